From an optimization exercise on the open Yosys and OpenROAD flow, aimed at small area and a short achievable clock period; shortcuts taken in it are not production practice. RTL that was checked went through simulation tests only; none was proved equivalent to the original. Order is by start time. A run may have started before the one above it ended, and the first run may already hold edits. Some runs may be left out. An edit can pass the tests and still lose a function that they never use. Function not checked in runs 3, 7 and 10 to 14: the RTL went through the layout flow alone. Power figures rest on the tool's default switching activity, not on a simulated workload.

### design/flow/design.v
`timescale 1 ps / 1 ps
module Camera_To_AXIS_Converter # (
    parameter C_WIDTH = 8,  
    parameter TUSER_WIDTH = 1, 
    parameter FIFO_DEPTH = 4096,
    parameter PIXEL_PER_CLK = 1,
    parameter DEBUBBLE = 0,
    parameter LINES_TO_SKIP = 1
) (
    input   i_video_reset, 
    input   i_video_clk,
    input   i_frame_start,
    input   i_data_valid,
    input   [PIXEL_PER_CLK * C_WIDTH - 1 : 0] i_Data,
    input   [11:0]   i_vres,
    input   [11:0]   i_hres,
    output  reg [15:0]   o_frames_skipped,  
    output  reg o_pushback_detected,  
    input   i_axis_reset, 
    input   i_axis_clk,
    input   i_tready,
    output  o_tlast,
    output  o_tvalid,
    output  [TUSER_WIDTH-1:0] o_tuser,
    output  [PIXEL_PER_CLK * C_WIDTH - 1 : 0] o_tdata
);
    wire EOF, EOL, SOF, s, r;
    wire fifo_o_valid;
    reg SOF_delay;
    reg q;
    reg frame_start_delay;
    reg data_valid_fe, data_valid_re, frame_start_re;
    reg data_valid_delay [1:0];
    reg  [PIXEL_PER_CLK * C_WIDTH - 1 : 0] data_i_delay[1:0];
    reg [11:0] v_count;
    reg [12:0] flush_v_count, flush_h_count;
    reg skip_frame;
    reg i_frame_start_reg;
    assign o_tvalid = fifo_o_valid & !skip_frame;
    assign EOL = data_valid_fe;
    assign SOF = data_valid_re & q;
    assign s = frame_start_re;
    assign r = data_valid_re && (v_count == 1);
    wire axis_tvalid;
    always @ (posedge i_video_clk or posedge i_video_reset) begin
        if (i_video_reset)
            q <= 1;
        else begin
            if (s == 1)
                q <= 1;
            else if (r == 1)
                q <= 0;
            else
                q <= q;
        end
    end
    always @ (posedge i_video_clk or posedge i_video_reset) begin
        if (i_video_reset) begin 
            v_count <= 0;
        end
        else begin
            if (i_frame_start_reg == 0 && i_frame_start == 1)
                v_count <= 0;
            else if (data_valid_fe) begin 
                v_count <= v_count + 1;
            end
        end
    end
    integer i;
    always @ (posedge i_video_clk or posedge i_video_reset) begin
        if (i_video_reset) begin
            frame_start_delay <= 0;
            data_valid_delay[0] <= 0;
            data_valid_delay[1] <= 0;
            data_valid_fe <= 0;
            data_valid_re <= 0;
            frame_start_re <= 0;
            data_i_delay[0] <= 0;
            data_i_delay[1] <= 0;
            SOF_delay <= 0;
            i_frame_start_reg <= 0;
        end
        else begin
            SOF_delay <= SOF;
            i_frame_start_reg <= i_frame_start;
            for(i=0; i < PIXEL_PER_CLK; i = i + 1)
                data_i_delay[0][C_WIDTH * i +: C_WIDTH ] <= i_Data[C_WIDTH * i +: C_WIDTH];
            data_i_delay[1] <= data_i_delay[0]; 
            data_valid_delay[0] <= i_data_valid;
            data_valid_delay[1] <= data_valid_delay[0];
            frame_start_delay <= i_frame_start;
            data_valid_fe <= (data_valid_delay[0] & !i_data_valid) ? 1 : 0;
            data_valid_re <= (!data_valid_delay[0] & i_data_valid) ? 1 : 0;
            frame_start_re <= (!frame_start_delay & i_frame_start) ? 1 : 0;
        end
    end
    always @ (posedge i_axis_clk) begin
        if (i_axis_reset) begin
            skip_frame <= 0; 
            o_frames_skipped <= 0;
            o_pushback_detected <= 0;
        end
        else if (fifo_o_valid && (o_tuser[0] == 1) && !i_tready && !skip_frame) begin 
            skip_frame <= 1;
            o_frames_skipped <= o_frames_skipped + 1;
            o_pushback_detected <= 1;
        end
        else if(flush_v_count == i_vres-1 && flush_h_count == i_hres-1)begin
            skip_frame <= 0;
        end
    end
    always @ (posedge i_axis_clk) begin
        if (i_axis_reset) begin
            flush_v_count <= 0;
            flush_h_count <= 0;
        end
        else if (!skip_frame) begin 
            flush_v_count <= 0;
            flush_h_count <= 0;
        end
        else if(fifo_o_valid)begin
            if (flush_h_count < i_hres-1)
                flush_h_count <= flush_h_count+PIXEL_PER_CLK;
            else begin
                flush_h_count <= 0;
                if (flush_v_count < i_vres-1)
                    flush_v_count <= flush_v_count+1;
                else
                    flush_v_count <= 0;
            end
        end
    end
    assign axis_tvalid = (LINES_TO_SKIP > 0) ? (data_valid_delay[1] && (v_count > LINES_TO_SKIP - 1)) : data_valid_delay[1];
    axis_async_fifo #(
        .DEPTH          (FIFO_DEPTH),
        .DATA_WIDTH     (PIXEL_PER_CLK * C_WIDTH),
        .KEEP_ENABLE    (0),
        .LAST_ENABLE    (1),
        .USER_ENABLE    (1),
        .USER_WIDTH     (1),
        .FRAME_FIFO     (DEBUBBLE)
    ) FIFO_A(
        .s_clk          (i_video_clk),
        .s_rst          (i_video_reset),
        .s_axis_tdata   (data_i_delay[1]),
        .s_axis_tvalid  (axis_tvalid),
        .s_axis_tlast   (EOL),
        .s_axis_tuser   (SOF_delay),
        .m_clk          (i_axis_clk),
        .m_rst          (i_axis_reset),
        .m_axis_tlast   (o_tlast),
        .m_axis_tuser   (o_tuser),
        .m_axis_tdata   (o_tdata),
        .m_axis_tvalid  (fifo_o_valid),
        .m_axis_tready  (i_tready | skip_frame)
    );
endmodule
module axis_async_fifo #
(
    parameter DEPTH = 4096,
    parameter DATA_WIDTH = 8,
    parameter KEEP_ENABLE = (DATA_WIDTH>8),
    parameter KEEP_WIDTH = ((DATA_WIDTH+7)/8),
    parameter LAST_ENABLE = 1,
    parameter ID_ENABLE = 0,
    parameter ID_WIDTH = 8,
    parameter DEST_ENABLE = 0,
    parameter DEST_WIDTH = 8,
    parameter USER_ENABLE = 1,
    parameter USER_WIDTH = 1,
    parameter RAM_PIPELINE = 1,
    parameter OUTPUT_FIFO_ENABLE = 0,
    parameter FRAME_FIFO = 0,
    parameter USER_BAD_FRAME_VALUE = 1'b1,
    parameter USER_BAD_FRAME_MASK = 1'b1,
    parameter DROP_OVERSIZE_FRAME = FRAME_FIFO,
    parameter DROP_BAD_FRAME = 0,
    parameter DROP_WHEN_FULL = 0
)
(
    input  wire                   s_clk,
    input  wire                   s_rst,
    input  wire [DATA_WIDTH-1:0]  s_axis_tdata,
    input  wire [KEEP_WIDTH-1:0]  s_axis_tkeep,
    input  wire                   s_axis_tvalid,
    output wire                   s_axis_tready,
    input  wire                   s_axis_tlast,
    input  wire [ID_WIDTH-1:0]    s_axis_tid,
    input  wire [DEST_WIDTH-1:0]  s_axis_tdest,
    input  wire [USER_WIDTH-1:0]  s_axis_tuser,
    input  wire                   m_clk,
    input  wire                   m_rst,
    output wire [DATA_WIDTH-1:0]  m_axis_tdata,
    output wire [KEEP_WIDTH-1:0]  m_axis_tkeep,
    output wire                   m_axis_tvalid,
    input  wire                   m_axis_tready,
    output wire                   m_axis_tlast,
    output wire [ID_WIDTH-1:0]    m_axis_tid,
    output wire [DEST_WIDTH-1:0]  m_axis_tdest,
    output wire [USER_WIDTH-1:0]  m_axis_tuser,
    output wire                   s_status_overflow,
    output wire                   s_status_bad_frame,
    output wire                   s_status_good_frame,
    output wire                   m_status_overflow,
    output wire                   m_status_bad_frame,
    output wire                   m_status_good_frame
);
parameter ADDR_WIDTH = (KEEP_ENABLE && KEEP_WIDTH > 1) ? $clog2(DEPTH/KEEP_WIDTH) : $clog2(DEPTH);
parameter OUTPUT_FIFO_ADDR_WIDTH = RAM_PIPELINE < 2 ? 3 : $clog2(RAM_PIPELINE*2+7);
localparam KEEP_OFFSET = DATA_WIDTH;
localparam LAST_OFFSET = KEEP_OFFSET + (KEEP_ENABLE ? KEEP_WIDTH : 0);
localparam ID_OFFSET   = LAST_OFFSET + (LAST_ENABLE ? 1          : 0);
localparam DEST_OFFSET = ID_OFFSET   + (ID_ENABLE   ? ID_WIDTH   : 0);
localparam USER_OFFSET = DEST_OFFSET + (DEST_ENABLE ? DEST_WIDTH : 0);
localparam WIDTH       = USER_OFFSET + (USER_ENABLE ? USER_WIDTH : 0);
reg [ADDR_WIDTH:0] wr_ptr_reg;
reg [ADDR_WIDTH:0] wr_ptr_cur_reg;
reg [ADDR_WIDTH:0] wr_ptr_gray_reg;
reg [ADDR_WIDTH:0] wr_ptr_sync_gray_reg;
reg [ADDR_WIDTH:0] wr_ptr_cur_gray_reg;
reg [ADDR_WIDTH:0] rd_ptr_reg;
reg [ADDR_WIDTH:0] rd_ptr_gray_reg;
reg [ADDR_WIDTH:0] wr_ptr_temp;
reg [ADDR_WIDTH:0] rd_ptr_temp;
(* SHREG_EXTRACT = "NO" *)
reg [ADDR_WIDTH:0] wr_ptr_gray_sync1_reg;
(* SHREG_EXTRACT = "NO" *)
reg [ADDR_WIDTH:0] wr_ptr_gray_sync2_reg;
(* SHREG_EXTRACT = "NO" *)
reg [ADDR_WIDTH:0] rd_ptr_gray_sync1_reg;
(* SHREG_EXTRACT = "NO" *)
reg [ADDR_WIDTH:0] rd_ptr_gray_sync2_reg;
reg wr_ptr_update_valid_reg;
reg wr_ptr_update_reg;
(* SHREG_EXTRACT = "NO" *)
reg wr_ptr_update_sync1_reg;
(* SHREG_EXTRACT = "NO" *)
reg wr_ptr_update_sync2_reg;
(* SHREG_EXTRACT = "NO" *)
reg wr_ptr_update_sync3_reg;
(* SHREG_EXTRACT = "NO" *)
reg wr_ptr_update_ack_sync1_reg;
(* SHREG_EXTRACT = "NO" *)
reg wr_ptr_update_ack_sync2_reg;
(* SHREG_EXTRACT = "NO" *)
reg s_rst_sync1_reg;
(* SHREG_EXTRACT = "NO" *)
reg s_rst_sync2_reg;
(* SHREG_EXTRACT = "NO" *)
reg s_rst_sync3_reg;
(* SHREG_EXTRACT = "NO" *)
reg m_rst_sync1_reg;
(* SHREG_EXTRACT = "NO" *)
reg m_rst_sync2_reg;
(* SHREG_EXTRACT = "NO" *)
reg m_rst_sync3_reg;
(* ramstyle = "no_rw_check" *)
reg [WIDTH-1:0] mem[(2**ADDR_WIDTH)-1:0];
reg [WIDTH-1:0] mem_read_data_reg;
reg mem_read_data_valid_reg;
(* shreg_extract = "no" *)
reg [WIDTH-1:0] m_axis_pipe_reg[RAM_PIPELINE+1-1:0];
reg [RAM_PIPELINE+1-1:0] m_axis_tvalid_pipe_reg;
wire full = wr_ptr_gray_reg == (rd_ptr_gray_sync2_reg ^ {2'b11, {ADDR_WIDTH-1{1'b0}}});
wire full_cur = wr_ptr_cur_gray_reg == (rd_ptr_gray_sync2_reg ^ {2'b11, {ADDR_WIDTH-1{1'b0}}});
wire empty = rd_ptr_gray_reg == (FRAME_FIFO ? wr_ptr_gray_sync1_reg : wr_ptr_gray_sync2_reg);
wire full_wr = wr_ptr_reg == (wr_ptr_cur_reg ^ {1'b1, {ADDR_WIDTH{1'b0}}});
reg write;
reg read;
reg store_output;
reg s_frame_reg;
reg m_frame_reg;
reg drop_frame_reg;
reg send_frame_reg;
reg overflow_reg;
reg bad_frame_reg;
reg good_frame_reg;
reg m_drop_frame_reg;
reg m_terminate_frame_reg;
reg overflow_sync1_reg;
reg overflow_sync2_reg;
reg overflow_sync3_reg;
reg overflow_sync4_reg;
reg bad_frame_sync1_reg;
reg bad_frame_sync2_reg;
reg bad_frame_sync3_reg;
reg bad_frame_sync4_reg;
reg good_frame_sync1_reg;
reg good_frame_sync2_reg;
reg good_frame_sync3_reg;
reg good_frame_sync4_reg;
assign s_axis_tready = (FRAME_FIFO ? (!full_cur || (full_wr && DROP_OVERSIZE_FRAME) || DROP_WHEN_FULL) : !full) && !s_rst_sync3_reg;
wire [WIDTH-1:0] s_axis;
generate
    assign s_axis[DATA_WIDTH-1:0] = s_axis_tdata;
    if (KEEP_ENABLE) assign s_axis[KEEP_OFFSET +: KEEP_WIDTH] = s_axis_tkeep;
    if (LAST_ENABLE) assign s_axis[LAST_OFFSET]               = s_axis_tlast;
    if (ID_ENABLE)   assign s_axis[ID_OFFSET   +: ID_WIDTH]   = s_axis_tid;
    if (DEST_ENABLE) assign s_axis[DEST_OFFSET +: DEST_WIDTH] = s_axis_tdest;
    if (USER_ENABLE) assign s_axis[USER_OFFSET +: USER_WIDTH] = s_axis_tuser;
endgenerate
wire [WIDTH-1:0] m_axis = RAM_PIPELINE ? m_axis_pipe_reg[RAM_PIPELINE+1-1] : mem_read_data_reg;
wire                   m_axis_tvalid_pipe = m_axis_tvalid_pipe_reg[RAM_PIPELINE+1-1];
wire [DATA_WIDTH-1:0]  m_axis_tdata_pipe  = m_axis[DATA_WIDTH-1:0];
wire [KEEP_WIDTH-1:0]  m_axis_tkeep_pipe  = KEEP_ENABLE ? m_axis[KEEP_OFFSET +: KEEP_WIDTH] : {KEEP_WIDTH{1'b1}};
wire                   m_axis_tlast_pipe  = LAST_ENABLE ? m_axis[LAST_OFFSET] | m_terminate_frame_reg : 1'b1;
wire [ID_WIDTH-1:0]    m_axis_tid_pipe    = ID_ENABLE   ? m_axis[ID_OFFSET +: ID_WIDTH] : {ID_WIDTH{1'b0}};
wire [DEST_WIDTH-1:0]  m_axis_tdest_pipe  = DEST_ENABLE ? m_axis[DEST_OFFSET +: DEST_WIDTH] : {DEST_WIDTH{1'b0}};
wire [USER_WIDTH-1:0]  m_axis_tuser_pipe  = USER_ENABLE ? (m_terminate_frame_reg ? USER_BAD_FRAME_VALUE : m_axis[USER_OFFSET +: USER_WIDTH]) : {USER_WIDTH{1'b0}};
wire pipe_ready;
assign s_status_overflow = overflow_reg;
assign s_status_bad_frame = bad_frame_reg;
assign s_status_good_frame = good_frame_reg;
assign m_status_overflow = overflow_sync3_reg ^ overflow_sync4_reg;
assign m_status_bad_frame = bad_frame_sync3_reg ^ bad_frame_sync4_reg;
assign m_status_good_frame = good_frame_sync3_reg ^ good_frame_sync4_reg;
always @(posedge m_clk or posedge m_rst) begin
    if (m_rst) begin
        s_rst_sync1_reg <= 1'b1;
    end else begin
        s_rst_sync1_reg <= 1'b0;
    end
end
always @(posedge s_clk) begin
    s_rst_sync2_reg <= s_rst_sync1_reg;
    s_rst_sync3_reg <= s_rst_sync2_reg;
end
always @(posedge s_clk or posedge s_rst) begin
    if (s_rst) begin
        m_rst_sync1_reg <= 1'b1;
    end else begin
        m_rst_sync1_reg <= 1'b0;
    end
end
always @(posedge m_clk) begin
    m_rst_sync2_reg <= m_rst_sync1_reg;
    m_rst_sync3_reg <= m_rst_sync2_reg;
end
always @(posedge s_clk) begin
    overflow_reg <= 1'b0;
    bad_frame_reg <= 1'b0;
    good_frame_reg <= 1'b0;
    if (FRAME_FIFO && wr_ptr_update_valid_reg) begin
        if (wr_ptr_update_reg == wr_ptr_update_ack_sync2_reg) begin
            wr_ptr_update_valid_reg <= 1'b0;
            wr_ptr_sync_gray_reg <= wr_ptr_gray_reg;
            wr_ptr_update_reg <= !wr_ptr_update_ack_sync2_reg;
        end
    end
    if (s_axis_tready && s_axis_tvalid && LAST_ENABLE) begin
        s_frame_reg <= !s_axis_tlast;
    end
    if (s_rst_sync3_reg && LAST_ENABLE) begin
        if (s_frame_reg && !(s_axis_tready && s_axis_tvalid && s_axis_tlast)) begin
            drop_frame_reg <= 1'b1;
        end
        if (s_axis_tready && s_axis_tvalid && !s_axis_tlast) begin
            drop_frame_reg <= 1'b1;
        end
    end
    if (s_axis_tready && s_axis_tvalid) begin
        if (!FRAME_FIFO) begin
            mem[wr_ptr_reg[ADDR_WIDTH-1:0]] <= s_axis;
            if (drop_frame_reg && LAST_ENABLE) begin
                if (s_axis_tlast) begin
                    drop_frame_reg <= 1'b0;
                end
            end else begin
                wr_ptr_temp = wr_ptr_reg + 1;
                wr_ptr_reg <= wr_ptr_temp;
                wr_ptr_gray_reg <= wr_ptr_temp ^ (wr_ptr_temp >> 1);
            end
        end else if ((full_cur && DROP_WHEN_FULL) || (full_wr && DROP_OVERSIZE_FRAME) || drop_frame_reg) begin
            drop_frame_reg <= 1'b1;
            if (s_axis_tlast) begin
                wr_ptr_temp = wr_ptr_reg;
                wr_ptr_cur_reg <= wr_ptr_temp;
                wr_ptr_cur_gray_reg <= wr_ptr_temp ^ (wr_ptr_temp >> 1);
                drop_frame_reg <= 1'b0;
                overflow_reg <= 1'b1;
            end
        end else begin
            mem[wr_ptr_cur_reg[ADDR_WIDTH-1:0]] <= s_axis;
            wr_ptr_temp = wr_ptr_cur_reg + 1;
            wr_ptr_cur_reg <= wr_ptr_temp;
            wr_ptr_cur_gray_reg <= wr_ptr_temp ^ (wr_ptr_temp >> 1);
            if (s_axis_tlast || (!DROP_OVERSIZE_FRAME && (full_wr || send_frame_reg))) begin
                send_frame_reg <= !s_axis_tlast;
                if (s_axis_tlast && DROP_BAD_FRAME && USER_BAD_FRAME_MASK & ~(s_axis_tuser ^ USER_BAD_FRAME_VALUE)) begin
                    wr_ptr_temp = wr_ptr_reg;
                    wr_ptr_cur_reg <= wr_ptr_temp;
                    wr_ptr_cur_gray_reg <= wr_ptr_temp ^ (wr_ptr_temp >> 1);
                    bad_frame_reg <= 1'b1;
                end else begin
                    wr_ptr_temp = wr_ptr_cur_reg + 1;
                    wr_ptr_reg <= wr_ptr_temp;
                    wr_ptr_gray_reg <= wr_ptr_temp ^ (wr_ptr_temp >> 1);
                    if (wr_ptr_update_reg == wr_ptr_update_ack_sync2_reg) begin
                        wr_ptr_update_valid_reg <= 1'b0;
                        wr_ptr_sync_gray_reg <= wr_ptr_temp ^ (wr_ptr_temp >> 1);
                        wr_ptr_update_reg <= !wr_ptr_update_ack_sync2_reg;
                    end else begin
                        wr_ptr_update_valid_reg <= 1'b1;
                    end
                    good_frame_reg <= s_axis_tlast;
                end
            end
        end
    end else if (s_axis_tvalid && full_wr && FRAME_FIFO && !DROP_OVERSIZE_FRAME) begin
        send_frame_reg <= 1'b1;
        wr_ptr_temp = wr_ptr_cur_reg;
        wr_ptr_reg <= wr_ptr_temp;
        wr_ptr_gray_reg <= wr_ptr_temp ^ (wr_ptr_temp >> 1);
        if (wr_ptr_update_reg == wr_ptr_update_ack_sync2_reg) begin
            wr_ptr_update_valid_reg <= 1'b0;
            wr_ptr_sync_gray_reg <= wr_ptr_temp ^ (wr_ptr_temp >> 1);
            wr_ptr_update_reg <= !wr_ptr_update_ack_sync2_reg;
        end else begin
            wr_ptr_update_valid_reg <= 1'b1;
        end
    end
    if (s_rst_sync3_reg) begin
        wr_ptr_reg <= {ADDR_WIDTH+1{1'b0}};
        wr_ptr_cur_reg <= {ADDR_WIDTH+1{1'b0}};
        wr_ptr_gray_reg <= {ADDR_WIDTH+1{1'b0}};
        wr_ptr_sync_gray_reg <= {ADDR_WIDTH+1{1'b0}};
        wr_ptr_cur_gray_reg <= {ADDR_WIDTH+1{1'b0}};
        wr_ptr_update_valid_reg <= 1'b0;
        wr_ptr_update_reg <= 1'b0;
    end
    if (s_rst) begin
        wr_ptr_reg <= {ADDR_WIDTH+1{1'b0}};
        wr_ptr_cur_reg <= {ADDR_WIDTH+1{1'b0}};
        wr_ptr_gray_reg <= {ADDR_WIDTH+1{1'b0}};
        wr_ptr_sync_gray_reg <= {ADDR_WIDTH+1{1'b0}};
        wr_ptr_cur_gray_reg <= {ADDR_WIDTH+1{1'b0}};
        wr_ptr_update_valid_reg <= 1'b0;
        wr_ptr_update_reg <= 1'b0;
        s_frame_reg <= 1'b0;
        drop_frame_reg <= 1'b0;
        send_frame_reg <= 1'b0;
        overflow_reg <= 1'b0;
        bad_frame_reg <= 1'b0;
        good_frame_reg <= 1'b0;
    end
end
always @(posedge s_clk) begin
    rd_ptr_gray_sync1_reg <= rd_ptr_gray_reg;
    rd_ptr_gray_sync2_reg <= rd_ptr_gray_sync1_reg;
    wr_ptr_update_ack_sync1_reg <= wr_ptr_update_sync3_reg;
    wr_ptr_update_ack_sync2_reg <= wr_ptr_update_ack_sync1_reg;
    if (s_rst) begin
        rd_ptr_gray_sync1_reg <= {ADDR_WIDTH+1{1'b0}};
        rd_ptr_gray_sync2_reg <= {ADDR_WIDTH+1{1'b0}};
        wr_ptr_update_ack_sync1_reg <= 1'b0;
        wr_ptr_update_ack_sync2_reg <= 1'b0;
    end
end
always @(posedge m_clk) begin
    if (!FRAME_FIFO) begin
        wr_ptr_gray_sync1_reg <= wr_ptr_gray_reg;
    end else if (wr_ptr_update_sync2_reg ^ wr_ptr_update_sync3_reg) begin
        wr_ptr_gray_sync1_reg <= wr_ptr_sync_gray_reg;
    end
    wr_ptr_gray_sync2_reg <= wr_ptr_gray_sync1_reg;
    wr_ptr_update_sync1_reg <= wr_ptr_update_reg;
    wr_ptr_update_sync2_reg <= wr_ptr_update_sync1_reg;
    wr_ptr_update_sync3_reg <= wr_ptr_update_sync2_reg;
    if (FRAME_FIFO && m_rst_sync3_reg) begin
        wr_ptr_gray_sync1_reg <= {ADDR_WIDTH+1{1'b0}};
    end
    if (m_rst) begin
        wr_ptr_gray_sync1_reg <= {ADDR_WIDTH+1{1'b0}};
        wr_ptr_gray_sync2_reg <= {ADDR_WIDTH+1{1'b0}};
        wr_ptr_update_sync1_reg <= 1'b0;
        wr_ptr_update_sync2_reg <= 1'b0;
        wr_ptr_update_sync3_reg <= 1'b0;
    end
end
always @(posedge s_clk) begin
    overflow_sync1_reg <= overflow_sync1_reg ^ overflow_reg;
    bad_frame_sync1_reg <= bad_frame_sync1_reg ^ bad_frame_reg;
    good_frame_sync1_reg <= good_frame_sync1_reg ^ good_frame_reg;
    if (s_rst) begin
        overflow_sync1_reg <= 1'b0;
        bad_frame_sync1_reg <= 1'b0;
        good_frame_sync1_reg <= 1'b0;
    end
end
always @(posedge m_clk) begin
    overflow_sync2_reg <= overflow_sync1_reg;
    overflow_sync3_reg <= overflow_sync2_reg;
    overflow_sync4_reg <= overflow_sync3_reg;
    bad_frame_sync2_reg <= bad_frame_sync1_reg;
    bad_frame_sync3_reg <= bad_frame_sync2_reg;
    bad_frame_sync4_reg <= bad_frame_sync3_reg;
    good_frame_sync2_reg <= good_frame_sync1_reg;
    good_frame_sync3_reg <= good_frame_sync2_reg;
    good_frame_sync4_reg <= good_frame_sync3_reg;
    if (m_rst) begin
        overflow_sync2_reg <= 1'b0;
        overflow_sync3_reg <= 1'b0;
        overflow_sync4_reg <= 1'b0;
        bad_frame_sync2_reg <= 1'b0;
        bad_frame_sync3_reg <= 1'b0;
        bad_frame_sync4_reg <= 1'b0;
        good_frame_sync2_reg <= 1'b0;
        good_frame_sync3_reg <= 1'b0;
        good_frame_sync4_reg <= 1'b0;
    end
end
integer j;
always @(posedge m_clk) begin
    if (OUTPUT_FIFO_ENABLE || m_axis_tready) begin
        m_axis_tvalid_pipe_reg[RAM_PIPELINE+1-1] <= 1'b0;
        m_terminate_frame_reg <= 1'b0;
    end
    for (j = RAM_PIPELINE+1-1; j > 0; j = j - 1) begin
        if (OUTPUT_FIFO_ENABLE || m_axis_tready || ((~m_axis_tvalid_pipe_reg) >> j)) begin
            m_axis_tvalid_pipe_reg[j] <= m_axis_tvalid_pipe_reg[j-1];
            m_axis_pipe_reg[j] <= j == 1 ? mem_read_data_reg : m_axis_pipe_reg[j-1];
            m_axis_tvalid_pipe_reg[j-1] <= 1'b0;
        end
    end
    if (OUTPUT_FIFO_ENABLE || m_axis_tready || ~m_axis_tvalid_pipe_reg) begin
        m_axis_tvalid_pipe_reg[0] <= 1'b0;
        mem_read_data_reg <= mem[rd_ptr_reg[ADDR_WIDTH-1:0]];
        if (!empty && !m_rst_sync3_reg && !m_drop_frame_reg && pipe_ready) begin
            m_axis_tvalid_pipe_reg[0] <= 1'b1;
            rd_ptr_temp = rd_ptr_reg + 1;
            rd_ptr_reg <= rd_ptr_temp;
            rd_ptr_gray_reg <= rd_ptr_temp ^ (rd_ptr_temp >> 1);
        end
    end
    if (m_axis_tvalid_pipe && LAST_ENABLE) begin
        if (m_axis_tlast_pipe && (OUTPUT_FIFO_ENABLE || m_axis_tready)) begin
            m_frame_reg <= 1'b0;
        end else begin
            m_frame_reg <= 1'b1;
        end
    end
    if (m_drop_frame_reg && (OUTPUT_FIFO_ENABLE ? pipe_ready : m_axis_tready || !m_axis_tvalid_pipe) && LAST_ENABLE) begin
        m_axis_tvalid_pipe_reg[RAM_PIPELINE+1-1] <= 1'b1;
        m_terminate_frame_reg <= 1'b1;
        m_drop_frame_reg <= 1'b0;
    end
    if (m_rst_sync3_reg && LAST_ENABLE) begin
        if (RAM_PIPELINE > 0) begin
            m_axis_tvalid_pipe_reg[RAM_PIPELINE+1-2:0] <= 0;
        end
        if (m_frame_reg && (!m_axis_tvalid_pipe || (m_axis_tvalid_pipe && !m_axis_tlast_pipe)) &&
                !(m_drop_frame_reg || m_terminate_frame_reg)) begin
            m_drop_frame_reg <= 1'b1;
        end
    end
    if (m_rst_sync3_reg) begin
        rd_ptr_reg <= {ADDR_WIDTH+1{1'b0}};
        rd_ptr_gray_reg <= {ADDR_WIDTH+1{1'b0}};
    end
    if (m_rst) begin
        rd_ptr_reg <= {ADDR_WIDTH+1{1'b0}};
        rd_ptr_gray_reg <= {ADDR_WIDTH+1{1'b0}};
        m_axis_tvalid_pipe_reg <= 0;
        m_frame_reg <= 1'b0;
        m_drop_frame_reg <= 1'b0;
        m_terminate_frame_reg <= 1'b0;
    end
end
generate
if (!OUTPUT_FIFO_ENABLE) begin
    assign pipe_ready = 1'b1;
    assign m_axis_tvalid = m_axis_tvalid_pipe;
    assign m_axis_tdata = m_axis_tdata_pipe;
    assign m_axis_tkeep = m_axis_tkeep_pipe;
    assign m_axis_tlast = m_axis_tlast_pipe;
    assign m_axis_tid   = m_axis_tid_pipe;
    assign m_axis_tdest = m_axis_tdest_pipe;
    assign m_axis_tuser = m_axis_tuser_pipe;
end else begin
    reg [DATA_WIDTH-1:0] m_axis_tdata_reg;
    reg [KEEP_WIDTH-1:0] m_axis_tkeep_reg;
    reg                  m_axis_tvalid_reg;
    reg                  m_axis_tlast_reg;
    reg [ID_WIDTH-1:0]   m_axis_tid_reg;
    reg [DEST_WIDTH-1:0] m_axis_tdest_reg;
    reg [USER_WIDTH-1:0] m_axis_tuser_reg;
    reg [OUTPUT_FIFO_ADDR_WIDTH+1-1:0] out_fifo_wr_ptr_reg;
    reg [OUTPUT_FIFO_ADDR_WIDTH+1-1:0] out_fifo_rd_ptr_reg;
    reg out_fifo_half_full_reg;
    wire out_fifo_full = out_fifo_wr_ptr_reg == (out_fifo_rd_ptr_reg ^ {1'b1, {OUTPUT_FIFO_ADDR_WIDTH{1'b0}}});
    wire out_fifo_empty = out_fifo_wr_ptr_reg == out_fifo_rd_ptr_reg;
    (* ram_style = "distributed", ramstyle = "no_rw_check, mlab" *)
    reg [DATA_WIDTH-1:0] out_fifo_tdata[2**OUTPUT_FIFO_ADDR_WIDTH-1:0];
    (* ram_style = "distributed", ramstyle = "no_rw_check, mlab" *)
    reg [KEEP_WIDTH-1:0] out_fifo_tkeep[2**OUTPUT_FIFO_ADDR_WIDTH-1:0];
    (* ram_style = "distributed", ramstyle = "no_rw_check, mlab" *)
    reg                  out_fifo_tlast[2**OUTPUT_FIFO_ADDR_WIDTH-1:0];
    (* ram_style = "distributed", ramstyle = "no_rw_check, mlab" *)
    reg [ID_WIDTH-1:0]   out_fifo_tid[2**OUTPUT_FIFO_ADDR_WIDTH-1:0];
    (* ram_style = "distributed", ramstyle = "no_rw_check, mlab" *)
    reg [DEST_WIDTH-1:0] out_fifo_tdest[2**OUTPUT_FIFO_ADDR_WIDTH-1:0];
    (* ram_style = "distributed", ramstyle = "no_rw_check, mlab" *)
    reg [USER_WIDTH-1:0] out_fifo_tuser[2**OUTPUT_FIFO_ADDR_WIDTH-1:0];
    assign pipe_ready = !out_fifo_half_full_reg;
    assign m_axis_tdata  = m_axis_tdata_reg;
    assign m_axis_tkeep  = KEEP_ENABLE ? m_axis_tkeep_reg : {KEEP_WIDTH{1'b1}};
    assign m_axis_tvalid = m_axis_tvalid_reg;
    assign m_axis_tlast  = LAST_ENABLE ? m_axis_tlast_reg : 1'b1;
    assign m_axis_tid    = ID_ENABLE   ? m_axis_tid_reg   : {ID_WIDTH{1'b0}};
    assign m_axis_tdest  = DEST_ENABLE ? m_axis_tdest_reg : {DEST_WIDTH{1'b0}};
    assign m_axis_tuser  = USER_ENABLE ? m_axis_tuser_reg : {USER_WIDTH{1'b0}};
    always @(posedge m_clk) begin
        m_axis_tvalid_reg <= m_axis_tvalid_reg && !m_axis_tready;
        out_fifo_half_full_reg <= $unsigned(out_fifo_wr_ptr_reg - out_fifo_rd_ptr_reg) >= 2**(OUTPUT_FIFO_ADDR_WIDTH-1);
        if (!out_fifo_full && m_axis_tvalid_pipe) begin
            out_fifo_tdata[out_fifo_wr_ptr_reg[OUTPUT_FIFO_ADDR_WIDTH-1:0]] <= m_axis_tdata_pipe;
            out_fifo_tkeep[out_fifo_wr_ptr_reg[OUTPUT_FIFO_ADDR_WIDTH-1:0]] <= m_axis_tkeep_pipe;
            out_fifo_tlast[out_fifo_wr_ptr_reg[OUTPUT_FIFO_ADDR_WIDTH-1:0]] <= m_axis_tlast_pipe;
            out_fifo_tid[out_fifo_wr_ptr_reg[OUTPUT_FIFO_ADDR_WIDTH-1:0]] <= m_axis_tid_pipe;
            out_fifo_tdest[out_fifo_wr_ptr_reg[OUTPUT_FIFO_ADDR_WIDTH-1:0]] <= m_axis_tdest_pipe;
            out_fifo_tuser[out_fifo_wr_ptr_reg[OUTPUT_FIFO_ADDR_WIDTH-1:0]] <= m_axis_tuser_pipe;
            out_fifo_wr_ptr_reg <= out_fifo_wr_ptr_reg + 1;
        end
        if (!out_fifo_empty && (!m_axis_tvalid_reg || m_axis_tready)) begin
            m_axis_tdata_reg <= out_fifo_tdata[out_fifo_rd_ptr_reg[OUTPUT_FIFO_ADDR_WIDTH-1:0]];
            m_axis_tkeep_reg <= out_fifo_tkeep[out_fifo_rd_ptr_reg[OUTPUT_FIFO_ADDR_WIDTH-1:0]];
            m_axis_tvalid_reg <= 1'b1;
            m_axis_tlast_reg <= out_fifo_tlast[out_fifo_rd_ptr_reg[OUTPUT_FIFO_ADDR_WIDTH-1:0]];
            m_axis_tid_reg <= out_fifo_tid[out_fifo_rd_ptr_reg[OUTPUT_FIFO_ADDR_WIDTH-1:0]];
            m_axis_tdest_reg <= out_fifo_tdest[out_fifo_rd_ptr_reg[OUTPUT_FIFO_ADDR_WIDTH-1:0]];
            m_axis_tuser_reg <= out_fifo_tuser[out_fifo_rd_ptr_reg[OUTPUT_FIFO_ADDR_WIDTH-1:0]];
            out_fifo_rd_ptr_reg <= out_fifo_rd_ptr_reg + 1;
        end
        if (m_rst) begin
            out_fifo_wr_ptr_reg <= 0;
            out_fifo_rd_ptr_reg <= 0;
            m_axis_tvalid_reg <= 1'b0;
        end
    end
end
endgenerate
endmodule
`resetall
module camera_to_axis (
    input          clk,
    input          rst,
    input          i_frame_start,
    input          i_data_valid,
    input  [23:0]  i_data,
    input  [11:0]  i_vres,
    input  [11:0]  i_hres,
    input          i_tready,
    output         o_tvalid,
    output         o_tlast,
    output         o_tuser,
    output [23:0]  o_tdata,
    output [15:0]  o_frames_skipped,
    output         o_pushback_detected
);
    Camera_To_AXIS_Converter #(
        .C_WIDTH       (24),
        .TUSER_WIDTH   (1),
        .FIFO_DEPTH    (64),
        .PIXEL_PER_CLK (1),
        .DEBUBBLE      (0),
        .LINES_TO_SKIP (1)
    ) u_conv (
        .i_video_reset       (rst),
        .i_video_clk         (clk),
        .i_frame_start       (i_frame_start),
        .i_data_valid        (i_data_valid),
        .i_Data              (i_data),
        .i_vres              (i_vres),
        .i_hres              (i_hres),
        .o_frames_skipped    (o_frames_skipped),
        .o_pushback_detected (o_pushback_detected),
        .i_axis_reset        (rst),
        .i_axis_clk          (clk),
        .i_tready            (i_tready),
        .o_tlast             (o_tlast),
        .o_tvalid            (o_tvalid),
        .o_tuser             (o_tuser),
        .o_tdata             (o_tdata)
    );
endmodule
### design/flow/run.sh
#!/bin/bash
# synth_recipe.tcl (not shown) runs the flow's synth.tcl, then flattens the netlist and writes it again
# the make line also repeats each setting of config.mk as NAME=value (left out here)
make -C /OpenROAD-flow-scripts/flow DESIGN_CONFIG=/design/flow/config.mk WORK_HOME=/design/flow/orfs CLKGATE_MAP_FILE= SYNTH_SCRIPT=/design/flow/synth_recipe.tcl finish
### design/flow/config.mk
export PLATFORM = sky130hd
export DESIGN_NAME = camera_to_axis
export DESIGN_NICKNAME = camera_to_axis
export VERILOG_FILES = /design/flow/design.v
export SDC_FILE = /design/flow/constraint.sdc
export NUM_CORES = 4
export LEC_CHECK = 0
export CAP_MARGIN = 20
export CORE_MARGIN = 2
export CORE_UTILIZATION = 45
export PLACE_DENSITY = 0.6
export SLEW_MARGIN = 20
### design/flow/constraint.sdc
create_clock -name core_clock -period 5.0 [get_ports {clk}]
set_input_delay 1.0000 -clock core_clock [delete_from_list [all_inputs] [get_ports {clk}]]
set_output_delay 1.0000 -clock core_clock [all_outputs]
set_load 0.01 [all_outputs]
==> results.toml, run 1 <==
[final_layout]
layoutNonFillerInstCount = 5864
finish.utilization_pct = 51.9
synthToLayoutAreaGrowth_pct = 14.7
largest_register_ffs = 1664
leading_cell_types_in_the_layout_fill_and_taps_excluded = "sky130_fd_sc_hd__edfxtp_1, sky130_fd_sc_hd__mux4_2, sky130_fd_sc_hd__clkbuf_16, sky130_fd_sc_hd__buf_4, sky130_fd_sc_hd__dfxtp_1"
fillerInstances = 12400
share_of_final_layout_standard_cells_stronger_than_drive_strength_1_pct = 28.1
stdcell_area_sq_um = 83100
final_common_cell = "sky130_fd_sc_hd__edfxtp_1"
design.final.nets = 3633

[yosys]
synthesized_nets = 3389
synth_warnings = 7
number_of_distinct_library_cells_after_synthesis = 58
seq_area_frac_synth_pct = 76.5
syn_avg_cell_area_sq_um = 21.9
synth-adder-area-share_pct = 0.587
postSynthCellCount = 3302
share_of_synthesized_area_spent_on_multiplexers_pct = 16.3
synth_top_family_by_area = "multiplexers"
async_reset_ff_share_pct = 3.65
synth_top_flop_cell = "sky130_fd_sc_hd__edfxtp_1"
count_of_flip_flops_with_a_built_in_enable_after_synthesis = 1716
synthXorXnorAreaFrac_pct = 1.22
complex_gate_fraction_of_the_synthesized_area_pct = 1.30
mappedNetlistArea_sq_um = 72500
synth_simple_gate_area_share_pct = 2.68
yosys_register_bits = 1892

[clock_tree]
cts_inserted_buffers = 184
clock_sinks = 1892
cts_hold_repair.buffers = 0
clock_latency_ns = 0.82
tritoncts = "yes"
cts_root_buf = "sky130_fd_sc_hd__clkbuf_16"
post_cts_resize_count = 0
postCtsSetupBuffers = 0
ctsHtreeMaxLevel = 4
deepest_clock_path_buffer_count = 3
cts.reportedPaths.clkPinSlew_ns = 0.07

[route]
drt_first_iter_violations = 3711
remaining_drc_errors = 0
routed_via_density = 5.75
detailroute.via_count = 33700
route.detailed.wl_per_inst_um = 28.9
detail_route.first_pass.iterations = 7
detail_route.wirelength_mm = 169
ant_nets = 0

[placement]
dp.final_hpwl_mm = 94.4
pre_cts_ws_ns = 0.382
place_congestion = 0.804
place_inst = 5515
dpl-instance-area_sq_um = 77100
number_of_i_o_port_buffers = 96

[setup_path]
cpMaxStageDelayCell = "sky130_fd_sc_hd__nor2_4"
reg2reg_depth = 8
path_cells = "inv_1 > ha_1 > and4_1 > a211oi_2 > nand4b_1 > buf_4 > nor2_4 > buf_4"
cp_max_fo = 20
critical-path-top-cell-by-count = "sky130_fd_sc_hd__buf_4"
crit-reg2reg-capture = "u_conv.FIFO_A.mem[38][0]"
worst-r2r-setup-slack_ns = 1.13
critPathKind = "reg2reg"
launching_point_of_the_worst_reg2reg_path = "u_conv.v_count[0]"
crit_path_max_incr_delay_ns = 0.75
crit_path_end = "u_conv.FIFO_A.mem[38][0]"
critical_path_arrival_ns = 4.38
startpoint_type = "flip-flop"
critical_path_origin = "u_conv.v_count[0]"
endpoint_kind = "flip-flop"
worstPathRequired_ns = 5.51

[global_routing]
gr-total-overflow = 0
grt_pass1_wl_mm = 245
first_global_vias = 34100
gr-usage-all-layers_pct = 20.8
antenna_found_initial = 4
grt_max_degree = 71

[sta]
worst_clock_skew_ns = 0.0296
fmax_mhz = 259
setup_ws_ns = 1.13
period_share_pct = 77.4
max-slew-margin-rel_pct = 28.3
final.setup.tns_ns = 0
tightest_slew_ns = 1.07
hold_viol = 0
rsz_0062_raised_after_global_routing = "false"
report.final.setup_viol = 0
slew_violations = 0
holdWs_ns = 0.165
post-route-min-period_ns = 3.87

[worst_hold_path]
worstHoldPathType = "in2async"

[power_and_ir_drop]
power_switching_share_pct = 20.2
share_seq_of_total_power_pct = 54.5
intPower_mw = 25.5
leakagePower_nw = 25.4
power_frac_clock_pct = 42.4
report.power.total_mw = 31.9
p_per_area_nw_per_um2 = 384
combPwrFrac_pct = 3.0
ir_drop_uv = 277
netSwitchingPower_mw = 6.46

[die]
die-area_sq_um = 164000
floorplan.initialDensity_pct = 45.2
coreArea_sq_um = 160000
die-width_um = 405
fp-row-count = 147
die_h_um = 405
io-pin-count = 97

[job]
maxCapViolations = 0

[outcome]
run_status = "finished clean"
## worst min-delay path by stage
stage                             startpoint                             to  slack [ns]  depth (start not counted)
3_3_place_gp   u_conv.FIFO_A.m_rst_sync2_reg  u_conv.FIFO_A.m_rst_sync3_reg        0.31                          0
5_1_grt                                  rst      u_conv.data_i_delay[0][1]        0.15                          2
2_1_floorplan  u_conv.FIFO_A.m_rst_sync2_reg  u_conv.FIFO_A.m_rst_sync3_reg        0.31                          0
6_report                                 rst              u_conv.v_count[2]        0.16                          2
3_5_place_dp   u_conv.FIFO_A.m_rst_sync2_reg  u_conv.FIFO_A.m_rst_sync3_reg        0.33                          0
4_1_cts                                  rst      u_conv.data_i_delay[0][1]        0.11                          2
## synth_stat cells, types with 30 or more instances
library cell               count  area share, %
sky130_fd_sc_hd__xnor2_1      42           0.51
sky130_fd_sc_hd__dfrtp_1      67            2.3
sky130_fd_sc_hd__buf_2        30           0.21
sky130_fd_sc_hd__dfxtp_1     107            3.0
sky130_fd_sc_hd__nand2_1      67           0.35
sky130_fd_sc_hd__buf_4        44           0.46
sky130_fd_sc_hd__nor2b_1      40           0.35
sky130_fd_sc_hd__clkbuf_1     85           0.44
sky130_fd_sc_hd__mux4_2      520             16
sky130_fd_sc_hd__a22oi_1      53           0.55
sky130_fd_sc_hd__nand3_1      35           0.24
sky130_fd_sc_hd__nor2_1      156           0.81
sky130_fd_sc_hd__xor2_1       59           0.71
sky130_fd_sc_hd__edfxtp_1   1716             71
sky130_fd_sc_hd__ha_1         34           0.59
## metal layers
| metal | GRT usage (%) | vias to the layer above | part of all wire [%] |
|---|---|---|---|
| li1 | - | 14200 | - |
| met1 | 30.9 | 18200 | 43 |
| met2 | 32.5 | 1201 | 48 |
| met3 | 3.44 | 182 | 6.7 |
| met4 | 5.24 | 0 | 1.8 |
| met5 | 0 | - | 0 |
## cells by family after synthesis
| group | count (synthesis) |
|---|---|
| AOI/OAI and AO/OA | 131 |
| xor gates and xnor gates | 101 |
| adders and majority gates | 34 |
| buffers and inverters | 210 |
| DFF | 1892 |
| muxes | 531 |
| other | 1 |
| and+or+nand+nor | 402 |
## cell type report
type | instances | area, sq um | area share [%]
flip-flops and latches | 1892 | 55500 | 66.7
multi-input cells | 1200 | 16500 | 19.9
clock buffers | 247 | 5060 | 6.09
well taps | 2160 | 2700 | 3.25
repair buffers | 245 | 2490 | 3.00
clock inverters | 96 | 827 | 0.995
inverters | 23 | 88.8 | 0.107
diodes | 1 | 2.50 | 0.00301
## worst max-delay path: cells and delay by family (launching register included)
kind,cells,cell delay [ns]
buf+inv,3,0.76
flops,1,0.42
compound gates,1,0.54
fa+ha+maj,1,0.19
simple gates,3,1.65
## power groups by stage
| stage | clock, mW | sequential, mW | combinational, mW |
|---|---|---|---|
| 2_1_floorplan | 0 | 17.8 | 0.475 |
| 3_3_place_gp | 0 | 17.7 | 0.963 |
| 3_5_place_dp | 0 | 17.8 | 0.980 |
| 4_1_cts | 13.8 | 17.4 | 0.981 |
| 5_1_grt | 14.4 | 17.4 | 1.04 |
| 6_report | 13.6 | 17.4 | 0.966 |
==> run 2, diff against run 1 <==
==> design/flow/design.v (replaced) <==
module Camera_To_AXIS_Converter (
    input             clk,
    input             rst,
    input             i_frame_start,
    input             i_data_valid,
    input      [23:0] i_data,
    input      [11:0] i_vres,
    input      [11:0] i_hres,
    input             i_tready,
    output            o_tvalid,
    output            o_tlast,
    output            o_tuser,
    output     [23:0] o_tdata,
    output reg [15:0] o_frames_skipped,
    output reg        o_pushback_detected
);
    reg        fs_d;         
    reg        dv_d0, dv_d1;
    reg        dv_fe, dv_re, fs_re;
    reg        q;            
    reg        sof_d;
    reg [11:0] v_count;
    reg [23:0] data_d0, data_d1;
    wire fs_rise = ~fs_d & i_frame_start;
    always @(posedge clk or posedge rst) begin
        if (rst) begin
            fs_d    <= 1'b0;
            dv_d0   <= 1'b0;
            dv_d1   <= 1'b0;
            dv_fe   <= 1'b0;
            dv_re   <= 1'b0;
            fs_re   <= 1'b0;
            sof_d   <= 1'b0;
            q       <= 1'b1;
            v_count <= 12'd0;
        end else begin
            fs_d  <= i_frame_start;
            dv_d0 <= i_data_valid;
            dv_d1 <= dv_d0;
            dv_fe <= dv_d0 & ~i_data_valid;
            dv_re <= ~dv_d0 & i_data_valid;
            fs_re <= fs_rise;
            sof_d <= dv_re & q;
            if (fs_re)
                q <= 1'b1;
            else if (dv_re && v_count == 12'd1)
                q <= 1'b0;
            if (fs_rise)
                v_count <= 12'd0;
            else if (dv_fe)
                v_count <= v_count + 12'd1;
        end
    end
    always @(posedge clk) begin
        data_d0 <= i_data;
        data_d1 <= data_d0;
    end
    reg r1, r2, r3;
    always @(posedge clk or posedge rst) begin
        if (rst) r1 <= 1'b1;
        else     r1 <= 1'b0;
    end
    always @(posedge clk) begin
        r2 <= r1;
        r3 <= r2;
    end
    reg [6:0] wr_ptr;
    reg [6:0] rd_ptr_d1;     
    reg       wr_en;         
    reg [25:0] mem [0:63];
    wire [6:0] wr_ptr_next = r3 ? 7'd0 : wr_ptr + {6'd0, wr_en};
    wire [6:0] wr_fill_next = wr_ptr_next - rd_ptr_d1;
    wire       full_next = wr_fill_next == 7'd64;
    wire       v_nz_next = ~fs_rise & (dv_fe ? (v_count != 12'hfff) : (v_count != 12'd0));
    always @(posedge clk or posedge rst) begin
        if (rst) wr_en <= 1'b0;
        else     wr_en <= ~full_next & ~r2 & dv_d0 & v_nz_next;
    end
    always @(posedge clk) begin
        if (rst) wr_ptr <= 7'd0;
        else     wr_ptr <= wr_ptr_next;
    end
    always @(posedge clk) begin
        if (wr_en)
            mem[wr_ptr[5:0]] <= {sof_d, dv_fe, data_d1};
    end
    reg [6:0]  rd_ptr;
    reg [6:0]  wr_ptr_d1, wr_ptr_d2;
    reg        tv0, tv1;
    reg [25:0] st0, st1;
    reg        skip_frame;
    reg        tvalid_q;
    wire empty = rd_ptr == wr_ptr_d2;
    wire ready = i_tready | skip_frame;
    wire ld1   = ready | ~tv1;
    wire ld0   = ld1 | ~tv0;
    wire rd_en = ld0 & ~empty & ~r3;
    wire tv1_next = rst ? 1'b0 : (ld1 ? tv0 : tv1);
    always @(posedge clk) begin
        if (rst) begin
            rd_ptr    <= 7'd0;
            rd_ptr_d1 <= 7'd0;
            wr_ptr_d1 <= 7'd0;
            wr_ptr_d2 <= 7'd0;
            tv0       <= 1'b0;
        end else begin
            rd_ptr    <= r3 ? 7'd0 : rd_ptr + {6'd0, rd_en};
            rd_ptr_d1 <= rd_ptr;
            wr_ptr_d1 <= wr_ptr;
            wr_ptr_d2 <= wr_ptr_d1;
            tv0       <= ~r3 & (~ld0 | ~empty);
        end
        tv1 <= tv1_next;
        if (ld1) st1 <= st0;
        if (ld0) st0 <= mem[rd_ptr[5:0]];
    end
    reg [13:0] h_cnt1, v_cnt1;
    wire skip_set = tv1 & st1[25] & ~i_tready & ~skip_frame;
    wire skip_end = (h_cnt1 == {2'b00, i_hres}) & (v_cnt1 == {2'b00, i_vres});
    wire h_lt = (i_hres == 12'd0) | (h_cnt1 < {2'b00, i_hres});
    wire v_lt = (i_vres == 12'd0) | (v_cnt1 < {2'b00, i_vres});
    wire [13:0] h_inc = h_cnt1[13] ? 14'd1 : h_cnt1 + 14'd1;
    wire [13:0] v_inc = v_cnt1[13] ? 14'd1 : v_cnt1 + 14'd1;
    wire skip_next = rst ? 1'b0 : skip_set ? 1'b1 : skip_end ? 1'b0 : skip_frame;
    always @(posedge clk) begin
        skip_frame <= skip_next;
        tvalid_q   <= tv1_next & ~skip_next;
        if (rst) begin
            o_frames_skipped    <= 16'd0;
            o_pushback_detected <= 1'b0;
        end else if (skip_set) begin
            o_frames_skipped    <= o_frames_skipped + 16'd1;
            o_pushback_detected <= 1'b1;
        end
        if (rst || !skip_frame) begin
            h_cnt1 <= 14'd1;
            v_cnt1 <= 14'd1;
        end else if (tv1) begin
            if (h_lt) begin
                h_cnt1 <= h_inc;
            end else begin
                h_cnt1 <= 14'd1;
                v_cnt1 <= v_lt ? v_inc : 14'd1;
            end
        end
    end
    assign o_tvalid = tvalid_q;
    assign o_tdata  = st1[23:0];
    assign o_tlast  = st1[24];
    assign o_tuser  = st1[25];
endmodule
module camera_to_axis (
    input          clk,
    input          rst,
    input          i_frame_start,
    input          i_data_valid,
    input  [23:0]  i_data,
    input  [11:0]  i_vres,
    input  [11:0]  i_hres,
    input          i_tready,
    output         o_tvalid,
    output         o_tlast,
    output         o_tuser,
    output [23:0]  o_tdata,
    output [15:0]  o_frames_skipped,
    output         o_pushback_detected
);
    Camera_To_AXIS_Converter u_conv (
        .clk                 (clk),
        .rst                 (rst),
        .i_frame_start       (i_frame_start),
        .i_data_valid        (i_data_valid),
        .i_data              (i_data),
        .i_vres              (i_vres),
        .i_hres              (i_hres),
        .i_tready            (i_tready),
        .o_tvalid            (o_tvalid),
        .o_tlast             (o_tlast),
        .o_tuser             (o_tuser),
        .o_tdata             (o_tdata),
        .o_frames_skipped    (o_frames_skipped),
        .o_pushback_detected (o_pushback_detected)
    );
endmodule
==> run 2 against run 1 <==
Maximum frequency increased by 13%; clock skew decreased by 0.0039 ns; routed wire length fell by 1.2%; largest cell class unchanged; via count grew 2.0%; setup slack gained 0.43 ns; flip-flop and latch count shrank 21; sequential share of layout area rose by 0.98 points; register-to-register slack better by 0.43 ns; synthesized area decreased by 2.4%; critical path type unchanged.
==> results.toml, run 2 <==
[outcome]
run_status = "finished clean"

[setup_path]
startpoint_type = "flip-flop"
crit_buf_inv = 1
critPathKind = "reg2reg"
path_cells = "buf_12 > mux4_2 > a22o_1 > a221oi_1 > o221ai_1"
crit-reg2reg-capture = "u_conv.st0[7]"
cp_max_fo = 61
critical_path_arrival_ns = 3.95
launching_point_of_the_worst_reg2reg_path = "u_conv.rd_ptr[0]"
reg2reg_depth = 5
crit_path_max_incr_delay_ns = 0.74
worst-r2r-setup-slack_ns = 1.56
worstPathRequired_ns = 5.51
critPathTopFamily = "compound AO/OA/AOI/OAI gates"
cpMaxStageDelayCell = "sky130_fd_sc_hd__dfxtp_4"
endpoint_kind = "flip-flop"
critical_path_origin = "u_conv.rd_ptr[0]"

[sta]
tightest_slew_ns = 1.10
report.final.setup_viol = 0
max-slew-margin-rel_pct = 26.6
hold_viol = 0
post-route-min-period_ns = 3.44
fmax_mhz = 291
period_share_pct = 68.8
rsz_0062_raised_after_global_routing = "false"
worst_clock_skew_ns = 0.0257
final.setup.tns_ns = 0
slew_violations = 0
setup_ws_ns = 1.56

[route]
detailroute.via_count = 34400
routed_via_density = 5.90
drt_first_iter_violations = 3708
detail_route.wirelength_mm = 167
detail_route.first_pass.iterations = 5
remaining_drc_errors = 0
route.detailed.wl_per_inst_um = 28.7
ant_nets = 0

[yosys]
number_of_distinct_library_cells_after_synthesis = 66
synthesized_nets = 3459
commonest_cells_post_synth = "sky130_fd_sc_hd__edfxtp_1, sky130_fd_sc_hd__mux4_2, sky130_fd_sc_hd__dfxtp_1"
mappedNetlistArea_sq_um = 70700
netlist_top_cells_area = "sky130_fd_sc_hd__edfxtp_1, sky130_fd_sc_hd__mux4_2, sky130_fd_sc_hd__dfxtp_1, sky130_fd_sc_hd__a22oi_1, sky130_fd_sc_hd__a22o_1"
synth_top_flop_cell = "sky130_fd_sc_hd__edfxtp_1"
postSynthCellCount = 3365
cell_taking_the_most_area_after_synthesis = "sky130_fd_sc_hd__edfxtp_1"
async_reset_ff_share_pct = 1.12
count_of_flip_flops_with_a_built_in_enable_after_synthesis = 1716
yosysTopAreaCellShare_pct = 72.9
yosys_register_bits = 1871
seq_area_frac_synth_pct = 77.4
synth_warnings = 1
post-synth-top-count-cell = "sky130_fd_sc_hd__edfxtp_1"
syn_avg_cell_area_sq_um = 21.0

[placement]
place_inst = 5481
dp.final_hpwl_mm = 93.6
place_congestion = 0.860
number_of_i_o_port_buffers = 96
pre_cts_ws_ns = 1.28

[global_routing]
grt_max_degree = 105
first_global_vias = 34400
grt_pass1_wl_mm = 242
antenna_found_initial = 1
gr-total-overflow = 0
gr-usage-all-layers_pct = 20.9

[die]
die-area_sq_um = 160000
coreArea_sq_um = 156000
fp-row-count = 145
die_h_um = 400
io-pin-count = 97
floorplan.initialDensity_pct = 45.3
die-width_um = 400

[final_layout]
finish.utilization_pct = 51.8
share_of_final_layout_standard_cells_stronger_than_drive_strength_1_pct = 24.5
design.final.nets = 3704
final_common_cell = "sky130_fd_sc_hd__edfxtp_1"
ff_latch_area_sq_um = 54800
synthToLayoutAreaGrowth_pct = 14.5
multiInputGateArea_sq_um = 15400
layoutNonFillerInstCount = 5830
leading_cell_types_in_the_layout_fill_and_taps_excluded = "sky130_fd_sc_hd__edfxtp_1, sky130_fd_sc_hd__mux4_2, sky130_fd_sc_hd__clkbuf_16, sky130_fd_sc_hd__a22oi_1, sky130_fd_sc_hd__buf_4"
largest_register_ffs = 1664
fillerInstances = 12100

[power_and_ir_drop]
ir_drop_uv = 353
p_per_area_nw_per_um2 = 381
leakagePower_nw = 25.3
report.power.total_mw = 30.9

[clock_tree]
cts_hold_repair.buffers = 0
post_cts_resize_count = 0
clock_latency_ns = 0.81
cts_root_buf = "sky130_fd_sc_hd__clkbuf_16"
clock_sinks = 1871
deepest_clock_path_buffer_count = 3
ctsHtreeMaxLevel = 4
postCtsSetupBuffers = 0
cts.reportedPaths.clkPinSlew_ns = 0.06
tritoncts = "yes"
cts_inserted_buffers = 182

[worst_hold_path]
worstHoldPathType = "in2async"

[job]
maxCapViolations = 0
==> run 2: kinds of logic (layout without fill, tap and decap cells) <==
| group | after synthesis | in the layout | share of synthesized area, % |
|---|---|---|---|
| AOI/OAI and AO/OA | 349 | 349 | 3.82 |
| xor gates and xnor gates | 43 | 43 | 0.533 |
| adders and majority gates | 41 | 41 | 0.726 |
| buffers and inverters | 219 | 623 | 1.28 |
| DFF | 1871 | 1871 | 77.4 |
| muxes | 419 | 419 | 13.3 |
| other | 1 | 4 | 0.00530 |
| and+or+nand+nor | 422 | 422 | 2.92 |
==> run 2: worst max path at each step <==
stage                         to  slack [ns]  depth (start not counted)
2_1_floorplan  u_conv.mem[33][0]        1.94                          4
3_3_place_gp    u_conv.h_cnt1[0]        1.34                          8
3_5_place_dp    u_conv.v_cnt1[0]        1.28                          9
4_1_cts            u_conv.st0[6]        1.51                          6
5_1_grt            u_conv.st0[6]        1.32                          6
6_report           u_conv.st0[7]        1.56                          5
==> run 2: worst min-delay path, stage by stage <==
cell and delay (ns):
sky130_fd_sc_hd__buf_2 0.10, sky130_fd_sc_hd__inv_1 0.04, sky130_fd_sc_hd__buf_4 0.31
==> run 2: area by class of cell <==
type,count,area share (%)
Sequential cell,1871,67.7
Multi-Input combinational cell,1275,19.0
Clock buffer,240,6.07
Tap cell,2058,3.18
Timing Repair Buffer,238,2.85
Clock inverter,103,1.00
Inverter,42,0.195
Antenna cell,3,0.00927
==> run 2: metal layers <==
| metal | wire [um] | track usage (%) |
|---|---|---|
| met5 | 0 | 0 |
| met2 | 76100 | 31.1 |
| met4 | 3350 | 5.15 |
| met3 | 13100 | 4.25 |
| met1 | 74500 | 31.7 |
==> run 2: through the flow <==
step,hold WS [ns],instance area (sq um)
final,0.279,80900
after global routing,0.291,80900
after CTS,0.232,80900
after detailed placement,0.312,75100
after global placement,0.310,75000
after floorplan,0.310,70700
==> run 2: where the power goes <==
group          total [mW]  internal, mW  switching [mW]
combinational       0.538         0.137           0.401
clock                13.1          7.32            5.82
sequential           17.2          17.1          0.0509
==> run 3, diff against run 2 <==
--- a/design/flow/design.v
+++ b/design/flow/design.v
@@ -97,2 +97,16 @@
     wire rd_en = ld0 & ~empty & ~r3;
+    reg  [7:0] rd_lo, rd_hi;
+    reg  [25:0] rd_grp [0:7];
+    reg  [25:0] rd_data;
+    integer g, k;
+    always @(*) begin
+        for (g = 0; g < 8; g = g + 1) begin
+            rd_grp[g] = 26'd0;
+            for (k = 0; k < 8; k = k + 1)
+                rd_grp[g] = rd_grp[g] | (mem[8*g+k] & {26{rd_lo[k]}});
+        end
+        rd_data = 26'd0;
+        for (g = 0; g < 8; g = g + 1)
+            rd_data = rd_data | (rd_grp[g] & {26{rd_hi[g]}});
+    end
     wire tv1_next = rst ? 1'b0 : (ld1 ? tv0 : tv1);
@@ -101,2 +115,4 @@
             rd_ptr    <= 7'd0;
+            rd_lo     <= 8'd1;
+            rd_hi     <= 8'd1;
             rd_ptr_d1 <= 7'd0;
@@ -107,2 +123,9 @@
             rd_ptr    <= r3 ? 7'd0 : rd_ptr + {6'd0, rd_en};
+            if (r3) begin
+                rd_lo <= 8'd1;
+                rd_hi <= 8'd1;
+            end else if (rd_en) begin
+                rd_lo <= {rd_lo[6:0], rd_lo[7]};
+                if (rd_lo[7]) rd_hi <= {rd_hi[6:0], rd_hi[7]};
+            end
             rd_ptr_d1 <= rd_ptr;
@@ -114,3 +137,3 @@
         if (ld1) st1 <= st0;
-        if (ld0) st0 <= mem[rd_ptr[5:0]];
+        if (ld0) st0 <= rd_data;
     end
--- a/design/flow/config.mk
+++ b/design/flow/config.mk
@@ -11,2 +11,3 @@
 export PLACE_DENSITY = 0.6
+export SETUP_SLACK_MARGIN = 2.5
 export SLEW_MARGIN = 20
==> run 3 against run 2 <==
Combinational power grew 5.6%; critical path depth grew 6; synthesized cell count grew 16%; count of clock-buffer cells in the layout grew 22; core utilization grew 2.4 points; non-clock buffer count grew 130; highest routed layer is now met5; global-route usage grew 6.1 points; total power grew 1.6%; design area grew 0.47%; clock skew grew 0.013 ns; first-iteration DRC count grew 78%.
==> results.toml, run 3 <==
[outcome]
run_status = "finished clean"

[clock_tree]
clock_latency_ns = 0.83
cts_hold_repair.buffers = 0
clock_sinks = 1887
tritoncts = "yes"
ctsHtreeMaxLevel = 4
cts_inserted_buffers = 185
cts_root_buf = "sky130_fd_sc_hd__clkbuf_16"
cts.reportedPaths.clkPinSlew_ns = 0.06
deepest_clock_path_buffer_count = 3

[global_routing]
gr-usage-all-layers_pct = 27.0
grt_max_degree = 72
first_global_vias = 38100
grt_pass1_wl_mm = 293
antenna_found_initial = 14
gr-total-overflow = 0

[sta]
report.final.setup_viol = 0
fmax_mhz = 365
max-slew-margin-rel_pct = 16.4
holdWs_ns = 0.267
post-route-min-period_ns = 2.74
period_share_pct = 54.7
worst_clock_skew_ns = 0.0386
hold_viol = 0
tightest_slew_ns = 1.25
rsz_0062_raised_after_global_routing = "true"
final.setup.tns_ns = 0
slew_violations = 0

[die]
io-pin-count = 97
fp-row-count = 142
floorplan.initialDensity_pct = 45.4
die-area_sq_um = 155000
die-width_um = 393
die_h_um = 393
coreArea_sq_um = 150000

[power_and_ir_drop]
ir_drop_uv = 388
p_per_area_nw_per_um2 = 386
share_seq_of_total_power_pct = 55.2
intPower_mw = 25.0
netSwitchingPower_mw = 6.32
power_switching_share_pct = 20.2
combPwrFrac_pct = 1.8
report.power.total_mw = 31.4
power_frac_clock_pct = 43.0
leakagePower_nw = 25.5

[worst_hold_path]
worstHoldPathType = "in2async"

[setup_path]
critPathKind = "reg2reg"
endpoint_kind = "flip-flop"
worstPathRequired_ns = 5.69
cp_max_fo = 3
critical-path-top-cell-by-count = "sky130_fd_sc_hd__ha_4"
crit_path_max_incr_delay_ns = 0.46
cpMaxStageDelayCell = "sky130_fd_sc_hd__or4b_4"
startpoint_type = "flip-flop"
path_cells = "ha_4 > ha_4 > xnor2_2 > nor2_1 > ha_1 > o21ai_2 > a21oi_2 > o21ai_1 > or4b_4 > mux2_4 > o31a_1"
critical_path_arrival_ns = 3.43

[route]
drt_first_iter_violations = 6589
route.detailed.wl_per_inst_um = 33.4
routed_via_density = 6.42
detail_route.wirelength_mm = 215
detail_route.first_pass.iterations = 6
remaining_drc_errors = 0
detailroute.via_count = 41200
ant_nets = 0

[yosys]
seq_area_frac_synth_pct = 80.8
post-synth-top-count-cell = "sky130_fd_sc_hd__edfxtp_1"
async_reset_ff_share_pct = 1.11
count_of_flip_flops_with_a_built_in_enable_after_synthesis = 1716
syn_avg_cell_area_sq_um = 17.4
synthesized_nets = 4003
netlist_top_cells_area = "sky130_fd_sc_hd__edfxtp_1, sky130_fd_sc_hd__a22oi_1, sky130_fd_sc_hd__dfxtp_1, sky130_fd_sc_hd__nand4_1, sky130_fd_sc_hd__clkbuf_1"
commonest_cells_post_synth = "sky130_fd_sc_hd__edfxtp_1, sky130_fd_sc_hd__a22oi_1, sky130_fd_sc_hd__nand4_1"
synth_warnings = 2
postSynthCellCount = 3910
synth_top_flop_cell = "sky130_fd_sc_hd__edfxtp_1"
yosysTopAreaCellShare_pct = 75.6
cell_taking_the_most_area_after_synthesis = "sky130_fd_sc_hd__edfxtp_1"
yosys_register_bits = 1887
number_of_distinct_library_cells_after_synthesis = 60
mappedNetlistArea_sq_um = 68100

[final_layout]
largest_register_ffs = 1664
final_common_cell = "sky130_fd_sc_hd__edfxtp_1"
layoutNonFillerInstCount = 6417
design.final.nets = 4345
ff_latch_area_sq_um = 55200
multiInputGateArea_sq_um = 13500
leading_cell_types_in_the_layout_fill_and_taps_excluded = "sky130_fd_sc_hd__edfxtp_1, sky130_fd_sc_hd__a22oi_1, sky130_fd_sc_hd__nand4_1, sky130_fd_sc_hd__clkbuf_16, sky130_fd_sc_hd__buf_4"
fillerInstances = 11700
share_of_final_layout_standard_cells_stronger_than_drive_strength_1_pct = 18.9
synthToLayoutAreaGrowth_pct = 19.3

[placement]
number_of_i_o_port_buffers = 96
place_congestion = 0.878
place_inst = 5905
dp.final_hpwl_mm = 110

[job]
maxCapViolations = 0
run 3: area by class of cell:
class | instances | area share [%]
timing repair buffer | 368 | 5.11
tap | 2016 | 3.10
inverter | 39 | 0.206
clock buffer | 262 | 6.41
clock inverter | 72 | 0.722
multi-input combinational | 1771 | 16.6
sequential | 1887 | 67.8
antenna | 2 | 0.00615
run 3: final timing paths:
path	to	from	slack [ns]	depth (start not counted)
max	u_conv.wr_en	u_conv.wr_en	2.26	11
min	u_conv.v_count[0]	rst	0.27	2
max reg2reg	u_conv.wr_en	u_conv.wr_en	2.26	11
min reg2reg	u_conv.data_d1[23]	u_conv.data_d0[23]	0.33	0
max in group asynchronous	u_conv.sof_d	rst	4.38	2
min in group core_clock	u_conv.data_d1[23]	u_conv.data_d0[23]	0.33	0
run 3: per-layer routing:
metal | vias up | track usage [%] | share of wire [%]
met4 | 4 | 9.65 | 3.6
met2 | 2666 | 40.6 | 45
met5 | - | 0 | 0.011
met1 | 21300 | 38.9 | 40
li1 | 16900 | - | -
met3 | 362 | 5.92 | 12
run 3: critical path, delay by kind of cell (launching register included):
kind                       cells  cell delay (ns)
muxes                          1             0.27
DFF                            1             0.43
AOI/OAI and AO/OA              4             0.58
xor gates and xnor gates       1             0.16
adders and majority gates      3             0.65
and+or+nand+nor                2             0.52
run 3: cells by family after synthesis:
family / Yosys count / share of synthesized area (%)
AO/OA/AOI/OAI: 1030 / 11.2
XOR/XNOR: 44 / 0.565
adder cells (fa/ha/maj): 40 / 0.734
buffers and inverters: 280 / 1.56
flip-flops: 1887 / 80.8
multiplexers: 18 / 0.266
other: 1 / 0.00550
AND/OR/NAND/NOR: 610 / 4.83
run 3: metrics by stage:
stage	setup slack [ns]	utilization, %	instance area [sq um]
finish	2.26	54.2	81300
global route	2.17	54.2	81300
CTS	2.11	53.3	80100
detailed placement	1.22	48.3	72500
global placement	1.17	48.2	72400
floorplan	1.82	-	68400
run 3: what timing repair did:
action / 4_1_cts / 5_1_grt
gates resized for setup: 210 / 106
pin swaps: 68 / 73
cloned: 25 / 12
setup endpoints to repair: 1637 / 688
buffers inserted: 86 / 51
run 3: power groups by stage:
stage	clock, mW	sequential (mW)	combinational (mW)
finish	13.5	17.3	0.568
global route	14.2	17.3	0.593
CTS	13.6	17.3	0.535
detailed placement	0	17.7	0.525
global placement	0	17.7	0.513
floorplan	0	17.7	0.105
==> run 4, diff against run 3 <==
--- a/design/flow/design.v
+++ b/design/flow/design.v
@@ -17,8 +17,7 @@
     reg        fs_d;         
-    reg        dv_d0, dv_d1;
+    reg        dv_d0;
     reg        dv_fe, dv_re, fs_re;
     reg        q;            
-    reg        sof_d;
     reg [11:0] v_count;
-    reg [23:0] data_d0, data_d1;
+    reg [23:0] data_d0;
     wire fs_rise = ~fs_d & i_frame_start;
@@ -28,3 +27,2 @@
             dv_d0   <= 1'b0;
-            dv_d1   <= 1'b0;
             dv_fe   <= 1'b0;
@@ -32,3 +30,2 @@
             fs_re   <= 1'b0;
-            sof_d   <= 1'b0;
             q       <= 1'b1;
@@ -38,3 +35,2 @@
             dv_d0 <= i_data_valid;
-            dv_d1 <= dv_d0;
             dv_fe <= dv_d0 & ~i_data_valid;
@@ -42,3 +38,2 @@
             fs_re <= fs_rise;
-            sof_d <= dv_re & q;
             if (fs_re)
@@ -53,6 +48,4 @@
     end
-    always @(posedge clk) begin
+    always @(posedge clk)
         data_d0 <= i_data;
-        data_d1 <= data_d0;
-    end
     reg r1, r2, r3;
@@ -66,21 +59,18 @@
     end
+    reg [6:0] wr_ptr_ahead;
     reg [6:0] wr_ptr;
     reg [6:0] rd_ptr_d1;     
-    reg       wr_en;         
     reg [25:0] mem [0:63];
-    wire [6:0] wr_ptr_next = r3 ? 7'd0 : wr_ptr + {6'd0, wr_en};
-    wire [6:0] wr_fill_next = wr_ptr_next - rd_ptr_d1;
-    wire       full_next = wr_fill_next == 7'd64;
-    wire       v_nz_next = ~fs_rise & (dv_fe ? (v_count != 12'hfff) : (v_count != 12'd0));
+    wire full_next = (wr_ptr_ahead[6] != rd_ptr_d1[6]) & (wr_ptr_ahead[5:0] == rd_ptr_d1[5:0]);
+    wire v_nz_next = ~fs_rise & (dv_fe ? (v_count != 12'hfff) : (v_count != 12'd0));
+    wire wr_now    = ~full_next & ~r2 & dv_d0 & v_nz_next;
     always @(posedge clk or posedge rst) begin
-        if (rst) wr_en <= 1'b0;
-        else     wr_en <= ~full_next & ~r2 & dv_d0 & v_nz_next;
+        if (rst)     wr_ptr_ahead <= 7'd0;
+        else if (r2) wr_ptr_ahead <= 7'd0;
+        else         wr_ptr_ahead <= wr_ptr_ahead + {6'd0, wr_now};
     end
     always @(posedge clk) begin
-        if (rst) wr_ptr <= 7'd0;
-        else     wr_ptr <= wr_ptr_next;
-    end
-    always @(posedge clk) begin
-        if (wr_en)
-            mem[wr_ptr[5:0]] <= {sof_d, dv_fe, data_d1};
+        wr_ptr <= wr_ptr_ahead;
+        if (wr_now)
+            mem[wr_ptr_ahead[5:0]] <= {dv_re & q, dv_d0 & ~i_data_valid, data_d0};
     end
--- a/design/flow/config.mk
+++ b/design/flow/config.mk
@@ -9,4 +9,6 @@
 export CORE_MARGIN = 2
-export CORE_UTILIZATION = 45
-export PLACE_DENSITY = 0.6
+export CORE_UTILIZATION = 70
+export CTS_CLUSTER_DIAMETER = 60
+export CTS_CLUSTER_SIZE = 30
+export PLACE_DENSITY = 0.8
 export SETUP_SLACK_MARGIN = 2.5
==> run 4 against run 3 <==
Critical path type unchanged; count of clock-buffer cells in the layout shrank 152; hold slack gained 0.11 ns; routed wire length shrank 1.9%; still clean; register-to-register slack lost 0.20 ns.
==> results.toml, run 4 <==
[final_layout]
fillerInstances = 4175
final_common_cell = "sky130_fd_sc_hd__edfxtp_1"
finish.utilization_pct = 82.2
synthToLayoutAreaGrowth_pct = 17.0
leading_cell_types_in_the_layout_fill_and_taps_excluded = "sky130_fd_sc_hd__edfxtp_1, sky130_fd_sc_hd__a22oi_1, sky130_fd_sc_hd__nand4_1, sky130_fd_sc_hd__clkbuf_16, sky130_fd_sc_hd__buf_4"
ff_latch_area_sq_um = 54800
largest_register_ffs = 1664
multiInputGateArea_sq_um = 13200
share_of_final_layout_standard_cells_stronger_than_drive_strength_1_pct = 17.9
design.final.nets = 4217

[yosys]
netlist_top_cells_area = "sky130_fd_sc_hd__edfxtp_1, sky130_fd_sc_hd__a22oi_1, sky130_fd_sc_hd__dfxtp_1, sky130_fd_sc_hd__nand4_1, sky130_fd_sc_hd__clkbuf_1"
cell_taking_the_most_area_after_synthesis = "sky130_fd_sc_hd__edfxtp_1"
number_of_distinct_library_cells_after_synthesis = 54
synth_warnings = 2
async_reset_ff_share_pct = 1.39
post-synth-top-count-cell = "sky130_fd_sc_hd__edfxtp_1"
syn_avg_cell_area_sq_um = 17.6
yosys_register_bits = 1868
synthesized_nets = 3937
synth_top_flop_cell = "sky130_fd_sc_hd__edfxtp_1"
mappedNetlistArea_sq_um = 67700
postSynthCellCount = 3850
commonest_cells_post_synth = "sky130_fd_sc_hd__edfxtp_1, sky130_fd_sc_hd__a22oi_1, sky130_fd_sc_hd__nand4_1"
seq_area_frac_synth_pct = 80.8
yosysTopAreaCellShare_pct = 76.1
count_of_flip_flops_with_a_built_in_enable_after_synthesis = 1716

[global_routing]
grt_pass1_wl_mm = 269
gr-usage-all-layers_pct = 38.3
grt_max_degree = 107
first_global_vias = 38500
gr-total-overflow = 0
antenna_found_initial = 23

[setup_path]
path_cells = "buf_12 > a22oi_1 > nand4_1 > a22oi_1 > nand4_1"
startpoint_type = "flip-flop"
critical_path_arrival_ns = 3.36
endpoint_kind = "flip-flop"
crit_path_max_incr_delay_ns = 0.70
cpMaxStageDelayCell = "sky130_fd_sc_hd__nand4_1"
worstPathRequired_ns = 5.43
critPathTopFamily = "simple AND/OR/NAND/NOR gates"
cp_max_fo = 77
crit_buf_inv = 1
critPathKind = "reg2reg"

[power_and_ir_drop]
share_seq_of_total_power_pct = 60.5
intPower_mw = 21.9
combPwrFrac_pct = 2.5
netSwitchingPower_mw = 6.50
power_switching_share_pct = 22.9
ir_drop_uv = 441
p_per_area_nw_per_um2 = 359
power_frac_clock_pct = 37.0
leakagePower_nw = 25.0

[sta]
rsz_0062_raised_after_global_routing = "true"
report.final.setup_viol = 0
post-route-min-period_ns = 2.93
hold_viol = 0
fmax_mhz = 341
final.setup.tns_ns = 0
period_share_pct = 58.6
worst_clock_skew_ns = 0.0347
slew_violations = 0
tightest_slew_ns = 1.13
max-slew-margin-rel_pct = 24.7

[clock_tree]
deepest_clock_path_buffer_count = 3
clock_latency_ns = 0.75
clock_sinks = 1868
ctsHtreeMaxLevel = 3
cts.reportedPaths.clkPinSlew_ns = 0.10
cts_hold_repair.buffers = 0
cts_root_buf = "sky130_fd_sc_hd__clkbuf_16"
cts_inserted_buffers = 108
tritoncts = "yes"

[placement]
place_congestion = 0.935
dp.final_hpwl_mm = 101
number_of_i_o_port_buffers = 96

[die]
io-pin-count = 97
die-area_sq_um = 99200
fp-row-count = 114
die-width_um = 315
coreArea_sq_um = 96300
die_h_um = 315
floorplan.initialDensity_pct = 70.3

[route]
remaining_drc_errors = 0
detailroute.via_count = 43000
detail_route.wirelength_mm = 211
routed_via_density = 7.81
route.detailed.wl_per_inst_um = 38.3
detail_route.first_pass.iterations = 10
drt_first_iter_violations = 9401
ant_nets = 0

[worst_hold_path]
worstHoldPathType = "in2reg"

[job]
maxCapViolations = 0

[outcome]
run_status = "finished clean"
run 4: power by group through the flow:
stage | logic (mW) | registers, mW | clock network (mW)
2_1_floorplan | 0.174 | 17.6 | 0
3_3_place_gp | 0.547 | 17.5 | 0
3_5_place_dp | 0.562 | 17.5 | 0
4_1_cts | 0.598 | 17.2 | 10.3
5_1_grt | 0.713 | 17.2 | 11.0
6_report | 0.699 | 17.2 | 10.5
run 4: cell families after synthesis:
family / synth area share (%)
mux: 0.251
fa+ha+maj: 0.629
xor+xnor: 0.582
buf+inv: 1.60
other cells: 0.00554
flops: 80.8
simple gates: 4.83
compound gates: 11.3
run 4: routing by layer:
metal,routed length (um),track usage [%],vias to the layer above
li1,-,-,16500
met1,64600,51.8,21000
met2,94700,57.7,4505
met3,34400,10.9,943
met4,16400,20.4,30
met5,493,0.774,-
run 4: area by class of cell:
type	count	share of cell area (%)
inverter	36	0.171
sequential	1868	69.2
tap	1276	2.02
timing repair buffer	412	6.85
antenna	7	0.0221
clock buffer	110	3.42
clock inverter	92	1.63
multi-input combinational	1704	16.7
run 4: what timing repair did:
| item | CTS | global route |
|---|---|---|
| gates cloned | 14 | 40 |
| buffers inserted | 64 | 60 |
| endpoints found under the setup margin | 1760 | 1688 |
| resized for setup | 294 | 180 |
| pin swaps | 52 | 51 |
run 4: worst register-to-register path, stage by stage (launching register included):
cell and delay (ns):
sky130_fd_sc_hd__dfxtp_4 0.52, sky130_fd_sc_hd__buf_12 0.29, sky130_fd_sc_hd__a22oi_1 0.42, sky130_fd_sc_hd__nand4_1 0.70, sky130_fd_sc_hd__a22oi_1 0.47, sky130_fd_sc_hd__nand4_1 0.21
run 4: metrics by stage:
| step | hold slack, ns | setup WS (ns) | power (mW) | cell area, sq um | instances |
|---|---|---|---|---|---|
| after global placement | 0.387 | 0.709 | 18.1 | 71200 | 5118 |
| final | 0.381 | 2.07 | 28.4 | 79200 | 5505 |
| after detailed placement | 0.387 | 0.678 | 18.1 | 71200 | 5118 |
| after floorplan | 0.342 | 1.61 | 17.8 | 68200 | 3850 |
| after CTS | 0.380 | 2.32 | 28.1 | 76900 | 5398 |
| after global routing | 0.364 | 2.18 | 28.9 | 79200 | 5500 |
run 4: worst paths after layout:
check                           startpoint           endpoint  cells after the start  slack, ns
max                        u_conv.rd_lo[3]     u_conv.st0[25]                      5       2.07
min                          i_frame_start        u_conv.fs_d                      1       0.38
max reg2reg                u_conv.rd_lo[3]     u_conv.st0[25]                      5       2.07
min reg2reg                      u_conv.r1          u_conv.r2                      0       0.39
max in group asynchronous              rst          u_conv.r1                      4       3.62
min in group asynchronous              rst  u_conv.v_count[8]                      4       1.05
==> run 5, diff against run 4 <==
--- a/design/flow/config.mk
+++ b/design/flow/config.mk
@@ -9,6 +9,4 @@
 export CORE_MARGIN = 2
-export CORE_UTILIZATION = 70
-export CTS_CLUSTER_DIAMETER = 60
-export CTS_CLUSTER_SIZE = 30
-export PLACE_DENSITY = 0.8
+export CORE_UTILIZATION = 45
+export PLACE_DENSITY = 0.6
 export SETUP_SLACK_MARGIN = 2.5
==> run 5 against run 4 <==
Total power grew 11%; non-clock buffer count is 132 higher; synthesized area stayed put; synthesized cell count unchanged; via count down 3.0%; final cell count grew 18%; global-route usage shrank 11 points; critical endpoint is now u_conv.mem[56][8].
==> results.toml, run 5 <==
[die]
die-area_sq_um = 153000
coreArea_sq_um = 150000
die_h_um = 392
fp-row-count = 142
floorplan.initialDensity_pct = 45.2
io-pin-count = 97
die-width_um = 392

[final_layout]
final_common_cell = "sky130_fd_sc_hd__edfxtp_1"
design.final.nets = 4423
stdcell_area_sq_um = 85300
synthToLayoutAreaGrowth_pct = 26.0
largest_register_ffs = 1664
share_of_final_layout_standard_cells_stronger_than_drive_strength_1_pct = 20.9
fillerInstances = 11200
leading_cell_types_in_the_layout_fill_and_taps_excluded = "sky130_fd_sc_hd__edfxtp_1, sky130_fd_sc_hd__a22oi_1, sky130_fd_sc_hd__nand4_1, sky130_fd_sc_hd__clkbuf_16, sky130_fd_sc_hd__buf_12"
layoutNonFillerInstCount = 6512

[yosys]
mappedNetlistArea_sq_um = 67700
netlist_top_cells_area = "sky130_fd_sc_hd__edfxtp_1, sky130_fd_sc_hd__a22oi_1, sky130_fd_sc_hd__dfxtp_1, sky130_fd_sc_hd__nand4_1, sky130_fd_sc_hd__clkbuf_1"
cell_taking_the_most_area_after_synthesis = "sky130_fd_sc_hd__edfxtp_1"
synthesized_nets = 3937
synth_top_flop_cell = "sky130_fd_sc_hd__edfxtp_1"
number_of_distinct_library_cells_after_synthesis = 54
commonest_cells_post_synth = "sky130_fd_sc_hd__edfxtp_1, sky130_fd_sc_hd__a22oi_1, sky130_fd_sc_hd__nand4_1"
yosysTopAreaCellShare_pct = 76.1
yosys_register_bits = 1868
postSynthCellCount = 3850
count_of_flip_flops_with_a_built_in_enable_after_synthesis = 1716
async_reset_ff_share_pct = 1.39
synth_warnings = 2
post-synth-top-count-cell = "sky130_fd_sc_hd__edfxtp_1"
seq_area_frac_synth_pct = 80.8
syn_avg_cell_area_sq_um = 17.6

[sta]
hold_viol = 0
report.final.setup_viol = 0
slew_violations = 0
max-slew-margin-rel_pct = 25.2
post-route-min-period_ns = 2.76
fmax_mhz = 363
worst_clock_skew_ns = 0.0321
period_share_pct = 55.2
tightest_slew_ns = 1.12
final.setup.tns_ns = 0
rsz_0062_raised_after_global_routing = "true"
holdWs_ns = 0.391

[clock_tree]
tritoncts = "yes"
cts_hold_repair.buffers = 0
cts.reportedPaths.clkPinSlew_ns = 0.06
clock_sinks = 1868
ctsHtreeMaxLevel = 4
deepest_clock_path_buffer_count = 3
clock_latency_ns = 0.84
cts_inserted_buffers = 186
cts_root_buf = "sky130_fd_sc_hd__clkbuf_16"

[route]
detail_route.wirelength_mm = 222
detailroute.via_count = 41700
routed_via_density = 6.41
drt_first_iter_violations = 6642
route.detailed.wl_per_inst_um = 34.1
ant_nets = 0
remaining_drc_errors = 0
detail_route.first_pass.iterations = 6

[global_routing]
gr-total-overflow = 0
grt_pass1_wl_mm = 291
first_global_vias = 38300
antenna_found_initial = 14
grt_max_degree = 103
gr-usage-all-layers_pct = 26.8

[setup_path]
startpoint_type = "flip-flop"
critical-path-top-cell-by-count = "sky130_fd_sc_hd__buf_6"
crit_path_max_incr_delay_ns = 0.42
cpMaxStageDelayCell = "sky130_fd_sc_hd__or3_4"
worstPathRequired_ns = 5.53
critPathKind = "reg2reg"
critical_path_arrival_ns = 3.29
cp_max_fo = 6
path_cells = "and3_4 > nand4_1 > o32ai_4 > or3_4 > buf_6 > buf_6 > buf_16 > buf_12 > nor4_4 > buf_6 > clkbuf_16"
endpoint_kind = "flip-flop"

[power_and_ir_drop]
ir_drop_uv = 332
leakagePower_nw = 27.3
power_switching_share_pct = 20.8
p_per_area_nw_per_um2 = 370
power_frac_clock_pct = 43.2
intPower_mw = 25.0
netSwitchingPower_mw = 6.58
combPwrFrac_pct = 2.1
share_seq_of_total_power_pct = 54.7

[placement]
place_congestion = 0.849
dpl-instance-area_sq_um = 72200
place_inst = 5849
number_of_i_o_port_buffers = 96
dp.final_hpwl_mm = 105

[job]
maxCapViolations = 0

[outcome]
run_status = "finished clean"

[worst_hold_path]
worstHoldPathType = "in2reg"
-- run 5: cell counts after synthesis --
No cell type changed its count.
-- run 5: routing by layer --
layer	GRT usage (%)	up-vias	wire length [um]
li1	-	17100	-
met1	37.9	21400	84600
met2	41.5	2862	102000
met3	5.82	416	25900
met4	8.97	8	8990
met5	0	-	57
-- run 5: cell families (layout without fill, tap and decap cells) --
group / Yosys count / count (layout) / synth area share [%]
adders and majority gates: 34 / 34 / 0.629
DFF: 1868 / 1868 / 80.8
xor gates and xnor gates: 45 / 45 / 0.582
AOI/OAI and AO/OA: 1021 / 1021 / 11.3
muxes: 17 / 17 / 0.251
and+or+nand+nor: 581 / 582 / 4.83
other: 1 / 3 / 0.00554
buffers and inverters: 283 / 926 / 1.60
-- run 5: worst max-delay path: cells and delay by family (launching register included) --
kind / cells / cell delay (ns)
buf+inv: 6 / 0.97
flops: 1 / 0.39
simple gates: 4 / 0.94
compound gates: 1 / 0.15
-- run 5: what timing repair did --
action	4_1_cts	5_1_grt
pin swaps	54	52
setup endpoints to repair	1771	1711
gates cloned	59	85
setup buffers	120	51
gates resized for setup	472	166
endpoints found under the hold margin	0	0
-- run 5: layout make-up --
type / instances / area, sq um / share of cell area (%)
inverter: 36 / 135 / 0.158
clock buffer: 238 / 4920 / 5.77
tap: 2016 / 2520 / 2.96
multi-input combinational: 1700 / 13100 / 15.4
sequential: 1868 / 54800 / 64.3
timing repair buffer: 544 / 8810 / 10.3
antenna: 2 / 5.00 / 0.00587
clock inverter: 108 / 972 / 1.14
-- run 5: power by group through the flow --
stage	registers (mW)	clock network, mW	logic, mW
after floorplan	17.6	0	0.174
after global placement	17.6	0	0.498
after detailed placement	17.6	0	0.506
after CTS	17.3	13.7	0.618
after global routing	17.3	14.3	0.687
final	17.3	13.6	0.663
-- run 5: path summary, 6_finish.rpt --
path | start | endpoint | slack, ns | cells past startpoint
max | u_conv.v_count[7] | u_conv.mem[56][8] | 2.24 | 11
min | i_frame_start | u_conv.fs_d | 0.39 | 1
max reg2reg | u_conv.v_count[7] | u_conv.mem[56][8] | 2.24 | 11
min reg2reg | u_conv.r1 | u_conv.r2 | 0.40 | 0
max in group asynchronous | rst | u_conv.q | 4.00 | 3
min in group asynchronous | rst | u_conv.v_count[10] | 0.66 | 3
-- run 5: stage by stage --
step	power, mW	worst slack (ns)	util, %
3_5_place_dp	18.1	0.825	48.3
2_1_floorplan	17.8	1.61	-
5_1_grt	32.3	2.21	57.0
3_3_place_gp	18.1	0.866	48.3
6_report	31.6	2.24	57.0
4_1_cts	31.6	2.28	55.0
==> run 6, diff against run 5 <==
--- a/design/flow/config.mk
+++ b/design/flow/config.mk
@@ -10,2 +10,4 @@
 export CORE_UTILIZATION = 45
+export CTS_CLUSTER_DIAMETER = 60
+export CTS_CLUSTER_SIZE = 30
 export PLACE_DENSITY = 0.6
==> run 6 against run 5 <==
Still clean; die area stayed put; count of clock-buffer cells in the layout is 111 lower; global-route usage is 0.73 points lower; sequential share of layout area is 2.0 points higher; largest power group unchanged; highest routed layer unchanged.
==> results.toml, run 6 <==
[outcome]
run_status = "finished clean"

[setup_path]
worstPathRequired_ns = 5.51
cpMaxStageDelayCell = "sky130_fd_sc_hd__or3_4"
path_cells = "and3_4 > nand4_1 > o32ai_4 > or3_4 > or3b_4 > buf_12 > buf_12 > nor2_4 > buf_12 > clkbuf_16"
crit_path_max_incr_delay_ns = 0.43
endpoint_kind = "flip-flop"
critical_path_arrival_ns = 3.30
critPathKind = "reg2reg"
critical-path-top-cell-by-count = "sky130_fd_sc_hd__buf_12"
cp_max_fo = 8
startpoint_type = "flip-flop"
reg2reg_depth = 10

[yosys]
yosys_register_bits = 1868
synth_warnings = 2
count_of_flip_flops_with_a_built_in_enable_after_synthesis = 1716
post-synth-top-count-cell = "sky130_fd_sc_hd__edfxtp_1"
number_of_distinct_library_cells_after_synthesis = 54
syn_avg_cell_area_sq_um = 17.6
cell_taking_the_most_area_after_synthesis = "sky130_fd_sc_hd__edfxtp_1"
seq_area_frac_synth_pct = 80.8
postSynthCellCount = 3850
mappedNetlistArea_sq_um = 67700
yosysTopAreaCellShare_pct = 76.1
synth_top_flop_cell = "sky130_fd_sc_hd__edfxtp_1"
commonest_cells_post_synth = "sky130_fd_sc_hd__edfxtp_1, sky130_fd_sc_hd__a22oi_1, sky130_fd_sc_hd__nand4_1"
async_reset_ff_share_pct = 1.39
synthesized_nets = 3937
netlist_top_cells_area = "sky130_fd_sc_hd__edfxtp_1, sky130_fd_sc_hd__a22oi_1, sky130_fd_sc_hd__dfxtp_1, sky130_fd_sc_hd__nand4_1, sky130_fd_sc_hd__clkbuf_1"

[final_layout]
leading_cell_types_in_the_layout_fill_and_taps_excluded = "sky130_fd_sc_hd__edfxtp_1, sky130_fd_sc_hd__a22oi_1, sky130_fd_sc_hd__nand4_1, sky130_fd_sc_hd__clkbuf_16, sky130_fd_sc_hd__buf_12"
largest_register_ffs = 1664
final_common_cell = "sky130_fd_sc_hd__edfxtp_1"
design.final.nets = 4317
share_of_final_layout_standard_cells_stronger_than_drive_strength_1_pct = 19.6
synthToLayoutAreaGrowth_pct = 22.2

[placement]
place_congestion = 0.849
dp.final_hpwl_mm = 105
number_of_i_o_port_buffers = 96

[clock_tree]
clock_latency_ns = 0.80
cts_hold_repair.buffers = 0
cts_inserted_buffers = 121
tritoncts = "yes"
ctsHtreeMaxLevel = 3
cts.reportedPaths.clkPinSlew_ns = 0.09
deepest_clock_path_buffer_count = 3
cts_root_buf = "sky130_fd_sc_hd__clkbuf_16"
clock_sinks = 1868

[sta]
max-slew-margin-rel_pct = 27.4
slew_violations = 0
rsz_0062_raised_after_global_routing = "true"
post-route-min-period_ns = 2.79
worst_clock_skew_ns = 0.0565
period_share_pct = 55.9
report.final.setup_viol = 0
hold_viol = 0
fmax_mhz = 358
final.setup.tns_ns = 0
tightest_slew_ns = 1.09

[power_and_ir_drop]
combPwrFrac_pct = 2.2
netSwitchingPower_mw = 6.73
report.power.total_mw = 29.4
p_per_area_nw_per_um2 = 356
intPower_mw = 22.7
leakagePower_nw = 26.3
share_seq_of_total_power_pct = 58.6
power_frac_clock_pct = 39.2
ir_drop_uv = 305
power_switching_share_pct = 22.9

[global_routing]
gr-usage-all-layers_pct = 26.1
antenna_found_initial = 8
gr-total-overflow = 0
grt_pass1_wl_mm = 285
grt_max_degree = 103
first_global_vias = 37400

[die]
die-area_sq_um = 153000
coreArea_sq_um = 150000
floorplan.initialDensity_pct = 45.2
fp-row-count = 142
die-width_um = 392
io-pin-count = 97
die_h_um = 392

[job]
maxCapViolations = 0

[route]
detailroute.via_count = 40600
remaining_drc_errors = 0
detail_route.wirelength_mm = 214
drt_first_iter_violations = 6099
detail_route.first_pass.iterations = 9
ant_nets = 0
route.detailed.wl_per_inst_um = 33.7
routed_via_density = 6.39

[worst_hold_path]
min_delay_path_depth = 1
worstHoldPathType = "in2reg"
run 6: cells by family after synthesis:
kind of cell	synth area share [%]
buffers and inverters	1.60
multiplexers	0.251
AND/OR/NAND/NOR	4.83
AO/OA/AOI/OAI	11.3
XOR/XNOR	0.582
adder cells (fa/ha/maj)	0.629
flip-flops	80.8
other	0.00554
run 6: cell type report:
| cell class | instances | area, sq um |
|---|---|---|
| clock buffer | 127 | 3090 |
| inverter | 36 | 135 |
| fill | 11500 | 66900 |
| antenna | 1 | 2.50 |
| tap | 2016 | 2520 |
| multi-input combinational | 1700 | 13000 |
| sequential | 1868 | 54800 |
| timing repair buffer | 503 | 7600 |
| clock inverter | 105 | 1510 |
run 6: final timing paths:
| kind | from | end | slack [ns] |
|---|---|---|---|
| max | u_conv.v_count[7] | u_conv.mem[9][14] | 2.21 |
| min reg2reg | u_conv.r1 | u_conv.r2 | 0.40 |
| min in group asynchronous | rst | u_conv.dv_d0 | 0.72 |
| max in group asynchronous | rst | u_conv.r1 | 3.94 |
| max reg2reg | u_conv.v_count[7] | u_conv.mem[9][14] | 2.21 |
| min | i_frame_start | u_conv.fs_d | 0.36 |
run 6: metrics by stage:
| stage | hold slack (ns) | util (%) | cell area (sq um) | instances | setup slack, ns |
|---|---|---|---|---|---|
| after floorplan | 0.342 | - | 68200 | 3850 | 1.61 |
| after global placement | 0.387 | 48.3 | 72200 | 5849 | 0.866 |
| after detailed placement | 0.396 | 48.3 | 72200 | 5849 | 0.825 |
| after CTS | 0.398 | 53.7 | 80300 | 6242 | 2.27 |
| after global routing | 0.321 | 55.3 | 82700 | 6355 | 2.17 |
| final | 0.361 | 55.3 | 82700 | 6356 | 2.21 |
run 6: metal layers:
layer | vias up | GRT usage, % | share of wire (%)
met5 | - | 0 | 0.0065
met4 | 2 | 7.48 | 3.6
met3 | 326 | 5.51 | 11
met2 | 2467 | 40.5 | 46
met1 | 21100 | 37.4 | 39
li1 | 16800 | - | -
run 6: power groups by stage:
stage	Sequential, mW	Combinational [mW]	Clock [mW]
after floorplan	17.6	0.174	0
after global placement	17.6	0.498	0
after detailed placement	17.6	0.506	0
after CTS	17.3	0.628	11.7
after global routing	17.3	0.680	12.2
final	17.3	0.653	11.5
run 6: repair_timing:
action | in CTS | in global routing
gates cloned | 46 | 49
setup buffers | 115 | 64
setup endpoints to repair | 1771 | 1678
resized for setup | 404 | 132
pin swaps | 50 | 44
run 6: worst max-delay path: cells and delay by family (launching register included):
family	cells	cell delay [ns]
AOI/OAI and AO/OA	1	0.17
buffers and inverters	4	0.61
DFF	1	0.41
and+or+nand+nor	5	1.33
==> run 7, diff against run 6 <==
--- a/design/flow/design.v
+++ b/design/flow/design.v
@@ -64,4 +64,5 @@
     wire full_next = (wr_ptr_ahead[6] != rd_ptr_d1[6]) & (wr_ptr_ahead[5:0] == rd_ptr_d1[5:0]);
-    wire v_nz_next = ~fs_rise & (dv_fe ? (v_count != 12'hfff) : (v_count != 12'd0));
-    wire wr_now    = ~full_next & ~r2 & dv_d0 & v_nz_next;
+    wire v_nz_inc  = dv_fe ? (v_count != 12'hfff) : (v_count != 12'd0);
+    wire wr_try    = ~full_next & ~r2 & dv_d0 & v_nz_inc;
+    wire wr_now    = wr_try & ~fs_rise;
     always @(posedge clk or posedge rst) begin
@@ -73,3 +74,3 @@
         wr_ptr <= wr_ptr_ahead;
-        if (wr_now)
+        if (wr_try)
             mem[wr_ptr_ahead[5:0]] <= {dv_re & q, dv_d0 & ~i_data_valid, data_d0};
==> run 7 against run 6 <==
Still clean; synthesized cell count is 0.47% lower; flip-flop and latch count unchanged; clock power about the same; largest cell class unchanged.
==> results.toml, run 7 <==
[route]
detail_route.wirelength_mm = 216
detail_route.first_pass.iterations = 7
detailroute.via_count = 41200
route.detailed.wl_per_inst_um = 33.3
remaining_drc_errors = 0
wl_met2_mm = 102
drt_first_iter_violations = 6121
top_signal_layer_used = "met5"
routed_via_density = 6.37
met3WireLength_mm = 22.8
detail_route.wirelength.met1_mm = 81.7
ant_nets = 0

[final_layout]
largest_register_ffs = 1664
share_of_final_layout_standard_cells_stronger_than_drive_strength_1_pct = 22.2
synthToLayoutAreaGrowth_pct = 24.0
multiInputGateArea_sq_um = 13500
ff_latch_area_sq_um = 54800
fillerInstances = 11100
final_common_cell = "sky130_fd_sc_hd__edfxtp_1"
design.final.nets = 4443
leading_cell_types_in_the_layout_fill_and_taps_excluded = "sky130_fd_sc_hd__edfxtp_1, sky130_fd_sc_hd__a22oi_1, sky130_fd_sc_hd__nand4_1, sky130_fd_sc_hd__buf_12, sky130_fd_sc_hd__clkbuf_16"

[worst_hold_path]
worstHoldPathType = "reg2reg"

[sta]
post-route-min-period_ns = 2.88
hold_viol = 0
rsz_0062_raised_after_global_routing = "true"
period_share_pct = 57.6
final.setup.tns_ns = 0
max-slew-margin-rel_pct = 20.1
tightest_slew_ns = 1.20
setup_ws_ns = 2.12
fmax_mhz = 347
worst_clock_skew_ns = 0.0770
slew_violations = 0
report.final.setup_viol = 0

[yosys]
synth_top_flop_cell = "sky130_fd_sc_hd__edfxtp_1"
post-synth-top-count-cell = "sky130_fd_sc_hd__edfxtp_1"
netlist_top_cells_area = "sky130_fd_sc_hd__edfxtp_1, sky130_fd_sc_hd__a22oi_1, sky130_fd_sc_hd__dfxtp_1, sky130_fd_sc_hd__nand4_1, sky130_fd_sc_hd__clkbuf_1"
yosysTopAreaCellShare_pct = 76.3
synth_warnings = 2
syn_avg_cell_area_sq_um = 17.6
cell_taking_the_most_area_after_synthesis = "sky130_fd_sc_hd__edfxtp_1"
yosys_register_bits = 1868
async_reset_ff_share_pct = 1.39
number_of_distinct_library_cells_after_synthesis = 54
mappedNetlistArea_sq_um = 67600
seq_area_frac_synth_pct = 81.0
commonest_cells_post_synth = "sky130_fd_sc_hd__edfxtp_1, sky130_fd_sc_hd__a22oi_1, sky130_fd_sc_hd__nand4_1"
postSynthCellCount = 3832
count_of_flip_flops_with_a_built_in_enable_after_synthesis = 1716
synthesized_nets = 3919

[global_routing]
grt_pass1_wl_mm = 293
grt_max_degree = 87
first_global_vias = 38800
antenna_found_initial = 7
gr-total-overflow = 0
gr-usage-all-layers_pct = 27.0

[setup_path]
cp_max_fo = 13
startpoint_type = "flip-flop"
critPathKind = "reg2reg"
endpoint_kind = "flip-flop"
critical_path_arrival_ns = 3.37
worstPathRequired_ns = 5.49

[clock_tree]
cts_root_buf = "sky130_fd_sc_hd__clkbuf_16"
cts_hold_repair.buffers = 0
deepest_clock_path_buffer_count = 3
tritoncts = "yes"
ctsHtreeMaxLevel = 3
cts.reportedPaths.clkPinSlew_ns = 0.07
cts_inserted_buffers = 120
clock_sinks = 1868
clock_latency_ns = 0.83

[placement]
dp.final_hpwl_mm = 101
pre_cts_ws_ns = 1.37
number_of_i_o_port_buffers = 96
place_congestion = 0.835

[die]
die-area_sq_um = 153000
die_h_um = 391
floorplan.initialDensity_pct = 45.2
coreArea_sq_um = 149000
io-pin-count = 97
die-width_um = 391
fp-row-count = 142

[power_and_ir_drop]
p_per_area_nw_per_um2 = 350
leakagePower_nw = 26.3
ir_drop_uv = 313

[job]
maxCapViolations = 0

[outcome]
run_status = "finished clean"
-- run 7: cell families (layout without fill, tap and decap cells) --
family | count (synthesis) | in the layout | synth area share [%]
flip-flops | 1868 | 1868 | 81.0
AO/OA/AOI/OAI | 1020 | 1020 | 11.3
AND/OR/NAND/NOR | 569 | 620 | 4.64
buffers and inverters | 275 | 851 | 1.55
XOR/XNOR | 48 | 48 | 0.622
adder cells (fa/ha/maj) | 34 | 34 | 0.630
multiplexers | 17 | 17 | 0.252
other | 1 | 4 | 0.00555
-- run 7: worst paths after layout --
path | startpoint | to | slack (ns) | depth (start not counted)
max | u_conv.v_count[1] | u_conv.mem[39][8] | 2.12 | 13
min in group asynchronous | rst | u_conv.wr_ptr_ahead[2] | 0.72 | 3
min reg2reg | u_conv.r1 | u_conv.r2 | 0.40 | 0
min | u_conv.r1 | u_conv.r2 | 0.40 | 0
max in group asynchronous | rst | u_conv.r1 | 3.96 | 3
max reg2reg | u_conv.v_count[1] | u_conv.mem[39][8] | 2.12 | 13
-- run 7: through the flow --
stage               instances  total power [mW]  hold WS, ns  util (%)  instance area (sq um)
global placement         5799              18.1        0.386      48.1                  71800
floorplan                3832              17.8        0.342         -                  68300
CTS                      6402              29.3        0.398      54.7                  81800
global route             6475              30.0        0.404      56.0                  83700
detailed placement       5802              18.1        0.388      48.1                  71900
finish                   6478              29.3        0.398      56.1                  83800
-- run 7: final cells by class --
| class | instances | share of cell area [%] |
|---|---|---|
| repair buffers | 591 | 9.95 |
| diodes | 3 | 0.00896 |
| multi-input cells | 1740 | 16.1 |
| clock buffers | 127 | 3.67 |
| well taps | 2016 | 3.01 |
| clock inverters | 98 | 1.61 |
| flip-flops and latches | 1868 | 65.4 |
| inverters | 35 | 0.184 |
-- run 7: where the power goes --
part | internal [mW] | leakage [nW] | switching [mW]
registers | 17.1 | 16.9 | 0.0662
clock network | 5.60 | 2.14 | 5.79
logic | 0.254 | 7.25 | 0.488
-- run 7: metal layers --
layer	global-route usage [%]	vias up
li1	-	17000
met1	37.1	21200
met2	42.9	2567
met3	4.93	440
met4	10.2	2
met5	0	-
-- run 7: worst max-delay path, cell delays in order, from the launching register on --
cell	delay, ns
sky130_fd_sc_hd__dfrtp_2	0.45
sky130_fd_sc_hd__ha_4	0.18
sky130_fd_sc_hd__nand4_1	0.13
sky130_fd_sc_hd__nor2_4	0.06
sky130_fd_sc_hd__a311oi_4	0.32
sky130_fd_sc_hd__buf_6	0.15
sky130_fd_sc_hd__buf_6	0.09
sky130_fd_sc_hd__buf_6	0.08
sky130_fd_sc_hd__nand4_1	0.27
sky130_fd_sc_hd__buf_6	0.24
sky130_fd_sc_hd__buf_16	0.15
sky130_fd_sc_hd__buf_4	0.15
sky130_fd_sc_hd__nor2_4	0.13
sky130_fd_sc_hd__buf_12	0.18
-- run 7: timing repair --
| action | 4_1_cts | 5_1_grt |
|---|---|---|
| resized for setup | 299 | 227 |
| setup buffers | 303 | 54 |
| setup endpoints to repair | 1763 | 1720 |
| cloned | 72 | 17 |
| pin swaps | 127 | 55 |
==> run 8, diff against run 7 <==
--- a/design/flow/design.v
+++ b/design/flow/design.v
@@ -88,15 +88,28 @@
     wire rd_en = ld0 & ~empty & ~r3;
-    reg  [7:0] rd_lo, rd_hi;
-    reg  [25:0] rd_grp [0:7];
-    reg  [25:0] rd_data;
+    reg  [7:0]  ev_lo, od_lo;
+    reg  [3:0]  ev_hi, od_hi;
+    reg  [25:0] pf_even, pf_odd;
+    reg  [25:0] ev_grp [0:3];
+    reg  [25:0] od_grp [0:3];
+    reg  [25:0] ev_data, od_data;
     integer g, k;
     always @(*) begin
-        for (g = 0; g < 8; g = g + 1) begin
-            rd_grp[g] = 26'd0;
-            for (k = 0; k < 8; k = k + 1)
-                rd_grp[g] = rd_grp[g] | (mem[8*g+k] & {26{rd_lo[k]}});
-        end
-        rd_data = 26'd0;
-        for (g = 0; g < 8; g = g + 1)
-            rd_data = rd_data | (rd_grp[g] & {26{rd_hi[g]}});
+        for (g = 0; g < 4; g = g + 1) begin
+            ev_grp[g] = 26'd0;
+            od_grp[g] = 26'd0;
+            for (k = 0; k < 8; k = k + 1) begin
+                ev_grp[g] = ev_grp[g] | (mem[16*g+2*k]   & {26{ev_lo[k]}});
+                od_grp[g] = od_grp[g] | (mem[16*g+2*k+1] & {26{od_lo[k]}});
+            end
+        end
+        ev_data = 26'd0;
+        od_data = 26'd0;
+        for (g = 0; g < 4; g = g + 1) begin
+            ev_data = ev_data | (ev_grp[g] & {26{ev_hi[g]}});
+            od_data = od_data | (od_grp[g] & {26{od_hi[g]}});
+        end
+    end
+    always @(posedge clk) begin
+        pf_even <= ev_data;
+        pf_odd  <= od_data;
     end
@@ -106,4 +119,6 @@
             rd_ptr    <= 7'd0;
-            rd_lo     <= 8'd1;
-            rd_hi     <= 8'd1;
+            ev_lo     <= 8'd1;
+            ev_hi     <= 4'd1;
+            od_lo     <= 8'd1;
+            od_hi     <= 4'd1;
             rd_ptr_d1 <= 7'd0;
@@ -115,7 +130,14 @@
             if (r3) begin
-                rd_lo <= 8'd1;
-                rd_hi <= 8'd1;
+                ev_lo <= 8'd1;
+                ev_hi <= 4'd1;
+                od_lo <= 8'd1;
+                od_hi <= 4'd1;
             end else if (rd_en) begin
-                rd_lo <= {rd_lo[6:0], rd_lo[7]};
-                if (rd_lo[7]) rd_hi <= {rd_hi[6:0], rd_hi[7]};
+                if (!rd_ptr[0]) begin
+                    ev_lo <= {ev_lo[6:0], ev_lo[7]};
+                    if (ev_lo[7]) ev_hi <= {ev_hi[2:0], ev_hi[3]};
+                end else begin
+                    od_lo <= {od_lo[6:0], od_lo[7]};
+                    if (od_lo[7]) od_hi <= {od_hi[2:0], od_hi[3]};
+                end
             end
@@ -128,3 +150,3 @@
         if (ld1) st1 <= st0;
-        if (ld0) st0 <= rd_data;
+        if (ld0) st0 <= rd_ptr[0] ? pf_odd : pf_even;
     end
==> run 8 against run 7 <==
Die area up 2.6%; synthesized cell count up 4.1%; routed wire length down 8.6%; largest power group unchanged; highest routed layer unchanged; clock power about the same; flip-flop and latch count up 60; hold slack worse by 0.034 ns.
==> results.toml, run 8 <==
[outcome]
run_status = "finished clean"

[die]
io-pin-count = 97
die_h_um = 396
fp-row-count = 144
die-width_um = 396
die-area_sq_um = 157000
coreArea_sq_um = 154000
floorplan.initialDensity_pct = 45.2

[sta]
holdWs_ns = 0.364
rsz_0062_raised_after_global_routing = "true"
max-slew-margin-rel_pct = 34.4
hold_viol = 0
final.setup.tns_ns = 0
post-route-min-period_ns = 2.59
fmax_mhz = 386
slew_violations = 0
period_share_pct = 51.8
report.final.setup_viol = 0
worst_clock_skew_ns = 0.0450
setup_ws_ns = 2.41
tightest_slew_ns = 0.984

[setup_path]
critPathKind = "reg2reg"
critical_path_arrival_ns = 3.06
startpoint_type = "flip-flop"
endpoint_kind = "flip-flop"
worstPathRequired_ns = 5.47
cp_max_fo = 12
reg2reg_depth = 10

[yosys]
syn_avg_cell_area_sq_um = 17.4
post-synth-top-count-cell = "sky130_fd_sc_hd__edfxtp_1"
commonest_cells_post_synth = "sky130_fd_sc_hd__edfxtp_1, sky130_fd_sc_hd__a22oi_1, sky130_fd_sc_hd__nand4_1"
async_reset_ff_share_pct = 1.35
seq_area_frac_synth_pct = 80.7
postSynthCellCount = 3990
yosys_register_bits = 1928
count_of_flip_flops_with_a_built_in_enable_after_synthesis = 1716
number_of_distinct_library_cells_after_synthesis = 59
cell_taking_the_most_area_after_synthesis = "sky130_fd_sc_hd__edfxtp_1"
synthesized_nets = 4078
yosysTopAreaCellShare_pct = 74.3
synth_warnings = 3
mappedNetlistArea_sq_um = 69300
netlist_top_cells_area = "sky130_fd_sc_hd__edfxtp_1, sky130_fd_sc_hd__a22oi_1, sky130_fd_sc_hd__dfxtp_1, sky130_fd_sc_hd__nand4_1, sky130_fd_sc_hd__clkbuf_1"
synth_top_flop_cell = "sky130_fd_sc_hd__edfxtp_1"

[placement]
pre_cts_ws_ns = 1.21
place_congestion = 0.801
dp.final_hpwl_mm = 102
number_of_i_o_port_buffers = 96
place_inst = 6004
dpl-instance-area_sq_um = 73900

[global_routing]
first_global_vias = 37500
grt_max_degree = 88
gr-usage-all-layers_pct = 24.3
grt_pass1_wl_mm = 277
gr-total-overflow = 0
antenna_found_initial = 8

[route]
detail_route.first_pass.iterations = 5
detailroute.via_count = 39800
ant_nets = 0
drt_first_iter_violations = 5252
route.detailed.wl_per_inst_um = 30.9
remaining_drc_errors = 0
detail_route.wirelength_mm = 197
routed_via_density = 6.22

[final_layout]
design.final.nets = 4325
leading_cell_types_in_the_layout_fill_and_taps_excluded = "sky130_fd_sc_hd__edfxtp_1, sky130_fd_sc_hd__a22oi_1, sky130_fd_sc_hd__nand4_1, sky130_fd_sc_hd__clkbuf_16, sky130_fd_sc_hd__dfxtp_1"
ff_latch_area_sq_um = 56000
finish.utilization_pct = 53.0
largest_register_ffs = 1664
synthToLayoutAreaGrowth_pct = 17.4
final_common_cell = "sky130_fd_sc_hd__edfxtp_1"
stdcell_area_sq_um = 81400
fillerInstances = 12100
multiInputGateArea_sq_um = 13600
share_of_final_layout_standard_cells_stronger_than_drive_strength_1_pct = 18.1
layoutNonFillerInstCount = 6390

[clock_tree]
clock_latency_ns = 0.78
tritoncts = "yes"
cts_root_buf = "sky130_fd_sc_hd__clkbuf_16"
deepest_clock_path_buffer_count = 3
cts.reportedPaths.clkPinSlew_ns = 0.09
cts_inserted_buffers = 121
clock_sinks = 1928
ctsHtreeMaxLevel = 3

[power_and_ir_drop]
report.power.total_mw = 29.5
leakagePower_nw = 25.2
ir_drop_uv = 308
p_per_area_nw_per_um2 = 363

[worst_hold_path]
worstHoldPathType = "in2async"

[job]
maxCapViolations = 0
[run 8: cell types whose count changed after synthesis, sizes merged, moves of 9 or more]
cell / before / now
nand2: 34 / 99
dfxtp: 126 / 186
buf: 8 / 46
mux2: 0 / 26
nand4: 249 / 223
clkbuf: 232 / 209
nand3: 30 / 40
mux2i: 17 / 26
nor4: 13 / 22
[run 8: power by group]
part	internal (mW)	switching, mW	total (mW)	leakage [nW]
clock network	5.21	5.96	11.2	2.10
registers	17.6	0.0912	17.7	17.5
logic	0.185	0.472	0.657	5.67
[run 8: cell type report]
type | count | share of cell area (%)
tap | 2044 | 3.14
timing repair buffer | 366 | 5.68
sequential | 1928 | 68.9
antenna | 3 | 0.00923
inverter | 37 | 0.215
multi-input combinational | 1783 | 16.7
clock buffer | 133 | 3.91
clock inverter | 96 | 1.49
[run 8: final timing paths]
check	start	end	slack, ns
setup reg to reg	u_conv.v_count[7]	u_conv.mem[41][2]	2.41
max in group asynchronous	rst	u_conv.wr_ptr_ahead[1]	4.16
hold / removal	rst	u_conv.v_count[6]	0.36
setup / recovery	u_conv.v_count[7]	u_conv.mem[41][2]	2.41
min in group core_clock	u_conv.r1	u_conv.r2	0.40
hold reg to reg	u_conv.r1	u_conv.r2	0.40
[run 8: kinds of logic after synthesis]
logic type	after synthesis	synth area share, %
AOI/OAI and AO/OA	1005	10.9
xor gates and xnor gates	51	0.644
adders and majority gates	35	0.632
buffers and inverters	292	1.59
DFF	1928	80.7
muxes	52	0.798
other	1	0.00541
and+or+nand+nor	626	4.80
[run 8: per-layer routing]
layer	part of all wire, %	vias to the layer above	global-route usage (%)
li1	-	16800	-
met1	43	20700	37.4
met2	45	2041	35.8
met3	10	200	4.75
met4	2.0	8	5.49
met5	0.030	-	0
[run 8: repair_timing]
action,in CTS,in global routing
buffers inserted,104,16
gates resized for setup,240,170
setup endpoints to repair,1782,1651
hold buffers,0,0
pin swaps,38,29
gates cloned,15,19
[run 8: worst max-delay path, stage by stage (launching register included)]
cell	delay [ns]
sky130_fd_sc_hd__dfrtp_1	0.41
sky130_fd_sc_hd__and3_4	0.18
sky130_fd_sc_hd__and3_4	0.17
sky130_fd_sc_hd__and3_4	0.19
sky130_fd_sc_hd__nor4b_4	0.28
sky130_fd_sc_hd__buf_4	0.18
sky130_fd_sc_hd__buf_6	0.09
sky130_fd_sc_hd__nand3b_1	0.12
sky130_fd_sc_hd__buf_12	0.19
sky130_fd_sc_hd__nor2_4	0.24
sky130_fd_sc_hd__buf_12	0.21
==> run 9, diff against run 8 <==
==> design/flow/flow/run.sh (new file) <==
#!/bin/bash
export BUFFER_PORTS_ARGS="-buffer_cell sky130_fd_sc_hd__buf_4"
export CTS_ARGS="-sink_clustering_enable -repair_clock_nets -sink_clustering_size 30 -sink_clustering_max_diameter 60 -dont_use_dummy_load"
bash standard.sh > standard.log 2>&1
==> design/flow/standard.sh (new file) <==
#!/bin/bash
# synth_recipe.tcl (not shown) runs the flow's synth.tcl, then flattens the netlist and writes it again
# the make line also repeats each setting of config.mk as NAME=value (left out here)
make -C /OpenROAD-flow-scripts/flow DESIGN_CONFIG=/design/flow/config.mk WORK_HOME=/design/flow/orfs CLKGATE_MAP_FILE= SYNTH_SCRIPT=/design/flow/synth_recipe.tcl "${@:-finish}"
removed: design/flow/run.sh
==> run 9 against run 8 <==
Non-clock buffer count increased by 74; synthesized cell count is the same; largest power group unchanged; routed wire length up 2.2%; hold slack worse by 0.034 ns; setup slack got worse by 0.046 ns; combinational power grew 2%; critical path depth did not move; final cell count down 0.53%; flip-flop and latch count unchanged; highest routed layer unchanged; sequential share of layout area is essentially flat; still clean; critical path type unchanged; sequential power barely moved.
==> results.toml, run 9 <==
[global_routing]
gr-total-overflow = 0
grt_max_degree = 73
grt_pass1_wl_mm = 278
antenna_found_initial = 17
gr-usage-all-layers_pct = 24.4
first_global_vias = 37600

[outcome]
run_status = "finished clean"

[sta]
rsz_0062_raised_after_global_routing = "true"
fmax_mhz = 379
hold_viol = 0
tightest_slew_ns = 1.06
report.final.setup_viol = 0
setup_ws_ns = 2.36
period_share_pct = 52.7
worst_clock_skew_ns = 0.0828
max-slew-margin-rel_pct = 29.2
final.setup.tns_ns = 0
post-route-min-period_ns = 2.64
slew_violations = 0

[final_layout]
final_common_cell = "sky130_fd_sc_hd__edfxtp_1"
layoutNonFillerInstCount = 6356
synthToLayoutAreaGrowth_pct = 17.3
share_of_final_layout_standard_cells_stronger_than_drive_strength_1_pct = 19.3
stdcell_area_sq_um = 81300
finish.utilization_pct = 53.0
leading_cell_types_in_the_layout_fill_and_taps_excluded = "sky130_fd_sc_hd__edfxtp_1, sky130_fd_sc_hd__a22oi_1, sky130_fd_sc_hd__nand4_1, sky130_fd_sc_hd__buf_4, sky130_fd_sc_hd__dfxtp_1"
design.final.nets = 4400
largest_register_ffs = 1664

[setup_path]
crit_path_end = "u_conv.mem[62][14]"
critPathKind = "reg2reg"
launching_point_of_the_worst_reg2reg_path = "u_conv.wr_ptr_ahead[3]"
critical_path_origin = "u_conv.wr_ptr_ahead[3]"
reg2reg_depth = 10
worstPathRequired_ns = 5.42
critical_path_arrival_ns = 3.06
startpoint_type = "flip-flop"
endpoint_kind = "flip-flop"
crit-reg2reg-capture = "u_conv.mem[62][14]"
worst-r2r-setup-slack_ns = 2.36
cp_max_fo = 9

[power_and_ir_drop]
power_frac_clock_pct = 33.3
combPwrFrac_pct = 2.4
intPower_mw = 22.1
power_switching_share_pct = 20.0
leakagePower_nw = 25.2
p_per_area_nw_per_um2 = 339
share_seq_of_total_power_pct = 64.2
ir_drop_uv = 299
netSwitchingPower_mw = 5.51

[yosys]
postSynthCellCount = 3990
synth_warnings = 3
number_of_distinct_library_cells_after_synthesis = 59
async_reset_ff_share_pct = 1.35
yosysTopAreaCellShare_pct = 74.3
cell_taking_the_most_area_after_synthesis = "sky130_fd_sc_hd__edfxtp_1"
mappedNetlistArea_sq_um = 69300
post-synth-top-count-cell = "sky130_fd_sc_hd__edfxtp_1"
count_of_flip_flops_with_a_built_in_enable_after_synthesis = 1716
synthesized_nets = 4078
seq_area_frac_synth_pct = 80.7
yosys_register_bits = 1928
synth_top_flop_cell = "sky130_fd_sc_hd__edfxtp_1"
netlist_top_cells_area = "sky130_fd_sc_hd__edfxtp_1, sky130_fd_sc_hd__a22oi_1, sky130_fd_sc_hd__dfxtp_1, sky130_fd_sc_hd__nand4_1, sky130_fd_sc_hd__clkbuf_1"
commonest_cells_post_synth = "sky130_fd_sc_hd__edfxtp_1, sky130_fd_sc_hd__a22oi_1, sky130_fd_sc_hd__nand4_1"
syn_avg_cell_area_sq_um = 17.4

[placement]
dpl-instance-area_sq_um = 73600
pre_cts_ws_ns = 1.56
place_congestion = 0.811
place_inst = 6002
dp.final_hpwl_mm = 102
number_of_i_o_port_buffers = 96

[clock_tree]
ctsHtreeMaxLevel = 3
cts_inserted_buffers = 121
deepest_clock_path_buffer_count = 3
cts.reportedPaths.clkPinSlew_ns = 0.08
cts_root_buf = "sky130_fd_sc_hd__clkbuf_16"
cts_hold_repair.buffers = 0
tritoncts = "yes"
clock_latency_ns = 0.79
clock_sinks = 1928

[die]
floorplan.initialDensity_pct = 45.2
die-width_um = 396
die_h_um = 396
fp-row-count = 144
coreArea_sq_um = 154000
io-pin-count = 97
die-area_sq_um = 157000

[route]
detail_route.wirelength_mm = 201
detail_route.first_pass.iterations = 5
routed_via_density = 6.33
detailroute.via_count = 40200
ant_nets = 0
route.detailed.wl_per_inst_um = 31.7
drt_first_iter_violations = 6067
remaining_drc_errors = 0

[job]
maxCapViolations = 0

[worst_hold_path]
worstHoldPathType = "in2reg"
-- run 9: cell counts after synthesis --
Identical to the previous run, type by type.
-- run 9: worst min-delay path by stage --
stage / slack, ns / endpoint / from / depth (start not counted)
3_5_place_dp: 0.39 / u_conv.r2 / u_conv.r1 / 0
2_1_floorplan: 0.33 / u_conv.r3 / u_conv.r2 / 0
4_1_cts: 0.28 / u_conv.data_d0[2] / i_data[2] / 1
3_3_place_gp: 0.39 / u_conv.r2 / u_conv.r1 / 0
6_report: 0.33 / u_conv.data_d0[17] / i_data[17] / 1
5_1_grt: 0.30 / u_conv.data_d0[17] / i_data[17] / 1
-- run 9: final cells by class --
type | instances | area, sq um
antenna | 2 | 5.00
clock buffer | 121 | 3030
fill | 12000 | 72200
inverter | 37 | 175
multi-input combinational | 1783 | 13600
sequential | 1928 | 56000
tap | 2044 | 2560
timing repair buffer | 440 | 5900
timing repair inverter | 1 | 5.00
-- run 9: per-layer routing --
metal	share of wire [%]	vias up	track usage [%]
li1	-	16900	-
met1	42	20800	37.6
met2	45	2327	35.7
met3	11	232	4.63
met4	2.4	4	6.15
met5	0.011	-	0
-- run 9: power by group through the flow --
| stage | Clock [mW] | Sequential, mW | Combinational [mW] |
|---|---|---|---|
| floorplan | 0 | 18.1 | 0.178 |
| global placement | 0 | 18.1 | 0.588 |
| detailed placement | 0 | 18.1 | 0.598 |
| CTS | 9.29 | 17.7 | 0.630 |
| global route | 9.83 | 17.7 | 0.706 |
| finish | 9.18 | 17.7 | 0.673 |
-- run 9: stage by stage --
step                      hold WS [ns]  power (mW)
after floorplan                  0.329        18.3
after global placement           0.386        18.7
after detailed placement         0.391        18.7
after CTS                        0.280        27.6
after global routing             0.301        28.2
final                            0.330        27.6
-- run 9: logic make-up after synthesis --
logic type / share of synthesized area (%)
xor+xnor: 0.644
fa+ha+maj: 0.632
compound gates: 10.9
flops: 80.7
mux: 0.798
simple gates: 4.80
other cells: 0.00541
buf+inv: 1.59
-- run 9: critical path, cell delays in order, from the launching register on --
cell and delay, ns:
sky130_fd_sc_hd__dfrtp_2 0.47, sky130_fd_sc_hd__xnor2_2 0.16, sky130_fd_sc_hd__nand4_1 0.16, sky130_fd_sc_hd__o32ai_4 0.12
sky130_fd_sc_hd__nor4b_4 0.30, sky130_fd_sc_hd__buf_6 0.16, sky130_fd_sc_hd__nand4b_1 0.19, sky130_fd_sc_hd__buf_4 0.22
sky130_fd_sc_hd__buf_16 0.16, sky130_fd_sc_hd__nor2_4 0.17, sky130_fd_sc_hd__buf_12 0.17
-- run 9: timing repair --
item                                    in CTS  in global routing
pin swaps                                   40                 33
cloned                                      38                 32
buffers inserted                           121                 40
gates resized for setup                    263                 94
endpoints found under the setup margin    1691               1612
==> run 10, diff against run 9 <==
--- a/design/flow/design.v
+++ b/design/flow/design.v
@@ -21,2 +21,3 @@
     reg [11:0] v_count;
+    reg        v_zero, v_one, v_max;    
     reg [23:0] data_d0;
@@ -32,2 +33,5 @@
             v_count <= 12'd0;
+            v_zero  <= 1'b1;
+            v_one   <= 1'b0;
+            v_max   <= 1'b0;
         end else begin
@@ -40,8 +44,15 @@
                 q <= 1'b1;
-            else if (dv_re && v_count == 12'd1)
+            else if (dv_re && v_one)
                 q <= 1'b0;
-            if (fs_rise)
+            if (fs_rise) begin
                 v_count <= 12'd0;
-            else if (dv_fe)
+                v_zero  <= 1'b1;
+                v_one   <= 1'b0;
+                v_max   <= 1'b0;
+            end else if (dv_fe) begin
                 v_count <= v_count + 12'd1;
+                v_zero  <= v_max;
+                v_one   <= v_zero;
+                v_max   <= v_count == 12'hffe;
+            end
         end
@@ -64,3 +75,3 @@
     wire full_next = (wr_ptr_ahead[6] != rd_ptr_d1[6]) & (wr_ptr_ahead[5:0] == rd_ptr_d1[5:0]);
-    wire v_nz_inc  = dv_fe ? (v_count != 12'hfff) : (v_count != 12'd0);
+    wire v_nz_inc  = dv_fe ? ~v_max : ~v_zero;
     wire wr_try    = ~full_next & ~r2 & dv_d0 & v_nz_inc;
==> design/flow/run.sh (new file) <==
#!/bin/bash
# synth_recipe.tcl (not shown) runs the flow's synth.tcl, then flattens the netlist and writes it again
# the make line also repeats each setting of config.mk as NAME=value (left out here)
make -C /OpenROAD-flow-scripts/flow DESIGN_CONFIG=/design/flow/config.mk WORK_HOME=/design/flow/orfs CLKGATE_MAP_FILE= SYNTH_SCRIPT=/design/flow/synth_recipe.tcl finish
--- a/design/flow/config.mk
+++ b/design/flow/config.mk
@@ -7,3 +7,3 @@
 export LEC_CHECK = 0
-export CAP_MARGIN = 20
+export CAP_MARGIN = 0
 export CORE_MARGIN = 2
@@ -14,2 +14,2 @@
 export SETUP_SLACK_MARGIN = 2.5
-export SLEW_MARGIN = 20
+export SLEW_MARGIN = 0
removed: design/flow/flow/run.sh
removed: design/flow/standard.sh
==> run 10 against run 9 <==
First-iteration DRC count shrank 7.3%; synthesized cell count down 0.18%; via count hardly changed; final cell count rose by 1.5%; total power increased by 6.5%; critical path depth is 5 lower; routed wire length shrank 2.6%; clock skew is 0.024 ns lower; largest cell class unchanged; highest routed layer unchanged.
==> results.toml, run 10 <==
[outcome]
run_status = "finished clean"

[yosys]
synthesized_nets = 4070
netlist_top_cells_area = "sky130_fd_sc_hd__edfxtp_1, sky130_fd_sc_hd__a22oi_1, sky130_fd_sc_hd__dfxtp_1, sky130_fd_sc_hd__nand4_1, sky130_fd_sc_hd__clkbuf_1"
post-synth-top-count-cell = "sky130_fd_sc_hd__edfxtp_1"
yosysTopAreaCellShare_pct = 74.4
synth_warnings = 3
mappedNetlistArea_sq_um = 69300
postSynthCellCount = 3983
seq_area_frac_synth_pct = 80.8
async_reset_ff_share_pct = 1.50
yosys_register_bits = 1931
commonest_cells_post_synth = "sky130_fd_sc_hd__edfxtp_1, sky130_fd_sc_hd__a22oi_1, sky130_fd_sc_hd__nand4_1"
syn_avg_cell_area_sq_um = 17.4
number_of_distinct_library_cells_after_synthesis = 56
synth_top_flop_cell = "sky130_fd_sc_hd__edfxtp_1"
count_of_flip_flops_with_a_built_in_enable_after_synthesis = 1716
cell_taking_the_most_area_after_synthesis = "sky130_fd_sc_hd__edfxtp_1"

[sta]
fmax_mhz = 376
hold_viol = 0
post-route-min-period_ns = 2.66
period_share_pct = 53.2
slew_violations = 0
rsz_0062_raised_after_global_routing = "true"
worst_clock_skew_ns = 0.0591
max-slew-margin-rel_pct = 27.7
report.final.setup_viol = 0
holdWs_ns = 0.401
tightest_slew_ns = 1.08
final.setup.tns_ns = 0

[setup_path]
critPathKind = "reg2reg"
startpoint_type = "flip-flop"
cp_max_fo = 21
worst-r2r-setup-slack_ns = 2.34
endpoint_kind = "flip-flop"
reg2reg_depth = 5
critical_path_arrival_ns = 3.10
worstPathRequired_ns = 5.44

[route]
ant_nets = 0
detail_route.first_pass.iterations = 6
detailroute.via_count = 40200
detail_route.wirelength_mm = 196
routed_via_density = 6.23
drt_first_iter_violations = 5622
route.detailed.wl_per_inst_um = 30.4
remaining_drc_errors = 0

[global_routing]
gr-total-overflow = 0
first_global_vias = 37800
antenna_found_initial = 8
gr-usage-all-layers_pct = 24.2
grt_pass1_wl_mm = 276
grt_max_degree = 96

[power_and_ir_drop]
netSwitchingPower_mw = 6.36
power_frac_clock_pct = 38.1
ir_drop_uv = 312
p_per_area_nw_per_um2 = 362
leakagePower_nw = 25.4
report.power.total_mw = 29.4
combPwrFrac_pct = 1.8
share_seq_of_total_power_pct = 60.1
power_switching_share_pct = 21.7
intPower_mw = 23.0

[die]
die_h_um = 396
die-width_um = 396
floorplan.initialDensity_pct = 45.4
fp-row-count = 143
io-pin-count = 97
coreArea_sq_um = 152000
die-area_sq_um = 157000

[clock_tree]
cts.reportedPaths.clkPinSlew_ns = 0.09
clock_sinks = 1931
deepest_clock_path_buffer_count = 3
cts_inserted_buffers = 118
cts_root_buf = "sky130_fd_sc_hd__clkbuf_16"
tritoncts = "yes"
clock_latency_ns = 0.80
ctsHtreeMaxLevel = 3

[final_layout]
synthToLayoutAreaGrowth_pct = 17.2
leading_cell_types_in_the_layout_fill_and_taps_excluded = "sky130_fd_sc_hd__edfxtp_1, sky130_fd_sc_hd__a22oi_1, sky130_fd_sc_hd__nand4_1, sky130_fd_sc_hd__buf_4, sky130_fd_sc_hd__dfxtp_1"
final_common_cell = "sky130_fd_sc_hd__edfxtp_1"
share_of_final_layout_standard_cells_stronger_than_drive_strength_1_pct = 18.6
largest_register_ffs = 1664
design.final.nets = 4402

[worst_hold_path]
worstHoldPathType = "reg2reg"
min_delay_path_depth = 0

[placement]
number_of_i_o_port_buffers = 96
place_congestion = 0.820
dp.final_hpwl_mm = 99.6

[job]
maxCapViolations = 0
## run 10: cell count changes in the layout (fill, tap and decap cells not counted), sizes merged, moves of 11 or more
cell	change
clkinv	+35
nor2	+46
clkbuf	-16
clkdlybuf4s50	+41
bufinv	+11
clkdlybuf4s15	+13
buf	-107
inv	+46
dlygate4sd2	+22
## run 10: through the flow
step,cell area [sq um],worst slack (ns),util [%],instances
after floorplan,69500,1.97,-,3983
after global placement,73300,1.41,48.1,5947
after detailed placement,73300,1.41,48.1,5947
after CTS,79900,1.87,52.4,6376
after global routing,81100,2.31,53.2,6450
final,81100,2.34,53.2,6454
## run 10: what timing repair did
item	CTS	global route
pin swaps	80	47
endpoints found under the setup margin	1755	1615
hold buffers	0	0
buffers inserted	161	62
gates cloned	43	12
gates resized for setup	143	92
## run 10: path summary, 6_finish.rpt
path / from / endpoint
worst max-delay path: u_conv.wr_ptr_ahead[2] / u_conv.mem[45][8]
worst min-delay path: u_conv.r1 / u_conv.r2
worst max register to register: u_conv.wr_ptr_ahead[2] / u_conv.mem[45][8]
worst min register to register: u_conv.r1 / u_conv.r2
max in group asynchronous: rst / u_conv.dv_fe
min in group asynchronous: rst / u_conv.wr_ptr_ahead[0]
## run 10: cell type report
| cell class | count | area, sq um |
|---|---|---|
| Antenna cell | 4 | 10.0 |
| Tap cell | 2030 | 2540 |
| Fill cell | 12000 | 71300 |
| Multi-Input combinational cell | 1828 | 13700 |
| Sequential cell | 1931 | 56100 |
| Timing Repair Buffer | 401 | 4250 |
| Inverter | 34 | 146 |
| Clock buffer | 121 | 2990 |
| Clock inverter | 104 | 1380 |
| Timing Repair inverter | 1 | 5.00 |
## run 10: cell families after synthesis
| family | share of synthesized area [%] |
|---|---|
| mux | 0.827 |
| fa+ha+maj | 0.614 |
| flops | 80.8 |
| other cells | 0.00541 |
| buf+inv | 1.52 |
| simple gates | 4.68 |
| xor+xnor | 0.632 |
| compound gates | 10.9 |
## run 10: power by group through the flow
stage / combinational (mW) / clock (mW) / sequential (mW)
after floorplan: 0.111 / 0 / 18.1
after global placement: 0.487 / 0 / 18.0
final: 0.524 / 11.2 / 17.6
after global routing: 0.554 / 11.9 / 17.6
after detailed placement: 0.498 / 0 / 18.0
after CTS: 0.508 / 11.3 / 17.6
## run 10: per-layer routing
layer  up-vias  GRT usage [%]  wire length, um
li1      17000              -                -
met1     20700           36.7            83600
met2      2174           36.6            88400
met3       267           4.43            19700
met4         4           5.28             4540
met5         -              0               27
## run 10: worst max-delay path: stages, from the launching register on
cell	delay [ns]
sky130_fd_sc_hd__dfrtp_2	0.40
sky130_fd_sc_hd__buf_4	0.19
sky130_fd_sc_hd__nor2b_1	0.52
sky130_fd_sc_hd__nand2_4	0.46
sky130_fd_sc_hd__nor2_4	0.37
sky130_fd_sc_hd__buf_6	0.33
==> run 11, diff against run 10 <==
--- a/design/flow/config.mk
+++ b/design/flow/config.mk
@@ -7,3 +7,3 @@
 export LEC_CHECK = 0
-export CAP_MARGIN = 0
+export CAP_MARGIN = 20
 export CORE_MARGIN = 2
@@ -14,2 +14,2 @@
 export SETUP_SLACK_MARGIN = 2.5
-export SLEW_MARGIN = 0
+export SLEW_MARGIN = 20
==> run 11 against run 10 <==
Still clean on timing, DRC and antenna; register-to-register slack better by 0.03 ns; setup slack improved by 0.034 ns; global-route usage did not move; non-clock buffer count rose by 8; via count is 0.22% higher; hold slack hardly changed; clock power is essentially flat; synthesized cell count is the same; sequential power barely moved.
==> results.toml, run 11 <==
[die]
die-area_sq_um = 157000
floorplan.initialDensity_pct = 45.4
io-pin-count = 97
die-width_um = 396
fp-row-count = 143
die_h_um = 396
coreArea_sq_um = 152000

[global_routing]
grt_util_met2_pct = 36.6
grt_pass1_wl_mm = 276
global_route.peak_usage_layer = "met1"
grt.met3_usage_pct = 4.43
first_global_vias = 37800
antenna_found_initial = 7
gr-usage-all-layers_pct = 24.2
gr-total-overflow = 0
grt_max_degree = 96
grtUsageMet1_pct = 36.7

[route]
routed_via_density = 6.23
drt_first_iter_violations = 5700
detailroute.via_count = 40300
detail_route.first_pass.iterations = 8
ant_nets = 0
route.detailed.wl_per_inst_um = 30.5
remaining_drc_errors = 0
detail_route.wirelength_mm = 197

[yosys]
yosysTopAreaCellShare_pct = 74.4
netlist_top_cells_area = "sky130_fd_sc_hd__edfxtp_1, sky130_fd_sc_hd__a22oi_1, sky130_fd_sc_hd__dfxtp_1, sky130_fd_sc_hd__nand4_1, sky130_fd_sc_hd__clkbuf_1"
yosys_register_bits = 1931
syn_avg_cell_area_sq_um = 17.4
async_reset_ff_share_pct = 1.50
commonest_cells_post_synth = "sky130_fd_sc_hd__edfxtp_1, sky130_fd_sc_hd__a22oi_1, sky130_fd_sc_hd__nand4_1"
synth_warnings = 3
seq_area_frac_synth_pct = 80.8
number_of_distinct_library_cells_after_synthesis = 56
postSynthCellCount = 3983
post-synth-top-count-cell = "sky130_fd_sc_hd__edfxtp_1"
synthesized_nets = 4070
synth_top_flop_cell = "sky130_fd_sc_hd__edfxtp_1"
cell_taking_the_most_area_after_synthesis = "sky130_fd_sc_hd__edfxtp_1"
count_of_flip_flops_with_a_built_in_enable_after_synthesis = 1716
mappedNetlistArea_sq_um = 69300

[clock_tree]
cts_inserted_buffers = 118
clock_latency_ns = 0.80
clock_sinks = 1931
deepest_clock_path_buffer_count = 3
cts_root_buf = "sky130_fd_sc_hd__clkbuf_16"
ctsHtreeMaxLevel = 3
tritoncts = "yes"
cts.reportedPaths.clkPinSlew_ns = 0.09

[setup_path]
cpMaxStageDelayCell = "sky130_fd_sc_hd__nor2_1"
critical-path-top-cell-by-count = "sky130_fd_sc_hd__buf_4"
path_depth = 6
worst-r2r-setup-slack_ns = 2.37
critPathTopFamily = "simple AND/OR/NAND/NOR gates"
critPathKind = "reg2reg"
worstPathRequired_ns = 5.46
crit_buf_inv = 3
crit-reg2reg-capture = "u_conv.mem[24][12]"
path_cells = "buf_4 > buf_4 > nor2_1 > nand2_8 > nor2_4 > buf_8"
reg2reg_depth = 6
cp_max_fo = 17
crit_path_max_incr_delay_ns = 0.61
critical_path_arrival_ns = 3.09
startpoint_type = "flip-flop"
launching_point_of_the_worst_reg2reg_path = "u_conv.wr_ptr_ahead[1]"
endpoint_kind = "flip-flop"

[job]
maxCapViolations = 0

[final_layout]
leading_cell_types_in_the_layout_fill_and_taps_excluded = "sky130_fd_sc_hd__edfxtp_1, sky130_fd_sc_hd__a22oi_1, sky130_fd_sc_hd__nand4_1, sky130_fd_sc_hd__buf_4, sky130_fd_sc_hd__dfxtp_1"
fillerInstances = 12000
share_of_final_layout_standard_cells_stronger_than_drive_strength_1_pct = 18.8
layoutNonFillerInstCount = 6462
final_common_cell = "sky130_fd_sc_hd__edfxtp_1"
design.final.nets = 4410
largest_register_ffs = 1664
synthToLayoutAreaGrowth_pct = 17.3

[placement]
pre_cts_ws_ns = 1.41
number_of_i_o_port_buffers = 96
place_inst = 5947
dp.final_hpwl_mm = 99.6
place_congestion = 0.820

[power_and_ir_drop]
leakagePower_nw = 25.5
power_frac_clock_pct = 38.2
p_per_area_nw_per_um2 = 362
netSwitchingPower_mw = 6.38
ir_drop_uv = 314
intPower_mw = 23.0
power_switching_share_pct = 21.7
combPwrFrac_pct = 1.8
share_seq_of_total_power_pct = 60.1

[sta]
slew_violations = 0
worst_clock_skew_ns = 0.0627
final.setup.tns_ns = 0
period_share_pct = 52.5
fmax_mhz = 381
rsz_0062_raised_after_global_routing = "true"
post-route-min-period_ns = 2.63
max-slew-margin-rel_pct = 28.5
hold_viol = 0
holdWs_ns = 0.401
setup_ws_ns = 2.37
tightest_slew_ns = 1.07
report.final.setup_viol = 0

[outcome]
run_status = "finished clean"

[worst_hold_path]
min_delay_path_depth = 0
hold_path_startpoint = "u_conv.r1"
hold_end = "u_conv.r2"
worstHoldPathType = "reg2reg"
## run 11: logic make-up (layout without fill, tap and decap cells)
| logic type | count (synthesis) | after routing | share of synthesized area [%] |
|---|---|---|---|
| compound gates | 1011 | 1011 | 10.9 |
| xor+xnor | 50 | 50 | 0.632 |
| fa+ha+maj | 34 | 34 | 0.614 |
| mux | 54 | 54 | 0.827 |
| other cells | 1 | 5 | 0.00541 |
| simple gates | 624 | 678 | 4.68 |
| buf+inv | 278 | 669 | 1.52 |
| flops | 1931 | 1931 | 80.8 |
## run 11: routing by layer
| metal | vias to the layer above | part of all wire [%] | wire (um) |
|---|---|---|---|
| met1 | 20800 | 42 | 83200 |
| met5 | - | 0.014 | 27 |
| met2 | 2221 | 45 | 88700 |
| met3 | 252 | 10 | 20600 |
| met4 | 4 | 2.2 | 4340 |
| li1 | 17000 | - | - |
## run 11: power groups by stage
| stage | sequential (mW) | clock (mW) | combinational, mW |
|---|---|---|---|
| global route | 17.6 | 11.9 | 0.552 |
| global placement | 18.0 | 0 | 0.487 |
| floorplan | 18.1 | 0 | 0.111 |
| CTS | 17.6 | 11.3 | 0.508 |
| finish | 17.6 | 11.2 | 0.524 |
| detailed placement | 18.0 | 0 | 0.498 |
## run 11: how the worst max path moves through the flow
stage,start,endpoint,slack [ns]
after floorplan,u_conv.dv_fe,u_conv.mem[63][0],1.97
after global placement,i_vres[4],u_conv.v_cnt1[12],1.41
after detailed placement,i_vres[4],u_conv.v_cnt1[12],1.41
after CTS,u_conv.wr_ptr_ahead[1],u_conv.mem[27][24],1.87
after global routing,u_conv.wr_ptr_ahead[2],u_conv.mem[37][22],2.31
final,u_conv.wr_ptr_ahead[1],u_conv.mem[24][12],2.37
## run 11: final cells by class
type	count	area [sq um]	share of cell area (%)
timing repair inverter	1	5.00	0.00616
antenna	4	10.0	0.0123
clock buffer	121	2990	3.67
inverter	34	146	0.180
tap	2030	2540	3.13
timing repair buffer	409	4340	5.34
clock inverter	104	1380	1.70
sequential	1931	56100	69.1
multi-input combinational	1828	13700	16.9
## run 11: repair_timing
action / CTS / global route
setup endpoints to repair: 1755 / 1622
gates resized for setup: 143 / 90
gates cloned: 43 / 12
setup buffers: 161 / 69
pin swaps: 80 / 48
hold buffers: 0 / 0
## run 11: per-stage QoR
stage / total power, mW / area, sq um / util, %
global placement: 18.5 / 73300 / 48.1
detailed placement: 18.5 / 73300 / 48.1
global route: 30.1 / 81200 / 53.3
finish: 29.4 / 81200 / 53.3
floorplan: 18.2 / 69500 / -
CTS: 29.5 / 79900 / 52.4
==> run 12, diff against run 11 <==
--- a/design/flow/config.mk
+++ b/design/flow/config.mk
@@ -9,6 +9,6 @@
 export CORE_MARGIN = 2
-export CORE_UTILIZATION = 45
+export CORE_UTILIZATION = 55
 export CTS_CLUSTER_DIAMETER = 60
 export CTS_CLUSTER_SIZE = 30
-export PLACE_DENSITY = 0.6
+export PLACE_DENSITY = 0.7
 export SETUP_SLACK_MARGIN = 2.5
==> run 12 against run 11 <==
Flip-flop and latch count unchanged; hold slack better by 0.0019 ns; setup slack worse by 0.22 ns; count of clock-buffer cells in the layout down 1; synthesized area unchanged; global-route usage up 3.2 points; critical endpoint is now u_conv.mem[8][2].
==> results.toml, run 12 <==
[sta]
final.setup.tns_ns = 0
period_share_pct = 57.0
worst_clock_skew_ns = 0.0478
tightest_slew_ns = 1.11
post-route-min-period_ns = 2.85
hold_viol = 0
max-slew-margin-rel_pct = 25.9
rsz_0062_raised_after_global_routing = "true"
report.final.setup_viol = 0
fmax_mhz = 351
slew_violations = 0

[power_and_ir_drop]
ir_drop_uv = 291
share_seq_of_total_power_pct = 60.6
combPwrFrac_pct = 1.7
power_switching_share_pct = 21.0
leakagePower_nw = 24.8
power_frac_clock_pct = 37.7
p_per_area_nw_per_um2 = 368
intPower_mw = 23.0
report.power.total_mw = 29.1
netSwitchingPower_mw = 6.13

[clock_tree]
cts_inserted_buffers = 114
cts.reportedPaths.clkPinSlew_ns = 0.10
tritoncts = "yes"
cts_root_buf = "sky130_fd_sc_hd__clkbuf_16"
deepest_clock_path_buffer_count = 3
clock_sinks = 1931
ctsHtreeMaxLevel = 3
cts_hold_repair.buffers = 0
clock_latency_ns = 0.77

[yosys]
commonest_cells_post_synth = "sky130_fd_sc_hd__edfxtp_1, sky130_fd_sc_hd__a22oi_1, sky130_fd_sc_hd__nand4_1"
async_reset_ff_share_pct = 1.50
synthesized_nets = 4070
yosysTopAreaCellShare_pct = 74.4
mappedNetlistArea_sq_um = 69300
netlist_top_cells_area = "sky130_fd_sc_hd__edfxtp_1, sky130_fd_sc_hd__a22oi_1, sky130_fd_sc_hd__dfxtp_1, sky130_fd_sc_hd__nand4_1, sky130_fd_sc_hd__clkbuf_1"
post-synth-top-count-cell = "sky130_fd_sc_hd__edfxtp_1"
cell_taking_the_most_area_after_synthesis = "sky130_fd_sc_hd__edfxtp_1"
number_of_distinct_library_cells_after_synthesis = 56
postSynthCellCount = 3983
syn_avg_cell_area_sq_um = 17.4
synth_warnings = 3
count_of_flip_flops_with_a_built_in_enable_after_synthesis = 1716
synth_top_flop_cell = "sky130_fd_sc_hd__edfxtp_1"
yosys_register_bits = 1931
seq_area_frac_synth_pct = 80.8

[route]
top_signal_layer_used = "met5"
routed_via_density = 6.76
met3WireLength_mm = 21.5
remaining_drc_errors = 0
detailroute.via_count = 40100
drt_first_iter_violations = 6113
detail_route.wirelength_mm = 184
ant_nets = 0
detail_route.first_pass.iterations = 5
route.detailed.wl_per_inst_um = 31.0
detail_route.wirelength.met1_mm = 72.1
wl_met2_mm = 83.8

[job]
maxCapViolations = 0

[die]
fp-row-count = 130
die-width_um = 359
coreArea_sq_um = 125000
die-area_sq_um = 129000
io-pin-count = 97
floorplan.initialDensity_pct = 55.3
die_h_um = 359

[worst_hold_path]
worstHoldPathType = "reg2reg"

[global_routing]
grt_max_degree = 107
antenna_found_initial = 4
first_global_vias = 38200
grt_pass1_wl_mm = 260
gr-usage-all-layers_pct = 27.5
gr-total-overflow = 0

[placement]
number_of_i_o_port_buffers = 96
dp.final_hpwl_mm = 94.3
place_congestion = 0.821

[final_layout]
final_common_cell = "sky130_fd_sc_hd__edfxtp_1"
design.final.nets = 4271
leading_cell_types_in_the_layout_fill_and_taps_excluded = "sky130_fd_sc_hd__edfxtp_1, sky130_fd_sc_hd__a22oi_1, sky130_fd_sc_hd__nand4_1, sky130_fd_sc_hd__buf_4, sky130_fd_sc_hd__dfxtp_1"
synthToLayoutAreaGrowth_pct = 14.4
share_of_final_layout_standard_cells_stronger_than_drive_strength_1_pct = 15.9
largest_register_ffs = 1664
total_inserted_antenna_cells = 0

[setup_path]
endpoint_kind = "flip-flop"
cp_max_fo = 26
crit_path_max_incr_delay_ns = 1.11
crit_buf_inv = 1
critPathKind = "reg2reg"
cpMaxStageDelayCell = "sky130_fd_sc_hd__nor2_4"
critical_path_arrival_ns = 3.22
path_cells = "buf_4 > nor2_1 > nand2_1 > nor2_4"
critPathTopFamily = "simple AND/OR/NAND/NOR gates"
startpoint_type = "flip-flop"
worstPathRequired_ns = 5.37

[outcome]
run_status = "finished clean"
## run 12: cell types whose count changed in the layout (fill, tap and decap cells not counted), sizes merged
cell	change
diode	-4
bufinv	+4
dlygate4sd2	+5
nor2	-34
clkinv	-1
clkinvlp	-5
nand3	+1
inv	-7
clkdlybuf4s15	+3
buf	-108
dlymetal6s2s	+2
clkdlybuf4s50	-2
clkbuf	-3
## run 12: repair_timing
item	4_1_cts	5_1_grt
pin swaps	21	34
buffers inserted	41	77
gates cloned	10	14
gates resized for setup	151	73
setup endpoints to repair	1738	1474
## run 12: power by group through the flow
| stage | sequential, mW | combinational [mW] | clock (mW) |
|---|---|---|---|
| final | 17.6 | 0.481 | 11.0 |
| after CTS | 17.6 | 0.460 | 11.1 |
| after global placement | 18.0 | 0.448 | 0 |
| after floorplan | 18.1 | 0.111 | 0 |
| after global routing | 17.7 | 0.509 | 11.6 |
| after detailed placement | 18.0 | 0.461 | 0 |
## run 12: kinds of logic (layout without fill, tap and decap cells)
kind of cell    after synthesis  in the layout  share of synthesized area, %
other cells                   1              1                       0.00541
mux                          54             54                         0.827
buf+inv                     278            557                          1.52
xor+xnor                     50             50                         0.632
compound gates             1011           1011                          10.9
simple gates                624            645                          4.68
fa+ha+maj                    34             34                         0.614
flops                      1931           1931                          80.8
## run 12: area by class of cell
cell class | count | area, sq um
clock buffers | 120 | 2890
fillers | 8491 | 46000
repair buffers | 307 | 3280
repair inverters | 1 | 5.00
well taps | 1650 | 2060
multi-input cells | 1795 | 13400
inverters | 34 | 146
flip-flops and latches | 1931 | 56100
clock inverters | 95 | 1350
## run 12: final timing paths
path	startpoint	end	slack (ns)	cells past startpoint
hold / removal	u_conv.r1	u_conv.r2	0.40	0
setup / recovery	u_conv.wr_ptr_ahead[5]	u_conv.mem[8][2]	2.15	4
setup reg to reg	u_conv.wr_ptr_ahead[5]	u_conv.mem[8][2]	2.15	4
max in group asynchronous	rst	u_conv.dv_fe	4.02	2
hold reg to reg	u_conv.r1	u_conv.r2	0.40	0
min in group asynchronous	rst	u_conv.v_count[7]	0.48	2
## run 12: worst reg2reg max path: stages, from the launching register on
cell	delay (ns)
sky130_fd_sc_hd__dfrtp_2	0.44
sky130_fd_sc_hd__buf_4	0.17
sky130_fd_sc_hd__nor2_1	0.08
sky130_fd_sc_hd__nand2_1	0.63
sky130_fd_sc_hd__nor2_4	1.11
## run 12: through the flow
stage / cells / utilization, % / instance area [sq um] / setup slack (ns) / hold slack (ns)
6_report: 5933 / 63.3 / 79200 / 2.15 / 0.403
5_1_grt: 5933 / 63.3 / 79200 / 2.08 / 0.407
4_1_cts: 5841 / 62.2 / 77900 / 1.93 / 0.401
3_5_place_dp: 5575 / 58.1 / 72700 / 1.42 / 0.388
3_3_place_gp: 5575 / 58.1 / 72700 / 1.43 / 0.387
2_1_floorplan: 3983 / - / 69500 / 1.97 / 0.342
## run 12: layer usage
layer  track usage [%]  up-vias
met5                 0        -
met4              9.45        4
met3              5.75      342
met2              42.1     2652
met1              39.6    20400
li1                  -    16700
==> run 13, diff against run 12 <==
--- a/design/flow/config.mk
+++ b/design/flow/config.mk
@@ -9,6 +9,6 @@
 export CORE_MARGIN = 2
-export CORE_UTILIZATION = 55
+export CORE_UTILIZATION = 60
 export CTS_CLUSTER_DIAMETER = 60
 export CTS_CLUSTER_SIZE = 30
-export PLACE_DENSITY = 0.7
+export PLACE_DENSITY = 0.75
 export SETUP_SLACK_MARGIN = 2.5
==> run 13 against run 12 <==
Core utilization increased by 6.3 points; maximum frequency rose by 11%; critical endpoint is now u_conv.pf_odd[8]; sequential share of layout area decreased by 0.28 points; critical path depth rose by 1; total power shrank 0.97%; sequential power barely moved.
==> results.toml, run 13 <==
[power_and_ir_drop]
combPwrFrac_pct = 1.8
power_frac_clock_pct = 37.0
p_per_area_nw_per_um2 = 363
ir_drop_uv = 361
intPower_mw = 22.8
power_switching_share_pct = 21.1
share_seq_of_total_power_pct = 61.2
leakagePower_nw = 24.8
report.power.total_mw = 28.8
netSwitchingPower_mw = 6.08

[placement]
number_of_i_o_port_buffers = 96
place_congestion = 0.822
pre_cts_ws_ns = 1.43
dp.final_hpwl_mm = 93.8

[yosys]
cell_taking_the_most_area_after_synthesis = "sky130_fd_sc_hd__edfxtp_1"
seq_area_frac_synth_pct = 80.8
mappedNetlistArea_sq_um = 69300
netlist_top_cells_area = "sky130_fd_sc_hd__edfxtp_1, sky130_fd_sc_hd__a22oi_1, sky130_fd_sc_hd__dfxtp_1, sky130_fd_sc_hd__nand4_1, sky130_fd_sc_hd__clkbuf_1"
number_of_distinct_library_cells_after_synthesis = 56
count_of_flip_flops_with_a_built_in_enable_after_synthesis = 1716
syn_avg_cell_area_sq_um = 17.4
synth_warnings = 3
post-synth-top-count-cell = "sky130_fd_sc_hd__edfxtp_1"
yosysTopAreaCellShare_pct = 74.4
postSynthCellCount = 3983
synth_top_flop_cell = "sky130_fd_sc_hd__edfxtp_1"
async_reset_ff_share_pct = 1.50
synthesized_nets = 4070
yosys_register_bits = 1931
commonest_cells_post_synth = "sky130_fd_sc_hd__edfxtp_1, sky130_fd_sc_hd__a22oi_1, sky130_fd_sc_hd__nand4_1"

[sta]
period_share_pct = 51.2
setup_ws_ns = 2.44
hold_viol = 0
max-slew-margin-rel_pct = 34.1
final.setup.tns_ns = 0
worst_clock_skew_ns = 0.0452
post-route-min-period_ns = 2.56
rsz_0062_raised_after_global_routing = "true"
holdWs_ns = 0.411
slew_violations = 0
report.final.setup_viol = 0
fmax_mhz = 391
tightest_slew_ns = 0.989

[clock_tree]
ctsHtreeMaxLevel = 3
cts_inserted_buffers = 112
clock_latency_ns = 0.75
tritoncts = "yes"
cts_root_buf = "sky130_fd_sc_hd__clkbuf_16"
cts.reportedPaths.clkPinSlew_ns = 0.09
clock_sinks = 1931
deepest_clock_path_buffer_count = 3

[final_layout]
largest_register_ffs = 1664
synthToLayoutAreaGrowth_pct = 14.8
fillerInstances = 6724
total_inserted_antenna_cells = 0
finish.utilization_pct = 69.5
final_common_cell = "sky130_fd_sc_hd__edfxtp_1"
leading_cell_types_in_the_layout_fill_and_taps_excluded = "sky130_fd_sc_hd__edfxtp_1, sky130_fd_sc_hd__a22oi_1, sky130_fd_sc_hd__nand4_1, sky130_fd_sc_hd__dfxtp_1, sky130_fd_sc_hd__buf_4"
share_of_final_layout_standard_cells_stronger_than_drive_strength_1_pct = 16.4
design.final.nets = 4293

[setup_path]
cp_max_fo = 45
endpoint_kind = "flip-flop"
worstPathRequired_ns = 5.57
critPathKind = "reg2reg"
startpoint_type = "flip-flop"
critical_path_arrival_ns = 3.13

[route]
detail_route.first_pass.iterations = 6
remaining_drc_errors = 0
detail_route.wirelength_mm = 190
routed_via_density = 7.07
ant_nets = 0
detailroute.via_count = 41100
drt_first_iter_violations = 7182
route.detailed.wl_per_inst_um = 32.7

[die]
fp-row-count = 124
die_h_um = 344
die-area_sq_um = 118000
coreArea_sq_um = 114000
die-width_um = 344
floorplan.initialDensity_pct = 60.6
io-pin-count = 97

[job]
maxCapViolations = 0

[global_routing]
gr-usage-all-layers_pct = 31.5
antenna_found_initial = 4
first_global_vias = 38800
grt_max_degree = 87
gr-total-overflow = 0
grt_pass1_wl_mm = 269

[outcome]
run_status = "finished clean"

[worst_hold_path]
worstHoldPathType = "reg2reg"
[run 13: worst paths after layout]
| path | slack, ns | startpoint | depth (start not counted) | to |
|---|---|---|---|---|
| max | 2.44 | u_conv.od_lo[0] | 5 | u_conv.pf_odd[8] |
| min | 0.41 | u_conv.r1 | 0 | u_conv.r2 |
| max reg2reg | 2.44 | u_conv.od_lo[0] | 5 | u_conv.pf_odd[8] |
| min reg2reg | 0.41 | u_conv.r1 | 0 | u_conv.r2 |
| max in group asynchronous | 3.84 | rst | 2 | u_conv.dv_fe |
| min in group asynchronous | 0.52 | rst | 2 | u_conv.v_count[7] |
[run 13: critical path: stages (launching register included)]
cell and delay, ns:
sky130_fd_sc_hd__dfxtp_4 0.59, sky130_fd_sc_hd__buf_4 0.40, sky130_fd_sc_hd__a22oi_1 0.24, sky130_fd_sc_hd__nand4_1 0.19
sky130_fd_sc_hd__a22oi_1 0.68, sky130_fd_sc_hd__nand2_1 0.27
[run 13: final cells by class]
class                      instances  area [sq um]  area share (%)
timing repair inverter             1          5.00         0.00629
timing repair buffer             320          3690            4.64
inverter                          34           146           0.184
tap                             1512          1890            2.38
sequential                      1931         56100            70.5
clock inverter                    86          1130            1.43
clock buffer                     126          2970            3.74
multi-input combinational       1806         13600            17.1
[run 13: power groups by stage]
stage | Sequential, mW | Combinational, mW | Clock [mW]
floorplan | 18.1 | 0.111 | 0
global placement | 18.0 | 0.453 | 0
detailed placement | 18.0 | 0.467 | 0
CTS | 17.6 | 0.484 | 10.7
global route | 17.7 | 0.534 | 11.3
finish | 17.6 | 0.510 | 10.7
[run 13: cell families (layout without fill, tap and decap cells)]
kind of cell | count (synthesis) | after routing | synth area share [%]
flip-flops | 1931 | 1931 | 80.8
AO/OA/AOI/OAI | 1011 | 1011 | 10.9
AND/OR/NAND/NOR | 624 | 656 | 4.68
buffers and inverters | 278 | 567 | 1.52
multiplexers | 54 | 54 | 0.827
XOR/XNOR | 50 | 50 | 0.632
adder cells (fa/ha/maj) | 34 | 34 | 0.614
other | 1 | 1 | 0.00541
[run 13: through the flow]
stage,instances,instance area [sq um]
after floorplan,3983,69500
after global placement,5441,72600
after detailed placement,5441,72600
after CTS,5790,78900
after global routing,5816,79500
final,5816,79500
[run 13: repair_timing]
item,in CTS,in global routing
setup buffers,103,25
pin swaps,66,27
hold buffers,0,0
setup endpoints to repair,1743,1579
gates resized for setup,189,79
cloned,34,1
[run 13: layer usage]
| layer | vias to the layer above | routed length, um | share of wire [%] | GRT usage [%] |
|---|---|---|---|---|
| met5 | - | 52 | 0.027 | 0 |
| met4 | 8 | 7020 | 3.7 | 10.9 |
| met3 | 448 | 26500 | 14 | 7.31 |
| met2 | 3375 | 86500 | 46 | 47.6 |
| met1 | 20600 | 69900 | 37 | 45.8 |
| li1 | 16700 | - | - | - |
==> run 14, diff against run 13 <==
--- a/design/flow/config.mk
+++ b/design/flow/config.mk
@@ -13,3 +13,3 @@
 export PLACE_DENSITY = 0.75
-export SETUP_SLACK_MARGIN = 2.5
+export SETUP_SLACK_MARGIN = 2.7
 export SLEW_MARGIN = 20
==> run 14 against run 13 <==
Clock skew is 0.0030 ns higher; final cell count is 3.3% higher; register-to-register slack better by 0.06 ns; critical path type unchanged; largest power group unchanged.
==> results.toml, run 14 <==
[sta]
report.final.setup_viol = 0
post-route-min-period_ns = 2.50
final.setup.tns_ns = 0
rsz_0062_raised_after_global_routing = "true"
slew_violations = 0
worst_clock_skew_ns = 0.0482
fmax_mhz = 400
hold_viol = 0
period_share_pct = 50.0
max-slew-margin-rel_pct = 26.1
tightest_slew_ns = 1.11

[global_routing]
gr-usage-all-layers_pct = 31.6
gr-total-overflow = 0
first_global_vias = 38900
grt_pass1_wl_mm = 269
antenna_found_initial = 12
grt_max_degree = 107

[clock_tree]
deepest_clock_path_buffer_count = 3
ctsHtreeMaxLevel = 3
clock_sinks = 1931
cts_root_buf = "sky130_fd_sc_hd__clkbuf_16"
cts_inserted_buffers = 111
tritoncts = "yes"
clock_latency_ns = 0.75
cts.reportedPaths.clkPinSlew_ns = 0.10

[yosys]
count_of_flip_flops_with_a_built_in_enable_after_synthesis = 1716
async_reset_ff_share_pct = 1.50
postSynthCellCount = 3983
cell_taking_the_most_area_after_synthesis = "sky130_fd_sc_hd__edfxtp_1"
netlist_top_cells_area = "sky130_fd_sc_hd__edfxtp_1, sky130_fd_sc_hd__a22oi_1, sky130_fd_sc_hd__dfxtp_1, sky130_fd_sc_hd__nand4_1, sky130_fd_sc_hd__clkbuf_1"
yosysTopAreaCellShare_pct = 74.4
commonest_cells_post_synth = "sky130_fd_sc_hd__edfxtp_1, sky130_fd_sc_hd__a22oi_1, sky130_fd_sc_hd__nand4_1"
post-synth-top-count-cell = "sky130_fd_sc_hd__edfxtp_1"
seq_area_frac_synth_pct = 80.8
mappedNetlistArea_sq_um = 69300
number_of_distinct_library_cells_after_synthesis = 56
synth_top_flop_cell = "sky130_fd_sc_hd__edfxtp_1"
synthesized_nets = 4070
syn_avg_cell_area_sq_um = 17.4
synth_warnings = 3
yosys_register_bits = 1931

[setup_path]
cp_max_fo = 6
endpoint_kind = "flip-flop"
crit_path_max_incr_delay_ns = 0.48
path_cells = "xnor2_2 > nand4_1 > o2111ai_4 > nor2_4 > buf_12 > buf_8 > nand2_8 > buf_12 > nor2_2 > buf_4"
critPathKind = "reg2reg"
critical-path-top-cell-by-count = "sky130_fd_sc_hd__buf_12"
worstPathRequired_ns = 5.45
cpMaxStageDelayCell = "sky130_fd_sc_hd__dfrtp_2"
critical_path_arrival_ns = 2.95
startpoint_type = "flip-flop"

[final_layout]
finish.utilization_pct = 71.7
largest_register_ffs = 1664
fillerInstances = 6314
multiInputGateArea_sq_um = 14300
synthToLayoutAreaGrowth_pct = 18.5
final_common_cell = "sky130_fd_sc_hd__edfxtp_1"
share_of_final_layout_standard_cells_stronger_than_drive_strength_1_pct = 22.3
ff_latch_area_sq_um = 56100
leading_cell_types_in_the_layout_fill_and_taps_excluded = "sky130_fd_sc_hd__edfxtp_1, sky130_fd_sc_hd__a22oi_1, sky130_fd_sc_hd__nand4_1, sky130_fd_sc_hd__buf_4, sky130_fd_sc_hd__buf_12"
design.final.nets = 4481

[die]
die_h_um = 344
floorplan.initialDensity_pct = 60.6
die-area_sq_um = 118000
coreArea_sq_um = 114000
fp-row-count = 124
die-width_um = 344
io-pin-count = 97

[power_and_ir_drop]
intPower_mw = 22.4
ir_drop_uv = 301
netSwitchingPower_mw = 6.24
p_per_area_nw_per_um2 = 349
report.power.total_mw = 28.6
power_frac_clock_pct = 36.5
combPwrFrac_pct = 1.9
leakagePower_nw = 25.7
share_seq_of_total_power_pct = 61.6
power_switching_share_pct = 21.8

[route]
remaining_drc_errors = 0
ant_nets = 0
detail_route.first_pass.iterations = 8
route.detailed.wl_per_inst_um = 35.3
detail_route.wirelength_mm = 212
drt_first_iter_violations = 8041
routed_via_density = 7.31
detailroute.via_count = 43900

[job]
maxCapViolations = 0

[placement]
number_of_i_o_port_buffers = 96
place_congestion = 0.808
dp.final_hpwl_mm = 91.5

[outcome]
run_status = "finished clean"

[worst_hold_path]
worstHoldPathType = "reg2reg"
==> run 14: kinds of logic (layout without fill, tap and decap cells) <==
kind of cell,count (synthesis),count (layout),synth area share [%]
buffers and inverters,278,720,1.52
other,1,7,0.00541
and+or+nand+nor,624,687,4.68
AOI/OAI and AO/OA,1011,1011,10.9
DFF,1931,1931,80.8
adders and majority gates,34,34,0.614
xor gates and xnor gates,50,50,0.632
muxes,54,54,0.827
==> run 14: metal layers <==
metal,up-vias,share of wire (%),track usage [%]
met4,16,5.3,11.2
met1,21500,34,45.3
met2,4446,45,47.7
li1,17200,-,-
met3,757,16,8.10
met5,-,0.13,0.761
==> run 14: power by group through the flow <==
| stage | logic (mW) | registers [mW] | clock network, mW |
|---|---|---|---|
| 3_5_place_dp | 0.487 | 18.0 | 0 |
| 2_1_floorplan | 0.127 | 18.1 | 0 |
| 6_report | 0.557 | 17.6 | 10.4 |
| 3_3_place_gp | 0.469 | 18.0 | 0 |
| 5_1_grt | 0.575 | 17.6 | 10.9 |
| 4_1_cts | 0.496 | 17.6 | 10.3 |
==> run 14: critical path, delay by kind of cell, from the launching register on <==
family          cells  cell delay, ns
buf+inv             4            0.72
xor+xnor            1            0.16
compound gates      1            0.22
simple gates        4            0.62
flops               1            0.48
==> run 14: metrics by stage <==
| step | worst slack (ns) | cell area [sq um] | instances | hold WS, ns |
|---|---|---|---|---|
| 2_1_floorplan | 2.36 | 70200 | 3983 | 0.368 |
| 3_3_place_gp | 1.44 | 72700 | 5410 | 0.387 |
| 3_5_place_dp | 1.35 | 72800 | 5412 | 0.390 |
| 4_1_cts | 2.11 | 79200 | 5828 | 0.401 |
| 5_1_grt | 2.51 | 82000 | 6000 | 0.418 |
| 6_report | 2.50 | 82000 | 6006 | 0.419 |
==> run 14: layout make-up <==
| type | count | share of cell area [%] |
|---|---|---|
| Inverter | 34 | 0.197 |
| Clock buffer | 127 | 3.62 |
| Timing Repair inverter | 1 | 0.00610 |
| Multi-Input combinational cell | 1837 | 17.4 |
| Antenna cell | 6 | 0.0183 |
| Sequential cell | 1931 | 68.4 |
| Timing Repair Buffer | 478 | 6.90 |
| Tap cell | 1512 | 2.31 |
| Clock inverter | 80 | 1.13 |
==> run 14: final timing paths <==
check / startpoint / to / slack [ns] / cells after the start
max in group asynchronous: rst / u_conv.dv_fe / 3.76 / 3
max: u_conv.wr_ptr_ahead[0] / u_conv.mem[20][3] / 2.50 / 10
min reg2reg: u_conv.r1 / u_conv.r2 / 0.42 / 0
min in group asynchronous: rst / u_conv.v_count[8] / 0.51 / 3
min: u_conv.r1 / u_conv.r2 / 0.42 / 0
max reg2reg: u_conv.wr_ptr_ahead[0] / u_conv.mem[20][3] / 2.50 / 10
==> run 14: timing repair <==
item                       4_1_cts  5_1_grt
setup buffers                  167      139
resized for setup              314      156
cloned                          42       30
setup endpoints to repair     1777     1549
hold buffers                     0        0
pin swaps                       63       97
==> run 15, diff against run 14 <==
--- a/design/flow/design.v
+++ b/design/flow/design.v
@@ -72,12 +72,32 @@
     reg [6:0] wr_ptr;
-    reg [6:0] rd_ptr_d1;     
+    reg [7:0] wr_lo, wr_hi;
+    reg       full_q;
     reg [25:0] mem [0:63];
-    wire full_next = (wr_ptr_ahead[6] != rd_ptr_d1[6]) & (wr_ptr_ahead[5:0] == rd_ptr_d1[5:0]);
+    wire [6:0] rd_ptr;
     wire v_nz_inc  = dv_fe ? ~v_max : ~v_zero;
-    wire wr_try    = ~full_next & ~r2 & dv_d0 & v_nz_inc;
+    wire wr_try    = ~full_q & ~r2 & dv_d0 & v_nz_inc;
     wire wr_now    = wr_try & ~fs_rise;
     always @(posedge clk or posedge rst) begin
-        if (rst)     wr_ptr_ahead <= 7'd0;
-        else if (r2) wr_ptr_ahead <= 7'd0;
-        else         wr_ptr_ahead <= wr_ptr_ahead + {6'd0, wr_now};
+        if (rst) begin
+            wr_ptr_ahead <= 7'd0;
+            wr_lo        <= 8'd1;
+            wr_hi        <= 8'd1;
+        end else if (r2) begin
+            wr_ptr_ahead <= 7'd0;
+            wr_lo        <= 8'd1;
+            wr_hi        <= 8'd1;
+        end else if (wr_now) begin
+            wr_ptr_ahead <= wr_ptr_ahead + 7'd1;
+            wr_lo        <= {wr_lo[6:0], wr_lo[7]};
+            if (wr_lo[7]) wr_hi <= {wr_hi[6:0], wr_hi[7]};
+        end
+    end
+    wire [6:0] wr_fill = wr_ptr_ahead - rd_ptr;
+    always @(posedge clk) begin
+        if (rst)
+            full_q <= 1'b0;
+        else if (r2)
+            full_q <= rd_ptr == 7'd64;
+        else
+            full_q <= wr_now ? (wr_fill == 7'd63) : (wr_fill == 7'd64);
     end
@@ -85,6 +105,12 @@
         wr_ptr <= wr_ptr_ahead;
-        if (wr_try)
-            mem[wr_ptr_ahead[5:0]] <= {dv_re & q, dv_d0 & ~i_data_valid, data_d0};
-    end
-    reg [6:0]  rd_ptr;
+    end
+    wire [25:0] wr_data = {dv_re & q, dv_d0 & ~i_data_valid, data_d0};
+    integer w;
+    always @(posedge clk) begin
+        for (w = 0; w < 64; w = w + 1)
+            if (wr_try & wr_hi[w / 8] & wr_lo[w % 8])
+                mem[w] <= wr_data;
+    end
+    reg [6:0]  rd_ptr_q;
+    assign rd_ptr = rd_ptr_q;
     reg [6:0]  wr_ptr_d1, wr_ptr_d2;
@@ -129,3 +155,3 @@
         if (rst) begin
-            rd_ptr    <= 7'd0;
+            rd_ptr_q  <= 7'd0;
             ev_lo     <= 8'd1;
@@ -134,3 +160,2 @@
             od_hi     <= 4'd1;
-            rd_ptr_d1 <= 7'd0;
             wr_ptr_d1 <= 7'd0;
@@ -139,3 +164,3 @@
         end else begin
-            rd_ptr    <= r3 ? 7'd0 : rd_ptr + {6'd0, rd_en};
+            rd_ptr_q  <= r3 ? 7'd0 : rd_ptr + {6'd0, rd_en};
             if (r3) begin
@@ -154,3 +179,2 @@
             end
-            rd_ptr_d1 <= rd_ptr;
             wr_ptr_d1 <= wr_ptr;
--- a/design/flow/config.mk
+++ b/design/flow/config.mk
@@ -13,3 +13,3 @@
 export PLACE_DENSITY = 0.75
-export SETUP_SLACK_MARGIN = 2.7
+export SETUP_SLACK_MARGIN = 2.5
 export SLEW_MARGIN = 20
==> run 15 against run 14 <==
Via count decreased by 4.7%; final cell count decreased by 2.5%; global-route usage about the same; hold slack got worse by 0.014 ns; maximum frequency decreased by 3.3%; critical path depth decreased by 5; register-to-register slack got worse by 0.09 ns; still clean; largest cell class unchanged; sequential share of layout area increased by 2.3 points; clock skew decreased by 0.014 ns; design area decreased by 2.8%; die area increased by 1.2%; count of clock-buffer cells in the layout unchanged.
==> results.toml, run 15 <==
[global_routing]
gr-total-overflow = 0
gr-usage-all-layers_pct = 31.6
grt_pass1_wl_mm = 274
grt_max_degree = 90
antenna_found_initial = 8
first_global_vias = 39600

[clock_tree]
cts_inserted_buffers = 116
tritoncts = "yes"
cts_root_buf = "sky130_fd_sc_hd__clkbuf_16"
clock_latency_ns = 0.75
cts.reportedPaths.clkPinSlew_ns = 0.09
clock_sinks = 1941
deepest_clock_path_buffer_count = 3
ctsHtreeMaxLevel = 3

[sta]
hold_viol = 0
rsz_0062_raised_after_global_routing = "true"
tightest_slew_ns = 1.15
worst_clock_skew_ns = 0.0345
period_share_pct = 51.7
max-slew-margin-rel_pct = 23.5
final.setup.tns_ns = 0
slew_violations = 0
fmax_mhz = 387
report.final.setup_viol = 0
post-route-min-period_ns = 2.59

[yosys]
cell_taking_the_most_area_after_synthesis = "sky130_fd_sc_hd__edfxtp_1"
number_of_distinct_library_cells_after_synthesis = 70
netlist_top_cells_area = "sky130_fd_sc_hd__edfxtp_1, sky130_fd_sc_hd__a22oi_1, sky130_fd_sc_hd__dfxtp_1, sky130_fd_sc_hd__nand4_1, sky130_fd_sc_hd__dfrtp_1"
synth_warnings = 4
seq_area_frac_synth_pct = 80.2
count_of_flip_flops_with_a_built_in_enable_after_synthesis = 1716
postSynthCellCount = 4053
async_reset_ff_share_pct = 2.32
syn_avg_cell_area_sq_um = 17.3
post-synth-top-count-cell = "sky130_fd_sc_hd__edfxtp_1"
synth_top_flop_cell = "sky130_fd_sc_hd__edfxtp_1"
commonest_cells_post_synth = "sky130_fd_sc_hd__edfxtp_1, sky130_fd_sc_hd__a22oi_1, sky130_fd_sc_hd__nand4_1"
yosysTopAreaCellShare_pct = 73.5
yosys_register_bits = 1941
synthesized_nets = 4146
mappedNetlistArea_sq_um = 70100

[die]
die_h_um = 346
die-area_sq_um = 120000
floorplan.initialDensity_pct = 60.4
fp-row-count = 125
io-pin-count = 97
die-width_um = 346
coreArea_sq_um = 116000

[route]
remaining_drc_errors = 0
drt_first_iter_violations = 7246
detailroute.via_count = 41800
routed_via_density = 7.14
ant_nets = 0
detail_route.first_pass.iterations = 8
detail_route.wirelength_mm = 195
route.detailed.wl_per_inst_um = 33.3

[final_layout]
share_of_final_layout_standard_cells_stronger_than_drive_strength_1_pct = 15.5
leading_cell_types_in_the_layout_fill_and_taps_excluded = "sky130_fd_sc_hd__edfxtp_1, sky130_fd_sc_hd__a22oi_1, sky130_fd_sc_hd__nand4_1, sky130_fd_sc_hd__dfxtp_1, sky130_fd_sc_hd__nand2_1"
design.final.nets = 4320
finish.utilization_pct = 68.7
largest_register_ffs = 1664
synthToLayoutAreaGrowth_pct = 13.7
total_inserted_antenna_cells = 0
final_common_cell = "sky130_fd_sc_hd__edfxtp_1"

[setup_path]
path_cells = "buf_4 > a22oi_1 > nand4_1 > a22oi_1 > nand2_1"
critPathKind = "reg2reg"
cp_max_fo = 60
critical_path_arrival_ns = 3.15
critical-path-top-cell-by-count = "sky130_fd_sc_hd__a22oi_1"
startpoint_type = "flip-flop"
crit_buf_inv = 1
critical_path_origin = "u_conv.od_lo[7]"
cpMaxStageDelayCell = "sky130_fd_sc_hd__dfxtp_4"
worstPathRequired_ns = 5.56
critPathTopFamily = "compound AO/OA/AOI/OAI gates"
launching_point_of_the_worst_reg2reg_path = "u_conv.od_lo[7]"
crit_path_max_incr_delay_ns = 0.63
endpoint_kind = "flip-flop"

[power_and_ir_drop]
ir_drop_uv = 362
p_per_area_nw_per_um2 = 366
leakagePower_nw = 25.3

[placement]
number_of_i_o_port_buffers = 96
place_congestion = 0.861
dp.final_hpwl_mm = 91.8

[outcome]
run_status = "finished clean"

[job]
maxCapViolations = 0

[worst_hold_path]
hold_path_startpoint = "u_conv.r1"
worstHoldPathType = "reg2reg"
[run 15: path summary, 6_finish.rpt]
path                                          endpoint  slack [ns]  depth (start not counted)
max in group asynchronous       u_conv.wr_ptr_ahead[0]        3.48                          4
worst max register to register       u_conv.pf_odd[11]        2.41                          5
min in group asynchronous       u_conv.wr_ptr_ahead[6]        1.08                          4
worst min register to register               u_conv.r2        0.40                          0
worst max-delay path                 u_conv.pf_odd[11]        2.41                          5
worst min-delay path                         u_conv.r2        0.40                          0
[run 15: through the flow]
stage          cell area (sq um)  hold slack [ns]  instances  power [mW]  setup slack (ns)
3_3_place_gp               73100            0.387       5493        18.6              1.02
4_1_cts                    78700            0.403       5799        29.2              2.40
5_1_grt                    79800            0.406       5855        29.8              2.48
3_5_place_dp               73100            0.388       5494        18.6             0.957
2_1_floorplan              70500            0.329       4053        18.3              2.33
6_report                   79800            0.405       5855        29.2              2.41
[run 15: area by class of cell]
class | count | area (sq um)
Inverter | 44 | 195
Clock inverter | 95 | 1280
Tap cell | 1524 | 1910
Sequential cell | 1941 | 56400
Fill cell | 7108 | 36300
Multi-Input combinational cell | 1879 | 14200
Timing Repair Buffer | 245 | 2800
Clock buffer | 127 | 3000
[run 15: logic make-up after synthesis]
group,after synthesis,share of synthesized area [%]
DFF,1941,80.2
AOI/OAI and AO/OA,1056,11.2
and+or+nand+nor,619,4.84
buffers and inverters,294,1.61
muxes,55,0.839
xor gates and xnor gates,47,0.587
adders and majority gates,40,0.724
other,1,0.00535
[run 15: timing repair]
action | CTS | global route
hold buffers | 0 | 0
cloned | 63 | 1
gates resized for setup | 221 | 60
pin swaps | 19 | 17
setup buffers | 20 | 55
endpoints found under the setup margin | 1736 | 1201
[run 15: layer usage]
layer | global-route usage, % | wire, um | part of all wire, % | up-vias
li1 | - | - | - | 17100
met4 | 13.2 | 8800 | 4.5 | 4
met5 | 0 | 26 | 0.013 | -
met2 | 46.7 | 87100 | 45 | 3513
met1 | 45.3 | 70300 | 36 | 20700
met3 | 8.21 | 28800 | 15 | 509
[run 15: power by group]
| group | leakage [nW] | switching (mW) | internal (mW) |
|---|---|---|---|
| registers | 17.7 | 0.0907 | 17.7 |
| clock network | 2.06 | 5.86 | 5.08 |
| logic | 5.60 | 0.383 | 0.140 |
| total | 25.3 | 6.33 | 22.9 |
==> run 16, diff against run 15 <==
--- a/design/flow/config.mk
+++ b/design/flow/config.mk
@@ -13,3 +13,3 @@
 export PLACE_DENSITY = 0.75
-export SETUP_SLACK_MARGIN = 2.5
+export SETUP_SLACK_MARGIN = 2.7
 export SLEW_MARGIN = 20
==> run 16 against run 15 <==
Clock power about the same; still clean on timing, DRC and antenna; final cell count increased by 1.6%; hold slack got worse by 0.031 ns; first-iteration DRC count increased by 8.7%; critical path depth decreased by 4; design area increased by 2.2%; non-clock buffer count increased by 91; setup slack improved by 0.11 ns; highest routed layer unchanged; combinational power increased by 8.2%; global-route usage increased by 1.5 points.
==> results.toml, run 16 <==
[setup_path]
reg2reg_depth = 5
critical_path_arrival_ns = 1.47
critPathKind = "reg2out"
worst-r2r-setup-slack_ns = 2.68
worstPathRequired_ns = 4.00
cpMaxStageDelayCell = "sky130_fd_sc_hd__edfxtp_1"
startpoint_type = "flip-flop"
crit-reg2reg-capture = "u_conv.pf_odd[12]"
cp_max_fo = 1
path_cells = "buf_2"
endpoint_kind = "output port"
path_depth = 1
critPathTopFamily = "flip-flops"
crit_buf_inv = 1
crit_path_max_incr_delay_ns = 0.51
launching_point_of_the_worst_reg2reg_path = "u_conv.od_lo[1]"

[die]
die-area_sq_um = 120000
floorplan.initialDensity_pct = 60.4
io-pin-count = 97
die-width_um = 346
fp-row-count = 125
coreArea_sq_um = 116000
die_h_um = 346

[worst_hold_path]
hold_path_startpoint = "u_conv.r1"
min_delay_path_depth = 0
hold_end = "u_conv.r2"
worstHoldPathType = "reg2reg"

[global_routing]
first_global_vias = 40700
gr-total-overflow = 0
antenna_found_initial = 6
gr-usage-all-layers_pct = 33.1
grt_pass1_wl_mm = 286
grt_max_degree = 95

[yosys]
commonest_cells_post_synth = "sky130_fd_sc_hd__edfxtp_1, sky130_fd_sc_hd__a22oi_1, sky130_fd_sc_hd__nand4_1"
synth-adder-area-share_pct = 0.724
syn_avg_cell_area_sq_um = 17.3
yosysTopAreaCellShare_pct = 73.5
netlist_top_cells_area = "sky130_fd_sc_hd__edfxtp_1, sky130_fd_sc_hd__a22oi_1, sky130_fd_sc_hd__dfxtp_1, sky130_fd_sc_hd__nand4_1, sky130_fd_sc_hd__dfrtp_1"
postSynthCellCount = 4053
async_reset_ff_share_pct = 2.32
seq_area_frac_synth_pct = 80.2
synthesized_nets = 4146
synth_top_flop_cell = "sky130_fd_sc_hd__edfxtp_1"
share_of_synthesized_area_spent_on_multiplexers_pct = 0.839
post-synth-top-count-cell = "sky130_fd_sc_hd__edfxtp_1"
count_of_flip_flops_with_a_built_in_enable_after_synthesis = 1716
number_of_distinct_library_cells_after_synthesis = 70
synth_top_family_by_area = "compound AO/OA/AOI/OAI gates"
synthXorXnorAreaFrac_pct = 0.587
synth_simple_gate_area_share_pct = 4.84
cell_taking_the_most_area_after_synthesis = "sky130_fd_sc_hd__edfxtp_1"
mappedNetlistArea_sq_um = 70100
synth_warnings = 4
yosys_register_bits = 1941
complex_gate_fraction_of_the_synthesized_area_pct = 11.2

[sta]
setup_ws_ns = 2.53
hold_viol = 0
final.setup.tns_ns = 0
max-slew-margin-rel_pct = 14.6
holdWs_ns = 0.374
report.final.setup_viol = 0
fmax_mhz = 405
worst_clock_skew_ns = 0.0483
tightest_slew_ns = 1.28
rsz_0062_raised_after_global_routing = "true"
slew_violations = 0
post-route-min-period_ns = 2.47
period_share_pct = 49.4

[placement]
number_of_i_o_port_buffers = 96
place_congestion = 0.849
dp.final_hpwl_mm = 91.6
pre_cts_ws_ns = 1.03

[power_and_ir_drop]
p_per_area_nw_per_um2 = 360
ir_drop_uv = 284
power_switching_share_pct = 21.6
combPwrFrac_pct = 1.9
netSwitchingPower_mw = 6.34
share_seq_of_total_power_pct = 60.4
power_frac_clock_pct = 37.7
intPower_mw = 23.0
leakagePower_nw = 25.9

[final_layout]
synthToLayoutAreaGrowth_pct = 16.2
final_common_cell = "sky130_fd_sc_hd__edfxtp_1"
ff_latch_area_sq_um = 56400
largest_register_ffs = 1664
share_of_final_layout_standard_cells_stronger_than_drive_strength_1_pct = 19.9
design.final.nets = 4414
fillerInstances = 6786
leading_cell_types_in_the_layout_fill_and_taps_excluded = "sky130_fd_sc_hd__edfxtp_1, sky130_fd_sc_hd__a22oi_1, sky130_fd_sc_hd__nand4_1, sky130_fd_sc_hd__and3_4, sky130_fd_sc_hd__buf_12"
multiInputGateArea_sq_um = 14500

[route]
route.detailed.wl_per_inst_um = 34.7
detail_route.first_pass.iterations = 6
detailroute.via_count = 43300
drt_first_iter_violations = 7880
remaining_drc_errors = 0
routed_via_density = 7.28
detail_route.wirelength_mm = 206
ant_nets = 0

[clock_tree]
ctsHtreeMaxLevel = 3
cts.reportedPaths.clkPinSlew_ns = 0.09
cts_inserted_buffers = 115
tritoncts = "yes"
cts_hold_repair.buffers = 0
clock_sinks = 1941
cts_root_buf = "sky130_fd_sc_hd__clkbuf_16"
clock_latency_ns = 0.76
deepest_clock_path_buffer_count = 3

[job]
maxCapViolations = 0

[outcome]
run_status = "finished clean"
==> run 16: cell counts after synthesis <==
Identical to the previous run, type by type.
==> run 16: cell type report <==
type	count	area share [%]
Clock inverter	98	1.58
Sequential cell	1941	69.2
Antenna cell	1	0.00307
Clock buffer	121	3.64
Multi-Input combinational cell	1883	17.8
Tap cell	1524	2.34
Timing Repair Buffer	336	5.15
Inverter	44	0.238
==> run 16: routing by layer <==
metal,track usage (%),part of all wire (%)
met1,46.7,35
met2,49.6,45
met3,8.34,15
met4,14.7,5.2
met5,0,0.034
==> run 16: cells by family after synthesis <==
group	Yosys count
compound gates	1056
simple gates	619
buf+inv	294
fa+ha+maj	40
xor+xnor	47
flops	1941
other cells	1
mux	55
==> run 16: worst register-to-register path, delay by kind of cell, from the launching register on <==
| kind | cells | cell delay (ns) |
|---|---|---|
| buffers and inverters | 1 | 0.40 |
| and+or+nand+nor | 2 | 0.35 |
| DFF | 1 | 0.56 |
| AOI/OAI and AO/OA | 2 | 0.87 |
==> run 16: worst max-delay path by stage <==
stage	end	start	slack [ns]
global placement	u_conv.v_cnt1[13]	i_vres[4]	1.04
finish	o_tdata[21]	u_conv.st1[21]	2.53
detailed placement	u_conv.v_cnt1[13]	i_vres[4]	1.03
CTS	o_tdata[21]	u_conv.st1[21]	2.51
global route	o_tdata[21]	u_conv.st1[21]	2.52
floorplan	u_conv.v_cnt1[3]	i_hres[11]	2.32
==> run 16: through the flow <==
step | power (mW) | cells | utilization [%] | area (sq um)
3_3_place_gp | 18.6 | 5489 | 63.2 | 73300
5_1_grt | 30.0 | 5947 | 70.2 | 81500
4_1_cts | 29.3 | 5899 | 69.3 | 80500
6_report | 29.4 | 5948 | 70.2 | 81500
3_5_place_dp | 18.6 | 5489 | 63.2 | 73300
2_1_floorplan | 18.3 | 4053 | - | 70800
==> run 16: repair_timing <==
action                      CTS  global route
gates resized for setup     367           109
pin swaps                    25            30
setup buffers               124            46
gates cloned                 67             1
setup endpoints to repair  1805           484
==> run 16: power by group through the flow <==
stage                     clock network (mW)  logic, mW  registers [mW]
after global placement                     0      0.481            18.1
after detailed placement                   0      0.501            18.1
after floorplan                            0      0.145            18.2
after global routing                    11.6      0.592            17.7
after CTS                               11.0      0.537            17.7
final                                   11.1      0.566            17.7
==> run 17, diff against run 16 <==
--- a/design/flow/config.mk
+++ b/design/flow/config.mk
@@ -9,7 +9,7 @@
 export CORE_MARGIN = 2
-export CORE_UTILIZATION = 60
+export CORE_UTILIZATION = 65
 export CTS_CLUSTER_DIAMETER = 60
 export CTS_CLUSTER_SIZE = 30
-export PLACE_DENSITY = 0.75
-export SETUP_SLACK_MARGIN = 2.7
+export PLACE_DENSITY = 0.8
+export SETUP_SLACK_MARGIN = 2.5
 export SLEW_MARGIN = 20
==> run 17 against run 16 <==
Still clean; total power is 1.9% lower; non-clock buffer count is 160 lower; synthesized cell count stayed put; synthesized area stayed put; combinational power is 13% lower; sequential power hardly changed; critical path depth is 4 higher; largest cell class unchanged.
==> results.toml, run 17 <==
[final_layout]
share_of_final_layout_standard_cells_stronger_than_drive_strength_1_pct = 13.1
synthToLayoutAreaGrowth_pct = 10.9
design.final.nets = 4208
fillerInstances = 5995
stdcell_area_sq_um = 77800
layoutNonFillerInstCount = 5615
final_common_cell = "sky130_fd_sc_hd__edfxtp_1"
multiInputGateArea_sq_um = 13800
largest_register_ffs = 1664
leading_cell_types_in_the_layout_fill_and_taps_excluded = "sky130_fd_sc_hd__edfxtp_1, sky130_fd_sc_hd__a22oi_1, sky130_fd_sc_hd__nand4_1, sky130_fd_sc_hd__dfxtp_1, sky130_fd_sc_hd__nand2_1"
ff_latch_area_sq_um = 56400

[sta]
report.final.setup_viol = 0
worst_clock_skew_ns = 0.0329
post-route-min-period_ns = 2.52
tightest_slew_ns = 1.10
max-slew-margin-rel_pct = 26.7
setup_ws_ns = 2.48
holdWs_ns = 0.407
rsz_0062_raised_after_global_routing = "true"
hold_viol = 0
fmax_mhz = 397
slew_violations = 0
period_share_pct = 50.4
final.setup.tns_ns = 0

[route]
ant_nets = 0
top_signal_layer_used = "met5"
detail_route.wirelength_mm = 185
detailroute.via_count = 41100
met3WireLength_mm = 28.0
remaining_drc_errors = 0
drt_first_iter_violations = 6417
route.detailed.wl_per_inst_um = 32.9
wl_met2_mm = 84.7
detail_route.first_pass.iterations = 6
detail_route.wirelength.met1_mm = 65.6
routed_via_density = 7.31

[yosys]
async_reset_ff_share_pct = 2.32
netlist_top_cells_area = "sky130_fd_sc_hd__edfxtp_1, sky130_fd_sc_hd__a22oi_1, sky130_fd_sc_hd__dfxtp_1, sky130_fd_sc_hd__nand4_1, sky130_fd_sc_hd__dfrtp_1"
synth_warnings = 4
synthXorXnorAreaFrac_pct = 0.587
seq_area_frac_synth_pct = 80.2
yosysTopAreaCellShare_pct = 73.5
cell_taking_the_most_area_after_synthesis = "sky130_fd_sc_hd__edfxtp_1"
synth_top_family_by_area = "compound AO/OA/AOI/OAI gates"
number_of_distinct_library_cells_after_synthesis = 70
synth_top_flop_cell = "sky130_fd_sc_hd__edfxtp_1"
postSynthCellCount = 4053
synth_simple_gate_area_share_pct = 4.84
post-synth-top-count-cell = "sky130_fd_sc_hd__edfxtp_1"
mappedNetlistArea_sq_um = 70100
yosys_register_bits = 1941
synth-adder-area-share_pct = 0.724
synthesized_nets = 4146
share_of_synthesized_area_spent_on_multiplexers_pct = 0.839
count_of_flip_flops_with_a_built_in_enable_after_synthesis = 1716
syn_avg_cell_area_sq_um = 17.3
commonest_cells_post_synth = "sky130_fd_sc_hd__edfxtp_1, sky130_fd_sc_hd__a22oi_1, sky130_fd_sc_hd__nand4_1"
complex_gate_fraction_of_the_synthesized_area_pct = 11.2

[clock_tree]
deepest_clock_path_buffer_count = 3
clock_latency_ns = 0.74
cts.reportedPaths.clkPinSlew_ns = 0.09
cts_inserted_buffers = 109
clock_sinks = 1941
ctsHtreeMaxLevel = 3
tritoncts = "yes"
cts_hold_repair.buffers = 0
cts_root_buf = "sky130_fd_sc_hd__clkbuf_16"

[placement]
pre_cts_ws_ns = 1.01
dpl-instance-area_sq_um = 72900
place_inst = 5366
dp.final_hpwl_mm = 92.0
number_of_i_o_port_buffers = 96
place_congestion = 0.833

[power_and_ir_drop]
p_per_area_nw_per_um2 = 370
ir_drop_uv = 340
leakagePower_nw = 24.5

[setup_path]
worst-r2r-setup-slack_ns = 2.48
worstPathRequired_ns = 5.58
critPathTopFamily = "compound AO/OA/AOI/OAI gates"
path_cells = "buf_4 > a22oi_1 > nand4_1 > a22oi_1 > nand2_1"
crit_buf_inv = 1
cp_max_fo = 56
startpoint_type = "flip-flop"
cpMaxStageDelayCell = "sky130_fd_sc_hd__a22oi_1"
crit_path_max_incr_delay_ns = 0.64
critical_path_arrival_ns = 3.10
critical-path-top-cell-by-count = "sky130_fd_sc_hd__a22oi_1"
endpoint_kind = "flip-flop"
critPathKind = "reg2reg"

[global_routing]
grt_pass1_wl_mm = 259
first_global_vias = 39000
grt_max_degree = 84
antenna_found_initial = 6
gr-total-overflow = 0
gr-usage-all-layers_pct = 32.2

[outcome]
run_status = "finished clean"

[die]
fp-row-count = 120
die-area_sq_um = 111000
die-width_um = 332
floorplan.initialDensity_pct = 65.5
die_h_um = 332
coreArea_sq_um = 107000
io-pin-count = 97

[job]
maxCapViolations = 0

[worst_hold_path]
worstHoldPathType = "reg2reg"
## run 17: changes by cell type in the layout (fill, tap and decap cells not counted), moves of 8 or more
cell,before,now
sky130_fd_sc_hd__buf_6,15,5
sky130_fd_sc_hd__a22oi_2,23,12
sky130_fd_sc_hd__buf_4,106,67
sky130_fd_sc_hd__a22oi_1,913,924
sky130_fd_sc_hd__and3_4,131,75
sky130_fd_sc_hd__clkinv_8,14,29
sky130_fd_sc_hd__buf_12,125,7
sky130_fd_sc_hd__bufinv_16,11,3
sky130_fd_sc_hd__buf_2,40,5
sky130_fd_sc_hd__dlygate4sd2_1,7,42
sky130_fd_sc_hd__dfxtp_1,98,129
sky130_fd_sc_hd__dfxtp_2,56,30
sky130_fd_sc_hd__clkdlybuf4s50_1,27,35
## run 17: path summary, 6_finish.rpt
path,cells past startpoint,startpoint,endpoint
worst max-delay path,5,u_conv.od_lo[6],u_conv.pf_odd[14]
worst min register to register,0,u_conv.r1,u_conv.r2
worst min-delay path,0,u_conv.r1,u_conv.r2
max in group asynchronous,4,rst,u_conv.dv_fe
min in group asynchronous,4,rst,u_conv.wr_ptr_ahead[6]
worst max register to register,5,u_conv.od_lo[6],u_conv.pf_odd[14]
## run 17: kinds of logic (layout without fill, tap and decap cells)
| kind of cell | Yosys count | after routing |
|---|---|---|
| mux | 55 | 55 |
| compound gates | 1056 | 1058 |
| flops | 1941 | 1941 |
| other cells | 1 | 2 |
| xor+xnor | 47 | 47 |
| fa+ha+maj | 40 | 40 |
| buf+inv | 294 | 427 |
| simple gates | 619 | 642 |
## run 17: per-stage QoR
stage | util, % | power [mW]
4_1_cts | 72.3 | 28.8
3_3_place_gp | 68.1 | 18.6
6_report | 72.7 | 28.8
3_5_place_dp | 68.1 | 18.6
5_1_grt | 72.7 | 29.3
2_1_floorplan | - | 18.3
## run 17: layout make-up
cell class | count | area share, %
multi-input cells | 1843 | 17.7
well taps | 1403 | 2.26
diodes | 1 | 0.00322
clock inverters | 93 | 1.66
repair buffers | 176 | 2.06
inverters | 44 | 0.251
clock buffers | 114 | 3.58
flip-flops and latches | 1941 | 72.5
## run 17: routing by layer
layer	vias to the layer above	GRT usage, %
li1	16700	-
met1	20400	46.6
met2	3486	48.7
met3	383	7.62
met4	6	11.3
met5	-	0
## run 17: repair_timing
| action | 4_1_cts | 5_1_grt |
|---|---|---|
| endpoints found under the setup margin | 1756 | 1401 |
| gates cloned | 8 | 17 |
| buffers inserted | 9 | 6 |
| resized for setup | 160 | 64 |
| pin swaps | 13 | 22 |
## run 17: power breakdown
part,total [mW],leakage (nW),internal [mW],switching [mW]
Clock,10.6,1.97,4.68,5.87
Sequential,17.8,17.7,17.7,0.0890
Combinational,0.490,4.85,0.125,0.364
==> run 18, diff against run 17 <==
--- a/design/flow/config.mk
+++ b/design/flow/config.mk
@@ -13,3 +13,3 @@
 export PLACE_DENSITY = 0.8
-export SETUP_SLACK_MARGIN = 2.5
+export SETUP_SLACK_MARGIN = 2.7
 export SLEW_MARGIN = 20
==> run 18 against run 17 <==
Now fails the layout checks on max-capacitance violations, max-slew violations; register-to-register slack worse by 0.02 ns; flip-flop and latch count unchanged; die area unchanged; non-clock buffer count up 153; highest routed layer unchanged; design area up 4.8%; sequential power about the same; global-route usage up 2.3 points; count of clock-buffer cells in the layout up 10; core utilization up 3.5 points.
==> results.toml, run 18 <==
[yosys]
synth_warnings = 4
synth_top_flop_cell = "sky130_fd_sc_hd__edfxtp_1"
count_of_flip_flops_with_a_built_in_enable_after_synthesis = 1716
yosysTopAreaCellShare_pct = 73.5
post-synth-top-count-cell = "sky130_fd_sc_hd__edfxtp_1"
yosys_register_bits = 1941
cell_taking_the_most_area_after_synthesis = "sky130_fd_sc_hd__edfxtp_1"
async_reset_ff_share_pct = 2.32
syn_avg_cell_area_sq_um = 17.3
mappedNetlistArea_sq_um = 70100
netlist_top_cells_area = "sky130_fd_sc_hd__edfxtp_1, sky130_fd_sc_hd__a22oi_1, sky130_fd_sc_hd__dfxtp_1, sky130_fd_sc_hd__nand4_1, sky130_fd_sc_hd__dfrtp_1"
commonest_cells_post_synth = "sky130_fd_sc_hd__edfxtp_1, sky130_fd_sc_hd__a22oi_1, sky130_fd_sc_hd__nand4_1"
number_of_distinct_library_cells_after_synthesis = 70
seq_area_frac_synth_pct = 80.2
synthesized_nets = 4146
postSynthCellCount = 4053

[clock_tree]
tritoncts = "yes"
ctsHtreeMaxLevel = 3
clock_sinks = 1941
cts_root_buf = "sky130_fd_sc_hd__clkbuf_16"
cts.reportedPaths.clkPinSlew_ns = 0.11
cts_inserted_buffers = 111
deepest_clock_path_buffer_count = 3
clock_latency_ns = 0.79

[worst_hold_path]
hold_path_startpoint = "u_conv.r1"
worstHoldPathType = "reg2reg"

[die]
fp-row-count = 120
io-pin-count = 97
die_h_um = 332
floorplan.initialDensity_pct = 65.5
die-area_sq_um = 111000
die-width_um = 332
coreArea_sq_um = 107000

[global_routing]
grt_pass1_wl_mm = 275
first_global_vias = 40200
gr-total-overflow = 0
antenna_found_initial = 8
grt_max_degree = 113
gr-usage-all-layers_pct = 34.5

[setup_path]
endpoint_kind = "flip-flop"
startpoint_type = "flip-flop"
critPathKind = "reg2reg"
critical_path_arrival_ns = 3.12
worstPathRequired_ns = 5.58
worst-r2r-setup-slack_ns = 2.46
critical_path_origin = "u_conv.od_lo[4]"
critical-path-top-cell-by-count = "sky130_fd_sc_hd__a22oi_1"
path_cells = "buf_6 > a22oi_1 > nand4_1 > a22oi_1 > nand2_1"
launching_point_of_the_worst_reg2reg_path = "u_conv.od_lo[4]"
cp_max_fo = 42
cpMaxStageDelayCell = "sky130_fd_sc_hd__a22oi_1"
crit_path_max_incr_delay_ns = 0.62

[placement]
number_of_i_o_port_buffers = 96
dp.final_hpwl_mm = 91.7
pre_cts_ws_ns = 1.03
place_congestion = 0.849
dpl-instance-area_sq_um = 73100

[sta]
hold_viol = 0
tightest_slew_ns = 1.60
final.setup.tns_ns = 0
worst_clock_skew_ns = 0.0775
max-slew-margin-rel_pct = -6.56
rsz_0062_raised_after_global_routing = "true"
fmax_mhz = 393
report.final.setup_viol = 0
slew_violations = 54
period_share_pct = 50.9
setup_ws_ns = 2.46
post-route-min-period_ns = 2.54

[final_layout]
fillerInstances = 5271
final_common_cell = "sky130_fd_sc_hd__edfxtp_1"
stdcell_area_sq_um = 81500
synthToLayoutAreaGrowth_pct = 16.3
finish.utilization_pct = 76.2
share_of_final_layout_standard_cells_stronger_than_drive_strength_1_pct = 20.3
multiInputGateArea_sq_um = 14900
design.final.nets = 4448
ff_latch_area_sq_um = 56400
leading_cell_types_in_the_layout_fill_and_taps_excluded = "sky130_fd_sc_hd__edfxtp_1, sky130_fd_sc_hd__a22oi_1, sky130_fd_sc_hd__nand4_1, sky130_fd_sc_hd__and3_4, sky130_fd_sc_hd__nand2_1"
largest_register_ffs = 1664

[power_and_ir_drop]
report.power.total_mw = 29.4
share_seq_of_total_power_pct = 60.4
intPower_mw = 22.7
netSwitchingPower_mw = 6.64
p_per_area_nw_per_um2 = 360
ir_drop_uv = 453
leakagePower_nw = 26.0
power_switching_share_pct = 22.6
combPwrFrac_pct = 2.0
power_frac_clock_pct = 37.6

[route]
detail_route.wirelength_mm = 221
remaining_drc_errors = 0
detail_route.first_pass.iterations = 9
top_signal_layer_used = "met5"
route.detailed.wl_per_inst_um = 37.6
detailroute.via_count = 45500
drt_first_iter_violations = 9156
detail_route.wirelength.met1_mm = 69.6
wl_met2_mm = 96.6
ant_nets = 0
routed_via_density = 7.76
met3WireLength_mm = 38.6

[outcome]
run_status = "finished with violations"
checkFailReasons = "max-capacitance violations, max-slew violations"

[job]
maxCapViolations = 2
[run 18: through the flow]
stage	instances	hold slack [ns]
global placement	5368	0.387
detailed placement	5369	0.393
finish	5865	0.422
CTS	5674	0.407
floorplan	4053	0.329
global route	5857	0.418
[run 18: worst paths after layout]
path | cells past startpoint | to
setup / recovery | 5 | u_conv.pf_odd[2]
hold / removal | 0 | u_conv.r2
setup reg to reg | 5 | u_conv.pf_odd[2]
hold reg to reg | 0 | u_conv.r2
max in group asynchronous | 4 | u_conv.dv_fe
min in group asynchronous | 4 | u_conv.wr_ptr_ahead[5]
[run 18: power groups by stage]
stage,registers (mW),logic (mW),clock network (mW)
global placement,18.1,0.462,0
floorplan,18.2,0.145,0
CTS,17.7,0.497,10.8
finish,17.8,0.592,11.0
global route,17.8,0.612,11.5
detailed placement,18.1,0.483,0
[run 18: routing by layer]
layer | track usage, % | vias up
met5 | 0 | -
met4 | 15.5 | 4
met3 | 9.22 | 1089
met2 | 51.6 | 5189
met1 | 48.3 | 21800
li1 | - | 17400
[run 18: kinds of logic (layout without fill, tap and decap cells)]
| logic type | Yosys count | after routing | synth area share (%) |
|---|---|---|---|
| other | 1 | 9 | 0.00535 |
| DFF | 1941 | 1941 | 80.2 |
| buffers and inverters | 294 | 585 | 1.61 |
| xor gates and xnor gates | 47 | 47 | 0.587 |
| adders and majority gates | 40 | 40 | 0.724 |
| and+or+nand+nor | 619 | 728 | 4.84 |
| AOI/OAI and AO/OA | 1056 | 1057 | 11.2 |
| muxes | 55 | 55 | 0.839 |
[run 18: timing repair]
| item | CTS | global route |
|---|---|---|
| hold buffers | 0 | 0 |
| setup endpoints to repair | 1793 | 1672 |
| pin swaps | 28 | 22 |
| gates cloned | 61 | 56 |
| setup buffers | 32 | 127 |
| resized for setup | 374 | 120 |
[run 18: area by class of cell]
type,instances,area share (%)
Antenna cell,8,0.0246
Clock inverter,88,1.57
Multi-Input combinational cell,1928,18.3
Timing Repair Buffer,329,4.89
Sequential cell,1941,69.2
Tap cell,1403,2.15
Clock buffer,124,3.62
Inverter,44,0.238
[run 18: worst max-delay path, delay by kind of cell (launching register included)]
| family | cells | cell delay, ns |
|---|---|---|
| buffers and inverters | 1 | 0.33 |
| AND/OR/NAND/NOR | 2 | 0.50 |
| flip-flops | 1 | 0.58 |
| AO/OA/AOI/OAI | 2 | 0.87 |
==> run 19, diff against run 18 <==
--- a/design/flow/config.mk
+++ b/design/flow/config.mk
@@ -13,3 +13,3 @@
 export PLACE_DENSITY = 0.8
-export SETUP_SLACK_MARGIN = 2.7
+export SETUP_SLACK_MARGIN = 2.6
 export SLEW_MARGIN = 20
==> run 19 against run 18 <==
Synthesized area stayed put; the run now finishes clean; final cell count shrank 3.8%; maximum frequency is 3.2% higher; non-clock buffer count shrank 130; critical endpoint is now u_conv.mem[20][11].
==> results.toml, run 19 <==
[placement]
dp.final_hpwl_mm = 91.8
place_inst = 5370
number_of_i_o_port_buffers = 96
place_congestion = 0.856

[final_layout]
fillerInstances = 5863
finish.utilization_pct = 72.9
synthToLayoutAreaGrowth_pct = 11.3
leading_cell_types_in_the_layout_fill_and_taps_excluded = "sky130_fd_sc_hd__edfxtp_1, sky130_fd_sc_hd__a22oi_1, sky130_fd_sc_hd__nand4_1, sky130_fd_sc_hd__nand2_1, sky130_fd_sc_hd__clkbuf_16"
design.final.nets = 4230
largest_register_ffs = 1664
layoutNonFillerInstCount = 5641
final_common_cell = "sky130_fd_sc_hd__edfxtp_1"
share_of_final_layout_standard_cells_stronger_than_drive_strength_1_pct = 14.9

[setup_path]
critPathKind = "reg2reg"
critPathTopFamily = "simple AND/OR/NAND/NOR gates"
crit_path_end = "u_conv.mem[20][11]"
startpoint_type = "flip-flop"
critical_path_origin = "u_conv.dv_fe"
crit_buf_inv = 2
reg2reg_depth = 5
endpoint_kind = "flip-flop"
critical_path_arrival_ns = 2.82
crit-reg2reg-capture = "u_conv.mem[20][11]"
worst-r2r-setup-slack_ns = 2.54
worstPathRequired_ns = 5.35
path_cells = "mux2_4 > nor3_4 > buf_4 > buf_6 > and3_4"
path_depth = 5
launching_point_of_the_worst_reg2reg_path = "u_conv.dv_fe"
cp_max_fo = 26
cpMaxStageDelayCell = "sky130_fd_sc_hd__and3_4"
crit_path_max_incr_delay_ns = 0.57

[yosys]
syn_avg_cell_area_sq_um = 17.3
async_reset_ff_share_pct = 2.32
postSynthCellCount = 4053
synth_warnings = 4
commonest_cells_post_synth = "sky130_fd_sc_hd__edfxtp_1, sky130_fd_sc_hd__a22oi_1, sky130_fd_sc_hd__nand4_1"
netlist_top_cells_area = "sky130_fd_sc_hd__edfxtp_1, sky130_fd_sc_hd__a22oi_1, sky130_fd_sc_hd__dfxtp_1, sky130_fd_sc_hd__nand4_1, sky130_fd_sc_hd__dfrtp_1"
mappedNetlistArea_sq_um = 70100
cell_taking_the_most_area_after_synthesis = "sky130_fd_sc_hd__edfxtp_1"
seq_area_frac_synth_pct = 80.2
yosysTopAreaCellShare_pct = 73.5
synthesized_nets = 4146
synth_top_flop_cell = "sky130_fd_sc_hd__edfxtp_1"
number_of_distinct_library_cells_after_synthesis = 70
yosys_register_bits = 1941
post-synth-top-count-cell = "sky130_fd_sc_hd__edfxtp_1"
count_of_flip_flops_with_a_built_in_enable_after_synthesis = 1716

[route]
detailroute.via_count = 41300
route.detailed.wl_per_inst_um = 33.1
drt_first_iter_violations = 7154
routed_via_density = 7.32
remaining_drc_errors = 0
detail_route.first_pass.iterations = 8
detail_route.wirelength_mm = 187
ant_nets = 0

[clock_tree]
clock_sinks = 1941
cts.reportedPaths.clkPinSlew_ns = 0.10
deepest_clock_path_buffer_count = 3
cts_root_buf = "sky130_fd_sc_hd__clkbuf_16"
tritoncts = "yes"
clock_latency_ns = 0.74
cts_inserted_buffers = 112
ctsHtreeMaxLevel = 3

[sta]
final.setup.tns_ns = 0
period_share_pct = 49.3
post-route-min-period_ns = 2.46
slew_violations = 0
max-slew-margin-rel_pct = 33.6
fmax_mhz = 406
hold_viol = 0
worst_clock_skew_ns = 0.0435
report.final.setup_viol = 0
rsz_0062_raised_after_global_routing = "true"
tightest_slew_ns = 0.996

[global_routing]
antenna_found_initial = 8
grtUsageMet1_pct = 45.8
gr-total-overflow = 0
grt_pass1_wl_mm = 261
grt_max_degree = 107
gr-usage-all-layers_pct = 32.3
global_route.peak_usage_layer = "met2"
grt.met3_usage_pct = 8.26
first_global_vias = 39800
grt_util_met2_pct = 49.2

[die]
die-area_sq_um = 111000
io-pin-count = 97
fp-row-count = 120
die-width_um = 332
die_h_um = 332
coreArea_sq_um = 107000
floorplan.initialDensity_pct = 65.5

[job]
maxCapViolations = 0

[power_and_ir_drop]
leakagePower_nw = 24.5
ir_drop_uv = 287
p_per_area_nw_per_um2 = 369
report.power.total_mw = 28.8

[outcome]
run_status = "finished clean"

[worst_hold_path]
worstHoldPathType = "reg2reg"
run 19: cell counts after synthesis:
Identical to the previous run, type by type.
run 19: final cells by class:
class                   instances  area, sq um  share of cell area, %
clock inverters                88         1060                   1.36
clock buffers                 125         2960                   3.79
well taps                    1403         1760                   2.25
inverters                      44          195                  0.250
diodes                          2         5.00                0.00641
repair buffers                199         1860                   2.38
multi-input cells            1839        13800                   17.7
flip-flops and latches       1941        56400                   72.3
run 19: where the power goes:
| group | internal, mW | switching, mW | leakage, nW |
|---|---|---|---|
| Sequential | 17.7 | 0.0900 | 17.7 |
| Clock | 4.88 | 5.63 | 1.94 |
| Combinational | 0.133 | 0.372 | 4.91 |
| Total | 22.7 | 6.09 | 24.5 |
run 19: metal layers:
layer / up-vias / share of wire [%]
met5: - / 0.063
met4: 14 / 3.6
met3: 433 / 15
met2: 3494 / 46
met1: 20600 / 35
li1: 16800 / -
run 19: worst min-delay path by stage:
stage                    from        end  cells past startpoint
floorplan           u_conv.r2  u_conv.r3                      0
global placement    u_conv.r1  u_conv.r2                      0
detailed placement  u_conv.r1  u_conv.r2                      0
CTS                 u_conv.r1  u_conv.r2                      0
global route        u_conv.r1  u_conv.r2                      0
finish              u_conv.r1  u_conv.r2                      0
run 19: worst register-to-register path, cell delays in order (launching register included):
cell and delay (ns):
sky130_fd_sc_hd__dfrtp_2 0.48, sky130_fd_sc_hd__mux2_4 0.36, sky130_fd_sc_hd__nor3_4 0.22, sky130_fd_sc_hd__buf_4 0.19, sky130_fd_sc_hd__buf_6 0.25, sky130_fd_sc_hd__and3_4 0.58
run 19: cell families after synthesis:
logic type	after synthesis	share of synthesized area, %
XOR/XNOR	47	0.587
AO/OA/AOI/OAI	1056	11.2
AND/OR/NAND/NOR	619	4.84
other	1	0.00535
multiplexers	55	0.839
adder cells (fa/ha/maj)	40	0.724
buffers and inverters	294	1.61
flip-flops	1941	80.2
run 19: what timing repair did:
item                                     CTS  global route
gates resized for setup                  273           104
hold buffers                               0             0
pin swaps                                 14            20
endpoints found under the setup margin  1678          1711
endpoints found under the hold margin      0             0
setup buffers                             20            11
cloned                                     2            23
run 19: through the flow:
step	area (sq um)	hold WS (ns)	setup WS, ns
final	78100	0.402	2.54
after global routing	78100	0.407	2.47
after CTS	77500	0.401	2.42
after detailed placement	72900	0.390	0.972
after global placement	72900	0.386	1.06
after floorplan	70500	0.329	2.33

[afterwards: timing with drivers on the ports]
Ports are ideal in the flow. The routed layouts listed here were re-timed in OpenROAD.
Step 1: set_driving_cell puts a clkbuf_16 on clk and a buf_2 on each other input, an assumption about the parent block.
Step 2 moves the port delays by t, midway between the first and last clock arrival at a register: inputs arrive t later, outputs are due t later. That takes back most of the time a late clock gives input paths.
Slacks: no drivers / after step 1 / after step 2; pairs: no drivers / after step 1.
run	shift t [ns]	setup slack, ns	worst setup path at the end
run 1	0.879	1.132 / 1.132 / 0.354	input to register
run 2	0.875	1.562 / 1.562 / 1.260	input to register
run 3	0.885	2.263 / 2.263 / 1.719	input to register
run 4	0.797	2.068 / 2.068 / 1.467	input to register
run 5	0.900	2.242 / 2.242 / 1.442	input to register
run 6	0.847	2.207 / 2.207 / 1.524	input to register
run 7	0.865	2.118 / 2.118 / 1.723	input to register
run 8	0.839	2.409 / 2.409 / 1.786	input to register
run 9	0.826	2.363 / 2.363 / 1.788	input to register
run 10	0.838	2.341 / 2.341 / 1.693	input to register
run 11	0.840	2.374 / 2.374 / 1.688	input to register
run 12	0.821	2.152 / 2.152 / 1.762	input to register
run 13	0.800	2.440 / 2.440 / 1.734	input to register
run 14	0.802	2.500 / 2.478 / 1.932	input to register
run 15	0.804	2.414 / 2.414 / 1.784	input to register
run 16	0.812	2.528 / 2.455 / 1.905	input to register
run 17	0.800	2.478 / 2.433 / 1.764	input to register
run 18	0.820	2.457 / 2.451 / 1.987	input to register
run 19	0.787	2.537 / 2.517 / 1.856	input to register
For run 5, which loses most, drivers alone change the setup slack by 0.000 ns; drivers and shift together by -0.800 ns.
